Background: an optimization exercise with open tools, aiming at a short achievable clock period and few clock cycles. Do not read the settings as production practice. Where RTL was checked, it was by simulation tests only, not by an equivalence proof against the original. Order is by start time. A run may have started before the one above it ended, and the first run may already hold edits. Some runs may be left out. An edit can pass the tests and still lose a function that they never use. Only the layout flow was run in runs 6, 7 and 10; the RTL was not checked for function there.

File: config.mk
export PLATFORM = sky130hd
export DESIGN_NAME = miniRV
export DESIGN_NICKNAME = miniRV
export VERILOG_FILES = /design/flow/design.v
export SDC_FILE = /design/flow/constraint.sdc
export NUM_CORES = 4
export LEC_CHECK = 0
export CAP_MARGIN = 20
export CORE_MARGIN = 2
export CORE_UTILIZATION = 40
export SLEW_MARGIN = 20
File: constraint.sdc
create_clock -name core_clock -period 9.5 [get_ports {clk}]
set_input_delay 1.9000 -clock core_clock [delete_from_list [all_inputs] [get_ports {clk}]]
set_output_delay 1.9000 -clock core_clock [all_outputs]
set_load 0.01 [all_outputs]
File: design.v
module pc (
    input   wire                clk,
    input   wire                rst,
    input   wire                pause_i,
    input   wire                sel_i,
    input   wire[15:0]  br_addr_i,
    output  wire[15:0]  pc4_o,
    output  reg[15:0]   pc_o
);
assign pc4_o = pc_o + 4;
always @(posedge clk or posedge rst) begin
    if(rst) begin
        pc_o <= 16'h0000;
    end else if (pause_i == 1'b1) begin
        pc_o <= pc_o;
    end else if (sel_i == 1'b1)begin
        pc_o <= br_addr_i;
    end else begin
        pc_o <= pc_o + 4;
    end
end
endmodule  
module if_id (
    input   wire                clk,
    input   wire                rst,
    input   wire                pause_i,
    input   wire[15:0]  pc_i,
    input   wire[15:0]  pc4_i,
    input   wire[31:0]      inst_i,
    input   wire                flush_i,
    output  reg[15:0]   pc_o,
    output  reg[15:0]   pc4_o,
    output  reg[31:0]       inst_o
);
always @(posedge clk or posedge rst) begin
    if(rst) begin
        pc_o   <= 16'b0;
        pc4_o  <= 16'b0;
        inst_o <= 32'b0;
    end else if(flush_i) begin
        pc_o   <= 16'b0;
        pc4_o  <= 16'b0;
        inst_o <= 32'b0;
    end else if(pause_i == 1'b1) begin
        pc_o   <= pc_o;
        pc4_o  <= pc4_o;
        inst_o <= inst_o;
    end else begin
        pc_o   <= pc_i;
        pc4_o  <= pc4_i;
        inst_o <= inst_i;
    end
end
endmodule  
module regfile (
    input   wire                clk,
    input   wire                wen,
    input   wire[4:0]   waddr,
    input   wire[4:0]   raddr1,
    input   wire[4:0]   raddr2,
    input   wire[31:0]      wdata,
    output  wire[31:0]      data1_o,     
    output  wire[31:0]      data2_o      
);
reg [31:0]  regs[0:31];
assign  data1_o = (raddr1 == 5'b00000) ? 32'h0000_0000 
                  : (wen && raddr1 == waddr) ?  wdata
                  : regs[raddr1];
assign  data2_o = (raddr2 == 5'b00000) ? 32'h0000_0000 
                  : (wen && raddr2 == waddr) ?  wdata
                  : regs[raddr2];
always @(posedge clk) begin
    if(wen) begin
        regs[waddr] <= wdata;
    end else begin
        regs[0] <= 32'h0000_0000; 
    end
end
endmodule  
module ctrl (
    input   wire        rst,
    input   wire[6:0]   opcode,
    input   wire[2:0]   func3,
    input   wire[6:0]   func7,
    output  reg         inst_valid,
    output  reg[2:0]    imm_sel,
    output  reg         reg_wen,
    output  reg         op1_sel,
    output  reg         op2_sel,
    output  reg[1:0]    alu_sel,
    output  reg[3:0]    alu_op,
    output  reg         mem_wen,
    output  reg[1:0]    wb_sel,
    output  reg[2:0]    br_sel,
    output  wire        is_jalr_o
);
assign is_jalr_o = (opcode == 7'b1100111) && (func3 == 3'b000);
always @(*) begin
    if(rst) begin
        inst_valid = 1'b0;
        imm_sel    = 3'b000;
        reg_wen    = 1'b0;
        op1_sel    = 1'b0;
        op2_sel    = 1'b1;
        alu_sel    = 2'b00;
        alu_op     = 4'b0000;
        mem_wen    = 1'b0;
        wb_sel     = 2'b00;
        br_sel     = 3'b000;
    end
    else begin
        case (opcode)
            7'b0110011: begin
                case (func7[5]) 
                    1'b0: begin
                        case (func3)
                            3'b000: begin        
                                inst_valid = 1'b1;             
                                imm_sel    = 3'b000;
                                reg_wen    = 1'b1;
                                op1_sel    = 1'b1;
                                op2_sel    = 1'b0;
                                alu_sel    = 2'b01;
                                alu_op     = 4'b0001;
                                mem_wen    = 1'b0;
                                wb_sel     = 2'b10;
                                br_sel     = 3'b000;
                            end
                            3'b010: begin      
                                inst_valid = 1'b1;                 
                                imm_sel    = 3'b000;
                                reg_wen    = 1'b1;
                                op1_sel    = 1'b1;
                                op2_sel    = 1'b0;
                                alu_sel    = 2'b01;
                                alu_op     = 4'b1011;
                                mem_wen    = 1'b0;
                                wb_sel     = 2'b10;
                                br_sel     = 3'b000;
                            end
                            3'b011: begin     
                                inst_valid = 1'b1;                   
                                imm_sel    = 3'b000;
                                reg_wen    = 1'b1;
                                op1_sel    = 1'b1;
                                op2_sel    = 1'b0;
                                alu_sel    = 2'b01;
                                alu_op     = 4'b1100;
                                mem_wen    = 1'b0;
                                wb_sel     = 2'b10;
                                br_sel     = 3'b000;
                            end
                            3'b111: begin     
                                inst_valid = 1'b1;                  
                                imm_sel    = 3'b000;
                                reg_wen    = 1'b1;
                                op1_sel    = 1'b1;
                                op2_sel    = 1'b0;
                                alu_sel    = 2'b11;
                                alu_op     = 4'b1000;
                                mem_wen    = 1'b0;
                                wb_sel     = 2'b10;
                                br_sel     = 3'b000;
                            end
                            3'b110: begin    
                                inst_valid = 1'b1;               
                                imm_sel    = 3'b000;
                                reg_wen    = 1'b1;
                                op1_sel    = 1'b1;
                                op2_sel    = 1'b0;
                                alu_sel    = 2'b11;
                                alu_op     = 4'b1001;
                                mem_wen    = 1'b0;
                                wb_sel     = 2'b10;
                                br_sel     = 3'b000;
                            end
                            3'b100: begin     
                                inst_valid = 1'b1;                 
                                imm_sel    = 3'b000;
                                reg_wen    = 1'b1;
                                op1_sel    = 1'b1;
                                op2_sel    = 1'b0;
                                alu_sel    = 2'b11;
                                alu_op     = 4'b1010;
                                mem_wen    = 1'b0;
                                wb_sel     = 2'b10;
                                br_sel     = 3'b000;
                            end
                            3'b001: begin   
                                inst_valid = 1'b1;                    
                                imm_sel    = 3'b000;
                                reg_wen    = 1'b1;
                                op1_sel    = 1'b1;
                                op2_sel    = 1'b0;
                                alu_sel    = 2'b10;
                                alu_op     = 4'b0101;
                                mem_wen    = 1'b0;
                                wb_sel     = 2'b10;
                                br_sel     = 3'b000;
                            end
                            3'b101: begin    
                                inst_valid = 1'b1;                    
                                imm_sel    = 3'b000;
                                reg_wen    = 1'b1;
                                op1_sel    = 1'b1;
                                op2_sel    = 1'b0;
                                alu_sel    = 2'b10;
                                alu_op     = 4'b0110;
                                mem_wen    = 1'b0;
                                wb_sel     = 2'b10;
                                br_sel     = 3'b000;
                            end
                            default begin
                                inst_valid = 1'b0;
                                imm_sel    = 3'b000;
                                reg_wen    = 1'b0;
                                op1_sel    = 1'b0;
                                op2_sel    = 1'b1;
                                alu_sel    = 2'b00;
                                alu_op     = 4'b0000;
                                mem_wen    = 1'b0;
                                wb_sel     = 2'b00;
                                br_sel     = 3'b000;
                            end
                        endcase
                    end
                    1'b1: begin
                        case (func3)
                            3'b000: begin   
                                inst_valid = 1'b1;                    
                                imm_sel    = 3'b000;
                                reg_wen    = 1'b1;
                                op1_sel    = 1'b1;
                                op2_sel    = 1'b0;
                                alu_sel    = 2'b01;
                                alu_op     = 4'b0010;
                                mem_wen    = 1'b0;
                                wb_sel     = 2'b10;
                                br_sel     = 3'b000;
                            end
                            3'b101: begin
                                inst_valid = 1'b1;
                                imm_sel    = 3'b000;
                                reg_wen    = 1'b1;
                                op1_sel    = 1'b1;
                                op2_sel    = 1'b0;
                                alu_sel    = 2'b10;
                                alu_op     = 4'b0111;
                                mem_wen    = 1'b0;
                                wb_sel     = 2'b10;
                                br_sel     = 3'b000;
                            end
                            default begin
                                inst_valid = 1'b0;
                                imm_sel    = 3'b000;
                                reg_wen    = 1'b0;
                                op1_sel    = 1'b0;
                                op2_sel    = 1'b1;
                                alu_sel    = 2'b00;
                                alu_op     = 4'b0000;
                                mem_wen    = 1'b0;
                                wb_sel     = 2'b00;
                                br_sel     = 3'b000;
                            end
                        endcase
                    end
                    default begin
                        inst_valid = 1'b0;
                        imm_sel    = 3'b000;
                        reg_wen    = 1'b0;
                        op1_sel    = 1'b0;
                        op2_sel    = 1'b1;
                        alu_sel    = 2'b00;
                        alu_op     = 4'b0000;
                        mem_wen    = 1'b0;
                        wb_sel     = 2'b00;
                        br_sel     = 3'b000;
                    end
                endcase
            end
            7'b0010011: begin
                case (func3)
                    3'b000: begin       
                        inst_valid = 1'b1;                 
                        imm_sel    = 3'b001;
                        reg_wen    = 1'b1;
                        op1_sel    = 1'b1;
                        op2_sel    = 1'b1;
                        alu_sel    = 2'b01;
                        alu_op     = 4'b0001;
                        mem_wen    = 1'b0;
                        wb_sel     = 2'b10;
                        br_sel     = 3'b000;
                    end
                    3'b010: begin       
                        inst_valid = 1'b1;                
                        imm_sel    = 3'b001;
                        reg_wen    = 1'b1;
                        op1_sel    = 1'b1;
                        op2_sel    = 1'b1;
                        alu_sel    = 2'b01;
                        alu_op     = 4'b1011;
                        mem_wen    = 1'b0;
                        wb_sel     = 2'b10;
                        br_sel     = 3'b000;
                    end
                    3'b011: begin      
                        inst_valid = 1'b1;                  
                        imm_sel    = 3'b001;
                        reg_wen    = 1'b1;
                        op1_sel    = 1'b1;
                        op2_sel    = 1'b1;
                        alu_sel    = 2'b01;
                        alu_op     = 4'b1100;
                        mem_wen    = 1'b0;
                        wb_sel     = 2'b10;
                        br_sel     = 3'b000;
                    end
                    3'b111: begin     
                        inst_valid = 1'b1;                  
                        imm_sel    = 3'b001;
                        reg_wen    = 1'b1;
                        op1_sel    = 1'b1;
                        op2_sel    = 1'b1;
                        alu_sel    = 2'b11;
                        alu_op     = 4'b1000;
                        mem_wen    = 1'b0;
                        wb_sel     = 2'b10;
                        br_sel     = 3'b000;
                    end
                    3'b110: begin        
                        inst_valid = 1'b1;                
                        imm_sel    = 3'b001;
                        reg_wen    = 1'b1;
                        op1_sel    = 1'b1;
                        op2_sel    = 1'b1;
                        alu_sel    = 2'b11;
                        alu_op     = 4'b1001;
                        mem_wen    = 1'b0;
                        wb_sel     = 2'b10;
                        br_sel     = 3'b000;
                    end 
                    3'b100: begin     
                        inst_valid = 1'b1;                  
                        imm_sel    = 3'b001;
                        reg_wen    = 1'b1;
                        op1_sel    = 1'b1;
                        op2_sel    = 1'b1;
                        alu_sel    = 2'b11;
                        alu_op     = 4'b1010;
                        mem_wen    = 1'b0;
                        wb_sel     = 2'b10;
                        br_sel     = 3'b000;
                    end
                    3'b001: begin     
                        inst_valid = 1'b1;                  
                        imm_sel    = 3'b001;
                        reg_wen    = 1'b1;
                        op1_sel    = 1'b1;
                        op2_sel    = 1'b1;
                        alu_sel    = 2'b10;
                        alu_op     = 4'b0101;
                        mem_wen    = 1'b0;
                        wb_sel     = 2'b10;
                        br_sel     = 3'b000;
                    end
                    3'b101: begin   
                        inst_valid = 1'b1;                    
                        imm_sel    = 3'b001;
                        reg_wen    = 1'b1;
                        op1_sel    = 1'b1;
                        op2_sel    = 1'b1;
                        alu_sel    = 2'b10;
                        mem_wen    = 1'b0;
                        wb_sel     = 2'b10;
                        br_sel     = 3'b000;
                        if(func7[5]) begin
                            alu_op = 4'b0111;
                        end else begin
                            alu_op = 4'b0110;
                        end
                    end
                    default begin
                        inst_valid = 1'b0;
                        imm_sel    = 3'b000;
                        reg_wen    = 1'b0;
                        op1_sel    = 1'b0;
                        op2_sel    = 1'b1;
                        alu_sel    = 2'b00;
                        alu_op     = 4'b0000;
                        mem_wen    = 1'b0;
                        wb_sel     = 2'b00;
                        br_sel     = 3'b000;
                    end
                endcase
            end
            7'b0000011: begin
                case (func3)
                    3'b010: begin
                        inst_valid = 1'b1;
                        imm_sel    = 3'b001;
                        reg_wen    = 1'b1;
                        op1_sel    = 1'b1;
                        op2_sel    = 1'b1;
                        alu_sel    = 2'b01;
                        alu_op     = 4'b0001;
                        mem_wen    = 1'b0;
                        wb_sel     = 2'b11;
                        br_sel     = 3'b000;
                    end
                    default begin
                        inst_valid = 1'b0;
                        imm_sel    = 3'b000;
                        reg_wen    = 1'b0;
                        op1_sel    = 1'b0;
                        op2_sel    = 1'b1;
                        alu_sel    = 2'b00;
                        alu_op     = 4'b0000;
                        mem_wen    = 1'b0;
                        wb_sel     = 2'b00;
                        br_sel     = 3'b000;
                    end
                endcase
            end
            7'b1100111: begin
                if(func3 == 3'b000) begin
                        inst_valid = 1'b1;                       
                        imm_sel    = 3'b001;
                        reg_wen    = 1'b1;
                        op1_sel    = 1'b0;
                        op2_sel    = 1'b1;
                        alu_sel    = 2'b00;
                        alu_op     = 4'b0000;
                        mem_wen    = 1'b0;
                        wb_sel     = 2'b01;
                        br_sel     = 3'b111;
                end else begin     
                    inst_valid = 1'b0;
                    imm_sel    = 3'b000;
                    reg_wen    = 1'b0;
                    op1_sel    = 1'b0;
                    op2_sel    = 1'b1;
                    alu_sel    = 2'b00;
                    alu_op     = 4'b0000;
                    mem_wen    = 1'b0;
                    wb_sel     = 2'b00;
                    br_sel     = 3'b000;
                end
            end
            7'b0100011: begin
                case (func3)
                    3'b010: begin
                        inst_valid = 1'b1;
                        imm_sel    = 3'b010;
                        reg_wen    = 1'b0;
                        op1_sel    = 1'b1;
                        op2_sel    = 1'b1;
                        alu_sel    = 2'b01;
                        alu_op     = 4'b0001;
                        mem_wen    = 1'b1;
                        wb_sel     = 2'b00;
                        br_sel     = 3'b000;
                    end
                    default begin     
                        inst_valid = 1'b0;
                        imm_sel    = 3'b000;
                        reg_wen    = 1'b0;
                        op1_sel    = 1'b0;
                        op2_sel    = 1'b1;
                        alu_sel    = 2'b00;
                        alu_op     = 4'b0000;
                        mem_wen    = 1'b0;
                        wb_sel     = 2'b00;
                        br_sel     = 3'b000;
                    end
                endcase
            end
            7'b1100011: begin
                case (func3)
                    3'b000: begin
                        inst_valid = 1'b1;
                        imm_sel    = 3'b011;
                        reg_wen    = 1'b0;
                        op1_sel    = 1'b0;
                        op2_sel    = 1'b1;
                        alu_sel    = 2'b01;
                        alu_op     = 4'b0001;
                        mem_wen    = 1'b0;
                        wb_sel     = 2'b00;
                        br_sel     = 3'b001;
                    end
                    3'b001: begin
                        inst_valid = 1'b1;
                        imm_sel    = 3'b011;
                        reg_wen    = 1'b0;
                        op1_sel    = 1'b0;
                        op2_sel    = 1'b1;
                        alu_sel    = 2'b01;
                        alu_op     = 4'b0001;
                        mem_wen    = 1'b0;
                        wb_sel     = 2'b00;
                        br_sel     = 3'b010;
                    end
                    3'b100: begin
                        inst_valid = 1'b1;
                        imm_sel    = 3'b011;
                        reg_wen    = 1'b0;
                        op1_sel    = 1'b0;
                        op2_sel    = 1'b1;
                        alu_sel    = 2'b01;
                        alu_op     = 4'b0001;
                        mem_wen    = 1'b0;
                        wb_sel     = 2'b00;
                        br_sel     = 3'b011;
                    end
                    3'b110: begin
                        inst_valid = 1'b1;
                        imm_sel    = 3'b011;
                        reg_wen    = 1'b0;
                        op1_sel    = 1'b0;
                        op2_sel    = 1'b1;
                        alu_sel    = 2'b01;
                        alu_op     = 4'b0001;
                        mem_wen    = 1'b0;
                        wb_sel     = 2'b00;
                        br_sel     = 3'b100;
                    end
                    3'b101: begin
                        inst_valid = 1'b1;
                        imm_sel    = 3'b011;
                        reg_wen    = 1'b0;
                        op1_sel    = 1'b0;
                        op2_sel    = 1'b1;
                        alu_sel    = 2'b01;
                        alu_op     = 4'b0001;
                        mem_wen    = 1'b0;
                        wb_sel     = 2'b00;
                        br_sel     = 3'b101;
                    end
                    3'b111: begin 
                        inst_valid = 1'b1;   
                        imm_sel    = 3'b011;
                        reg_wen    = 1'b0;
                        op1_sel    = 1'b0;
                        op2_sel    = 1'b1;
                        alu_sel    = 2'b01;
                        alu_op     = 4'b0001;
                        mem_wen    = 1'b0;
                        wb_sel     = 2'b00;
                        br_sel     = 3'b110;
                    end
                    default begin   
                        inst_valid = 1'b0;
                        imm_sel    = 3'b000;
                        reg_wen    = 1'b0;
                        op1_sel    = 1'b0;
                        op2_sel    = 1'b1;
                        alu_sel    = 2'b00;
                        alu_op     = 4'b0000;
                        mem_wen    = 1'b0;
                        wb_sel     = 2'b00;
                        br_sel     = 3'b000;
                    end
                endcase
            end
            7'b0110111: begin
                inst_valid = 1'b1;
                imm_sel    = 3'b100;
                reg_wen    = 1'b1;
                op1_sel    = 1'b1;
                op2_sel    = 1'b1;
                alu_sel    = 2'b01;
                alu_op     = 4'b0011;
                mem_wen    = 1'b0;
                wb_sel     = 2'b10;
                br_sel     = 3'b000;
            end
            7'b0010111: begin       
                inst_valid = 1'b1;      
                imm_sel    = 3'b100;
                reg_wen    = 1'b1;
                op1_sel    = 1'b0;
                op2_sel    = 1'b1;
                alu_sel    = 2'b01;
                alu_op     = 4'b0001;
                mem_wen    = 1'b0;
                wb_sel     = 2'b10;
                br_sel     = 3'b000;
            end
            7'b1101111: begin
                inst_valid = 1'b1;
                imm_sel    = 3'b101;
                reg_wen    = 1'b1;
                op1_sel    = 1'b0;
                op2_sel    = 1'b1;
                alu_sel    = 2'b01;
                alu_op     = 4'b0001;
                mem_wen    = 1'b0;
                wb_sel     = 2'b01;
                br_sel     = 3'b111;
            end
            default begin
                inst_valid = 1'b0;
                imm_sel    = 3'b000;
                reg_wen    = 1'b0;
                op1_sel    = 1'b0;
                op2_sel    = 1'b1;
                alu_sel    = 2'b00;
                alu_op     = 4'b0000;
                mem_wen    = 1'b0;
                wb_sel     = 2'b00;
                br_sel     = 3'b000;
            end
        endcase
    end
end
endmodule  
module imm_gen (
    input   wire            rst,
    input   wire[2:0]       sel_i,
    input   wire[31:7]      data_i,
    output  reg[31:0]   imm_o
);
always @(*) begin
    if(rst) begin
        imm_o = 32'h0000_0000;
    end else begin
        case (sel_i)
            3'b001: begin
                imm_o = { { 20{data_i[31]} }, data_i[31:20]};
            end
            3'b010: begin
                imm_o = { { 20{data_i[31]} } , data_i[31:25], data_i[11:7]};
            end
            3'b011: begin
                imm_o = { { 20{data_i[31]} } , data_i[7], data_i[30:25], data_i[11:8], 1'b0};
            end
            3'b100: begin
                imm_o = { data_i[31:12], 12'b0};
            end
            3'b101: begin
                imm_o = {  { 12{data_i[31]} }, data_i[19:12], data_i[20], data_i[30:21], 1'b0 };
            end
            default begin
                imm_o = 32'h0000_0000;
            end
        endcase
    end
end
endmodule  
module branch (
    input   wire            rst,
    input   wire[2:0]       sel_i,
    input   wire[31:0]  data1_i,
    input   wire[31:0]  data2_i,
    input   wire[15:0]      pc_i,
    input   wire[15:0]      imm_i,
    input   wire            is_jalr_i,
    output  wire[15:0]      br_addr_o,
    output  reg             pc_sel_o
);
assign br_addr_o = (is_jalr_i) ? (data1_i + imm_i) : pc_i + imm_i;
wire[31:0] data_sub = data1_i + ( ~data2_i + 1 );
wire data1_eq_data2 = (data1_i == data2_i);
wire data1_lt_data2 = ( (sel_i == 3'b011) || (sel_i == 3'b101) ) ?
                            (  ( data1_i[31] && !data2_i[31])
                            || ( data1_i[31] &&  data2_i[31] && data_sub[31])
                            || (!data1_i[31] && !data2_i[31] && data_sub[31]) )
                            :  ( data1_i < data2_i );
always @(*) begin
    if(rst) begin
        pc_sel_o = 1'b0;
    end else begin
        case (sel_i)
            3'b001: begin
                pc_sel_o = data1_eq_data2;
            end
            3'b010: begin
                pc_sel_o = ~data1_eq_data2;
            end          
            3'b011,3'b100: begin
                pc_sel_o = data1_lt_data2;
            end     
            3'b101,3'b110: begin
                pc_sel_o = ~data1_lt_data2;
            end
            3'b111: begin
                pc_sel_o = 1'b1;
            end
            default begin
                pc_sel_o = 1'b0;
            end
        endcase
    end
end
endmodule  
module id (
    input   wire                rst,
    input   wire[31:0]      inst_i,
    input   wire[31:0]      rdata1_i,
    input   wire[31:0]      rdata2_i,
    input   wire[15:0]          pc_i,
    output  wire                inst_valid_o,
    output  wire                pc_sel_o,
    output  wire[15:0]          br_addr_o,
    output  wire                reg_wen_o,
    output  wire[4:0]   reg_waddr_o,
    output  wire[31:0]      op1_o,
    output  wire[31:0]      op2_o,
    output  wire[1:0]           alu_sel_o,
    output  wire[3:0]           alu_op_o,
    output  wire                mem_wen_o,
    output  wire[31:0]      mem_wdata_o,
    output  wire[1:0]           wb_sel_o,
    input   wire                ex_wen_i,
    input   wire[4:0]   ex_waddr_i,
    input   wire[31:0]      ex_wdata_i,
    input   wire                mem_wen_i,
    input   wire[4:0]   mem_waddr_i,
    input   wire[31:0]      mem_wdata_i,
    output  wire                op1_sel_o,
    output  wire[4:0]   raddr1_o,
    output  wire                op2_sel_o,
    output  wire[4:0]   raddr2_o
);
wire[2:0]    ctrl_imm_sel_o;
wire         ctrl_op1_sel_o;
wire         ctrl_op2_sel_o;
wire[2:0]    ctrl_br_sel_o;
wire         ctrl_is_jalr_o;
wire[31:0]  immgen_imm_o;
wire    reg1_ex_forward = (ex_wen_i == 1'b1) && (ex_waddr_i == inst_i[19:15]);
wire    reg1_mem_forward = (mem_wen_i == 1'b1) && (mem_waddr_i == inst_i[19:15]);
wire    reg2_ex_forward = (ex_wen_i == 1'b1) && (ex_waddr_i == inst_i[24:20]);
wire    reg2_mem_forward = (mem_wen_i == 1'b1) && (mem_waddr_i == inst_i[24:20]);
wire[31:0]    reg1_data = (inst_i[19:15] == 5'b00000) ? 32'h0000_0000 
                                : (reg1_ex_forward == 1'b1) ? ex_wdata_i
                                : (reg1_mem_forward == 1'b1) ? mem_wdata_i
                                : rdata1_i ;
wire[31:0]    reg2_data = (inst_i[24:20] == 5'b00000) ? 32'h0000_0000
                                : (reg2_ex_forward == 1'b1) ? ex_wdata_i
                                : (reg2_mem_forward == 1'b1) ? mem_wdata_i
                                : rdata2_i ;
assign op1_o = (ctrl_op1_sel_o == 1'b0) ? {16'b0,pc_i} 
                : reg1_data;
assign op2_o = (ctrl_op2_sel_o == 1'b1) ? immgen_imm_o 
                : reg2_data;
ctrl u_ctrl(
    .rst(rst),
    .opcode(inst_i[6:0]),
    .func3(inst_i[14:12]),
    .func7(inst_i[31:25]),
    .inst_valid(inst_valid_o),
    .imm_sel(ctrl_imm_sel_o),
    .reg_wen(reg_wen_o),
    .op1_sel(ctrl_op1_sel_o),
    .op2_sel(ctrl_op2_sel_o),
    .alu_sel(alu_sel_o),
    .alu_op(alu_op_o),
    .mem_wen(mem_wen_o),
    .wb_sel(wb_sel_o),
    .br_sel(ctrl_br_sel_o),
    .is_jalr_o(ctrl_is_jalr_o)
);
imm_gen u_imm_gen(
    .rst(rst),
    .sel_i(ctrl_imm_sel_o),
    .data_i(inst_i[31:7]),
    .imm_o(immgen_imm_o)
);
branch u_branch(
    .rst(rst),
    .sel_i(ctrl_br_sel_o),
    .data1_i(reg1_data),
    .data2_i(reg2_data),
    .pc_i(pc_i),
    .imm_i(immgen_imm_o[15:0]),
    .is_jalr_i(ctrl_is_jalr_o),
    .pc_sel_o(pc_sel_o),
    .br_addr_o(br_addr_o)
);
assign reg_waddr_o = inst_i[11:7];
assign mem_wdata_o = reg2_data;
wire uses_rs1 = (inst_i[6:0] == 7'b0110011)  || (inst_i[6:0] == 7'b0010011) ||
                (inst_i[6:0] == 7'b0000011) || (inst_i[6:0] == 7'b1100111) ||
                (inst_i[6:0] == 7'b0100011)  || (inst_i[6:0] == 7'b1100011);
wire uses_rs2 = (inst_i[6:0] == 7'b0110011)  || (inst_i[6:0] == 7'b0100011)  ||
                (inst_i[6:0] == 7'b1100011);
assign op1_sel_o = uses_rs1 ? 1'b1 : 1'b0;
assign raddr1_o  = inst_i[19:15];
assign op2_sel_o = uses_rs2 ? 1'b0 : 1'b1;
assign raddr2_o  = inst_i[24:20]; 
endmodule  
module id_ex (
    input   wire                clk,
    input   wire                rst,
    input   wire                pause_i,
    input   wire                inst_valid_i,
    input   wire[31:0]      op1_i,
    input   wire[31:0]      op2_i,
    input   wire[1:0]           alu_sel_i,
    input   wire[3:0]           alu_op_i,
    input   wire                reg_wen_i,
    input   wire[4:0]   reg_waddr_i,
    input   wire[1:0]           wb_sel_i,
    input   wire[15:0]  pc_i,
    input   wire[15:0]  pc4_i,
    input   wire                mem_wen_i,
    input   wire[31:0]      mem_wdata_i,
    output  reg                 inst_valid_o,
    output  reg[31:0]       op1_o,
    output  reg[31:0]       op2_o,
    output  reg[1:0]            alu_sel_o,
    output  reg[3:0]            alu_op_o,
    output  reg                 reg_wen_o,
    output  reg[4:0]    reg_waddr_o,
    output  reg[1:0]            wb_sel_o,
    output  reg[15:0]   pc_o,
    output  reg[15:0]   pc4_o,
    output  reg                 mem_wen_o,
    output  reg[31:0]       mem_wdata_o
);
always @(posedge clk or posedge rst) begin
    if(rst) begin
        inst_valid_o <= 1'b0;
        op1_o        <= 32'h0000_0000;
        op2_o        <= 32'h0000_0000;
        alu_sel_o    <= 2'b00;
        alu_op_o     <= 4'b0000;
        reg_wen_o    <= 1'b0;
        reg_waddr_o  <= 5'b00000;
        wb_sel_o     <= 2'b00;
        pc_o         <= 16'h0000;
        pc4_o        <= 16'h0000;
        mem_wen_o    <= 1'b0;
        mem_wdata_o  <= 1'b0;
    end else if(pause_i == 1'b1) begin
        inst_valid_o <= 1'b0;
        op1_o        <= 32'h0000_0000;
        op2_o        <= 32'h0000_0000;
        alu_sel_o    <= 2'b00;
        alu_op_o     <= 4'b0000;
        reg_wen_o    <= 1'b0;
        reg_waddr_o  <= 5'b00000;
        wb_sel_o     <= 2'b00;
        pc_o         <= 16'h0000;
        pc4_o        <= 16'h0000;
        mem_wen_o    <= 1'b0;
        mem_wdata_o  <= 1'b0;
    end else begin
        inst_valid_o <= inst_valid_i;
        op1_o        <= op1_i;
        op2_o        <= op2_i;
        alu_sel_o    <= alu_sel_i;
        alu_op_o     <= alu_op_i;
        reg_wen_o    <= reg_wen_i;
        reg_waddr_o  <= reg_waddr_i;
        wb_sel_o     <= wb_sel_i;
        pc_o         <= pc_i;
        pc4_o        <= pc4_i;
        mem_wen_o    <= mem_wen_i;
        mem_wdata_o  <= mem_wdata_i;
    end
end
endmodule  
module alu (
    input   wire            rst,
    input   wire[31:0]  num1_i,
    input   wire[31:0]  num2_i,
    input   wire[1:0]       sel,    
    input   wire[3:0]       op,     
    output  reg[31:0]       result_o
);
reg[31:0]   result_arith;
reg[31:0]   result_shift;
reg[31:0]   result_logic;
wire[31:0] num_add = num1_i + num2_i;
wire[31:0] num_sub = num1_i + ( ~num2_i + 1 );
wire num1_eq_num2 = (num1_i == num2_i);
wire num1_lt_num2 = ( op == 4'b1011) ?
                            (  ( num1_i[31] && !num2_i[31])
                            || ( num1_i[31] &&  num2_i[31] && num_sub[31])
                            || (!num1_i[31] && !num2_i[31] && num_sub[31]) )
                            :  ( num1_i < num2_i );
always @(*) begin
    if(rst) begin
        result_arith = 32'h0000_0000;
    end else begin
        case (op)
            4'b0001: begin
                result_arith = num_add;
            end
            4'b0010: begin
                result_arith = num_sub;
            end
            4'b0011: begin
                result_arith = num2_i;
            end
            4'b1011,4'b1100: begin
                result_arith = num1_lt_num2;
            end
            default begin
                result_arith = 32'h0000_0000;
            end        
        endcase
    end
end
always @(*) begin
    if(rst) begin
        result_shift = 32'h0000_0000;
    end else begin
        case (op)
            4'b0101: begin
                result_shift = num1_i << num2_i[4:0];
            end
            4'b0110: begin
                result_shift = num1_i >> num2_i[4:0];
            end
            4'b0111: begin
                result_shift = $signed( num1_i ) >>> num2_i[4:0];
            end
            default begin
                result_shift = 32'h0000_0000;
            end
        endcase
    end
end
always @(*) begin
    if(rst) begin
        result_logic = 32'h0000_0000;
    end else begin
        case (op)
            4'b1000: begin
                result_logic = num1_i & num2_i;
            end
            4'b1001: begin
                result_logic = num1_i | num2_i;
            end
            4'b1010: begin
                result_logic = num1_i ^ num2_i;
            end
            default begin
                result_logic = 32'h0000_0000;
            end
        endcase
    end 
end
always @(*) begin
    case (sel)
        2'b01: begin
            result_o = result_arith;
        end
        2'b11: begin
            result_o = result_logic;
        end
        2'b10: begin
            result_o = result_shift;
        end
        default begin
            result_o = 32'h0000_0000;
        end
    endcase
end
endmodule  
module ex (      
    input  wire                 rst,
    input  wire                 inst_valid_i,
    input  wire[31:0]       op1_i,
    input  wire[31:0]       op2_i,
    input  wire[1:0]            alu_sel_i,
    input  wire[3:0]            alu_op_i,
    input  wire                 reg_wen_i,
    input  wire[4:0]    reg_waddr_i,
    input  wire[1:0]            wb_sel_i,
    input  wire[15:0]   pc_i,
    input  wire[15:0]   pc4_i,
    input  wire                 mem_wen_i,
    input  wire[31:0]       mem_wdata_i, 
    output wire                 inst_valid_o,
    output wire                 mem_wen_o,
    output wire[31:0]       mem_wdata_o,
    output wire                 reg_wen_o,
    output wire[4:0]    reg_waddr_o,
    output wire[31:0]       alu_result_o,
    output wire[1:0]            wb_sel_o,
    output wire[15:0]           pc_o,
    output wire[15:0]           pc4_o,
    output wire[31:0]       data_forward_o
);
assign inst_valid_o = inst_valid_i;
assign mem_wen_o = mem_wen_i;
assign mem_wdata_o = mem_wdata_i;
assign reg_wen_o = reg_wen_i;
assign reg_waddr_o = reg_waddr_i;
assign wb_sel_o = wb_sel_i;
assign pc_o  = pc_i;
assign pc4_o = pc4_i;
alu u_alu(
    .rst(rst),
    .num1_i(op1_i),
    .num2_i(op2_i),
    .sel(alu_sel_i),
    .op(alu_op_i),
    .result_o(alu_result_o)
);
assign data_forward_o = wb_sel_i == (2'b01) ? {16'b0,pc4_i} : alu_result_o;
endmodule  
module ex_mem (
    input   wire                clk,
    input   wire                rst,
    input   wire                pause_i, 
    input   wire                inst_valid_i,
    input   wire                mem_wen_i,
    input   wire[31:0]      mem_wdata_i,
    input   wire                reg_wen_i,
    input   wire[4:0]   reg_waddr_i,
    input   wire[31:0]      alu_result_i,
    input   wire[1:0]           wb_sel_i, 
    input   wire[15:0]          pc_i,
    input   wire[15:0]          pc4_i,
    output   reg                inst_valid_o,
    output   reg                mem_wen_o,
    output   reg[31:0]      mem_wdata_o,
    output   reg                reg_wen_o,
    output   reg[4:0]   reg_waddr_o,
    output   reg[31:0]      alu_result_o,
    output   reg[1:0]           wb_sel_o,
    output   reg[15:0]          pc_o,
    output   reg[15:0]          pc4_o
);
always @(posedge clk or posedge rst) begin
    if(rst) begin
        inst_valid_o <= 1'b0;
        mem_wen_o    <= 1'b0;
        mem_wdata_o  <= 32'h0000_0000;
        reg_wen_o    <= 1'b0;
        reg_waddr_o  <= 5'b00000;
        alu_result_o <= 32'h0000_0000;
        wb_sel_o     <= 2'b00;
        pc_o         <= 16'h0000;
        pc4_o        <= 16'h0000;
    end else if(pause_i == 1'b1) begin
        inst_valid_o <= 1'b0;
        mem_wen_o    <= 1'b0;
        mem_wdata_o  <= 32'h0000_0000;
        reg_wen_o    <= 1'b0;
        reg_waddr_o  <= 5'b00000;
        alu_result_o <= 32'h0000_0000;
        wb_sel_o     <= 2'b00;
        pc_o         <= 16'h0000;
        pc4_o        <= 16'h0000;
    end else begin
        inst_valid_o <= inst_valid_i;
        mem_wen_o    <= mem_wen_i;
        mem_wdata_o  <= mem_wdata_i;
        reg_wen_o    <= reg_wen_i;
        reg_waddr_o  <= reg_waddr_i;
        alu_result_o <= alu_result_i;
        wb_sel_o     <= wb_sel_i;
        pc_o         <= pc_i;
        pc4_o        <= pc4_i;
    end
end
endmodule  
module mem (
    input   wire[31:0]      alu_result_i,
    input   wire[1:0]           wb_sel_i,
    input   wire[15:0]          pc4_i,
    input   wire[31:0]      dm_data_i,
    output  wire[31:0]      reg_wdata_o
);
assign  reg_wdata_o = (wb_sel_i == 2'b10) ? alu_result_i
                        : (wb_sel_i == 2'b01) ? pc4_i
                        : (wb_sel_i == 2'b11) ? dm_data_i
                        : 32'h0000_0000;
endmodule  
module mem_wb (
    input   wire                clk,
    input   wire                rst,
    input   wire                pause_i, 
    input   wire                inst_valid_i,
    input   wire                reg_wen_i,
    input   wire[4:0]   reg_waddr_i,
    input   wire[31:0]      reg_wdata_i,
    input   wire[15:0]          pc_i,
    output  reg                 inst_valid_o,
    output  reg                 reg_wen_o,
    output  reg[4:0]    reg_waddr_o,
    output  reg[31:0]       reg_wdata_o,
    output  reg[15:0]           pc_o
);
always @(posedge clk or posedge rst) begin
    if(rst) begin
        inst_valid_o <= 1'b0;
        reg_wen_o    <= 1'b0;
        reg_waddr_o  <= 5'b00000;
        reg_wdata_o  <= 32'h0000_0000;
        pc_o         <= 16'h0000;
    end else if(pause_i == 1'b1) begin
        inst_valid_o <= 1'b0;
        reg_wen_o    <= 1'b0;
        reg_waddr_o  <= 5'b00000;
        reg_wdata_o  <= 32'h0000_0000;
        pc_o         <= 16'h0000;
    end else begin
        inst_valid_o <= inst_valid_i;
        reg_wen_o    <= reg_wen_i;
        reg_waddr_o  <= reg_waddr_i;
        reg_wdata_o  <= reg_wdata_i;
        pc_o         <= pc_i;
    end
end
endmodule  
module bubble (
    input   wire                rst,
    input   wire                ex_wen_i,
    input   wire[1:0]           ex_wb_sel_i,
    input   wire[4:0]   ex_reg_waddr_i,
    input   wire                id_op1_sel_i,
    input   wire[4:0]   id_raddr1_i,
    input   wire                id_op2_sel_i,
    input   wire[4:0]   id_raddr2_i,
    output  reg                 pc_pause_o,
    output  reg                 ifid_pause_o,
    output  reg                 idex_pause_o,
    output  reg                 exmem_pause_o,
    output  reg                 memwb_pause_o
);
wire    lu_pause = (ex_wen_i == 1'b1) && ( ex_wb_sel_i == 2'b11 ) 
                && ( ( id_op1_sel_i == 1'b1 && id_raddr1_i == ex_reg_waddr_i)
                    || (id_op2_sel_i == 1'b0 && id_raddr2_i == ex_reg_waddr_i) );
always @(*) begin
    if(rst) begin
        pc_pause_o    = 1'b0; 
        ifid_pause_o  = 1'b0;
        idex_pause_o  = 1'b0;
        exmem_pause_o = 1'b0;
        memwb_pause_o = 1'b0;
    end else if(lu_pause) begin
        pc_pause_o    = 1'b1; 
        ifid_pause_o  = 1'b1;
        idex_pause_o  = 1'b1;
        exmem_pause_o = 1'b0;
        memwb_pause_o = 1'b0;
    end else begin
        pc_pause_o    = 1'b0; 
        ifid_pause_o  = 1'b0;
        idex_pause_o  = 1'b0;
        exmem_pause_o = 1'b0;
        memwb_pause_o = 1'b0;
    end
end
endmodule  
module miniRV (
    input   wire                clk,
    input   wire                rst,
    input   wire[31:0]      inst_i,
    input   wire[31:0]      mem_rdata_i,
    output  wire[13:0]   inst_addr_o,
    output  wire[15:0]          mem_addr_o,
    output  wire                mem_wen_o,
    output  wire[31:0]      mem_wdata_o,
    output          debug_wb_have_inst,    
    output [31:0]   debug_wb_pc,           
    output          debug_wb_ena,          
    output [4:0]    debug_wb_reg,          
    output [31:0]   debug_wb_value         
);
wire                pc_sel_i;
wire                id_pc_sel_o;
wire[15:0]          pc_br_addr_i;
wire[15:0]  pc_pc_o;
wire[15:0]  pc_pc4_o;
assign inst_addr_o = pc_pc_o[15:2];
wire[15:0]          ifid_pc_o;
wire[15:0]          ifid_pc4_o;
wire[31:0]      ifid_inst_o;
wire                idex_inst_valid_i;
wire[31:0]      idex_op1_i;
wire[31:0]      idex_op2_i;
wire[1:0]           idex_alu_sel_i;
wire[3:0]           idex_alu_op_i;
wire                idex_reg_wen_i;
wire[4:0]   idex_reg_waddr_i;
wire[1:0]           idex_wb_sel_i;
wire                idex_mem_wen_i;
wire[31:0]      idex_mem_wdata_i;
wire[31:0]      idex_op1_o;
wire[31:0]      idex_op2_o;
wire[1:0]           idex_alu_sel_o;
wire[3:0]           idex_alu_op_o;
wire                idex_reg_wen_o;
wire[4:0]   idex_reg_waddr_o;
wire[1:0]           idex_wb_sel_o;
wire[15:0]  idex_pc_o;
wire[15:0]  idex_pc4_o;
wire                idex_mem_wen_o;
wire[31:0]      idex_mem_wdata_o;
wire[31:0]      ex_data_forward_o;
wire                exmem_inst_valid_i;
wire                exmem_mem_wen_i;
wire[31:0]      exmem_mem_wdata_i;
wire                exmem_reg_wen_i;
wire[4:0]   exmem_reg_waddr_i;
wire[31:0]      exmem_alu_result_i;
wire[1:0]           exmem_wb_sel_i;
wire[15:0]          exmem_pc4_i;
wire                exmem_inst_valid_o;
wire                exmem_reg_wen_o;
wire[4:0]   exmem_reg_waddr_o;
wire[31:0]      exmem_alu_result_o;
wire[1:0]           exmem_wb_sel_o;
wire[15:0]          exmem_pc4_o;
wire[15:0]          exmem_pc_i;
wire[15:0]          exmem_pc_o;
wire                memwb_reg_wen_i;
wire[4:0]   memwb_reg_waddr_i;
wire[31:0]      memwb_reg_wdata_i;
wire[15:0]          trace_pc; 
wire                regfile_wen_i;
wire[31:0]      regfile_wdata_i;
wire[4:0]   regfile_waddr_i;
wire[4:0]   regfile_raddr1_i;
wire[4:0]   regfile_raddr2_i;
wire[31:0]      regfile_data1_o;
wire[31:0]      regfile_data2_o;
wire[31:0]      alu_num1_i;
wire[31:0]      alu_num2_i;
wire[1:0]           alu_sel_i;    
wire[5:0]           alu_op_i;     
wire                bubble_id_op1_sel_i;
wire[4:0]   bubble_id_raddr1_i;
wire                bubble_id_op2_sel_i;
wire[4:0]   bubble_id_raddr2_i;
wire                bubble_pc_pause_o;
wire                bubble_ifid_pause_o;
wire                bubble_idex_pause_o;
wire                bubble_exmem_pause_o;
wire                bubble_memwb_pause_o;
pc u_pc(
    .clk(clk),
    .rst(rst),
    .pause_i(bubble_pc_pause_o),
    .sel_i(pc_sel_i),
    .br_addr_i(pc_br_addr_i),
    .pc4_o(pc_pc4_o),
    .pc_o(pc_pc_o)
);
if_id u_if_id(
    .clk(clk),
    .rst(rst),
    .pause_i(bubble_ifid_pause_o),
    .pc_i(pc_pc_o),
    .pc4_i(pc_pc4_o),
    .inst_i(inst_i),
    .flush_i(pc_sel_i),
    .pc_o(ifid_pc_o),
    .pc4_o(ifid_pc4_o),
    .inst_o(ifid_inst_o)
);
regfile u_regfile(
    .clk(clk),
    .wen(regfile_wen_i),
    .waddr(regfile_waddr_i),
    .raddr1(ifid_inst_o[19:15]),
    .raddr2(ifid_inst_o[24:20]),
    .wdata(regfile_wdata_i),
    .data1_o(regfile_data1_o),
    .data2_o(regfile_data2_o)
);
id u_id(
    .rst(rst),
    .inst_i(ifid_inst_o),
    .rdata1_i(regfile_data1_o),
    .rdata2_i(regfile_data2_o),
    .pc_i(ifid_pc_o),
    .pc_sel_o(id_pc_sel_o),
    .br_addr_o(pc_br_addr_i),
    .reg_wen_o(idex_reg_wen_i),
    .reg_waddr_o(idex_reg_waddr_i),
    .inst_valid_o(idex_inst_valid_i),
    .op1_o(idex_op1_i),
    .op2_o(idex_op2_i),
    .alu_sel_o(idex_alu_sel_i),
    .alu_op_o(idex_alu_op_i),
    .mem_wen_o(idex_mem_wen_i),
    .mem_wdata_o(idex_mem_wdata_i),
    .wb_sel_o(idex_wb_sel_i),
    .ex_wen_i(exmem_reg_wen_i),
    .ex_waddr_i(exmem_reg_waddr_i),
    .ex_wdata_i(ex_data_forward_o),
    .mem_wen_i(exmem_reg_wen_o),
    .mem_waddr_i(exmem_reg_waddr_o),
    .mem_wdata_i(memwb_reg_wdata_i),
    .op1_sel_o(bubble_id_op1_sel_i),
    .raddr1_o(bubble_id_raddr1_i),
    .op2_sel_o(bubble_id_op2_sel_i),
    .raddr2_o(bubble_id_raddr2_i)
);
wire idex_inst_valid_o;
id_ex u_id_ex(
    .clk(clk),
    .rst(rst),
    .pause_i(bubble_idex_pause_o),
    .inst_valid_i(idex_inst_valid_i),
    .op1_i(idex_op1_i),
    .op2_i(idex_op2_i),
    .alu_sel_i(idex_alu_sel_i),
    .alu_op_i(idex_alu_op_i),
    .reg_wen_i(idex_reg_wen_i),
    .reg_waddr_i(idex_reg_waddr_i),
    .wb_sel_i(idex_wb_sel_i),
    .pc_i(ifid_pc_o),
    .pc4_i(ifid_pc4_o),
    .mem_wen_i(idex_mem_wen_i),
    .mem_wdata_i(idex_mem_wdata_i),
    .inst_valid_o(idex_inst_valid_o),
    .op1_o(idex_op1_o),
    .op2_o(idex_op2_o),
    .alu_sel_o(idex_alu_sel_o),
    .alu_op_o(idex_alu_op_o),
    .reg_wen_o(idex_reg_wen_o),
    .reg_waddr_o(idex_reg_waddr_o),
    .wb_sel_o(idex_wb_sel_o),
    .pc_o(idex_pc_o),
    .pc4_o(idex_pc4_o),
    .mem_wen_o(idex_mem_wen_o),
    .mem_wdata_o(idex_mem_wdata_o)
);
ex u_ex(
    .rst(rst),
    .inst_valid_i(idex_inst_valid_o),
    .op1_i(idex_op1_o),
    .op2_i(idex_op2_o),
    .alu_sel_i(idex_alu_sel_o),
    .alu_op_i(idex_alu_op_o),
    .reg_wen_i(idex_reg_wen_o),
    .reg_waddr_i(idex_reg_waddr_o),
    .wb_sel_i(idex_wb_sel_o),
    .pc_i(idex_pc_o),
    .pc4_i(idex_pc4_o),
    .mem_wen_i(idex_mem_wen_o),
    .mem_wdata_i(idex_mem_wdata_o),
    .inst_valid_o(exmem_inst_valid_i),
    .mem_wen_o(exmem_mem_wen_i),
    .mem_wdata_o(exmem_mem_wdata_i),
    .reg_wen_o(exmem_reg_wen_i),
    .reg_waddr_o(exmem_reg_waddr_i),
    .alu_result_o(exmem_alu_result_i),
    .wb_sel_o(exmem_wb_sel_i),
    .pc_o(exmem_pc_i),
    .pc4_o(exmem_pc4_i),
    .data_forward_o(ex_data_forward_o)
);
ex_mem u_ex_mem(
    .clk(clk),
    .rst(rst),
    .pause_i(bubble_exmem_pause_o),
    .inst_valid_i(exmem_inst_valid_i),
    .mem_wen_i(exmem_mem_wen_i),
    .mem_wdata_i(exmem_mem_wdata_i),
    .reg_wen_i(exmem_reg_wen_i),
    .reg_waddr_i(exmem_reg_waddr_i),
    .alu_result_i(exmem_alu_result_i),
    .wb_sel_i(exmem_wb_sel_i), 
    .pc4_i(exmem_pc4_i),
    .inst_valid_o(exmem_inst_valid_o),
    .mem_wen_o(mem_wen_o),
    .mem_wdata_o(mem_wdata_o),
    .reg_wen_o(exmem_reg_wen_o),
    .reg_waddr_o(exmem_reg_waddr_o),
    .alu_result_o(exmem_alu_result_o),
    .wb_sel_o(exmem_wb_sel_o), 
    .pc4_o(exmem_pc4_o),
    .pc_i(exmem_pc_i),
    .pc_o(exmem_pc_o)
);
mem u_mem(
    .alu_result_i(exmem_alu_result_o),
    .wb_sel_i(exmem_wb_sel_o),
    .pc4_i(exmem_pc4_o),
    .dm_data_i(mem_rdata_i),
    .reg_wdata_o(memwb_reg_wdata_i)
);
mem_wb u_mem_wb(
    .clk(clk),
    .rst(rst),
    .pause_i(bubble_memwb_pause_o),
    .inst_valid_i(exmem_inst_valid_o),
    .reg_wen_i(exmem_reg_wen_o),
    .reg_waddr_i(exmem_reg_waddr_o),
    .reg_wdata_i(memwb_reg_wdata_i),
    .inst_valid_o(debug_wb_have_inst),
    .reg_wen_o(regfile_wen_i),
    .reg_waddr_o(regfile_waddr_i),
    .reg_wdata_o(regfile_wdata_i),
    .pc_i(exmem_pc_o),
    .pc_o(trace_pc)
);
bubble u_bubble(
    .rst(rst),
    .ex_wen_i(idex_reg_wen_o),
    .ex_wb_sel_i(idex_wb_sel_o),
    .ex_reg_waddr_i(idex_reg_waddr_o),
    .id_op1_sel_i(bubble_id_op1_sel_i),
    .id_raddr1_i(bubble_id_raddr1_i),
    .id_op2_sel_i(bubble_id_op2_sel_i),
    .id_raddr2_i(bubble_id_raddr2_i),
    .pc_pause_o(bubble_pc_pause_o),
    .ifid_pause_o(bubble_ifid_pause_o),
    .idex_pause_o(bubble_idex_pause_o),
    .exmem_pause_o(bubble_exmem_pause_o),
    .memwb_pause_o(bubble_memwb_pause_o)
);
assign mem_addr_o = exmem_alu_result_o[15:0];
assign pc_sel_i = id_pc_sel_o & ~bubble_pc_pause_o;
assign debug_wb_pc        = {16'b0,trace_pc};
assign debug_wb_ena       = regfile_wen_i;
assign debug_wb_reg       = regfile_waddr_i;
assign debug_wb_value     = regfile_wdata_i;
endmodule  
File: run.sh
#!/bin/bash
# synth_recipe.tcl (not shown) runs the flow's synth.tcl, then flattens the netlist and writes it again
# the make line also repeats each setting of config.mk as NAME=value (left out here)
make -C /OpenROAD-flow-scripts/flow DESIGN_CONFIG=/design/flow/config.mk WORK_HOME=/design/flow/orfs CLKGATE_MAP_FILE= SYNTH_SCRIPT=/design/flow/synth_recipe.tcl finish
==> results of run 1 <==
==> cell families after synthesis <==
family | count (synthesis) | synth area share (%)
muxes | 892 | 23.5
DFF | 1403 | 53.3
other | 1 | 0.00497
AOI/OAI and AO/OA | 1053 | 9.29
and+or+nand+nor | 1135 | 7.28
buffers and inverters | 562 | 3.25
adders and majority gates | 151 | 2.55
xor gates and xnor gates | 76 | 0.882
==> cells in the mapped netlist (36+ instances only) <==
master    count
a22o_1       80
mux4_2      695
nand3_1      77
a21oi_1     258
dfrtp_1     379
mux2_2       55
mux2i_1     140
ha_1        145
xnor2_1      46
and3_1       36
inv_1       119
nand2_1     312
buf_2       109
a211oi_1     67
nor2_1      310
nor3_1       67
clkbuf_1    211
buf_4        48
o211ai_1     49
o31ai_1      39
and2_1      113
nor2b_1      47
o21ai_0     214
a21o_1       39
edfxtp_1   1024
buf_1        63
==> worst max-delay path: cells and delay by family, from the launching register on <==
family          cells  cell delay, ns
compound gates     22            4.52
mux                 2            0.41
fa+ha+maj           4            1.42
flops               1            0.63
simple gates        9            0.89
buf+inv             4            0.72
==> layout by cell type (no fill, tap or decap), drive strengths merged, types with 36 or more instances in the layout <==
master and count:
a211oi 68, a21o 39, a21oi 259, a22o 80
and2 114, and3 36, buf 198, clkbuf 191
clkdlybuf4s50 183, clkinv 65, dfrtp 379, edfxtp 1024
ha 145, inv 130, mux2 57, mux2i 140
mux4 695, nand2 312, nand3 77, nor2 310
nor2b 47, nor3 69, o211ai 50, o21ai 235
o31ai 39, xnor2 46
==> flip-flops by register name, summed over array words and instances (netlist names), 5 cells and up <==
signal / flops
u_ex_mem.pc_o: 14
u_mem_wb.pc_o: 16
u_regfile.regs: 1024
u_ex_mem.mem_wdata_o: 32
u_if_id.pc_o: 14
u_if_id.inst_o: 32
u_ex_mem.reg_waddr_o: 5
u_id_ex.pc_o: 14
u_mem_wb.reg_wdata_o: 32
u_ex_mem.pc4_o: 16
u_if_id.pc4_o: 16
u_mem_wb.reg_waddr_o: 5
u_id_ex.reg_waddr_o: 5
u_ex_mem.alu_result_o: 32
u_id_ex.pc4_o: 16
u_id_ex.mem_wdata_o: 32
u_id_ex.op2_o: 32
u_id_ex.op1_o: 32
u_pc.pc_o: 16
==> metrics by stage <==
stage / setup slack (ns) / cells / instance area [sq um] / util, % / hold WS, ns
floorplan: 0.588 / 5288 / 75600 / - / 0.331
global placement: 0.688 / 7725 / 80600 / 43.0 / 0.332
detailed placement: 0.564 / 7725 / 80600 / 43.0 / 0.335
CTS: 0.943 / 8010 / 85800 / 45.8 / 0.337
global route: 0.272 / 8016 / 85900 / 45.8 / 0.350
finish: 0.774 / 8021 / 85900 / 45.8 / 0.334
==> cell type report <==
cell class / instances / area (sq um)
fill: 16300 / 102000
sequential: 1403 / 40300
multi-input combinational: 3323 / 33200
clock buffer: 191 / 4130
timing repair buffer: 381 / 3580
tap: 2495 / 3120
clock inverter: 94 / 1090
inverter: 125 / 495
antenna: 9 / 22.5
==> how the worst max path moves through the flow <==
stage / startpoint / endpoint / slack [ns]
final: u_id_ex.op1_o[6] / u_pc.pc_o[4] / 0.77
after detailed placement: rst / u_pc.pc_o[3] / 0.56
after global placement: rst / u_pc.pc_o[4] / 0.69
after floorplan: rst / u_if_id.inst_o[17] / 0.59
after global routing: u_id_ex.op1_o[6] / u_pc.pc_o[4] / 0.27
after CTS: u_id_ex.op1_o[6] / u_pc.pc_o[4] / 0.94
==> routing by layer <==
metal  part of all wire [%]  track usage (%)
met5                  0.031                0
met4                    8.0             20.5
met3                    7.8             5.35
met2                     48             49.9
met1                     36             36.9
==> results.cfg, run 1 <==
[run_status]
status = timing/DRC/antenna clean

[routing]
postRouteWirelength_microns = 295000
dr.pass1.iters = 7
vias = 52400
avgViaCountPerCell = 6.54
drtIter0Drc = 7160
wl_per_cell_microns = 36.8
drc_errors = 0
ant_nets = 0

[placed_design]
dp.final_hpwl_microns = 200000
io_buffers = 183
gp_congestion = 1.04

[worst_setup_path]
cp.required_ns = 10.19
r2r_start = u_id_ex.op1_o[6]
cpMostUsedCell = nor2_1
worst_path_largest_cell_delay_ns = 0.68
slowest_stage = a221oi_1
r2r-end = u_pc.pc_o[4]
rrSetupSlack_ns = 0.77
arrival_ns = 9.42
start_kind = flop
critPathKind = flop to flop
crit_path_end_kind = flop
ff2ff_path_depth = 41
path_max_fanout = 39

[yosys]
synth.area.top_cells = edfxtp_1 41%, mux4_2 21%, dfrtp_1 13%
syn_inst = 5273
syn_area_per_cell_sq_um = 14.3
yosys_most_used_dff = edfxtp_1
ys_types = 101
synth.top_cell.area_share_pct = 40.7
synth_area_leader_cell = edfxtp_1
ys_warn_count = 11
netlist_area_sq_um = 75500
synth-seq-area-share_pct = 53.3
ys_seq_elements = 1403
async_reset_ff_share_pct = 27.0
synth-edff-count = 1024

[floorplan]
core-area_sq_um = 188000
rows = 159
die_area_sq_um = 192000
start_util_pct = 40.2
io_pins = 200
die_w_microns = 438
die_height_microns = 438

[clock_network]
clk_latency_ns = 0.83
clockBufferDepth = 3
cts_tree = yes
cts_resized = 0
clock_sinks = 1403
path_clk_slew_ns = 0.06
cts_buffers = 153
postCtsSetupBuffers = 0
cts_htree_levels = 4
root_buffer = clkbuf_16
hold_buffers = 0

[global_routing]
overflow = 0
grt.total_usage_pct = 30.4
antenna_found_initial = 21
grt_pass1_vias = 52000
grt_first_pass_wirelength_microns = 411000
grt_max_degree = 197

[timing]
clock-skew-final_ns = 0.0296
tns_ns = 0
worst-slew-pin-transition_ns = 1.12
setup_violations = 0
hold_viol = 0
rsz0062_at_grt = no
maxSlewHeadroom_pct = 24.6
finalMaxSlewViolations = 0
post-route-min-period_ns = 8.73
min_period_over_period_pct = 91.8
max_freq_mhz = 115

[cells_and_area]
drive_above_1_share_pct = 23.5
num-nets-final = 5603
synthToLayoutAreaGrowth_pct = 13.8

[flow_run]
maxCapViolCount = 0

[min_path]
holdCritPathClass = flop to flop
hp-start = u_id_ex.mem_wdata_o[1]
min_to = u_ex_mem.mem_wdata_o[1]
worstHoldPathCells = 0
Power of run 1 is not shown: the default activity estimate is doubtful for this run.
==> run 2, diff against run 1 <==
==> design.v (replaced) <==
module miniRV (
    input  wire        clk,
    input  wire        rst,
    input  wire [31:0] inst_i,
    input  wire [31:0] mem_rdata_i,
    output wire [13:0] inst_addr_o,
    output wire [15:0] mem_addr_o,
    output wire        mem_wen_o,
    output wire [31:0] mem_wdata_o,
    output wire        debug_wb_have_inst,
    output wire [31:0] debug_wb_pc,
    output wire        debug_wb_ena,
    output wire [4:0]  debug_wb_reg,
    output wire [31:0] debug_wb_value
);
reg  [13:0] pc_q;                  
reg  [15:0] btb_v;
reg  [9:0]  btb_tag [0:15];
reg  [13:0] btb_tgt [0:15];
reg         bu_en;
reg         bu_set;
reg  [13:0] bu_pc;
reg  [13:0] bu_tgt;
reg         d_valid;
reg  [31:0] d_inst;
reg  [13:0] d_pc;
reg         d_pred;
reg  [13:0] d_ptgt;
reg         e_valid;
reg  [31:0] e_a;
reg  [31:0] e_b;
reg  [31:0] e_c;                   
reg  [15:0] e_t;                   
reg  [13:0] e_pc;
reg         e_pred;
reg         e_tmis;                
reg  [13:0] e_ptgt;
reg         e_br, e_jal, e_jalr;
reg  [2:0]  e_f3;
reg         e_uns;
reg         e_ld, e_st, e_wr;
reg  [4:0]  e_rd;
reg         e_c_ld;                
reg         e_sub;
reg         e_s_add, e_s_slt, e_s_xor, e_s_or, e_s_and, e_s_sll, e_s_sr;
reg         e_sra;
reg         m_valid;
reg  [31:0] m_res;
reg  [31:0] m_wdata;
reg         m_wen;
reg         m_ld;
reg         m_wr;
reg  [4:0]  m_rd;
reg  [13:0] m_pc;
reg         w_valid;
reg  [13:0] w_pc;
reg         w_ena;
reg  [4:0]  w_rd;
reg  [31:0] w_val;
reg  [31:0] rf [1:31];
wire [3:0]  f_idx  = pc_q[3:0];
wire        f_hit  = btb_v[f_idx] && (btb_tag[f_idx] == pc_q[13:4]);
wire [13:0] f_ptgt = btb_tgt[f_idx];
wire        stall;
wire        e_mis;
wire [13:0] e_redirect;
always @(posedge clk or posedge rst) begin
    if (rst)
        pc_q <= 14'd0;
    else if (e_mis)
        pc_q <= e_redirect;
    else if (!stall)
        pc_q <= f_hit ? f_ptgt : pc_q + 14'd1;
end
assign inst_addr_o = pc_q;
always @(posedge clk or posedge rst) begin
    if (rst)
        btb_v <= 16'd0;
    else if (bu_en)
        btb_v[bu_pc[3:0]] <= bu_set;
end
always @(posedge clk) begin
    if (bu_en && bu_set) begin
        btb_tag[bu_pc[3:0]] <= bu_pc[13:4];
        btb_tgt[bu_pc[3:0]] <= bu_tgt;
    end
end
always @(posedge clk or posedge rst) begin
    if (rst)
        d_valid <= 1'b0;
    else if (e_mis)
        d_valid <= 1'b0;
    else if (!stall)
        d_valid <= 1'b1;
end
always @(posedge clk) begin
    if (!stall) begin
        d_inst <= inst_i;
        d_pc   <= pc_q;
        d_pred <= f_hit;
        d_ptgt <= f_ptgt;
    end
end
wire [4:0]  opc = d_inst[6:2];
wire [4:0]  rd  = d_inst[11:7];
wire [2:0]  f3  = d_inst[14:12];
wire [4:0]  rs1 = d_inst[19:15];
wire [4:0]  rs2 = d_inst[24:20];
wire i_lui   = (opc == 5'b01101);
wire i_auipc = (opc == 5'b00101);
wire i_jal   = (opc == 5'b11011);
wire i_jalr  = (opc == 5'b11001);
wire i_br    = (opc == 5'b11000);
wire i_ld    = (opc == 5'b00000);
wire i_st    = (opc == 5'b01000);
wire i_opi   = (opc == 5'b00100);
wire i_op    = (opc == 5'b01100);
wire use1 = i_op | i_opi | i_ld | i_st | i_br | i_jalr;
wire use2 = i_op | i_st | i_br;
wire wr   = (i_op | i_opi | i_ld | i_lui | i_auipc | i_jal | i_jalr) && (rd != 5'd0);
wire [31:0] imm_i = {{20{d_inst[31]}}, d_inst[31:20]};
wire [31:0] imm_s = {{20{d_inst[31]}}, d_inst[31:25], d_inst[11:7]};
wire [31:0] imm_b = {{20{d_inst[31]}}, d_inst[7], d_inst[30:25], d_inst[11:8], 1'b0};
wire [31:0] imm_u = {d_inst[31:12], 12'd0};
wire [31:0] imm_j = {{12{d_inst[31]}}, d_inst[19:12], d_inst[20], d_inst[30:21], 1'b0};
wire [31:0] imm = i_st ? imm_s :
                  (i_lui | i_auipc) ? imm_u :
                  imm_i;
wire [15:0] pc_b   = {d_pc, 2'b00};
wire [15:0] tgt_pc = pc_b + (i_jal ? imm_j[15:0] : imm_b[15:0]);
wire [31:0] rf1 = (rs1 == 5'd0) ? 32'd0 : rf[rs1];
wire [31:0] rf2 = (rs2 == 5'd0) ? 32'd0 : rf[rs2];
wire [31:0] e_res;
wire [31:0] m_val = m_ld ? mem_rdata_i : m_res;
wire m_fwd1 = m_valid && m_wr && (m_rd == rs1);
wire m_fwd2 = m_valid && m_wr && (m_rd == rs2);
wire x_fwd1 = e_valid && e_wr && (e_rd == rs1);
wire x_fwd2 = e_valid && e_wr && (e_rd == rs2);
wire [31:0] r1_old = m_fwd1 ? m_val : rf1;
wire [31:0] r2_old = m_fwd2 ? m_val : rf2;
wire        a_pc    = i_auipc | i_jal | i_jalr;
wire        a_x     = x_fwd1 && !(a_pc | i_lui);
wire [31:0] a_old   = a_pc ? {16'd0, pc_b} : i_lui ? 32'd0 : r1_old;
wire        b_reg   = i_op | i_br;
wire        b_x     = x_fwd2 && b_reg;
wire [31:0] b_old   = b_reg ? r2_old : (i_jal | i_jalr) ? 32'd4 : imm;
wire        c_x     = i_st ? x_fwd2 : x_fwd1;
wire [31:0] c_old   = i_st ? r2_old : r1_old;
wire [31:0] a_next  = a_x ? e_res : a_old;
wire [31:0] b_next  = b_x ? e_res : b_old;
wire [31:0] c_next  = c_x ? e_res : c_old;
assign stall = d_valid && e_valid && e_ld && e_wr &&
               ((use1 && (rs1 == e_rd)) || (use2 && !i_st && (rs2 == e_rd)));
wire id_go = d_valid && !stall && !e_mis;
always @(posedge clk or posedge rst) begin
    if (rst)
        e_valid <= 1'b0;
    else
        e_valid <= id_go;
end
always @(posedge clk) begin
    e_a    <= a_next;
    e_b    <= b_next;
    e_c    <= c_next;
    e_t    <= i_jalr ? imm_i[15:0] : tgt_pc;
    e_pc   <= d_pc;
    e_pred <= d_pred;
    e_tmis <= (tgt_pc[15:2] != d_ptgt);
    e_ptgt <= d_ptgt;
    e_br   <= i_br;
    e_jal  <= i_jal;
    e_jalr <= i_jalr;
    e_f3   <= f3;
    e_uns  <= i_br ? f3[1] : f3[0];
    e_ld   <= i_ld;
    e_st   <= i_st;
    e_wr   <= wr;
    e_rd   <= rd;
    e_c_ld <= i_st && e_valid && e_ld && e_wr && (rs2 == e_rd);
    e_sub  <= i_op && d_inst[30] && (f3 == 3'b000);
    e_s_add <= !(i_op | i_opi) || (f3 == 3'b000);
    e_s_slt <= (i_op | i_opi) && (f3[2:1] == 2'b01);
    e_s_xor <= (i_op | i_opi) && (f3 == 3'b100);
    e_s_or  <= (i_op | i_opi) && (f3 == 3'b110);
    e_s_and <= (i_op | i_opi) && (f3 == 3'b111);
    e_s_sll <= (i_op | i_opi) && (f3 == 3'b001);
    e_s_sr  <= (i_op | i_opi) && (f3 == 3'b101);
    e_sra   <= d_inst[30];
end
wire [31:0] sum = e_a + (e_b ^ {32{e_sub}}) + {31'd0, e_sub};
wire        eq  = (e_a == e_b);
wire        ltu = (e_a < e_b);
wire        lts = (e_a[31] != e_b[31]) ? e_a[31] : ltu;
wire        lt  = e_uns ? ltu : lts;
wire [4:0]  sh  = e_b[4:0];
wire [31:0] sll = e_a << sh;
wire [31:0] srx = $signed({e_sra & e_a[31], e_a}) >>> sh;
assign e_res = ({32{e_s_add}} & sum)
             | ({32{e_s_slt}} & {31'd0, lt})
             | ({32{e_s_xor}} & (e_a ^ e_b))
             | ({32{e_s_or }} & (e_a | e_b))
             | ({32{e_s_and}} & (e_a & e_b))
             | ({32{e_s_sll}} & sll)
             | ({32{e_s_sr }} & srx);
wire        cond    = (e_f3[2] ? lt : eq) ^ e_f3[0];
wire        e_taken = e_jal | e_jalr | (e_br & cond);
wire [15:0] jtgt    = e_c[15:0] + e_t;
wire [13:0] tgt     = e_jalr ? jtgt[15:2] : e_t[15:2];
wire        tmis    = e_jalr ? (jtgt[15:2] != e_ptgt) : e_tmis;
assign e_mis      = e_valid && (e_taken ? (!e_pred || tmis) : e_pred);
assign e_redirect = e_taken ? tgt : e_pc + 14'd1;
always @(posedge clk or posedge rst) begin
    if (rst) begin
        bu_en <= 1'b0;
    end else begin
        bu_en <= e_valid && (e_taken || e_pred);
    end
end
always @(posedge clk) begin
    bu_set <= e_taken;
    bu_pc  <= e_pc;
    bu_tgt <= tgt;
end
always @(posedge clk or posedge rst) begin
    if (rst) begin
        m_valid <= 1'b0;
        m_wen   <= 1'b0;
    end else begin
        m_valid <= e_valid;
        m_wen   <= e_valid && e_st;
    end
end
always @(posedge clk) begin
    m_res   <= e_res;
    m_wdata <= e_c_ld ? mem_rdata_i : e_c;
    m_ld    <= e_ld;
    m_wr    <= e_wr;
    m_rd    <= e_rd;
    m_pc    <= e_pc;
end
assign mem_addr_o  = m_res[15:0];
assign mem_wen_o   = m_wen;
assign mem_wdata_o = m_wdata;
always @(posedge clk) begin
    if (m_valid && m_wr)
        rf[m_rd] <= m_val;
end
always @(posedge clk or posedge rst) begin
    if (rst)
        w_valid <= 1'b0;
    else
        w_valid <= m_valid;
end
always @(posedge clk) begin
    w_pc  <= m_pc;
    w_ena <= m_wr;
    w_rd  <= m_rd;
    w_val <= m_val;
end
assign debug_wb_have_inst = w_valid;
assign debug_wb_pc        = {16'd0, w_pc, 2'b00};
assign debug_wb_ena       = w_ena;
assign debug_wb_reg       = w_rd;
assign debug_wb_value     = w_val;
endmodule
==> results.cfg, run 2 <==
[timing]
maxSlewHeadroom_pct = 23.8
rsz0062_at_grt = no
post-route-min-period_ns = 5.30
max_freq_mhz = 189
tns_ns = 0
min_period_over_period_pct = 55.8
setup_violations = 0
clock-skew-final_ns = 0.0772
hold_viol = 0
worst-slew-pin-transition_ns = 1.14
finalMaxSlewViolations = 0

[global_routing]
grt_first_pass_wirelength_microns = 388000
grt_use_met3_pct = 4.02
antenna_found_initial = 13
use_met1_pct = 33.6
grt_pass1_vias = 52000
grt_max_degree = 115
grtUsageMet2_pct = 40.6
overflow = 0
grt_busiest_layer = met2
grt.total_usage_pct = 25.1

[worst_setup_path]
path_max_fanout = 43
crit_family = simple AND/OR/NAND/NOR gates
worst_path_largest_cell_delay_ns = 0.98
ff2ff_path_depth = 10
rrSetupSlack_ns = 4.20
start_kind = flop
r2r_start = e_b[0]
cp_cell_sequence = buf_4 -> inv_1 -> ha_1 -> or4_1 -> nor4_1 -> a21oi_1 -> nand4_1 -> nand3_2 -> a31oi_4 -> mux2_1
worst-path-buf-inv = 2
cp.required_ns = 10.20
crit_path_end_kind = flop
arrival_ns = 6.00
critPathKind = flop to flop
slowest_stage = a31oi_4
r2r-end = pc_q[10]

[yosys]
synth-seq-area-share_pct = 59.4
synth_area_leader_cell = edfxtp_1
ys_seq_elements = 1799
synth.top_cell.area_share_pct = 50.7
syn_area_per_cell_sq_um = 15.9
async_reset_ff_share_pct = 2.00
netlist_area_sq_um = 85100
ys_types = 88
synth.most_common_cell = edfxtp_1
synth_common_cells = 1435 x edfxtp_1, 733 x mux4_2, 348 x nor2_1
yosys_most_used_dff = edfxtp_1
syn_inst = 5338
synth-edff-count = 1435
ys_warn_count = 1
synth.area.top_cells = edfxtp_1 51%, mux4_2 19%, dfxtp_1 7.7%

[routing]
dr.pass1.iters = 6
wl_per_cell_microns = 32.6
avgViaCountPerCell = 6.16
drtIter0Drc = 6021
ant_nets = 0
drc_errors = 0
postRouteWirelength_microns = 275000
vias = 52100

[floorplan]
die_area_sq_um = 216000
start_util_pct = 40.2
io_pins = 200
die_height_microns = 465
core-area_sq_um = 212000
rows = 169
die_w_microns = 465

[placed_design]
io_buffers = 179
gp_congestion = 0.964
dp.final_hpwl_microns = 169000

[run_status]
status = timing/DRC/antenna clean

[clock_network]
clock_sinks = 1799
postCtsSetupBuffers = 0
clk_latency_ns = 0.86
cts_buffers = 191
cts_resized = 0
cts_htree_levels = 4
cts_tree = yes
path_clk_slew_ns = 0.06
hold_buffers = 0
clockBufferDepth = 3
root_buffer = clkbuf_16

[min_path]
min_to = e_pred
worstHoldPathCells = 0
hp-start = d_pred
holdCritPathClass = flop to flop

[cells_and_area]
max_flop_register = rf
largest_reg_flops = 992
final_cell_mix = 1435 x edfxtp_1, 733 x mux4_2, 312 x dfxtp_1
synthToLayoutAreaGrowth_pct = 13.7
layout_commonest_cell = edfxtp_1
num-nets-final = 5702
drive_above_1_share_pct = 24.2

[flow_run]
maxCapViolCount = 0
[run 2: cell count changes after synthesis, moves of 65 or more]
cell | before | now
edfxtp_1 | 1024 | 1435
dfrtp_1 | 379 | 36
dfxtp_1 | 0 | 328
nand2_1 | 312 | 200
and2_1 | 113 | 17
mux2i_1 | 140 | 235
a22o_1 | 80 | 5
buf_2 | 109 | 44
[run 2: worst max-delay path by stage]
stage,start,end,slack (ns),cells past startpoint
2_1_floorplan,e_b[1],e_a[31],5.42,15
3_3_place_gp,e_b[0],pc_q[10],4.26,10
3_5_place_dp,e_b[0],pc_q[12],4.23,10
4_1_cts,e_b[0],pc_q[10],4.20,10
5_1_grt,e_b[0],pc_q[10],3.98,10
6_report,e_b[0],pc_q[10],4.20,10
[run 2: final cells by class]
cell class / count / area, sq um
Timing Repair Buffer: 308 / 2900
Sequential cell: 1799 / 50600
Antenna cell: 3 / 7.51
Inverter: 161 / 604
Multi-Input combinational cell: 3011 / 32700
Clock inverter: 74 / 861
Tap cell: 2821 / 3530
Fill cell: 18200 / 115000
Clock buffer: 280 / 5530
[run 2: cell families (layout without fill, tap and decap cells)]
family	count (synthesis)	after routing	synth area share, %
compound gates	819	819	6.16
xor+xnor	151	151	1.57
fa+ha+maj	164	164	2.43
buf+inv	545	823	2.68
flops	1799	1799	59.4
mux	1075	1075	23.6
other cells	1	21	0.00441
simple gates	784	784	4.13
[run 2: worst register-to-register path, delay by kind of cell (launching register included)]
kind            cells  cell delay [ns]
simple gates        4             1.53
compound gates      2             1.14
buf+inv             2             1.04
flops               1             0.67
mux                 1             0.40
fa+ha+maj           1             0.37
[run 2: metrics by stage]
step	utilization, %	instances	setup slack (ns)	cell area, sq um	hold WS, ns
after floorplan	-	5355	5.42	85100	0.323
after global placement	42.6	8097	4.26	90200	0.342
after detailed placement	42.6	8098	4.23	90300	0.334
after CTS	45.7	8452	4.20	96700	0.342
after global routing	45.7	8455	3.98	96700	0.346
final	45.7	8457	4.20	96700	0.338
[run 2: metal layers]
metal,vias up,part of all wire (%)
li1,21600,-
met1,27500,40
met2,2496,48
met3,497,7.7
met4,2,4.7
met5,-,0.0022
Testbench counts for the RTL of run 2, summed over its fixed seeds: cycles 82,570.
Power of run 2 is not shown: the default activity estimate is doubtful for this run.
==> run 3, diff against run 2 <==
--- a/config.mk
+++ b/config.mk
@@ -5,7 +5,9 @@
 export SDC_FILE = /design/flow/constraint.sdc
 export NUM_CORES = 4
 export LEC_CHECK = 0
+export ABC_CLOCK_PERIOD_IN_PS = 2500
 export CAP_MARGIN = 20
 export CORE_MARGIN = 2
 export CORE_UTILIZATION = 40
+export SETUP_SLACK_MARGIN = 5
 export SLEW_MARGIN = 20
==> results.cfg, run 3 <==
[run_status]
status = timing/DRC/antenna clean

[floorplan]
io_pins = 200
rows = 169
die_w_microns = 465
die_height_microns = 465
core-area_sq_um = 212000
start_util_pct = 40.2
die_area_sq_um = 216000

[routing]
wl_per_cell_microns = 32.6
postRouteWirelength_microns = 276000
ant_nets = 0
drtIter0Drc = 5992
avgViaCountPerCell = 6.15
vias = 52100
drc_errors = 0
dr.pass1.iters = 5

[clock_network]
clk_latency_ns = 0.86
cts_htree_levels = 4
clockBufferDepth = 3
cts_tree = yes
root_buffer = clkbuf_16
path_clk_slew_ns = 0.06
clock_sinks = 1799
cts_buffers = 191

[worst_setup_path]
crit_end = e_a[18]
r2r-end = e_a[18]
slowest_stage = o21ai_0
path_max_fanout = 54
cp.required_ns = 10.20
critPathKind = flop to flop
worst-path-buf-inv = 2
crit_family = compound AO/OA/AOI/OAI gates
critPathLaunch = e_b[1]
rrSetupSlack_ns = 5.06
crit_cells = 12
worst_path_largest_cell_delay_ns = 0.75
ff2ff_path_depth = 12
crit_path_end_kind = flop
cp_cell_sequence = buf_4 -> mux2_2 -> a22oi_1 -> a21oi_1 -> nand2_1 -> o21ai_0 -> o21ai_0 -> o2111ai_1 -> a221oi_1 -> buf_4 -> nand2_1 -> and3_1
r2r_start = e_b[1]
arrival_ns = 5.14
start_kind = flop

[yosys]
ys_warn_count = 1
synth_common_cells = 1435 x edfxtp_1, 733 x mux4_2, 348 x nor2_1
netlist_area_sq_um = 85100
synth-edff-count = 1435
yosys_most_used_dff = edfxtp_1
synth-simple-area-share_pct = 4.13
synthXorXnorAreaFrac_pct = 1.57
async_reset_ff_share_pct = 2.00
synthMuxAreaShare_pct = 23.6
synth.area.top_cells = edfxtp_1 51%, mux4_2 19%, dfxtp_1 7.7%
synth_fa_ha_area_share_pct = 2.43
synth.most_common_cell = edfxtp_1
syn_area_per_cell_sq_um = 15.9
synth_area_leader_cell = edfxtp_1
synth-seq-area-share_pct = 59.4
ys_seq_elements = 1799
syn_inst = 5338
synth_top_family_by_area = multiplexers
synth.top_cell.area_share_pct = 50.7
synth-compound-area-share_pct = 6.16
ys_types = 88

[timing]
min_period_over_period_pct = 46.8
rsz0062_at_grt = yes
clock-skew-final_ns = 0.0760
tns_ns = 0
post-route-min-period_ns = 4.44
hold_viol = 0
setup_violations = 0
fin_ws_ns = 5.06
finalMaxSlewViolations = 0
max_freq_mhz = 225
maxSlewHeadroom_pct = 25.6
worst-slew-pin-transition_ns = 1.12

[cells_and_area]
multi_input_area_sq_um = 32700
n_fill_cell = 18100
max_flop_register = rf
largest_reg_flops = 992
layout_commonest_cell = edfxtp_1
ff_latch_area_sq_um = 50600
synthToLayoutAreaGrowth_pct = 14.0
final_cell_mix = 1435 x edfxtp_1, 733 x mux4_2, 311 x dfxtp_1
drive_above_1_share_pct = 24.5
num-nets-final = 5712

[global_routing]
grt_pass1_vias = 52100
grt_max_degree = 115
grt.total_usage_pct = 25.1
overflow = 0
antenna_found_initial = 12
grt_first_pass_wirelength_microns = 389000

[min_path]
hp-start = d_pred
holdCritPathClass = flop to flop

[placed_design]
io_buffers = 179
dp.final_hpwl_microns = 169000
pre_cts_ws_ns = 4.23
gp_congestion = 0.964

[flow_run]
maxCapViolCount = 0
==> run 3: cell count changes in the layout (fill, tap and decap cells not counted), moves of 2 or more <==
cell	change
diode_2	+2
buf_12	+5
buf_4	-3
a21oi_2	+2
a221oi_2	+3
a21oi_1	-2
buf_6	+6
a221oi_1	-4
==> run 3: worst min path at each step <==
stage             end  slack, ns  depth (start not counted)
2_1_floorplan  e_pred       0.32                          0
3_3_place_gp   e_pred       0.34                          0
3_5_place_dp   e_pred       0.33                          0
4_1_cts        e_pred       0.34                          0
5_1_grt        e_pred       0.35                          0
6_report       e_pred       0.34                          0
==> run 3: worst reg2reg max path, delay by kind of cell, from the launching register on <==
family	cells	cell delay [ns]
compound gates	6	1.98
mux	1	0.43
simple gates	3	0.34
flops	1	0.60
buf+inv	2	0.99
==> run 3: layout make-up <==
class,instances,area share [%]
antenna,5,0.0129
clock buffer,280,5.70
clock inverter,74,0.888
inverter,161,0.627
multi-input combinational,3012,33.8
sequential,1799,52.2
tap,2821,3.64
timing repair buffer,317,3.17
==> run 3: kinds of logic after synthesis <==
kind of cell / after synthesis
buffers and inverters: 545
other: 1
and+or+nand+nor: 784
muxes: 1075
AOI/OAI and AO/OA: 819
xor gates and xnor gates: 151
adders and majority gates: 164
DFF: 1799
==> run 3: what timing repair did <==
action | in CTS | in global routing
buffers inserted | 6 | 4
gates cloned | 1 | 0
pin swaps | 2 | 1
hold buffers | 0 | 0
resized for setup | 16 | 17
setup endpoints to repair | 46 | 41
==> run 3: per-stage QoR <==
stage	cell area [sq um]	utilization [%]	hold slack [ns]	std cells
final	97000	45.8	0.338	8469
after CTS	96800	45.7	0.342	8459
after detailed placement	90300	42.6	0.334	8098
after floorplan	85100	-	0.323	5355
after global routing	97000	45.8	0.346	8465
after global placement	90200	42.6	0.342	8097
==> run 3: per-layer routing <==
metal	wire [microns]	GRT usage, %	vias up
met5	32	0	-
met4	13300	10.9	4
met3	20900	4.12	516
met2	132000	40.7	2449
met1	110000	33.6	27500
li1	-	-	21600
Power of run 3 is not shown: the default activity estimate is doubtful for this run.
==> run 4, diff against run 3 <==
--- a/config.mk
+++ b/config.mk
@@ -5,7 +5,7 @@
 export SDC_FILE = /design/flow/constraint.sdc
 export NUM_CORES = 4
 export LEC_CHECK = 0
-export ABC_CLOCK_PERIOD_IN_PS = 2500
+export ABC_CLOCK_PERIOD_IN_PS = 4000
 export CAP_MARGIN = 20
 export CORE_MARGIN = 2
 export CORE_UTILIZATION = 40
==> results.cfg, run 4 <==
[yosys]
synth.most_common_cell = edfxtp_1
async_reset_ff_share_pct = 2.00
synth.area.top_cells = edfxtp_1 51%, mux4_2 19%, dfxtp_1 7.7%
synth_area_leader_cell = edfxtp_1
netlist_area_sq_um = 85100
yosys_most_used_dff = edfxtp_1
synth_common_cells = 1435 x edfxtp_1, 733 x mux4_2, 348 x nor2_1
ys_seq_elements = 1799
syn_area_per_cell_sq_um = 15.9
synth-seq-area-share_pct = 59.4
ys_types = 88
syn_inst = 5338
synth.top_cell.area_share_pct = 50.7
ys_warn_count = 1
synth-edff-count = 1435

[worst_setup_path]
crit_cells = 12
cp.required_ns = 10.20
crit_path_end_kind = flop
slowest_stage = o21ai_0
crit_family = compound AO/OA/AOI/OAI gates
arrival_ns = 5.14
worst-path-buf-inv = 2
r2r_start = e_b[1]
path_max_fanout = 54
worst_path_largest_cell_delay_ns = 0.75
critPathKind = flop to flop
crit_end = e_a[18]
start_kind = flop
rrSetupSlack_ns = 5.06
r2r-end = e_a[18]
critPathLaunch = e_b[1]
ff2ff_path_depth = 12
cp_cell_sequence = buf_4 -> mux2_2 -> a22oi_1 -> a21oi_1 -> nand2_1 -> o21ai_0 -> o21ai_0 -> o2111ai_1 -> a221oi_1 -> buf_4 -> nand2_1 -> and3_1

[flow_run]
maxCapViolCount = 0

[cells_and_area]
ff_latch_area_sq_um = 50600
num-nets-final = 5712
max_flop_register = rf
multi_input_area_sq_um = 32700
synthToLayoutAreaGrowth_pct = 14.0
largest_reg_flops = 992
layout_commonest_cell = edfxtp_1
n_fill_cell = 18100
fin_area_sq_um = 97000
final_cell_mix = 1435 x edfxtp_1, 733 x mux4_2, 311 x dfxtp_1
drive_above_1_share_pct = 24.5

[global_routing]
antenna_found_initial = 12
overflow = 0
grt_first_pass_wirelength_microns = 389000
grt.total_usage_pct = 25.1
grt_max_degree = 115
grt_pass1_vias = 52100

[floorplan]
start_util_pct = 40.2
die_area_sq_um = 216000
rows = 169
die_w_microns = 465
io_pins = 200
die_height_microns = 465
core-area_sq_um = 212000

[timing]
tns_ns = 0
hold_viol = 0
max_freq_mhz = 225
fin_hold_ws_ns = 0.338
min_period_over_period_pct = 46.8
worst-slew-pin-transition_ns = 1.12
finalMaxSlewViolations = 0
setup_violations = 0
clock-skew-final_ns = 0.0760
rsz0062_at_grt = yes
maxSlewHeadroom_pct = 25.6
post-route-min-period_ns = 4.44

[clock_network]
root_buffer = clkbuf_16
clock_sinks = 1799
path_clk_slew_ns = 0.06
clockBufferDepth = 3
cts_tree = yes
clk_latency_ns = 0.86
cts_htree_levels = 4
cts_buffers = 191

[routing]
drtIter0Drc = 5992
vias = 52100
dr.pass1.iters = 5
wl_per_cell_microns = 32.6
avgViaCountPerCell = 6.15
postRouteWirelength_microns = 276000
ant_nets = 0
drc_errors = 0

[placed_design]
io_buffers = 179
place_area_sq_um = 90300
dp.final_hpwl_microns = 169000
gp_congestion = 0.964

[min_path]
holdCritPathClass = flop to flop

[run_status]
status = timing/DRC/antenna clean
==> run 4: kinds of logic after synthesis <==
family | Yosys count | share of synthesized area [%]
simple gates | 784 | 4.13
compound gates | 819 | 6.16
flops | 1799 | 59.4
xor+xnor | 151 | 1.57
fa+ha+maj | 164 | 2.43
buf+inv | 545 | 2.68
other cells | 1 | 0.00441
mux | 1075 | 23.6
==> run 4: timing repair <==
action,CTS,global route
gates cloned,1,0
gates resized for setup,16,17
endpoints found under the hold margin,0,0
buffers inserted,6,4
hold buffers,0,0
setup endpoints to repair,46,41
pin swaps,2,1
==> run 4: routing by layer <==
metal  global-route usage [%]  routed length, microns  vias to the layer above
li1                         -                       -                    21600
met1                     33.6                  110000                    27500
met2                     40.7                  132000                     2449
met3                     4.12                   20900                      516
met4                     10.9                   13300                        4
met5                        0                      32                        -
==> run 4: area by class of cell <==
type | count | share of cell area, %
inverter | 161 | 0.627
clock buffer | 280 | 5.70
multi-input combinational | 3012 | 33.8
timing repair buffer | 317 | 3.17
antenna | 5 | 0.0129
clock inverter | 74 | 0.888
tap | 2821 | 3.64
sequential | 1799 | 52.2
==> run 4: how the worst min path moves through the flow <==
| stage | slack [ns] | startpoint | to | cells after the start |
|---|---|---|---|---|
| final | 0.34 | d_pred | e_pred | 0 |
| after global routing | 0.35 | d_pred | e_pred | 0 |
| after CTS | 0.34 | d_pred | e_pred | 0 |
| after detailed placement | 0.33 | d_pred | e_pred | 0 |
| after global placement | 0.34 | d_pred | e_pred | 0 |
| after floorplan | 0.32 | d_pred | e_pred | 0 |
==> run 4: through the flow <==
stage                     cells  setup slack [ns]  utilization, %
after floorplan            5355              5.42               -
after global placement     8097              4.26            42.6
after detailed placement   8098              4.23            42.6
after CTS                  8459              5.01            45.7
after global routing       8465              4.87            45.8
final                      8469              5.06            45.8
==> run 4: worst reg2reg max path, stage by stage, from the launching register on <==
cell	delay (ns)
dfxtp_2	0.60
buf_4	0.69
mux2_2	0.43
a22oi_1	0.19
a21oi_1	0.15
nand2_1	0.09
o21ai_0	0.17
o21ai_0	0.75
o2111ai_1	0.25
a221oi_1	0.47
buf_4	0.30
nand2_1	0.06
and3_1	0.19
Power of run 4 is not shown: the default activity estimate is doubtful for this run.
==> run 5, diff against run 4 <==
--- a/design.v
+++ b/design.v
@@ -41,6 +41,7 @@
 reg         e_ld, e_st, e_wr;
 reg  [4:0]  e_rd;
 reg         e_c_ld;                
+reg         e_a_ld, e_b_ld;        
 reg         e_sub;
 reg         e_s_add, e_s_slt, e_s_xor, e_s_or, e_s_and, e_s_sll, e_s_sr;
 reg         e_sra;
@@ -149,8 +150,9 @@
 wire [31:0] a_next  = a_x ? e_res : a_old;
 wire [31:0] b_next  = b_x ? e_res : b_old;
 wire [31:0] c_next  = c_x ? e_res : c_old;
-assign stall = d_valid && e_valid && e_ld && e_wr &&
-               ((use1 && (rs1 == e_rd)) || (use2 && !i_st && (rs2 == e_rd)));
+wire   ld1 = e_valid && e_ld && e_wr && (rs1 == e_rd);
+wire   ld2 = e_valid && e_ld && e_wr && (rs2 == e_rd);
+assign stall = d_valid && ((use1 && !i_br && ld1) || (use2 && !i_st && !i_br && ld2));
 wire id_go = d_valid && !stall && !e_mis;
 always @(posedge clk or posedge rst) begin
     if (rst)
@@ -176,7 +178,9 @@
     e_st   <= i_st;
     e_wr   <= wr;
     e_rd   <= rd;
-    e_c_ld <= i_st && e_valid && e_ld && e_wr && (rs2 == e_rd);
+    e_c_ld <= i_st && ld2;
+    e_a_ld <= ld1;
+    e_b_ld <= ld2;
     e_sub  <= i_op && d_inst[30] && (f3 == 3'b000);
     e_s_add <= !(i_op | i_opi) || (f3 == 3'b000);
     e_s_slt <= (i_op | i_opi) && (f3[2:1] == 2'b01);
@@ -202,7 +206,13 @@
              | ({32{e_s_and}} & (e_a & e_b))
              | ({32{e_s_sll}} & sll)
              | ({32{e_s_sr }} & srx);
-wire        cond    = (e_f3[2] ? lt : eq) ^ e_f3[0];
+wire [31:0] ba      = e_a_ld ? mem_rdata_i : e_a;
+wire [31:0] bb      = e_b_ld ? mem_rdata_i : e_b;
+wire        beq_    = (ba == bb);
+wire        bltu_   = (ba < bb);
+wire        blts_   = (ba[31] != bb[31]) ? ba[31] : bltu_;
+wire        blt_    = e_f3[1] ? bltu_ : blts_;
+wire        cond    = (e_f3[2] ? blt_ : beq_) ^ e_f3[0];
 wire        e_taken = e_jal | e_jalr | (e_br & cond);
 wire [15:0] jtgt    = e_c[15:0] + e_t;
 wire [13:0] tgt     = e_jalr ? jtgt[15:2] : e_t[15:2];
--- a/config.mk
+++ b/config.mk
@@ -5,7 +5,6 @@
 export SDC_FILE = /design/flow/constraint.sdc
 export NUM_CORES = 4
 export LEC_CHECK = 0
-export ABC_CLOCK_PERIOD_IN_PS = 4000
 export CAP_MARGIN = 20
 export CORE_MARGIN = 2
 export CORE_UTILIZATION = 40
==> results.cfg, run 5 <==
[yosys]
synth_area_leader_cell = edfxtp_1
netlist_area_sq_um = 86400
synth.most_common_cell = edfxtp_1
async_reset_ff_share_pct = 2.00
synth_common_cells = 1435 x edfxtp_1, 737 x mux4_2, 414 x nor2_1
ys_warn_count = 1
ys_types = 87
synth.top_cell.area_share_pct = 49.9
synth-edff-count = 1435
synth-seq-area-share_pct = 58.6
syn_inst = 5557
yosys_most_used_dff = edfxtp_1
ys_seq_elements = 1802
synth.area.top_cells = edfxtp_1 50%, mux4_2 19%, dfxtp_1 7.7%
syn_area_per_cell_sq_um = 15.6

[flow_run]
maxCapViolCount = 0

[placed_design]
io_buffers = 179
gp_congestion = 0.954
pre_cts_ws_ns = 2.59
dp.final_hpwl_microns = 180000

[global_routing]
grt_first_pass_wirelength_microns = 398000
overflow = 0
grt.total_usage_pct = 25.5
antenna_found_initial = 20
grt_pass1_vias = 52700
grt_max_degree = 134

[worst_setup_path]
cp.required_ns = 10.29
arrival_ns = 5.31
start_kind = input pin
worst_path_largest_cell_delay_ns = 0.43
slowest_stage = or4_4
critPathKind = input pin to flop
path_max_fanout = 8
cp_cell_sequence = buf_12 -> mux2_4 -> ha_4 -> nand4_1 -> buf_4 -> nor4_4 -> and3_4 -> and3_1 -> a211o_1 -> a311o_2 -> buf_12 -> nand3_2 -> or4_4 -> o21ai_4 -> buf_12 -> buf_16 -> mux2i_1
crit_path_end_kind = flop
cpMostUsedCell = buf_12

[cells_and_area]
n_fill_cell = 18400
drive_above_1_share_pct = 24.9
num-nets-final = 5993
final_cell_mix = 1435 x edfxtp_1, 737 x mux4_2, 368 x nor2_1
max_flop_register = rf
layout_commonest_cell = edfxtp_1
synthToLayoutAreaGrowth_pct = 14.6
largest_reg_flops = 992

[clock_network]
clock_sinks = 1802
hold_buffers = 0
cts_tree = yes
path_clk_slew_ns = 0.06
cts_htree_levels = 4
clockBufferDepth = 3
clk_latency_ns = 0.89
root_buffer = clkbuf_16
cts_buffers = 189

[timing]
fin_hold_ws_ns = 0.325
worst-slew-pin-transition_ns = 1.18
rsz0062_at_grt = yes
max_freq_mhz = 221
hold_viol = 0
setup_violations = 0
finalMaxSlewViolations = 0
min_period_over_period_pct = 47.6
clock-skew-final_ns = 0.0864
tns_ns = 0
maxSlewHeadroom_pct = 21.0
post-route-min-period_ns = 4.52
fin_ws_ns = 4.98

[routing]
drc_errors = 0
vias = 54600
wl_per_cell_microns = 32.7
postRouteWirelength_microns = 286000
ant_nets = 0
avgViaCountPerCell = 6.26
drtIter0Drc = 7520
dr.pass1.iters = 6

[floorplan]
io_pins = 200
die_w_microns = 469
die_height_microns = 469
rows = 170
core-area_sq_um = 215000
start_util_pct = 40.3
die_area_sq_um = 220000

[min_path]
holdCritPathClass = flop to flop

[run_status]
status = timing/DRC/antenna clean
run 5: changes by cell type in the layout (fill, tap and decap cells not counted), sizes merged, moves of 13 or more:
cell | previous run | this run
o21a | 15 | 33
o21ai | 181 | 199
ha | 162 | 194
nor2 | 348 | 414
a21oi | 244 | 287
clkdlybuf4s50 | 179 | 147
mux2 | 107 | 82
buf | 138 | 207
clkbuf | 280 | 267
mux2i | 235 | 281
run 5: final cells by class:
type | count | area (sq um) | area share, %
inverter | 155 | 594 | 0.600
antenna | 2 | 5.00 | 0.00506
timing repair buffer | 369 | 3540 | 3.57
clock buffer | 257 | 5320 | 5.38
clock inverter | 95 | 1130 | 1.14
multi-input combinational | 3214 | 34200 | 34.5
sequential | 1802 | 50700 | 51.2
tap | 2838 | 3550 | 3.59
run 5: worst max-delay path, delay by kind of cell:
kind / cells / cell delay (ns)
AND/OR/NAND/NOR: 6 / 1.45
buffers and inverters: 5 / 0.70
AO/OA/AOI/OAI: 3 / 0.49
multiplexers: 2 / 0.45
adder cells (fa/ha/maj): 1 / 0.28
run 5: what timing repair did:
| action | in CTS | in global routing |
|---|---|---|
| pin swaps | 26 | 33 |
| setup buffers | 23 | 15 |
| endpoints found under the hold margin | 0 | 0 |
| gates cloned | 4 | 1 |
| gates resized for setup | 142 | 93 |
| endpoints found under the setup margin | 85 | 45 |
run 5: worst paths after layout:
| kind | from | endpoint | slack, ns | depth (start not counted) |
|---|---|---|---|---|
| setup / recovery | mem_rdata_i[31] | pc_q[3] | 4.98 | 17 |
| hold / removal | d_ptgt[0] | e_ptgt[0] | 0.32 | 0 |
| setup reg to reg | e_a_ld | pc_q[3] | 5.07 | 17 |
| hold reg to reg | d_ptgt[0] | e_ptgt[0] | 0.32 | 0 |
| max in group asynchronous | rst | pc_q[0] | 7.21 | 2 |
| min in group asynchronous | rst | btb_v[2] | 1.57 | 2 |
run 5: logic make-up (layout without fill, tap and decap cells):
logic type	after synthesis	count (layout)	synth area share [%]
and+or+nand+nor	874	874	4.48
other	1	20	0.00434
AOI/OAI and AO/OA	874	874	6.32
muxes	1100	1100	23.5
adders and majority gates	196	196	2.86
xor gates and xnor gates	152	152	1.56
DFF	1802	1802	58.6
buffers and inverters	558	876	2.68
run 5: per-stage QoR:
| step | area, sq um | instances | util, % |
|---|---|---|---|
| after detailed placement | 91700 | 8331 | 42.7 |
| after floorplan | 86500 | 5574 | - |
| after CTS | 98600 | 8710 | 46.0 |
| after global routing | 99000 | 8732 | 46.1 |
| final | 99000 | 8732 | 46.1 |
| after global placement | 91700 | 8329 | 42.7 |
run 5: metal layers:
metal / global-route usage (%) / vias to the layer above / wire [microns]
met4: 9.26 / 8 / 11100
met3: 5.66 / 505 / 27600
met2: 39.4 / 2942 / 131000
met1: 35.5 / 28700 / 116000
li1: - / 22500 / -
met5: 0 / - / 52
Testbench counts for the RTL of run 5, summed over its fixed seeds: cycles 79,097.
Power of run 5 is not shown: the default activity estimate is doubtful for this run.
==> run 6, diff against run 5 <==
--- a/design.v
+++ b/design.v
@@ -27,21 +27,25 @@
 reg         d_pred;
 reg  [13:0] d_ptgt;
 reg         e_valid;
-reg  [31:0] e_a;
+reg  [31:0] e_a;                   
 reg  [31:0] e_b;
-reg  [31:0] e_c;                   
-reg  [15:0] e_t;                   
+reg  [4:0]  e_sh;                  
+reg  [31:0] e_r1;                  
+reg  [31:0] e_r2;                  
+reg  [13:0] e_t;                   
+reg  [15:0] e_jb;                  
+reg  [15:0] e_ji;                  
 reg  [13:0] e_pc;
+reg  [13:0] e_pc1;
+reg         e_jalr;
+reg         e_mt;                  
+reg         e_mn;                  
 reg         e_pred;
-reg         e_tmis;                
-reg  [13:0] e_ptgt;
-reg         e_br, e_jal, e_jalr;
-reg  [2:0]  e_f3;
+reg         e_c_eq, e_c_ltu, e_c_lts, e_c_inv;    
 reg         e_uns;
 reg         e_ld, e_st, e_wr;
 reg  [4:0]  e_rd;
-reg         e_c_ld;                
-reg         e_a_ld, e_b_ld;        
+reg         e_r1_ld, e_r2_ld;      
 reg         e_sub;
 reg         e_s_add, e_s_slt, e_s_xor, e_s_or, e_s_and, e_s_sll, e_s_sr;
 reg         e_sra;
@@ -63,15 +67,15 @@
 wire        f_hit  = btb_v[f_idx] && (btb_tag[f_idx] == pc_q[13:4]);
 wire [13:0] f_ptgt = btb_tgt[f_idx];
 wire        stall;
-wire        e_mis;
-wire [13:0] e_redirect;
+wire        cond;
+wire [13:0] pc_t;                  
+wire [13:0] pc_n;                  
+wire        mis_t, mis_n;
 always @(posedge clk or posedge rst) begin
     if (rst)
         pc_q <= 14'd0;
-    else if (e_mis)
-        pc_q <= e_redirect;
-    else if (!stall)
-        pc_q <= f_hit ? f_ptgt : pc_q + 14'd1;
+    else
+        pc_q <= cond ? pc_t : pc_n;
 end
 assign inst_addr_o = pc_q;
 always @(posedge clk or posedge rst) begin
@@ -86,6 +90,7 @@
         btb_tgt[bu_pc[3:0]] <= bu_tgt;
     end
 end
+wire e_mis = cond ? mis_t : mis_n;
 always @(posedge clk or posedge rst) begin
     if (rst)
         d_valid <= 1'b0;
@@ -116,6 +121,7 @@
 wire i_st    = (opc == 5'b01000);
 wire i_opi   = (opc == 5'b00100);
 wire i_op    = (opc == 5'b01100);
+wire i_alu   = i_op | i_opi;
 wire use1 = i_op | i_opi | i_ld | i_st | i_br | i_jalr;
 wire use2 = i_op | i_st | i_br;
 wire wr   = (i_op | i_opi | i_ld | i_lui | i_auipc | i_jal | i_jalr) && (rd != 5'd0);
@@ -142,18 +148,20 @@
 wire        a_pc    = i_auipc | i_jal | i_jalr;
 wire        a_x     = x_fwd1 && !(a_pc | i_lui);
 wire [31:0] a_old   = a_pc ? {16'd0, pc_b} : i_lui ? 32'd0 : r1_old;
-wire        b_reg   = i_op | i_br;
+wire        b_reg   = i_op;
 wire        b_x     = x_fwd2 && b_reg;
 wire [31:0] b_old   = b_reg ? r2_old : (i_jal | i_jalr) ? 32'd4 : imm;
-wire        c_x     = i_st ? x_fwd2 : x_fwd1;
-wire [31:0] c_old   = i_st ? r2_old : r1_old;
-wire [31:0] a_next  = a_x ? e_res : a_old;
-wire [31:0] b_next  = b_x ? e_res : b_old;
-wire [31:0] c_next  = c_x ? e_res : c_old;
+wire [31:0] a_next  = a_x    ? e_res : a_old;
+wire [31:0] b_next  = b_x    ? e_res : b_old;
+wire [31:0] r1_next = x_fwd1 ? e_res : r1_old;
+wire [31:0] r2_next = x_fwd2 ? e_res : r2_old;
+wire        i_sh    = i_alu && (f3[1:0] == 2'b01);
+wire [4:0]  sh_next = !i_sh ? 5'd0 : !i_op ? imm_i[4:0] : x_fwd2 ? e_res[4:0] : r2_old[4:0];
 wire   ld1 = e_valid && e_ld && e_wr && (rs1 == e_rd);
 wire   ld2 = e_valid && e_ld && e_wr && (rs2 == e_rd);
 assign stall = d_valid && ((use1 && !i_br && ld1) || (use2 && !i_st && !i_br && ld2));
-wire id_go = d_valid && !stall && !e_mis;
+wire mis_t_id = !d_pred || (tgt_pc[15:2] != d_ptgt);    
+wire id_go    = d_valid && !stall && !e_mis;
 always @(posedge clk or posedge rst) begin
     if (rst)
         e_valid <= 1'b0;
@@ -161,75 +169,108 @@
         e_valid <= id_go;
 end
 always @(posedge clk) begin
-    e_a    <= a_next;
-    e_b    <= b_next;
-    e_c    <= c_next;
-    e_t    <= i_jalr ? imm_i[15:0] : tgt_pc;
-    e_pc   <= d_pc;
-    e_pred <= d_pred;
-    e_tmis <= (tgt_pc[15:2] != d_ptgt);
-    e_ptgt <= d_ptgt;
-    e_br   <= i_br;
-    e_jal  <= i_jal;
-    e_jalr <= i_jalr;
-    e_f3   <= f3;
-    e_uns  <= i_br ? f3[1] : f3[0];
-    e_ld   <= i_ld;
-    e_st   <= i_st;
-    e_wr   <= wr;
-    e_rd   <= rd;
-    e_c_ld <= i_st && ld2;
-    e_a_ld <= ld1;
-    e_b_ld <= ld2;
-    e_sub  <= i_op && d_inst[30] && (f3 == 3'b000);
-    e_s_add <= !(i_op | i_opi) || (f3 == 3'b000);
-    e_s_slt <= (i_op | i_opi) && (f3[2:1] == 2'b01);
-    e_s_xor <= (i_op | i_opi) && (f3 == 3'b100);
-    e_s_or  <= (i_op | i_opi) && (f3 == 3'b110);
-    e_s_and <= (i_op | i_opi) && (f3 == 3'b111);
-    e_s_sll <= (i_op | i_opi) && (f3 == 3'b001);
-    e_s_sr  <= (i_op | i_opi) && (f3 == 3'b101);
+    e_a     <= a_next;
+    e_b     <= b_next;
+    e_sh    <= sh_next;
+    e_r1    <= r1_next;
+    e_r2    <= r2_next;
+    e_t     <= tgt_pc[15:2];
+    e_jb    <= {d_ptgt, 2'b00} - imm_i[15:0];
+    e_ji    <= imm_i[15:0];
+    e_pc    <= d_pc;
+    e_pc1   <= d_pc + 14'd1;
+    e_jalr  <= i_jalr;
+    e_mt    <= id_go && mis_t_id;
+    e_mn    <= id_go && d_pred;
+    e_pred  <= d_pred;
+    e_c_eq  <= i_br && !f3[2];
+    e_c_ltu <= i_br && f3[2] && f3[1];
+    e_c_lts <= i_br && f3[2] && !f3[1];
+    e_c_inv <= (i_br && f3[0]) || i_jal || i_jalr;
+    e_uns   <= f3[0];
+    e_ld    <= i_ld;
+    e_st    <= i_st;
+    e_wr    <= wr;
+    e_rd    <= rd;
+    e_r1_ld <= i_br && ld1;
+    e_r2_ld <= (i_br || i_st) && ld2;
+    e_sub   <= (i_op && d_inst[30] && (f3 == 3'b000)) || (i_alu && (f3[2:1] == 2'b01));
+    e_s_add <= !i_alu || (f3 == 3'b000);
+    e_s_slt <= i_alu && (f3[2:1] == 2'b01);
+    e_s_xor <= i_alu && (f3 == 3'b100);
+    e_s_or  <= i_alu && (f3 == 3'b110);
+    e_s_and <= i_alu && (f3 == 3'b111);
+    e_s_sll <= i_alu && (f3 == 3'b001);
+    e_s_sr  <= i_alu && (f3 == 3'b101);
     e_sra   <= d_inst[30];
 end
-wire [31:0] sum = e_a + (e_b ^ {32{e_sub}}) + {31'd0, e_sub};
-wire        eq  = (e_a == e_b);
-wire        ltu = (e_a < e_b);
-wire        lts = (e_a[31] != e_b[31]) ? e_a[31] : ltu;
-wire        lt  = e_uns ? ltu : lts;
-wire [4:0]  sh  = e_b[4:0];
-wire [31:0] sll = e_a << sh;
-wire [31:0] srx = $signed({e_sra & e_a[31], e_a}) >>> sh;
+wire [31:0] bx = e_b ^ {32{e_sub}};
+wire [31:0] g0 = e_a & bx;
+wire [31:0] p0 = e_a ^ bx;
+reg  [31:0] kg, kp;
+integer     lv, bi;
+always @(*) begin
+    kg = {g0[31:1], g0[0] | (p0[0] & e_sub)};
+    kp = p0;
+    for (lv = 1; lv < 32; lv = lv * 2) begin
+        for (bi = 31; bi >= lv; bi = bi - 1) begin
+            kg[bi] = kg[bi] | (kp[bi] & kg[bi - lv]);
+            kp[bi] = kp[bi] & kp[bi - lv];
+        end
+    end
+end
+wire [32:0] cy  = {kg, e_sub};           
+wire [31:0] sum = p0 ^ cy[31:0];
+wire        a_ltu = !cy[32];
+wire        a_lt  = e_uns ? a_ltu : (a_ltu ^ e_a[31] ^ e_b[31]);
+wire [31:0] sll = e_a << e_sh;
+wire [32:0] srx_w = $signed({e_sra & e_a[31], e_a}) >>> e_sh;
+wire [31:0] srx = srx_w[31:0];
 assign e_res = ({32{e_s_add}} & sum)
-             | ({32{e_s_slt}} & {31'd0, lt})
+             | ({32{e_s_slt}} & {31'd0, a_lt})
              | ({32{e_s_xor}} & (e_a ^ e_b))
              | ({32{e_s_or }} & (e_a | e_b))
              | ({32{e_s_and}} & (e_a & e_b))
              | ({32{e_s_sll}} & sll)
              | ({32{e_s_sr }} & srx);
-wire [31:0] ba      = e_a_ld ? mem_rdata_i : e_a;
-wire [31:0] bb      = e_b_ld ? mem_rdata_i : e_b;
-wire        beq_    = (ba == bb);
-wire        bltu_   = (ba < bb);
-wire        blts_   = (ba[31] != bb[31]) ? ba[31] : bltu_;
-wire        blt_    = e_f3[1] ? bltu_ : blts_;
-wire        cond    = (e_f3[2] ? blt_ : beq_) ^ e_f3[0];
-wire        e_taken = e_jal | e_jalr | (e_br & cond);
-wire [15:0] jtgt    = e_c[15:0] + e_t;
-wire [13:0] tgt     = e_jalr ? jtgt[15:2] : e_t[15:2];
-wire        tmis    = e_jalr ? (jtgt[15:2] != e_ptgt) : e_tmis;
-assign e_mis      = e_valid && (e_taken ? (!e_pred || tmis) : e_pred);
-assign e_redirect = e_taken ? tgt : e_pc + 14'd1;
+wire [31:0] ca  = e_r1_ld ? mem_rdata_i : e_r1;
+wire [31:0] cb  = e_r2_ld ? mem_rdata_i : e_r2;
+wire        ceq = (ca == cb);
+wire [31:0] cg0 = ca & ~cb;
+wire [31:0] cp0 = ~(ca ^ cb);
+reg  [31:0] tg, tp;
+integer     cl, cb_;
+always @(*) begin
+    tg = {cg0[31:1], cg0[0] | cp0[0]};
+    tp = cp0;
+    for (cl = 1; cl < 32; cl = cl * 2) begin
+        for (cb_ = 0; cb_ < 32; cb_ = cb_ + 2 * cl) begin
+            tg[cb_ + 2 * cl - 1] = tg[cb_ + 2 * cl - 1] | (tp[cb_ + 2 * cl - 1] & tg[cb_ + cl - 1]);
+            tp[cb_ + 2 * cl - 1] = tp[cb_ + 2 * cl - 1] & tp[cb_ + cl - 1];
+        end
+    end
+end
+wire        cltu = !tg[31];
+wire        clts = cltu ^ ca[31] ^ cb[31];
+assign cond = e_c_inv ^ ((e_c_eq & ceq) | (e_c_ltu & cltu) | (e_c_lts & clts));
+wire [15:0] jtgt   = e_r1[15:0] + e_ji;
+wire        jmis   = (e_r1[15:0] != e_jb);
+wire [13:0] nomis  = stall ? pc_q : f_hit ? f_ptgt : pc_q + 14'd1;
+assign mis_t = e_valid && (e_jalr ? (!e_pred || jmis) : e_mt);
+assign mis_n = e_mn;
+assign pc_t  = !mis_t ? nomis : e_jalr ? jtgt[15:2] : e_t;
+assign pc_n  = !mis_n ? nomis : e_pc1;
 always @(posedge clk or posedge rst) begin
     if (rst) begin
         bu_en <= 1'b0;
     end else begin
-        bu_en <= e_valid && (e_taken || e_pred);
-    end
-end
-always @(posedge clk) begin
-    bu_set <= e_taken;
+        bu_en <= e_valid && (cond || e_pred);
+    end
+end
+always @(posedge clk) begin
+    bu_set <= cond;
     bu_pc  <= e_pc;
-    bu_tgt <= tgt;
+    bu_tgt <= e_jalr ? jtgt[15:2] : e_t;
 end
 always @(posedge clk or posedge rst) begin
     if (rst) begin
@@ -242,7 +283,7 @@
 end
 always @(posedge clk) begin
     m_res   <= e_res;
-    m_wdata <= e_c_ld ? mem_rdata_i : e_c;
+    m_wdata <= cb;
     m_ld    <= e_ld;
     m_wr    <= e_wr;
     m_rd    <= e_rd;
==> results.cfg, run 6 <==
[run_status]
status = timing/DRC/antenna clean

[floorplan]
rows = 171
io_pins = 200
start_util_pct = 40.3
die_area_sq_um = 223000
die_w_microns = 472
die_height_microns = 472
core-area_sq_um = 217000

[clock_network]
root_buffer = clkbuf_16
hold_buffers = 0
clock_sinks = 1862
clockBufferDepth = 3
path_clk_slew_ns = 0.06
cts_tree = yes
clk_latency_ns = 0.86
cts_buffers = 195
cts_htree_levels = 4

[timing]
min_period_over_period_pct = 47.2
worst-slew-pin-transition_ns = 1.12
rsz0062_at_grt = no
finalMaxSlewViolations = 0
clock-skew-final_ns = 0.0614
max_freq_mhz = 223
setup_violations = 0
maxSlewHeadroom_pct = 25.3
hold_viol = 0
post-route-min-period_ns = 4.48
tns_ns = 0

[yosys]
ys_types = 93
netlist_area_sq_um = 87600
synth-edff-count = 1435
syn_area_per_cell_sq_um = 15.4
synth-simple-area-share_pct = 4.79
synthMuxAreaShare_pct = 22.3
synth_common_cells = 1435 x edfxtp_1, 705 x mux4_2, 391 x dfxtp_1
async_reset_ff_share_pct = 1.93
syn_inst = 5695
synth_top_family_by_area = multiplexers
ys_warn_count = 1
synth_area_leader_cell = edfxtp_1
synth.most_common_cell = edfxtp_1
ys_seq_elements = 1862
synth-compound-area-share_pct = 6.82
synth.area.top_cells = edfxtp_1 49%, mux4_2 18%, dfxtp_1 8.9%
synthXorXnorAreaFrac_pct = 1.53
synth-seq-area-share_pct = 59.1
synth_fa_ha_area_share_pct = 2.57
synth.top_cell.area_share_pct = 49.2
yosys_most_used_dff = edfxtp_1

[min_path]
holdCritPathClass = flop to flop

[placed_design]
dp.cells = 8464
gp_congestion = 0.933
io_buffers = 179
dp.final_hpwl_microns = 178000

[worst_setup_path]
critPathKind = input pin to flop
cp_cell_sequence = dlygate4sd2_1 -> mux2_2 -> ha_1 -> nor2b_1 -> o211ai_1 -> a21oi_4 -> a211o_4 -> a41oi_4 -> mux2i_4 -> buf_6 -> nor3_4 -> buf_6 -> nor2_4 -> buf_12 -> a21oi_1 -> a22o_1
crit_path_end_kind = flop
path_max_fanout = 5
worst_path_largest_cell_delay_ns = 0.51
cpMostUsedCell = buf_6
start_kind = input pin
worst-path-buf-inv = 4
cp.required_ns = 10.25
slowest_stage = dlygate4sd2_1
arrival_ns = 5.23
crit_family = compound AO/OA/AOI/OAI gates

[routing]
vias = 54800
postRouteWirelength_microns = 282000
wl_per_cell_microns = 31.7
drtIter0Drc = 6860
drc_errors = 0
avgViaCountPerCell = 6.18
ant_nets = 0
dr.pass1.iters = 6

[cells_and_area]
max_flop_register = rf
largest_reg_flops = 992
final_cell_mix = 1435 x edfxtp_1, 705 x mux4_2, 374 x dfxtp_1
num-nets-final = 6088
stdcell_count = 8869
drive_above_1_share_pct = 23.1
layout_commonest_cell = edfxtp_1
synthToLayoutAreaGrowth_pct = 14.1

[flow_run]
maxCapViolCount = 0

[global_routing]
grt_max_degree = 132
grt_pass1_vias = 53800
grt.total_usage_pct = 24.9
antenna_found_initial = 25
grt_first_pass_wirelength_microns = 397000
overflow = 0
-- run 6: path summary, 6_finish.rpt --
path	startpoint	endpoint	slack [ns]	cells after the start
max in group asynchronous	rst	pc_q[0]	7.50	3
worst min-delay path	e_pc[5]	m_pc[5]	0.33	0
worst max register to register	flop	e_b[27]	5.05	7
min in group asynchronous	rst	pc_q[7]	1.51	3
worst max-delay path	mem_rdata_i[0]	pc_q[3]	5.02	16
worst min register to register	e_pc[5]	m_pc[5]	0.33	0
-- run 6: cells by family after synthesis --
| group | count (synthesis) |
|---|---|
| flops | 1862 |
| mux | 1053 |
| compound gates | 932 |
| simple gates | 916 |
| buf+inv | 599 |
| fa+ha+maj | 179 |
| xor+xnor | 153 |
| other cells | 1 |
-- run 6: final cells by class --
| class | count | area [sq um] |
|---|---|---|
| Fill cell | 18700 | 117000 |
| Sequential cell | 1862 | 51900 |
| Multi-Input combinational cell | 3251 | 34000 |
| Clock buffer | 270 | 5420 |
| Tap cell | 2854 | 3570 |
| Timing Repair Buffer | 341 | 3330 |
| Clock inverter | 94 | 1080 |
| Inverter | 192 | 723 |
| Antenna cell | 5 | 12.5 |
-- run 6: repair_timing --
item                                    4_1_cts  5_1_grt
endpoints found under the setup margin       78       49
pin swaps                                    11       16
gates cloned                                  0        3
setup buffers                                18       14
resized for setup                            48       55
-- run 6: routing by layer --
layer	track usage, %	part of all wire, %	vias to the layer above
met1	34.7	41	28700
met4	9.17	3.8	2
met3	4.30	8.5	492
met2	39.1	47	2706
met5	0	0.0046	-
li1	-	-	22900
-- run 6: per-stage QoR --
| stage | area (sq um) | util [%] | hold WS, ns | setup WS (ns) |
|---|---|---|---|---|
| 5_1_grt | 100000 | 46.0 | 0.336 | 4.98 |
| 6_report | 100000 | 46.0 | 0.326 | 5.02 |
| 3_3_place_gp | 92700 | 42.7 | 0.313 | 2.75 |
| 3_5_place_dp | 92800 | 42.7 | 0.314 | 2.63 |
| 4_1_cts | 99600 | 45.8 | 0.327 | 5.00 |
| 2_1_floorplan | 87700 | - | 0.310 | 5.00 |
Power of run 6 is not shown: the default activity estimate is doubtful for this run.
==> run 7, diff against run 6 <==
==> flow/run.sh (new file) <==
#!/bin/bash
set -euo pipefail
MARGIN=${MARGIN:-6.5}
bash standard.sh SETUP_SLACK_MARGIN=$MARGIN finish > standard.log 2>&1
==> standard.sh (new file) <==
#!/bin/bash
# synth_recipe.tcl (not shown) runs the flow's synth.tcl, then flattens the netlist and writes it again
# the make line also repeats each setting of config.mk as NAME=value (left out here)
make -C /OpenROAD-flow-scripts/flow DESIGN_CONFIG=/design/flow/config.mk WORK_HOME=/design/flow/orfs CLKGATE_MAP_FILE= SYNTH_SCRIPT=/design/flow/synth_recipe.tcl "${@:-finish}"
removed: run.sh
==> results.cfg, run 7 <==
[floorplan]
core-area_sq_um = 217000
die_height_microns = 472
die_w_microns = 472
die_area_sq_um = 223000
rows = 171
io_pins = 200
start_util_pct = 40.3

[run_status]
status = timing/DRC/antenna clean

[cells_and_area]
final_cell_mix = 1435 x edfxtp_1, 705 x mux4_2, 315 x nor2_1
largest_reg_flops = 992
synthToLayoutAreaGrowth_pct = 22.5
max_flop_register = rf
layout_commonest_cell = edfxtp_1
drive_above_1_share_pct = 37.2
num-nets-final = 6456

[clock_network]
hold_buffers = 0
cts_buffers = 192
clk_latency_ns = 0.88
clock_sinks = 1862
cts_htree_levels = 4
root_buffer = clkbuf_16
clockBufferDepth = 3
cts_tree = yes
path_clk_slew_ns = 0.06

[routing]
avgViaCountPerCell = 6.31
postRouteWirelength_microns = 305000
wl_per_cell_microns = 33.0
drtIter0Drc = 7742
drc_errors = 0
vias = 58300
dr.pass1.iters = 6
ant_nets = 0

[worst_setup_path]
crit_path_end_kind = flop
cp.required_ns = 10.27
critPathLaunch = mem_rdata_i[30]
critPathKind = input pin to flop
arrival_ns = 4.90
r2r_start = e_r2_ld
start_kind = input pin
path_max_fanout = 11

[timing]
post-route-min-period_ns = 4.13
hold_viol = 0
setup_violations = 0
worst-slew-pin-transition_ns = 1.17
fin_hold_ws_ns = 0.319
finalMaxSlewViolations = 0
clock-skew-final_ns = 0.0577
max_freq_mhz = 242
min_period_over_period_pct = 43.5
rsz0062_at_grt = yes
maxSlewHeadroom_pct = 22.2
tns_ns = 0

[global_routing]
grt_pass1_vias = 56500
grt.total_usage_pct = 26.8
antenna_found_initial = 28
grt_first_pass_wirelength_microns = 425000
grt_max_degree = 61
overflow = 0

[yosys]
ys_types = 93
synth.top_cell.area_share_pct = 49.2
syn_area_per_cell_sq_um = 15.4
synth-seq-area-share_pct = 59.1
syn_inst = 5695
synth_common_cells = 1435 x edfxtp_1, 705 x mux4_2, 391 x dfxtp_1
netlist_area_sq_um = 87600
synth-edff-count = 1435
synth_area_leader_cell = edfxtp_1
async_reset_ff_share_pct = 1.93
synth.most_common_cell = edfxtp_1
ys_seq_elements = 1862
synth.area.top_cells = edfxtp_1 49%, mux4_2 18%, dfxtp_1 8.9%
ys_warn_count = 1
yosys_most_used_dff = edfxtp_1

[placed_design]
dp.final_hpwl_microns = 181000
gp_congestion = 1.01
io_buffers = 179

[flow_run]
maxCapViolCount = 0

[min_path]
holdCritPathClass = flop to flop
hp-start = e_pc[13]
-- run 7: cell counts after synthesis --
No cell type changed its count.
-- run 7: what timing repair did --
action	CTS	global route
setup endpoints to repair	1124	433
gates resized for setup	1291	241
pin swaps	144	115
cloned	35	10
buffers inserted	268	96
-- run 7: worst paths after layout --
| kind | endpoint | slack (ns) | cells past startpoint |
|---|---|---|---|
| max in group asynchronous | pc_q[1] | 7.49 | 3 |
| setup / recovery | pc_q[6] | 5.37 | 15 |
| setup reg to reg | pc_q[6] | 5.50 | 15 |
| hold reg to reg | m_pc[13] | 0.32 | 0 |
| hold / removal | m_pc[13] | 0.32 | 0 |
| min in group asynchronous | btb_v[12] | 1.50 | 3 |
-- run 7: critical path: stages --
cell,delay (ns)
buf_8,0.11
mux2_4,0.27
ha_4,0.27
nand4_1,0.21
nor3_4,0.30
buf_12,0.15
a221o_1,0.19
nor3_4,0.06
buf_12,0.15
buf_6,0.10
a31o_4,0.28
o21a_4,0.27
o21ai_4,0.26
nand2_8,0.17
o221ai_2,0.20
-- run 7: layer usage --
metal,up-vias,global-route usage [%],wire [microns]
met5,-,0,93
met4,12,11.8,15400
met3,679,6.35,33600
met2,3513,40.7,137000
met1,30500,36.8,118000
li1,23700,-,-
-- run 7: layout make-up --
cell class                      instances  area, sq um
Fill cell                           18000       110000
Multi-Input combinational cell       3253        36700
Clock buffer                          267         5340
Sequential cell                      1862        52100
Timing Repair inverter                  2         13.8
Inverter                              192          757
Timing Repair Buffer                  708         8060
Clock inverter                         92          800
Tap cell                             2854         3570
Antenna cell                            9         22.5
-- run 7: cells by family after synthesis --
| kind of cell | after synthesis | share of synthesized area, % |
|---|---|---|
| muxes | 1053 | 22.3 |
| buffers and inverters | 599 | 2.90 |
| xor gates and xnor gates | 153 | 1.53 |
| other | 1 | 0.00428 |
| adders and majority gates | 179 | 2.57 |
| AOI/OAI and AO/OA | 932 | 6.82 |
| DFF | 1862 | 59.1 |
| and+or+nand+nor | 916 | 4.79 |
-- run 7: per-stage QoR --
step | setup slack (ns) | utilization, % | cell area (sq um) | cells
floorplan | 5.13 | - | 88300 | 5712
global placement | 3.56 | 42.9 | 93200 | 8462
detailed placement | 3.48 | 42.9 | 93200 | 8462
CTS | 5.46 | 48.4 | 105000 | 9124
global route | 5.32 | 49.4 | 107000 | 9234
finish | 5.37 | 49.4 | 107000 | 9239
Power of run 7 is not shown: the default activity estimate is doubtful for this run.
==> run 8, diff against run 7 <==
--- a/design.v
+++ b/design.v
@@ -21,26 +21,18 @@
 reg         bu_set;
 reg  [13:0] bu_pc;
 reg  [13:0] bu_tgt;
-reg         d_valid;
-reg  [31:0] d_inst;
-reg  [13:0] d_pc;
-reg         d_pred;
-reg  [13:0] d_ptgt;
 reg         e_valid;
 reg  [31:0] e_a;                   
 reg  [31:0] e_b;
 reg  [4:0]  e_sh;                  
 reg  [31:0] e_r1;                  
 reg  [31:0] e_r2;                  
-reg  [13:0] e_t;                   
-reg  [15:0] e_jb;                  
 reg  [15:0] e_ji;                  
 reg  [13:0] e_pc;
 reg  [13:0] e_pc1;
 reg         e_jalr;
-reg         e_mt;                  
-reg         e_mn;                  
 reg         e_pred;
+reg  [13:0] e_ptgt;
 reg         e_c_eq, e_c_ltu, e_c_lts, e_c_inv;    
 reg         e_uns;
 reg         e_ld, e_st, e_wr;
@@ -91,22 +83,11 @@
     end
 end
 wire e_mis = cond ? mis_t : mis_n;
-always @(posedge clk or posedge rst) begin
-    if (rst)
-        d_valid <= 1'b0;
-    else if (e_mis)
-        d_valid <= 1'b0;
-    else if (!stall)
-        d_valid <= 1'b1;
-end
-always @(posedge clk) begin
-    if (!stall) begin
-        d_inst <= inst_i;
-        d_pc   <= pc_q;
-        d_pred <= f_hit;
-        d_ptgt <= f_ptgt;
-    end
-end
+wire        d_valid = 1'b1;
+wire [31:0] d_inst  = inst_i;
+wire [13:0] d_pc    = pc_q;
+wire        d_pred  = f_hit;
+wire [13:0] d_ptgt  = f_ptgt;
 wire [4:0]  opc = d_inst[6:2];
 wire [4:0]  rd  = d_inst[11:7];
 wire [2:0]  f3  = d_inst[14:12];
@@ -134,7 +115,6 @@
                   (i_lui | i_auipc) ? imm_u :
                   imm_i;
 wire [15:0] pc_b   = {d_pc, 2'b00};
-wire [15:0] tgt_pc = pc_b + (i_jal ? imm_j[15:0] : imm_b[15:0]);
 wire [31:0] rf1 = (rs1 == 5'd0) ? 32'd0 : rf[rs1];
 wire [31:0] rf2 = (rs2 == 5'd0) ? 32'd0 : rf[rs2];
 wire [31:0] e_res;
@@ -160,7 +140,6 @@
 wire   ld1 = e_valid && e_ld && e_wr && (rs1 == e_rd);
 wire   ld2 = e_valid && e_ld && e_wr && (rs2 == e_rd);
 assign stall = d_valid && ((use1 && !i_br && ld1) || (use2 && !i_st && !i_br && ld2));
-wire mis_t_id = !d_pred || (tgt_pc[15:2] != d_ptgt);    
 wire id_go    = d_valid && !stall && !e_mis;
 always @(posedge clk or posedge rst) begin
     if (rst)
@@ -174,15 +153,12 @@
     e_sh    <= sh_next;
     e_r1    <= r1_next;
     e_r2    <= r2_next;
-    e_t     <= tgt_pc[15:2];
-    e_jb    <= {d_ptgt, 2'b00} - imm_i[15:0];
-    e_ji    <= imm_i[15:0];
+    e_ji    <= i_jal ? imm_j[15:0] : i_br ? imm_b[15:0] : imm_i[15:0];
     e_pc    <= d_pc;
     e_pc1   <= d_pc + 14'd1;
     e_jalr  <= i_jalr;
-    e_mt    <= id_go && mis_t_id;
-    e_mn    <= id_go && d_pred;
     e_pred  <= d_pred;
+    e_ptgt  <= d_ptgt;
     e_c_eq  <= i_br && !f3[2];
     e_c_ltu <= i_br && f3[2] && f3[1];
     e_c_lts <= i_br && f3[2] && !f3[1];
@@ -204,6 +180,23 @@
     e_s_sr  <= i_alu && (f3 == 3'b101);
     e_sra   <= d_inst[30];
 end
+function [15:0] add16;
+    input [15:0] x;
+    input [15:0] y;
+    reg   [15:0] g, p, p0;
+    integer l, i;
+    begin
+        g  = x & y;
+        p0 = x ^ y;
+        p  = p0;
+        for (l = 1; l < 16; l = l * 2)
+            for (i = 15; i >= l; i = i - 1) begin
+                g[i] = g[i] | (p[i] & g[i - l]);
+                p[i] = p[i] & p[i - l];
+            end
+        add16 = p0 ^ {g[14:0], 1'b0};
+    end
+endfunction
 wire [31:0] bx = e_b ^ {32{e_sub}};
 wire [31:0] g0 = e_a & bx;
 wire [31:0] p0 = e_a ^ bx;
@@ -253,11 +246,14 @@
 wire        cltu = !tg[31];
 wire        clts = cltu ^ ca[31] ^ cb[31];
 assign cond = e_c_inv ^ ((e_c_eq & ceq) | (e_c_ltu & cltu) | (e_c_lts & clts));
-wire [15:0] jtgt   = e_r1[15:0] + e_ji;
-wire        jmis   = (e_r1[15:0] != e_jb);
+wire [15:0] jtgt   = add16(e_r1[15:0], e_ji);
+wire [15:0] btgt   = add16({e_pc, 2'b00}, e_ji);
+wire [13:0] e_t    = btgt[15:2];
+wire        jmis   = (jtgt[15:2] != e_ptgt);
 wire [13:0] nomis  = stall ? pc_q : f_hit ? f_ptgt : pc_q + 14'd1;
-assign mis_t = e_valid && (e_jalr ? (!e_pred || jmis) : e_mt);
-assign mis_n = e_mn;
+wire        tmis   = e_jalr ? jmis : (e_t != e_ptgt);
+assign mis_t = e_valid && (!e_pred || tmis);
+assign mis_n = e_valid && e_pred;
 assign pc_t  = !mis_t ? nomis : e_jalr ? jtgt[15:2] : e_t;
 assign pc_n  = !mis_n ? nomis : e_pc1;
 always @(posedge clk or posedge rst) begin
==> run.sh (new file) <==
#!/bin/bash
# synth_recipe.tcl (not shown) runs the flow's synth.tcl, then flattens the netlist and writes it again
# the make line also repeats each setting of config.mk as NAME=value (left out here)
make -C /OpenROAD-flow-scripts/flow DESIGN_CONFIG=/design/flow/config.mk WORK_HOME=/design/flow/orfs CLKGATE_MAP_FILE= SYNTH_SCRIPT=/design/flow/synth_recipe.tcl finish
removed: flow/run.sh
removed: standard.sh
==> results.cfg, run 8 <==
[min_path]
holdCritPathClass = flop to flop

[floorplan]
die_area_sq_um = 215000
die_w_microns = 463
die_height_microns = 463
start_util_pct = 40.3
io_pins = 200
core-area_sq_um = 210000
rows = 168

[placed_design]
io_buffers = 179
gp_congestion = 0.927
dp.final_hpwl_microns = 168000
place_area_sq_um = 89600

[cells_and_area]
synthToLayoutAreaGrowth_pct = 14.7
layout_commonest_cell = edfxtp_1
num-nets-final = 5776
ff_latch_area_sq_um = 49600
fin_area_sq_um = 96800
fin_util_pct = 46.2
n_fill_cell = 18100
multi_input_area_sq_um = 33200
final_cell_mix = 1376 x edfxtp_1, 720 x mux4_2, 361 x dfxtp_1
largest_reg_flops = 992
max_flop_register = rf
drive_above_1_share_pct = 24.6

[worst_setup_path]
critPathKind = input pin to flop
arrival_ns = 5.19
cp.required_ns = 10.20
crit_family = compound AO/OA/AOI/OAI gates
start_kind = input pin
rrSetupSlack_ns = 5.15
path_max_fanout = 6
worst_path_largest_cell_delay_ns = 0.48
cp_cell_sequence = dlygate4sd2_1 -> mux2_2 -> ha_1 -> nand3_1 -> o21bai_1 -> o211ai_1 -> a221oi_4 -> o21ai_4 -> mux2i_4 -> xor2_4 -> and2_4 -> a2bb2oi_4 -> buf_6 -> o221ai_1
worst-path-buf-inv = 2
crit_path_end_kind = flop
slowest_stage = a221oi_4

[global_routing]
grt.total_usage_pct = 25.1
grt_pass1_vias = 51600
grt_max_degree = 129
grt_first_pass_wirelength_microns = 388000
overflow = 0
antenna_found_initial = 16

[yosys]
synth.area.top_cells = edfxtp_1 49%, mux4_2 19%, dfxtp_1 8.7%
yosys_most_used_dff = edfxtp_1
synth.top_cell.area_share_pct = 49.0
synth-seq-area-share_pct = 58.7
netlist_area_sq_um = 84400
synth_common_cells = 1376 x edfxtp_1, 720 x mux4_2, 368 x dfxtp_1
async_reset_ff_share_pct = 1.97
synth.most_common_cell = edfxtp_1
synth-edff-count = 1376
ys_seq_elements = 1779
syn_area_per_cell_sq_um = 15.6
synth_area_leader_cell = edfxtp_1
ys_types = 92
ys_warn_count = 1
syn_inst = 5409

[routing]
vias = 52900
dr.pass1.iters = 8
drc_errors = 0
drtIter0Drc = 7133
postRouteWirelength_microns = 276000
avgViaCountPerCell = 6.20
wl_per_cell_microns = 32.3
ant_nets = 0

[run_status]
status = timing/DRC/antenna clean

[clock_network]
path_clk_slew_ns = 0.06
cts_tree = yes
cts_buffers = 190
clockBufferDepth = 3
root_buffer = clkbuf_16
clock_sinks = 1779
clk_latency_ns = 0.85
cts_htree_levels = 4

[timing]
tns_ns = 0
worst-slew-pin-transition_ns = 1.22
post-route-min-period_ns = 4.48
rsz0062_at_grt = yes
maxSlewHeadroom_pct = 16.1
min_period_over_period_pct = 47.2
setup_violations = 0
finalMaxSlewViolations = 0
hold_viol = 0
clock-skew-final_ns = 0.0702
max_freq_mhz = 223

[flow_run]
maxCapViolCount = 0
[run 8: cell types whose count changed after synthesis, sizes merged, moves of 14 or more]
cell | before | now
a21o | 41 | 26
o22ai | 24 | 57
a211oi | 128 | 26
dfxtp | 391 | 368
o221ai | 31 | 50
nor2 | 390 | 339
o21ai | 184 | 153
nand2 | 216 | 202
ha | 177 | 161
mux2i | 255 | 283
edfxtp | 1435 | 1376
mux2 | 91 | 72
[run 8: area by class of cell]
type                    count  share of cell area, %
diodes                      8                 0.0207
flip-flops and latches   1779                   51.2
multi-input cells        3050                   34.3
well taps                2805                   3.63
repair buffers            324                   3.44
clock buffers             248                   5.48
clock inverters           112                   1.14
inverters                 202                  0.783
[run 8: logic make-up after synthesis]
group	share of synthesized area, %
flops	58.7
simple gates	4.25
mux	23.5
xor+xnor	1.45
compound gates	6.66
other cells	0.00444
fa+ha+maj	2.43
buf+inv	2.94
[run 8: per-stage QoR]
stage	std cells	setup WS (ns)	hold WS, ns
floorplan	5426	5.01	0.329
global placement	8132	2.83	0.345
detailed placement	8136	2.90	0.358
CTS	8515	5.00	0.365
global route	8524	4.96	0.376
finish	8528	5.02	0.368
[run 8: worst paths after layout]
check,depth (start not counted),from,end
min in group asynchronous,3,rst,btb_v[9]
setup reg to reg,12,e_sh[2],e_b[0]
max in group asynchronous,3,rst,pc_q[0]
hold / removal,0,e_pc[6],m_pc[6]
hold reg to reg,0,e_pc[6],m_pc[6]
setup / recovery,14,mem_rdata_i[21],pc_q[10]
[run 8: routing by layer]
layer,wire [microns],up-vias,global-route usage [%]
li1,-,21900,-
met1,111000,27700,34.6
met2,131000,2777,40.1
met3,24100,477,4.51
met4,10500,0,8.97
met5,0,-,0
[run 8: repair_timing]
action,4_1_cts,5_1_grt
hold buffers,0,0
gates resized for setup,69,64
cloned,6,2
endpoints found under the setup margin,134,78
setup buffers,13,3
pin swaps,9,5
Testbench counts for the RTL of run 8, summed over its fixed seeds: cycles 76,343.
Power of run 8 is not shown: the default activity estimate is doubtful for this run.
==> run 9, diff against run 8 <==
--- a/design.v
+++ b/design.v
@@ -33,11 +33,12 @@
 reg         e_jalr;
 reg         e_pred;
 reg  [13:0] e_ptgt;
-reg         e_c_eq, e_c_ltu, e_c_lts, e_c_inv;    
+reg         e_c_eq, e_c_ne, e_c_lt, e_c_ge, e_c_ltu, e_c_geu, e_c_al;    
 reg         e_uns;
 reg         e_ld, e_st, e_wr;
 reg  [4:0]  e_rd;
-reg         e_r1_ld, e_r2_ld;      
+reg         e_r2_ld;               
+reg         e_s_rr, e_s_m1, e_s_m2, e_s_mm;    
 reg         e_sub;
 reg         e_s_add, e_s_slt, e_s_xor, e_s_or, e_s_and, e_s_sll, e_s_sr;
 reg         e_sra;
@@ -55,7 +56,8 @@
 reg  [4:0]  w_rd;
 reg  [31:0] w_val;
 reg  [31:0] rf [1:31];
-wire [3:0]  f_idx  = pc_q[3:0];
+reg  [3:0]  pcx_n;                 
+wire [3:0]  f_idx  = ~pcx_n;
 wire        f_hit  = btb_v[f_idx] && (btb_tag[f_idx] == pc_q[13:4]);
 wire [13:0] f_ptgt = btb_tgt[f_idx];
 wire        stall;
@@ -63,11 +65,15 @@
 wire [13:0] pc_t;                  
 wire [13:0] pc_n;                  
 wire        mis_t, mis_n;
+wire [13:0] pc_d = cond ? pc_t : pc_n;
 always @(posedge clk or posedge rst) begin
-    if (rst)
-        pc_q <= 14'd0;
-    else
-        pc_q <= cond ? pc_t : pc_n;
+    if (rst) begin
+        pc_q  <= 14'd0;
+        pcx_n <= 4'hf;
+    end else begin
+        pc_q  <= pc_d;
+        pcx_n <= ~pc_d[3:0];
+    end
 end
 assign inst_addr_o = pc_q;
 always @(posedge clk or posedge rst) begin
@@ -159,16 +165,22 @@
     e_jalr  <= i_jalr;
     e_pred  <= d_pred;
     e_ptgt  <= d_ptgt;
-    e_c_eq  <= i_br && !f3[2];
-    e_c_ltu <= i_br && f3[2] && f3[1];
-    e_c_lts <= i_br && f3[2] && !f3[1];
-    e_c_inv <= (i_br && f3[0]) || i_jal || i_jalr;
+    e_c_eq  <= i_br && (f3 == 3'b000);
+    e_c_ne  <= i_br && (f3 == 3'b001);
+    e_c_lt  <= i_br && (f3 == 3'b100);
+    e_c_ge  <= i_br && (f3 == 3'b101);
+    e_c_ltu <= i_br && (f3 == 3'b110);
+    e_c_geu <= i_br && (f3 == 3'b111);
+    e_c_al  <= i_jal || i_jalr;
+    e_s_rr  <= !(i_br && (ld1 || ld2));
+    e_s_m1  <= i_br && ld1 && !ld2;
+    e_s_m2  <= i_br && !ld1 && ld2;
+    e_s_mm  <= i_br && ld1 && ld2;
     e_uns   <= f3[0];
     e_ld    <= i_ld;
     e_st    <= i_st;
     e_wr    <= wr;
     e_rd    <= rd;
-    e_r1_ld <= i_br && ld1;
     e_r2_ld <= (i_br || i_st) && ld2;
     e_sub   <= (i_op && d_inst[30] && (f3 == 3'b000)) || (i_alu && (f3[2:1] == 2'b01));
     e_s_add <= !i_alu || (f3 == 3'b000);
@@ -226,26 +238,42 @@
              | ({32{e_s_and}} & (e_a & e_b))
              | ({32{e_s_sll}} & sll)
              | ({32{e_s_sr }} & srx);
-wire [31:0] ca  = e_r1_ld ? mem_rdata_i : e_r1;
-wire [31:0] cb  = e_r2_ld ? mem_rdata_i : e_r2;
-wire        ceq = (ca == cb);
-wire [31:0] cg0 = ca & ~cb;
-wire [31:0] cp0 = ~(ca ^ cb);
-reg  [31:0] tg, tp;
-integer     cl, cb_;
-always @(*) begin
-    tg = {cg0[31:1], cg0[0] | cp0[0]};
-    tp = cp0;
-    for (cl = 1; cl < 32; cl = cl * 2) begin
-        for (cb_ = 0; cb_ < 32; cb_ = cb_ + 2 * cl) begin
-            tg[cb_ + 2 * cl - 1] = tg[cb_ + 2 * cl - 1] | (tp[cb_ + 2 * cl - 1] & tg[cb_ + cl - 1]);
-            tp[cb_ + 2 * cl - 1] = tp[cb_ + 2 * cl - 1] & tp[cb_ + cl - 1];
-        end
+function [2:0] cmp;
+    input [31:0] a;
+    input [31:0] b;
+    reg   [31:0] e, l;
+    reg          s;
+    integer k, i;
+    begin
+        e = {1'b1, ~(a[30:0] ^ b[30:0])};
+        l = {1'b0, ~a[30:0] & b[30:0]};
+        for (k = 1; k < 32; k = k * 2)
+            for (i = 0; i + 2 * k <= 32; i = i + 2 * k) begin
+                l[i + 2 * k - 1] = l[i + 2 * k - 1] | (e[i + 2 * k - 1] & l[i + k - 1]);
+                e[i + 2 * k - 1] = e[i + 2 * k - 1] & e[i + k - 1];
+            end
+        s = ~(a[31] ^ b[31]);
+        cmp = {e[31] & s,
+               (~a[31] & b[31]) | (s & l[31]),
+               (a[31] & ~b[31]) | (s & l[31])};
     end
-end
-wire        cltu = !tg[31];
-wire        clts = cltu ^ ca[31] ^ cb[31];
-assign cond = e_c_inv ^ ((e_c_eq & ceq) | (e_c_ltu & cltu) | (e_c_lts & clts));
+endfunction
+wire [2:0]  c_rr = cmp(e_r1, e_r2);
+wire [2:0]  c_m1 = cmp(mem_rdata_i, e_r2);
+wire [2:0]  c_m2 = cmp(e_r1, mem_rdata_i);
+wire [5:0]  c_sel = {e_c_eq, e_c_ne, e_c_ltu, e_c_geu, e_c_lt, e_c_ge};
+function brc;
+    input [5:0] sel;
+    input [2:0] c;
+    begin
+        brc = (sel[5] & c[2]) | (sel[4] & ~c[2]) |
+              (sel[3] & c[1]) | (sel[2] & ~c[1]) |
+              (sel[1] & c[0]) | (sel[0] & ~c[0]);
+    end
+endfunction
+assign cond = e_c_al | (e_s_rr & brc(c_sel, c_rr)) | (e_s_m1 & brc(c_sel, c_m1)) |
+              (e_s_m2 & brc(c_sel, c_m2)) | (e_s_mm & (e_c_eq | e_c_ge | e_c_geu));
+wire [31:0] cb  = e_r2_ld ? mem_rdata_i : e_r2;
 wire [15:0] jtgt   = add16(e_r1[15:0], e_ji);
 wire [15:0] btgt   = add16({e_pc, 2'b00}, e_ji);
 wire [13:0] e_t    = btgt[15:2];
==> flow/run.sh (new file) <==
#!/bin/bash
set -euo pipefail
MARGIN=${MARGIN:-6.5}
bash standard.sh SETUP_SLACK_MARGIN=$MARGIN finish > standard.log 2>&1
==> standard.sh (new file) <==
#!/bin/bash
# synth_recipe.tcl (not shown) runs the flow's synth.tcl, then flattens the netlist and writes it again
# the make line also repeats each setting of config.mk as NAME=value (left out here)
make -C /OpenROAD-flow-scripts/flow DESIGN_CONFIG=/design/flow/config.mk WORK_HOME=/design/flow/orfs CLKGATE_MAP_FILE= SYNTH_SCRIPT=/design/flow/synth_recipe.tcl "${@:-finish}"
removed: run.sh
==> results.cfg, run 9 <==
[global_routing]
grt.total_usage_pct = 28.6
grt_first_pass_wirelength_microns = 447000
overflow = 0
antenna_found_initial = 20
grt_max_degree = 72
grt_pass1_vias = 57600

[yosys]
syn_area_per_cell_sq_um = 14.9
ys_seq_elements = 1789
synth.area.top_cells = edfxtp_1 48%, mux4_2 19%, dfxtp_1 8.6%
synth-seq-area-share_pct = 57.3
synth_area_leader_cell = edfxtp_1
syn_inst = 5817
yosys_most_used_dff = edfxtp_1
synth_common_cells = 1376 x edfxtp_1, 714 x mux4_2, 374 x dfxtp_1
synth-edff-count = 1376
synth.most_common_cell = edfxtp_1
ys_warn_count = 1
synth.top_cell.area_share_pct = 47.6
netlist_area_sq_um = 86900
async_reset_ff_share_pct = 2.18
ys_types = 93

[cells_and_area]
synthToLayoutAreaGrowth_pct = 25.8
largest_reg_flops = 992
num-nets-final = 6677
layout_commonest_cell = edfxtp_1
drive_above_1_share_pct = 37.4
final_cell_mix = 1376 x edfxtp_1, 714 x mux4_2, 312 x buf_4
max_flop_register = rf

[worst_setup_path]
crit_cells = 15
rrSetupSlack_ns = 5.45
path_max_fanout = 5
start_kind = input pin
crit_path_end_kind = flop
critPathKind = input pin to flop
crit_end = pc_q[11]
r2r-end = pc_q[11]
critPathLaunch = mem_rdata_i[28]
worst_path_largest_cell_delay_ns = 0.48
slowest_stage = or4b_4
arrival_ns = 4.96
cp.required_ns = 10.28
crit_family = compound AO/OA/AOI/OAI gates
cp_cell_sequence = buf_8 -> ha_4 -> nand3_4 -> nor4_4 -> buf_4 -> or4b_4 -> o22ai_4 -> nor3_4 -> mux2i_1 -> a31o_2 -> o2111a_2 -> clkinv_4 -> a41oi_4 -> clkbuf_16 -> o221a_4
worst-path-buf-inv = 4
ff2ff_path_depth = 14
r2r_start = e_r1[27]

[clock_network]
cts_tree = yes
clock_sinks = 1789
cts_htree_levels = 4
path_clk_slew_ns = 0.06
cts_buffers = 187
root_buffer = clkbuf_16
clk_latency_ns = 0.88
clockBufferDepth = 3

[min_path]
holdCritPathClass = flop to flop

[timing]
max_freq_mhz = 239
min_period_over_period_pct = 44.1
rsz0062_at_grt = yes
clock-skew-final_ns = 0.0833
finalMaxSlewViolations = 0
setup_violations = 0
tns_ns = 0
hold_viol = 0
maxSlewHeadroom_pct = 23.5
worst-slew-pin-transition_ns = 1.14
post-route-min-period_ns = 4.19

[floorplan]
core-area_sq_um = 217000
io_pins = 200
die_area_sq_um = 221000
die_height_microns = 470
rows = 171
die_w_microns = 470
start_util_pct = 40.1

[routing]
vias = 60000
dr.pass1.iters = 6
drtIter0Drc = 8228
ant_nets = 0
postRouteWirelength_microns = 324000
drc_errors = 0
wl_per_cell_microns = 34.5
avgViaCountPerCell = 6.38

[flow_run]
maxCapViolCount = 0

[placed_design]
dp.final_hpwl_microns = 183000
io_buffers = 179
gp_congestion = 0.952

[run_status]
status = timing/DRC/antenna clean
[run 9: area by class of cell]
type / count / area (sq um)
antenna: 5 / 12.5
clock buffer: 238 / 5060
clock inverter: 110 / 1510
fill: 17800 / 107000
inverter: 260 / 1040
multi-input combinational: 3373 / 38300
sequential: 1789 / 50000
tap: 2854 / 3570
timing repair buffer: 757 / 9730
timing repair inverter: 13 / 95.1
[run 9: repair_timing]
item                                   4_1_cts  5_1_grt
hold buffers                                 0        0
endpoints found under the hold margin        0        0
gates cloned                                82       11
pin swaps                                  134      156
gates resized for setup                   1464      351
setup endpoints to repair                 1305      661
setup buffers                              246      125
[run 9: layer usage]
metal	wire (microns)	track usage [%]	vias up
met2	149000	44.6	3710
met4	18900	14.7	16
met1	122000	37.7	31200
li1	-	-	24200
met5	304	0	-
met3	33500	6.24	782
[run 9: how the worst min path moves through the flow]
stage	startpoint	end	slack, ns	cells past startpoint
floorplan	m_pc[3]	w_pc[3]	0.33	0
global placement	e_pc[3]	m_pc[3]	0.35	0
detailed placement	e_pc[2]	m_pc[2]	0.35	0
CTS	e_pc[2]	m_pc[2]	0.36	0
global route	e_pc[2]	m_pc[2]	0.37	0
finish	e_pc[0]	m_pc[0]	0.36	0
[run 9: per-stage QoR]
stage	setup WS (ns)	cell area (sq um)	utilization (%)	hold WS [ns]	instances
finish	5.31	109000	50.5	0.363	9399
detailed placement	3.06	92300	42.6	0.353	8582
global route	5.27	109000	50.5	0.374	9395
floorplan	5.10	88700	-	0.329	5834
global placement	3.09	92300	42.6	0.346	8582
CTS	5.21	107000	49.3	0.362	9258
[run 9: cell families after synthesis]
logic type,count (synthesis),share of synthesized area (%)
AND/OR/NAND/NOR,948,5.06
other,1,0.00432
adder cells (fa/ha/maj),230,3.33
flip-flops,1789,57.3
XOR/XNOR,123,1.29
AO/OA/AOI/OAI,991,7.29
buffers and inverters,674,3.13
multiplexers,1061,22.6
Testbench counts for the RTL of run 9, summed over its fixed seeds: cycles 76,343.
Power of run 9 is not shown: the default activity estimate is doubtful for this run.
==> run 10, diff against run 9 <==
--- a/design.v
+++ b/design.v
@@ -62,10 +62,11 @@
 wire [13:0] f_ptgt = btb_tgt[f_idx];
 wire        stall;
 wire        cond;
-wire [13:0] pc_t;                  
-wire [13:0] pc_n;                  
 wire        mis_t, mis_n;
-wire [13:0] pc_d = cond ? pc_t : pc_n;
+reg         mis_q;                 
+reg  [13:0] rd_q;                  
+wire [13:0] nomis;
+wire [13:0] pc_d = mis_q ? rd_q : nomis;
 always @(posedge clk or posedge rst) begin
     if (rst) begin
         pc_q  <= 14'd0;
@@ -89,6 +90,16 @@
     end
 end
 wire e_mis = cond ? mis_t : mis_n;
+wire ev    = e_valid && !mis_q;    
+always @(posedge clk or posedge rst) begin
+    if (rst)
+        mis_q <= 1'b0;
+    else
+        mis_q <= e_mis;
+end
+always @(posedge clk) begin
+    rd_q <= cond ? (e_jalr ? jtgt[15:2] : e_t) : e_pc1;
+end
 wire        d_valid = 1'b1;
 wire [31:0] d_inst  = inst_i;
 wire [13:0] d_pc    = pc_q;
@@ -146,7 +157,7 @@
 wire   ld1 = e_valid && e_ld && e_wr && (rs1 == e_rd);
 wire   ld2 = e_valid && e_ld && e_wr && (rs2 == e_rd);
 assign stall = d_valid && ((use1 && !i_br && ld1) || (use2 && !i_st && !i_br && ld2));
-wire id_go    = d_valid && !stall && !e_mis;
+wire id_go    = d_valid && !stall && !mis_q;
 always @(posedge clk or posedge rst) begin
     if (rst)
         e_valid <= 1'b0;
@@ -278,17 +289,15 @@
 wire [15:0] btgt   = add16({e_pc, 2'b00}, e_ji);
 wire [13:0] e_t    = btgt[15:2];
 wire        jmis   = (jtgt[15:2] != e_ptgt);
-wire [13:0] nomis  = stall ? pc_q : f_hit ? f_ptgt : pc_q + 14'd1;
+assign nomis = stall ? pc_q : f_hit ? f_ptgt : pc_q + 14'd1;
 wire        tmis   = e_jalr ? jmis : (e_t != e_ptgt);
-assign mis_t = e_valid && (!e_pred || tmis);
-assign mis_n = e_valid && e_pred;
-assign pc_t  = !mis_t ? nomis : e_jalr ? jtgt[15:2] : e_t;
-assign pc_n  = !mis_n ? nomis : e_pc1;
+assign mis_t = ev && (!e_pred || tmis);
+assign mis_n = ev && e_pred;
 always @(posedge clk or posedge rst) begin
     if (rst) begin
         bu_en <= 1'b0;
     end else begin
-        bu_en <= e_valid && (cond || e_pred);
+        bu_en <= ev && (cond || e_pred);
     end
 end
 always @(posedge clk) begin
@@ -301,8 +310,8 @@
         m_valid <= 1'b0;
         m_wen   <= 1'b0;
     end else begin
-        m_valid <= e_valid;
-        m_wen   <= e_valid && e_st;
+        m_valid <= ev;
+        m_wen   <= ev && e_st;
     end
 end
 always @(posedge clk) begin
==> results.cfg, run 10 <==
[clock_network]
cts_tree = yes
root_buffer = clkbuf_16
clk_latency_ns = 0.87
clock_sinks = 1804
cts_buffers = 188
path_clk_slew_ns = 0.07
clockBufferDepth = 3
hold_buffers = 0
cts_htree_levels = 4

[yosys]
synth_area_leader_cell = edfxtp_1
ys_seq_elements = 1804
synth.top_cell.area_share_pct = 48.0
ys_types = 87
syn_area_per_cell_sq_um = 15.5
synth-seq-area-share_pct = 58.2
synth.most_common_cell = edfxtp_1
synth.area.top_cells = edfxtp_1 48%, mux4_2 20%, dfxtp_1 9.0%
yosys_most_used_dff = edfxtp_1
async_reset_ff_share_pct = 2.22
netlist_area_sq_um = 86100
synth_common_cells = 1376 x edfxtp_1, 755 x mux4_2, 388 x dfxtp_1
ys_warn_count = 1
syn_inst = 5549
synth-edff-count = 1376

[cells_and_area]
max_flop_register = rf
drive_above_1_share_pct = 39.5
num-nets-final = 6421
largest_reg_flops = 992
layout_commonest_cell = edfxtp_1
synthToLayoutAreaGrowth_pct = 26.3
final_cell_mix = 1376 x edfxtp_1, 755 x mux4_2, 300 x dfxtp_1

[floorplan]
start_util_pct = 40.2
die_height_microns = 468
core-area_sq_um = 214000
die_area_sq_um = 219000
die_w_microns = 468
rows = 170
io_pins = 200

[worst_setup_path]
path_max_fanout = 5
critPathLaunch = mem_rdata_i[26]
cpMostUsedCell = mux2_4
worst_path_largest_cell_delay_ns = 0.36
r2r_start = e_r2[3]
r2r-end = rd_q[0]
rrSetupSlack_ns = 5.56
cp.required_ns = 10.25
critPathKind = input pin to flop
ff2ff_path_depth = 11
arrival_ns = 4.85
crit_end = rd_q[0]
crit_path_end_kind = flop
start_kind = input pin
cp_cell_sequence = dlygate4sd2_1 -> ha_1 -> nand2_2 -> nor4_4 -> nand2_1 -> a21boi_2 -> nor3_2 -> mux2_4 -> o31ai_4 -> buf_6 -> nand3_4 -> buf_12 -> mux2_4
slowest_stage = nor4_4

[routing]
wl_per_cell_microns = 33.9
postRouteWirelength_microns = 309000
drc_errors = 0
ant_nets = 0
drtIter0Drc = 7376
vias = 57100
avgViaCountPerCell = 6.25
dr.pass1.iters = 6

[timing]
maxSlewHeadroom_pct = 26.3
clock-skew-final_ns = 0.0901
hold_viol = 0
rsz0062_at_grt = yes
min_period_over_period_pct = 43.2
setup_violations = 0
post-route-min-period_ns = 4.10
worst-slew-pin-transition_ns = 1.10
finalMaxSlewViolations = 0
max_freq_mhz = 244
tns_ns = 0

[global_routing]
grt_pass1_vias = 55200
grt.total_usage_pct = 27.7
grt_max_degree = 75
grt_first_pass_wirelength_microns = 428000
antenna_found_initial = 15
overflow = 0

[run_status]
status = timing/DRC/antenna clean

[placed_design]
dp.final_hpwl_microns = 176000
io_buffers = 179
gp_congestion = 0.936

[flow_run]
maxCapViolCount = 0

[min_path]
holdCritPathClass = flop to flop
## run 10: cell types whose count changed after synthesis, moves of 17 or more
cell / delta
a211oi_1: -17
a21oi_1: -35
clkbuf_1: -21
inv_1: -33
mux2i_1: -50
mux4_2: +41
nand2_1: +24
nor2_1: -36
nor3_1: -18
o21ai_0: -26
o221ai_1: -33
o22ai_1: -32
## run 10: stage by stage
step / setup slack (ns) / utilization (%) / std cells / area (sq um) / hold WS, ns
finish: 5.40 / 50.8 / 9137 / 109000 / 0.364
global placement: 3.38 / 42.8 / 8317 / 91600 / 0.351
global route: 5.33 / 50.8 / 9128 / 109000 / 0.370
CTS: 5.44 / 49.5 / 9006 / 106000 / 0.349
detailed placement: 3.33 / 42.8 / 8319 / 91600 / 0.363
floorplan: 5.24 / - / 5566 / 87700 / 0.329
## run 10: critical path, delay by kind of cell
| family | cells | cell delay (ns) |
|---|---|---|
| AOI/OAI and AO/OA | 2 | 0.48 |
| adders and majority gates | 1 | 0.33 |
| buffers and inverters | 3 | 0.70 |
| muxes | 2 | 0.60 |
| and+or+nand+nor | 5 | 0.82 |
## run 10: final cells by class
| cell class | instances | area (sq um) |
|---|---|---|
| Fill cell | 17300 | 105000 |
| Sequential cell | 1804 | 50300 |
| Multi-Input combinational cell | 3146 | 37600 |
| Timing Repair Buffer | 740 | 9870 |
| Clock buffer | 244 | 5150 |
| Tap cell | 2838 | 3550 |
| Clock inverter | 109 | 1210 |
| Inverter | 231 | 923 |
| Timing Repair inverter | 14 | 103 |
| Antenna cell | 11 | 27.5 |
## run 10: cell families (layout without fill, tap and decap cells)
kind of cell               Yosys count  after routing  synth area share [%]
DFF                               1804           1804                  58.2
muxes                             1058           1058                  23.4
and+or+nand+nor                    867            868                  4.58
AOI/OAI and AO/OA                  835            836                  6.08
buffers and inverters              618           1338                  2.95
adders and majority gates          230            230                  3.36
xor gates and xnor gates           136            136                  1.43
other                                1             29               0.00436
## run 10: worst min path at each step
stage | start | endpoint | slack (ns) | cells after the start
2_1_floorplan | m_pc[3] | w_pc[3] | 0.33 | 0
6_report | e_pc[0] | m_pc[0] | 0.36 | 0
5_1_grt | e_pc[0] | m_pc[0] | 0.37 | 0
4_1_cts | e_pc[0] | m_pc[0] | 0.35 | 0
3_3_place_gp | e_pc[8] | m_pc[8] | 0.35 | 0
3_5_place_dp | e_pc[8] | m_pc[8] | 0.36 | 0
## run 10: metal layers
| layer | global-route usage [%] | wire [microns] |
|---|---|---|
| met1 | 36.3 | 117000 |
| met2 | 44.8 | 148000 |
| met3 | 5.48 | 28400 |
| met4 | 12.5 | 16000 |
| met5 | 0 | 13 |
## run 10: repair_timing
action,in CTS,in global routing
pin swaps,135,153
gates cloned,87,14
endpoints found under the setup margin,1460,800
buffers inserted,247,106
resized for setup,1448,329
Power of run 10 is not shown: the default activity estimate is doubtful for this run.
==> run 11, diff against run 10 <==
--- a/design.v
+++ b/design.v
@@ -38,7 +38,6 @@
 reg         e_ld, e_st, e_wr;
 reg  [4:0]  e_rd;
 reg         e_r2_ld;               
-reg         e_s_rr, e_s_m1, e_s_m2, e_s_mm;    
 reg         e_sub;
 reg         e_s_add, e_s_slt, e_s_xor, e_s_or, e_s_and, e_s_sll, e_s_sr;
 reg         e_sra;
@@ -62,11 +61,10 @@
 wire [13:0] f_ptgt = btb_tgt[f_idx];
 wire        stall;
 wire        cond;
+wire [13:0] pc_t;                  
+wire [13:0] pc_n;                  
 wire        mis_t, mis_n;
-reg         mis_q;                 
-reg  [13:0] rd_q;                  
-wire [13:0] nomis;
-wire [13:0] pc_d = mis_q ? rd_q : nomis;
+wire [13:0] pc_d = cond ? pc_t : pc_n;
 always @(posedge clk or posedge rst) begin
     if (rst) begin
         pc_q  <= 14'd0;
@@ -90,16 +88,6 @@
     end
 end
 wire e_mis = cond ? mis_t : mis_n;
-wire ev    = e_valid && !mis_q;    
-always @(posedge clk or posedge rst) begin
-    if (rst)
-        mis_q <= 1'b0;
-    else
-        mis_q <= e_mis;
-end
-always @(posedge clk) begin
-    rd_q <= cond ? (e_jalr ? jtgt[15:2] : e_t) : e_pc1;
-end
 wire        d_valid = 1'b1;
 wire [31:0] d_inst  = inst_i;
 wire [13:0] d_pc    = pc_q;
@@ -156,8 +144,8 @@
 wire [4:0]  sh_next = !i_sh ? 5'd0 : !i_op ? imm_i[4:0] : x_fwd2 ? e_res[4:0] : r2_old[4:0];
 wire   ld1 = e_valid && e_ld && e_wr && (rs1 == e_rd);
 wire   ld2 = e_valid && e_ld && e_wr && (rs2 == e_rd);
-assign stall = d_valid && ((use1 && !i_br && ld1) || (use2 && !i_st && !i_br && ld2));
-wire id_go    = d_valid && !stall && !mis_q;
+assign stall = d_valid && ((use1 && ld1) || (use2 && !i_st && ld2));
+wire id_go    = d_valid && !stall && !e_mis;
 always @(posedge clk or posedge rst) begin
     if (rst)
         e_valid <= 1'b0;
@@ -183,16 +171,12 @@
     e_c_ltu <= i_br && (f3 == 3'b110);
     e_c_geu <= i_br && (f3 == 3'b111);
     e_c_al  <= i_jal || i_jalr;
-    e_s_rr  <= !(i_br && (ld1 || ld2));
-    e_s_m1  <= i_br && ld1 && !ld2;
-    e_s_m2  <= i_br && !ld1 && ld2;
-    e_s_mm  <= i_br && ld1 && ld2;
     e_uns   <= f3[0];
     e_ld    <= i_ld;
     e_st    <= i_st;
     e_wr    <= wr;
     e_rd    <= rd;
-    e_r2_ld <= (i_br || i_st) && ld2;
+    e_r2_ld <= i_st && ld2;
     e_sub   <= (i_op && d_inst[30] && (f3 == 3'b000)) || (i_alu && (f3[2:1] == 2'b01));
     e_s_add <= !i_alu || (f3 == 3'b000);
     e_s_slt <= i_alu && (f3[2:1] == 2'b01);
@@ -270,8 +254,6 @@
     end
 endfunction
 wire [2:0]  c_rr = cmp(e_r1, e_r2);
-wire [2:0]  c_m1 = cmp(mem_rdata_i, e_r2);
-wire [2:0]  c_m2 = cmp(e_r1, mem_rdata_i);
 wire [5:0]  c_sel = {e_c_eq, e_c_ne, e_c_ltu, e_c_geu, e_c_lt, e_c_ge};
 function brc;
     input [5:0] sel;
@@ -282,22 +264,23 @@
               (sel[1] & c[0]) | (sel[0] & ~c[0]);
     end
 endfunction
-assign cond = e_c_al | (e_s_rr & brc(c_sel, c_rr)) | (e_s_m1 & brc(c_sel, c_m1)) |
-              (e_s_m2 & brc(c_sel, c_m2)) | (e_s_mm & (e_c_eq | e_c_ge | e_c_geu));
+assign cond = e_c_al | brc(c_sel, c_rr);
 wire [31:0] cb  = e_r2_ld ? mem_rdata_i : e_r2;
 wire [15:0] jtgt   = add16(e_r1[15:0], e_ji);
 wire [15:0] btgt   = add16({e_pc, 2'b00}, e_ji);
 wire [13:0] e_t    = btgt[15:2];
 wire        jmis   = (jtgt[15:2] != e_ptgt);
-assign nomis = stall ? pc_q : f_hit ? f_ptgt : pc_q + 14'd1;
+wire [13:0] nomis  = stall ? pc_q : f_hit ? f_ptgt : pc_q + 14'd1;
 wire        tmis   = e_jalr ? jmis : (e_t != e_ptgt);
-assign mis_t = ev && (!e_pred || tmis);
-assign mis_n = ev && e_pred;
+assign mis_t = e_valid && (!e_pred || tmis);
+assign mis_n = e_valid && e_pred;
+assign pc_t  = !mis_t ? nomis : e_jalr ? jtgt[15:2] : e_t;
+assign pc_n  = !mis_n ? nomis : e_pc1;
 always @(posedge clk or posedge rst) begin
     if (rst) begin
         bu_en <= 1'b0;
     end else begin
-        bu_en <= ev && (cond || e_pred);
+        bu_en <= e_valid && (cond || e_pred);
     end
 end
 always @(posedge clk) begin
@@ -310,8 +293,8 @@
         m_valid <= 1'b0;
         m_wen   <= 1'b0;
     end else begin
-        m_valid <= ev;
-        m_wen   <= ev && e_st;
+        m_valid <= e_valid;
+        m_wen   <= e_valid && e_st;
     end
 end
 always @(posedge clk) begin
==> results.cfg, run 11 <==
[yosys]
synth-edff-count = 1376
ys_warn_count = 1
ys_types = 98
netlist_area_sq_um = 84500
synth_common_cells = 1376 x edfxtp_1, 734 x mux4_2, 370 x dfxtp_1
synth.top_cell.area_share_pct = 48.9
ys_seq_elements = 1785
syn_inst = 5409
syn_area_per_cell_sq_um = 15.6
synth_area_leader_cell = edfxtp_1
synth.area.top_cells = edfxtp_1 49%, mux4_2 20%, dfxtp_1 8.8%
synth-seq-area-share_pct = 58.8
yosys_most_used_dff = edfxtp_1
synth.most_common_cell = edfxtp_1
async_reset_ff_share_pct = 2.18

[global_routing]
grt.total_usage_pct = 27.8
antenna_found_initial = 12
grt_first_pass_wirelength_microns = 424000
grt_max_degree = 67
overflow = 0
grt_pass1_vias = 55000

[timing]
post-route-min-period_ns = 3.87
clock-skew-final_ns = 0.0895
maxSlewHeadroom_pct = 29.4
finalMaxSlewViolations = 0
setup_violations = 0
hold_viol = 0
max_freq_mhz = 258
rsz0062_at_grt = yes
tns_ns = 0
worst-slew-pin-transition_ns = 1.06
min_period_over_period_pct = 40.8

[cells_and_area]
final_cell_mix = 1376 x edfxtp_1, 734 x mux4_2, 284 x buf_4
synthToLayoutAreaGrowth_pct = 27.6
max_flop_register = rf
layout_commonest_cell = edfxtp_1
multi_input_area_sq_um = 36300
num-nets-final = 6251
n_fill_cell = 16900
drive_above_1_share_pct = 40.9
largest_reg_flops = 992
ff_latch_area_sq_um = 49900

[routing]
drtIter0Drc = 7842
dr.pass1.iters = 8
vias = 57200
drc_errors = 0
wl_per_cell_microns = 34.3
ant_nets = 0
avgViaCountPerCell = 6.35
postRouteWirelength_microns = 309000

[clock_network]
cts_buffers = 188
path_clk_slew_ns = 0.06
cts_htree_levels = 4
clockBufferDepth = 3
root_buffer = clkbuf_16
clock_sinks = 1785
cts_tree = yes
clk_latency_ns = 0.87

[floorplan]
die_area_sq_um = 215000
io_pins = 200
die_height_microns = 464
core-area_sq_um = 210000
die_w_microns = 464
rows = 168
start_util_pct = 40.3

[placed_design]
io_buffers = 179
dp.final_hpwl_microns = 170000
gp_congestion = 0.935

[worst_setup_path]
start_kind = flop
critPathKind = flop to flop
slowest_stage = xor2_1
crit_family = compound AO/OA/AOI/OAI gates
worst-path-buf-inv = 0
crit_path_end_kind = flop
cp_cell_sequence = ha_4 -> fa_2 -> a211oi_4 -> o21ai_0 -> o21ai_0 -> xor2_1 -> o221ai_4 -> xor2_1 -> a21oi_1 -> nand4_1 -> or3b_4 -> and2_4 -> a221o_1
cp.required_ns = 10.22
worst_path_largest_cell_delay_ns = 0.44
arrival_ns = 4.59
path_max_fanout = 7

[min_path]
holdCritPathClass = flop to flop

[run_status]
status = timing/DRC/antenna clean

[flow_run]
maxCapViolCount = 0
## run 11: cell count changes after synthesis, moves of 10 or more
cell      before  now
a21boi_0       5   19
a21o_1        36   25
a21oi_1      304  294
buf_1         81   57
buf_2         37   55
clkbuf_1     228  240
dfxtp_1      388  370
ha_1         228  162
inv_1        225  196
mux4_2       755  734
nand2_1      248  197
nand3_1       58   48
nor2_1       332  344
o221ai_1      19   35
## run 11: final cells by class
cell class,instances,share of cell area (%)
timing repair buffer,786,9.88
antenna,9,0.0209
clock buffer,239,4.72
timing repair inverter,15,0.104
clock inverter,116,1.20
multi-input combinational,3045,33.7
sequential,1785,46.3
tap,2805,3.26
inverter,200,0.780
## run 11: cell families (layout without fill, tap and decap cells)
family          count (synthesis)  in the layout  synth area share (%)
compound gates                846            847                  6.35
other cells                     1             27               0.00444
simple gates                  828            829                  4.54
mux                          1048           1048                  23.4
buf+inv                       598           1356                  2.97
xor+xnor                      139            139                  1.46
fa+ha+maj                     164            164                  2.45
flops                        1785           1785                  58.8
## run 11: worst reg2reg max path, delay by kind of cell (launching register included)
kind                       cells  cell delay (ns)
xor gates and xnor gates       2             0.64
and+or+nand+nor                3             0.85
AOI/OAI and AO/OA              6             1.36
adders and majority gates      2             0.55
DFF                            1             0.35
## run 11: per-layer routing
layer	global-route usage, %	wire length (microns)	vias up
met3	6.53	33200	785
met5	0	61	-
li1	-	-	22900
met2	43.5	143000	3651
met1	36.9	116000	29900
met4	12.8	17000	8
## run 11: worst paths after layout
check	from	cells after the start	slack (ns)	endpoint
max	e_ji[2]	13	5.63	pc_q[8]
min	e_rd[2]	0	0.36	m_rd[2]
max reg2reg	e_ji[2]	13	5.63	pc_q[8]
min reg2reg	e_rd[2]	0	0.36	m_rd[2]
max in group asynchronous	rst	2	7.18	pc_q[2]
min in group asynchronous	rst	2	1.59	btb_v[2]
## run 11: repair_timing
action / 4_1_cts / 5_1_grt
hold buffers: 0 / 0
resized for setup: 1435 / 312
pin swaps: 180 / 154
gates cloned: 110 / 12
setup buffers: 276 / 108
setup endpoints to repair: 1079 / 465
## run 11: metrics by stage
| step | setup slack, ns | util [%] | hold slack, ns | cell area [sq um] | instances |
|---|---|---|---|---|---|
| detailed placement | 3.64 | 42.7 | 0.355 | 89600 | 8129 |
| floorplan | 5.50 | - | 0.329 | 85700 | 5426 |
| CTS | 5.74 | 50.1 | 0.355 | 105000 | 8870 |
| global route | 5.57 | 51.4 | 0.367 | 108000 | 8996 |
| global placement | 3.57 | 42.7 | 0.353 | 89600 | 8129 |
| finish | 5.63 | 51.4 | 0.357 | 108000 | 9000 |
Testbench counts for the RTL of run 11, summed over its fixed seeds: cycles 79,816.
Power of run 11 is not shown: the default activity estimate is doubtful for this run.
==> run 12, diff against run 11 <==
--- a/design.v
+++ b/design.v
@@ -32,7 +32,6 @@
 reg  [13:0] e_pc1;
 reg         e_jalr;
 reg         e_pred;
-reg  [13:0] e_ptgt;
 reg         e_c_eq, e_c_ne, e_c_lt, e_c_ge, e_c_ltu, e_c_geu, e_c_al;    
 reg         e_uns;
 reg         e_ld, e_st, e_wr;
@@ -163,7 +162,6 @@
     e_pc1   <= d_pc + 14'd1;
     e_jalr  <= i_jalr;
     e_pred  <= d_pred;
-    e_ptgt  <= d_ptgt;
     e_c_eq  <= i_br && (f3 == 3'b000);
     e_c_ne  <= i_br && (f3 == 3'b001);
     e_c_lt  <= i_br && (f3 == 3'b100);
@@ -269,10 +267,8 @@
 wire [15:0] jtgt   = add16(e_r1[15:0], e_ji);
 wire [15:0] btgt   = add16({e_pc, 2'b00}, e_ji);
 wire [13:0] e_t    = btgt[15:2];
-wire        jmis   = (jtgt[15:2] != e_ptgt);
 wire [13:0] nomis  = stall ? pc_q : f_hit ? f_ptgt : pc_q + 14'd1;
-wire        tmis   = e_jalr ? jmis : (e_t != e_ptgt);
-assign mis_t = e_valid && (!e_pred || tmis);
+assign mis_t = e_valid && (!e_pred || e_jalr);
 assign mis_n = e_valid && e_pred;
 assign pc_t  = !mis_t ? nomis : e_jalr ? jtgt[15:2] : e_t;
 assign pc_n  = !mis_n ? nomis : e_pc1;
@@ -280,11 +276,11 @@
     if (rst) begin
         bu_en <= 1'b0;
     end else begin
-        bu_en <= e_valid && (cond || e_pred);
+        bu_en <= e_valid && ((cond && !e_jalr) || e_pred);
     end
 end
 always @(posedge clk) begin
-    bu_set <= cond;
+    bu_set <= cond && !e_jalr;
     bu_pc  <= e_pc;
     bu_tgt <= e_jalr ? jtgt[15:2] : e_t;
 end
==> results.cfg, run 12 <==
[run_status]
status = timing/DRC/antenna clean

[floorplan]
die_height_microns = 461
start_util_pct = 40.3
rows = 167
die_w_microns = 461
core-area_sq_um = 207000
io_pins = 200
die_area_sq_um = 213000

[worst_setup_path]
start_kind = flop
arrival_ns = 4.64
crit_path_end_kind = flop
r2r-end = pc_q[2]
critPathKind = flop to flop
cp.required_ns = 10.20
r2r_start = pcx_n[2]
ff2ff_path_depth = 12
path_max_fanout = 6
rrSetupSlack_ns = 5.56

[timing]
max_freq_mhz = 254
hold_viol = 0
worst-slew-pin-transition_ns = 1.12
rsz0062_at_grt = yes
maxSlewHeadroom_pct = 25.0
finalMaxSlewViolations = 0
min_period_over_period_pct = 41.5
post-route-min-period_ns = 3.94
setup_violations = 0
tns_ns = 0
clock-skew-final_ns = 0.108

[placed_design]
place_area_sq_um = 88900
io_buffers = 179
dp.final_hpwl_microns = 166000
gp_congestion = 0.953

[cells_and_area]
largest_reg_flops = 992
ff_latch_area_sq_um = 49600
num-nets-final = 6216
layout_commonest_cell = edfxtp_1
multi_input_area_sq_um = 35900
final_cell_mix = 1376 x edfxtp_1, 735 x mux4_2, 340 x buf_4
fin_util_pct = 52.1
synthToLayoutAreaGrowth_pct = 29.2
n_fill_cell = 16400
max_flop_register = rf
fin_area_sq_um = 108000
drive_above_1_share_pct = 42.5

[clock_network]
cts_buffers = 185
clockBufferDepth = 3
clk_latency_ns = 0.90
path_clk_slew_ns = 0.06
cts_htree_levels = 4
clock_sinks = 1771
root_buffer = clkbuf_16
cts_tree = yes

[yosys]
synth-seq-area-share_pct = 59.1
synth.most_common_cell = edfxtp_1
synth_common_cells = 1376 x edfxtp_1, 735 x mux4_2, 356 x dfxtp_1
syn_area_per_cell_sq_um = 15.9
synth.top_cell.area_share_pct = 49.4
ys_types = 83
synth-edff-count = 1376
synth.area.top_cells = edfxtp_1 49%, mux4_2 20%, dfxtp_1 8.5%
synth_area_leader_cell = edfxtp_1
yosys_most_used_dff = edfxtp_1
ys_seq_elements = 1771
async_reset_ff_share_pct = 2.20
syn_inst = 5271
ys_warn_count = 1
netlist_area_sq_um = 83600

[global_routing]
grt.total_usage_pct = 28.3
antenna_found_initial = 17
overflow = 0
grt_first_pass_wirelength_microns = 422000
grt_pass1_vias = 54500
grt_max_degree = 53

[min_path]
min_to = m_pc[10]
holdCritPathClass = flop to flop
worstHoldPathCells = 0
hp-start = e_pc[10]

[flow_run]
maxCapViolCount = 0

[routing]
met3WireLength_microns = 32600
avgViaCountPerCell = 6.35
vias = 56800
wl_met2_microns = 146000
drtIter0Drc = 7560
postRouteWirelength_microns = 309000
drc_errors = 0
wl_per_cell_microns = 34.6
met1Wirelength_microns = 113000
highest_layer = met5
ant_nets = 0
dr.pass1.iters = 6
[run 12: cell types whose count changed in the layout (fill, tap and decap cells not counted), moves of 12 or more]
cell	change
a21oi_1	-17
nor2_1	-45
mux2i_4	+14
o21ai_1	-13
clkinvlp_4	+22
o21ai_0	-12
a21oi_2	-30
buf_4	+56
o22ai_2	+16
xnor2_1	-21
o21ai_2	-15
a21boi_0	+12
[run 12: area by class of cell]
type,instances,share of cell area (%)
Tap cell,2788,3.23
Clock buffer,254,4.86
Timing Repair Buffer,871,10.8
Timing Repair inverter,27,0.191
Antenna cell,7,0.0162
Multi-Input combinational cell,2921,33.2
Clock inverter,91,0.923
Sequential cell,1771,46.0
Inverter,209,0.836
[run 12: how the worst max path moves through the flow]
stage                     startpoint  endpoint  slack (ns)  cells after the start
after floorplan           inst_i[20]   e_b[12]        5.49                     10
after global placement    inst_i[17]   pc_q[2]        3.30                     11
after detailed placement  inst_i[17]   pc_q[2]        3.25                     11
after CTS                   pcx_n[2]   pc_q[2]        5.51                     10
after global routing        pcx_n[2]   pc_q[2]        5.52                     11
final                       pcx_n[2]   pc_q[2]        5.56                     12
[run 12: cell families after synthesis]
family                     after synthesis  synth area share [%]
other                                    1               0.00448
muxes                                 1066                  23.9
DFF                                   1771                  59.1
xor gates and xnor gates               106                  1.11
adders and majority gates              164                  2.47
buffers and inverters                  600                  2.97
and+or+nand+nor                        746                  4.10
AOI/OAI and AO/OA                      817                  6.36
[run 12: repair_timing]
action,in CTS,in global routing
hold buffers,0,0
buffers inserted,319,138
setup endpoints to repair,991,722
pin swaps,170,181
gates cloned,121,20
resized for setup,1475,357
hold endpoints to repair,0,0
[run 12: layer usage]
metal  vias to the layer above  GRT usage, %
met5                         -             0
met4                        10          13.4
met3                       877          6.38
met2                      3679          45.6
met1                     29600          36.4
li1                      22600             -
[run 12: critical path, stage by stage, from the launching register on]
cell      delay (ns)
dfstp_4         0.69
buf_12          0.13
buf_16          0.11
buf_4           0.17
mux2i_1         0.09
a22o_1          0.26
o21a_1          0.21
o311ai_4        0.33
or2b_4          0.32
or4_4           0.61
mux2_4          0.32
o22a_1          0.22
a221o_1         0.34
[run 12: stage by stage]
step | cells | hold WS, ns | setup slack (ns)
6_report | 8939 | 0.389 | 5.56
5_1_grt | 8933 | 0.395 | 5.52
4_1_cts | 8773 | 0.394 | 5.51
3_5_place_dp | 7988 | 0.376 | 3.25
3_3_place_gp | 7985 | 0.390 | 3.30
2_1_floorplan | 5288 | 0.329 | 5.49
Testbench counts for the RTL of run 12, summed over its fixed seeds: cycles 80,576.
Power of run 12 is not shown: the default activity estimate is doubtful for this run.
==> run 13, diff against run 12 <==
--- a/design.v
+++ b/design.v
@@ -54,7 +54,7 @@
 reg  [4:0]  w_rd;
 reg  [31:0] w_val;
 reg  [31:0] rf [1:31];
-reg  [3:0]  pcx_n;                 
+reg  [3:0]  pcx_n;
 wire [3:0]  f_idx  = ~pcx_n;
 wire        f_hit  = btb_v[f_idx] && (btb_tag[f_idx] == pc_q[13:4]);
 wire [13:0] f_ptgt = btb_tgt[f_idx];
@@ -65,13 +65,16 @@
 wire        mis_t, mis_n;
 wire [13:0] pc_d = cond ? pc_t : pc_n;
 always @(posedge clk or posedge rst) begin
-    if (rst) begin
-        pc_q  <= 14'd0;
-        pcx_n <= 4'hf;
-    end else begin
-        pc_q  <= pc_d;
+    if (rst)
+        pc_q <= 14'd0;
+    else
+        pc_q <= pc_d;
+end
+always @(posedge clk or posedge rst) begin
+    if (rst)
+        pcx_n <= 4'h0;
+    else
         pcx_n <= ~pc_d[3:0];
-    end
 end
 assign inst_addr_o = pc_q;
 always @(posedge clk or posedge rst) begin
==> results.cfg, run 13 <==
[run_status]
status = timing/DRC/antenna clean

[cells_and_area]
stdcell_count = 8844
drive_above_1_share_pct = 40.9
final_cell_mix = 1376 x edfxtp_1, 735 x mux4_2, 293 x buf_4
n_fill_cell = 16600
fin_area_sq_um = 106000
largest_reg_flops = 992
max_flop_register = rf
layout_commonest_cell = edfxtp_1
synthToLayoutAreaGrowth_pct = 27.2
num-nets-final = 6116

[floorplan]
start_util_pct = 40.3
rows = 167
die_area_sq_um = 213000
die_w_microns = 461
core-area_sq_um = 207000
io_pins = 200
die_height_microns = 461

[yosys]
ys_warn_count = 1
syn_inst = 5271
ys_types = 82
ys_seq_elements = 1771
yosys_most_used_dff = edfxtp_1
async_reset_ff_share_pct = 2.20
synth.most_common_cell = edfxtp_1
synth.top_cell.area_share_pct = 49.4
synth_common_cells = 1376 x edfxtp_1, 735 x mux4_2, 356 x dfxtp_1
synth-seq-area-share_pct = 59.1
synth-edff-count = 1376
syn_area_per_cell_sq_um = 15.9
synth.area.top_cells = edfxtp_1 49%, mux4_2 20%, dfxtp_1 8.5%
synth_area_leader_cell = edfxtp_1
netlist_area_sq_um = 83600

[timing]
maxSlewHeadroom_pct = 28.6
post-route-min-period_ns = 3.84
rsz0062_at_grt = yes
finalMaxSlewViolations = 0
fin_hold_ws_ns = 0.384
max_freq_mhz = 260
clock-skew-final_ns = 0.0711
setup_violations = 0
worst-slew-pin-transition_ns = 1.07
min_period_over_period_pct = 40.4
hold_viol = 0
tns_ns = 0

[global_routing]
grt_first_pass_wirelength_microns = 416000
overflow = 0
grt_pass1_vias = 53900
grt_max_degree = 74
antenna_found_initial = 12
grt.total_usage_pct = 27.8

[routing]
highest_layer = met5
drc_errors = 0
wl_met2_microns = 144000
ant_nets = 0
postRouteWirelength_microns = 302000
vias = 55700
met1Wirelength_microns = 113000
dr.pass1.iters = 5
drtIter0Drc = 7886
avgViaCountPerCell = 6.30
wl_per_cell_microns = 34.2
met3WireLength_microns = 31100

[clock_network]
root_buffer = clkbuf_16
clock_sinks = 1771
path_clk_slew_ns = 0.06
clk_latency_ns = 0.86
cts_buffers = 184
hold_buffers = 0
cts_tree = yes
cts_htree_levels = 4
clockBufferDepth = 3

[placed_design]
gp_congestion = 0.935
place_area_sq_um = 88900
dp.final_hpwl_microns = 167000
io_buffers = 179
dp.cells = 7992

[worst_setup_path]
r2r-end = pcx_n[2]
start_kind = input pin
rrSetupSlack_ns = 5.69
path_max_fanout = 6
crit_path_end_kind = flop
cp.required_ns = 10.20
critPathKind = input pin to flop
ff2ff_path_depth = 13
r2r_start = pcx_n[1]
arrival_ns = 4.54

[min_path]
min_to = m_pc[13]
holdCritPathClass = flop to flop
hp-start = e_pc[13]
worstHoldPathCells = 0

[flow_run]
maxCapViolCount = 0
## run 13: cell count changes after synthesis, sizes merged
cell	before	now
dfrtp	35	39
dfstp	4	0
## run 13: repair_timing
item / CTS / global route
pin swaps: 165 / 162
gates resized for setup: 1474 / 298
buffers inserted: 262 / 109
setup endpoints to repair: 1163 / 741
gates cloned: 110 / 15
## run 13: cells by family after synthesis
group	Yosys count	share of synthesized area, %
and+or+nand+nor	746	4.10
AOI/OAI and AO/OA	817	6.36
xor gates and xnor gates	106	1.11
other	1	0.00449
adders and majority gates	164	2.47
muxes	1066	23.9
buffers and inverters	600	2.97
DFF	1771	59.1
## run 13: per-layer routing
layer  up-vias  GRT usage, %
met5         -             0
met4         4          11.3
met3       689          6.05
met2      3430          44.8
met1     29200          36.5
li1      22400             -
## run 13: through the flow
step           setup slack (ns)  util [%]
6_report                   5.66      51.2
2_1_floorplan              5.49         -
5_1_grt                    5.60      51.2
3_3_place_gp               3.07      42.8
3_5_place_dp               3.02      42.8
4_1_cts                    5.63      50.1
## run 13: worst max-delay path by stage
stage / depth (start not counted) / to / from / slack (ns)
floorplan: 10 / e_b[12] / inst_i[20] / 5.49
global placement: 9 / e_a[6] / inst_i[16] / 3.07
detailed placement: 10 / pcx_n[1] / inst_i[17] / 3.02
CTS: 10 / pc_q[2] / pcx_n[0] / 5.63
global route: 12 / pcx_n[2] / pcx_n[1] / 5.60
finish: 13 / e_b[23] / inst_i[20] / 5.66
## run 13: worst max-delay path, stage by stage
cell,delay (ns)
buf_16,0.11
buf_12,0.11
buf_16,0.14
buf_6,0.12
buf_12,0.10
buf_16,0.13
mux4_2,0.52
mux4_2,0.52
mux2i_4,0.28
o22ai_2,0.16
a21oi_2,0.18
a21oi_2,0.06
a21o_1,0.18
## run 13: final cells by class
class | count | area (sq um) | share of cell area (%)
flip-flops and latches | 1771 | 49600 | 46.7
inverters | 209 | 917 | 0.863
multi-input cells | 2921 | 35700 | 33.6
clock buffers | 269 | 5170 | 4.87
well taps | 2788 | 3490 | 3.28
clock inverters | 79 | 908 | 0.854
repair inverters | 28 | 203 | 0.191
diodes | 8 | 20.0 | 0.0188
repair buffers | 771 | 10200 | 9.62
Testbench counts for the RTL of run 13, summed over its fixed seeds: cycles 80,576.
Power of run 13 is not shown: the default activity estimate is doubtful for this run.

port drivers added, routing unchanged:
How much do the figures lean on ideal ports? The routed layouts below were timed once more, with nothing changed but the port constraints.
Step 1 (the two cells are an assumption about what drives the block):
set clk [get_ports {clk}]
set_driving_cell -lib_cell sky130_fd_sc_hd__clkbuf_16 $clk
set_driving_cell -lib_cell sky130_fd_sc_hd__buf_2 [delete_from_list [all_inputs] $clk]
Step 2, shift: input delay + t, output delay - t, t = (earliest + latest rising clock arrival at the registers) / 2. This alone moves slack from input paths to output paths.
a / b / c = ideal ports / drivers / drivers and shift; a / b = the first two.
| run | t (ns) | slack for setup (ns) | hold WS [ns] | worst slew at a driven data input, ns | cell pins on the clock port's net |
|---|---|---|---|---|---|
| run 1 | 0.909 | 0.774 / 0.774 / 0.394 | 0.334 / 0.334 / 0.334 | 0.06 | 1 |
| run 2 | 0.924 | 4.195 / 4.195 / 4.195 | 0.338 / 0.338 / 0.338 | 0.06 | 1 |
| run 3 | 0.924 | 5.056 / 5.032 / 4.777 | 0.338 / 0.338 / 0.338 | 0.06 | 1 |
| run 4 | 0.924 | 5.056 / 5.032 / 4.777 | 0.338 / 0.338 / 0.338 | 0.06 | 1 |
| run 5 | 0.937 | 4.977 / 5.003 / 4.082 | 0.325 / 0.325 / 0.325 | 0.14 | 1 |
| run 6 | 0.931 | 5.019 / 5.001 / 4.130 | 0.326 / 0.326 / 0.326 | 0.24 | 1 |
| run 7 | 0.941 | 5.372 / 5.418 / 4.478 | 0.319 / 0.319 / 0.319 | 0.19 | 1 |
| run 8 | 0.915 | 5.016 / 5.022 / 4.106 | 0.368 / 0.368 / 0.368 | 0.21 | 1 |
| run 9 | 0.933 | 5.310 / 5.239 / 4.306 | 0.363 / 0.363 / 0.363 | 0.54 | 1 |
| run 10 | 0.918 | 5.396 / 5.344 / 4.426 | 0.364 / 0.364 / 0.364 | 0.57 | 1 |
| run 11 | 0.921 | 5.629 / 5.334 / 4.413 | 0.357 / 0.357 / 0.357 | 0.59 | 1 |
| run 12 | 0.935 | 5.562 / 5.463 / 4.528 | 0.389 / 0.389 / 0.389 | 0.54 | 1 |
| run 13 | 0.906 | 5.658 / 5.393 / 4.487 | 0.384 / 0.384 / 0.384 | 0.39 | 1 |
After both steps setup and hold are still met in every run listed. The setup slack of run 11, which loses most, moves by -0.295 ns with the drivers and by -1.216 ns with both steps.
